Background: an optimization exercise with open tools, aiming at small area. Do not read the settings as production practice. In this exercise RTL edits were held to simulation tests only and were not proved equivalent to the original. The runs stand in the order in which they began. Some may have run side by side, so a run need not build on the results above it, and the first need not be the original design. The series may have gaps, and a smaller design here may also do less where the tests do not look. In runs 5 to 18 the design's own scripts or RTL, not TritonCTS, make the clock network. The clock port is modelled as an ideal driver, which makes a skipped or thinned clock tree look cheaper than it is; a real chip needs a root buffer or a tree. Power figures rest on the tool's default switching activity, not on a simulated workload.

--- run.sh ---
#!/bin/bash
# synth_recipe.tcl (not shown) runs the flow's synth.tcl, then flattens the netlist and writes it again
# the make line also repeats each setting of config.mk as NAME=value (left out here)
make -C /OpenROAD-flow-scripts/flow DESIGN_CONFIG=/design/flow/config.mk WORK_HOME=/design/flow/orfs CLKGATE_MAP_FILE= SYNTH_SCRIPT=/design/flow/synth_recipe.tcl finish
--- config.mk ---
export PLATFORM = sky130hd
export DESIGN_NAME = TopModule
export DESIGN_NICKNAME = TopModule
export VERILOG_FILES = /design/flow/design.v
export SDC_FILE = /design/flow/constraint.sdc
export NUM_CORES = 4
export LEC_CHECK = 0
export CAP_MARGIN = 20
export CORE_MARGIN = 2
export CORE_UTILIZATION = 40
export SLEW_MARGIN = 20
--- constraint.sdc ---
create_clock -name core_clock -period 10.0 [get_ports {clk}]
set_input_delay 2.0000 -clock core_clock [delete_from_list [all_inputs] [get_ports {clk}]]
set_output_delay 2.0000 -clock core_clock [all_outputs]
set_load 0.01 [all_outputs]
--- design.v ---
module Readwrite_Logic(
  input clk,
  input rst,
  input read_in,
  input write_in,
  input chipSelect,
  input A0In,
  input reg[7:0] inDataBus,
  output writeICW1,
  output writeICW2to4,
  output writeOCW1,
  output writeOCW2,
  output writeOCW3,
  output read_flag,
  output reg[7:0] internalDataBus
  );
reg A0Out;
reg delay_write;
wire posedge_write;
always @(posedge clk or negedge rst) begin
  if (!rst)
    delay_write <= 1'b1;
  else if (chipSelect)
    delay_write <= 1'b1;
  else
    delay_write <= write_in;
end
assign posedge_write = (~delay_write) & write_in;
assign read_flag = ~read_in & ~chipSelect;
always @(posedge clk or negedge rst) begin
  if (!rst)
    A0Out <= 1'b0;
  else
    A0Out <= A0In;
end
always @(posedge clk or negedge rst) begin
  if (~rst) begin
    internalDataBus <= 8'b00000000;
  end
  else if ( (~write_in) & (~chipSelect) ) begin
    internalDataBus <= inDataBus;
  end
  else begin
    internalDataBus <= internalDataBus;
  end     
end
assign writeICW1 = posedge_write & ~A0Out & internalDataBus[4] ;
assign writeICW2to4 = posedge_write & A0Out;
assign writeOCW1 = posedge_write & A0Out;
assign writeOCW2 = posedge_write & ~A0Out & ~internalDataBus[4] & ~internalDataBus[3];
assign writeOCW3 = posedge_write & ~A0Out & ~internalDataBus[4] & internalDataBus[3];
endmodule
module Control_Logic(
  input clk,
  input rst,
  input reg [7:0] internalDataBus,
  input writeICW1,
  input writeICW2to4,
  input writeOCW1,
  input writeOCW2,
  input writeOCW3,
  input read,
  input INTA,
  input [7:0]IRR_after_priority_resolver,
  input SP,
  input   wire   [2:0]   cascade_in,
  output  reg    [2:0]   cascade_out,
  output  wire            cascade_io,
  input [7:0] highest_level_in_service,
  output reg [7:0] IMR,
  output reg [2:0] priority_rotate,
  output reg [7:0] clear_IRR,
  output reg [7:0] end_of_interrupt,
  output  reg  out_control_logic_data,
  output  reg  [7:0] control_logic_data,
  output reg level_edge_triggered,
  output reg [1:0]RR_RIS,
  output reg INT,
  output reg freeze
  );
  reg IC4_bit;
  reg single_or_cascade_bit;
  reg auto_rotate;
  reg [7:0] master_or_slave_config;
  reg AEOI;
  reg [7:0] outAddress;
  reg [7:0] acknowledge_interrupt;
  reg cascade_slave;
  reg cascade_slave_enable;
  wire interrupt_from_slave_device;
  reg cascade_output_ack_2; 
  reg [7:0] interrupt_when_ack1;
  wire writeICW2 , writeICW3 , writeICW4 , writeOCW1afterInit , writeOCW2afterInit , writeOCW3afterInit;
  parameter CMD_ENDED_STATE = 2'b00, ICW2_STATE = 2'b01 , ICW3_STATE = 2'b10 , ICW4_STATE = 2'b11; 
  reg [1:0] initialization_state,initialization_nextState;
  assign writeICW2 = (initialization_state == ICW2_STATE) & writeICW2to4;
  assign writeICW3 = (initialization_state == ICW3_STATE) & writeICW2to4;
  assign writeICW4 = (initialization_state == ICW4_STATE) & writeICW2to4;
  assign writeOCW1afterInit = (initialization_state == CMD_ENDED_STATE) & writeOCW1;
  assign writeOCW2afterInit = (initialization_state == CMD_ENDED_STATE) & writeOCW2;  
  assign writeOCW3afterInit = (initialization_state == CMD_ENDED_STATE) & writeOCW3;
  always @(posedge clk or negedge rst) begin
    if(~rst)begin
      initialization_state<=CMD_ENDED_STATE;
    end
    else begin
      initialization_state<=initialization_nextState;  
    end
  end
   always @(initialization_state or writeICW1 or writeICW2to4 or single_or_cascade_bit or IC4_bit) begin
        if (writeICW1 == 1'b1)
            initialization_nextState = ICW2_STATE; 
        else if (writeICW2to4 == 1'b1) begin
            case(initialization_state)
                ICW2_STATE: begin
                    if (single_or_cascade_bit == 1'b0) 
                        initialization_nextState = ICW3_STATE;
                    else if (IC4_bit == 1'b1)
                        initialization_nextState = ICW4_STATE; 
                    else
                        initialization_nextState = CMD_ENDED_STATE;
                end
                ICW3_STATE: begin
                    if (IC4_bit == 1'b1)
                        initialization_nextState = ICW4_STATE;
                    else
                        initialization_nextState = CMD_ENDED_STATE;
                end
                ICW4_STATE: begin
                    initialization_nextState = CMD_ENDED_STATE;
                end
                default: begin
                    initialization_nextState = CMD_ENDED_STATE;
                end
            endcase
        end
        else
            initialization_nextState = initialization_state;
    end
    parameter CTRL_ENDED_STATE = 2'b00, ACK1_STATE = 2'b01 , ACK2_STATE = 2'b10; 
    reg [1:0] control_state,next_controlState;
    reg  delay_INTA;
    wire posedge_INTA,negedge_INTA,end_of_INTA_sequence;
    always @(posedge clk or negedge rst) begin
        if (~rst)
            delay_INTA <= 1'b1;
        else
            delay_INTA <= INTA;
    end
    assign posedge_INTA = ~delay_INTA &  INTA;
    assign negedge_INTA =  delay_INTA & ~INTA;
    always @(posedge clk or negedge rst) begin
        if (~rst)
            control_state <= CTRL_ENDED_STATE;
        else if (writeICW1 == 1'b1)
            control_state <= CTRL_ENDED_STATE;
        else
            control_state <= next_controlState;
    end
    always @(control_state or writeOCW2afterInit or negedge_INTA or posedge_INTA) begin
        case (control_state)
            CTRL_ENDED_STATE: begin
                if (writeOCW2afterInit == 1'b1)
                    next_controlState = CTRL_ENDED_STATE;
                else if (negedge_INTA == 1'b1)
                    next_controlState = ACK1_STATE;
                else
                    next_controlState = CTRL_ENDED_STATE;
            end
            ACK1_STATE: begin
                if (negedge_INTA == 1'b1)
                    next_controlState = ACK2_STATE;
                else
                    next_controlState = ACK1_STATE;
            end
            ACK2_STATE: begin
                if (posedge_INTA == 1'b1)
                    next_controlState = CTRL_ENDED_STATE;
                else
                    next_controlState = ACK2_STATE;
            end
            default: begin
                next_controlState = CTRL_ENDED_STATE;
            end
        endcase
    end
    assign end_of_INTA_sequence =  (control_state != CTRL_ENDED_STATE) & (next_controlState == CTRL_ENDED_STATE);
    always @(posedge clk or negedge rst) begin
      if (~rst) begin
         level_edge_triggered <= 1'b0;
         single_or_cascade_bit <= 1'b0;
         IC4_bit <= 1'b0;
      end
      else if (writeICW1 == 1'b1) begin
          level_edge_triggered <= internalDataBus[3];
          single_or_cascade_bit <= internalDataBus[1];
          IC4_bit <= internalDataBus[0];
      end
      else begin
          level_edge_triggered <= level_edge_triggered;
          single_or_cascade_bit <= single_or_cascade_bit;
          IC4_bit <= IC4_bit;
      end
    end
    always @(posedge clk or negedge rst) begin
        if (~rst)
            outAddress <= 8'b00000000;
        else if (writeICW1 == 1'b1) 
            outAddress <= 8'b00000000; 
        else if (writeICW2 == 1'b1) 
            outAddress <= internalDataBus;
        else
            outAddress <= outAddress;
    end
    always @(posedge clk or negedge rst) begin
        if (~rst)
            master_or_slave_config <= 8'b00000000; 
        else if (writeICW1 == 1'b1)
            master_or_slave_config <= 8'b00000000;
        else if (writeICW3 == 1'b1)
            master_or_slave_config <= internalDataBus;
        else
            master_or_slave_config <= master_or_slave_config;
    end
    always @(posedge clk or negedge rst) begin
        if (~rst)
            AEOI <= 1'b0;
        else if (writeICW1 == 1'b1)
            AEOI <= 1'b0;
        else if (writeICW4 == 1'b1)
            AEOI <= internalDataBus[1];
        else
            AEOI <= AEOI;
    end
    always @(posedge clk or negedge rst) begin
        if (~rst)
            IMR <= 8'b11111111;
        else if (writeICW1 == 1'b1) 
            IMR <= 8'b11111111;
        else if (writeOCW1afterInit == 1'b1)
            IMR <= internalDataBus;
        else
            IMR <= IMR;
    end
    always @(writeICW1 or AEOI or end_of_INTA_sequence or writeOCW2afterInit 
            or internalDataBus or highest_level_in_service) begin
        if (writeICW1 == 1'b1)
            end_of_interrupt = 8'b11111111; 
        else if ((AEOI == 1'b1) && (end_of_INTA_sequence == 1'b1)) 
            end_of_interrupt = highest_level_in_service;
        else if (writeOCW2afterInit == 1'b1) begin
            case (internalDataBus[6:5])
                2'b01:   end_of_interrupt = highest_level_in_service;
                2'b11: begin   
                case (internalDataBus[2:0])
                    3'b000:  end_of_interrupt = 8'b00000001;
                    3'b001:  end_of_interrupt = 8'b00000010;
                    3'b010:  end_of_interrupt = 8'b00000100;
                    3'b011:  end_of_interrupt = 8'b00001000;
                    3'b100:  end_of_interrupt = 8'b00010000;
                    3'b101:  end_of_interrupt = 8'b00100000;
                    3'b110:  end_of_interrupt = 8'b01000000;
                    3'b111:  end_of_interrupt = 8'b10000000;
                    default: end_of_interrupt = 8'b00000000;
                endcase
                end
                default: end_of_interrupt = 8'b00000000;
            endcase
        end
        else
            end_of_interrupt = 8'b00000000;
    end
    always @(posedge clk or negedge rst) begin
        if (~rst)
            auto_rotate <= 1'b0;
        else if (writeICW1 == 1'b1)
            auto_rotate <= 1'b0;
        else if (writeOCW2afterInit == 1'b1) begin
            case (internalDataBus[7:5])
                3'b100:  auto_rotate <= 1'b1;
                3'b000:  auto_rotate <= 1'b0;
                default: auto_rotate <= auto_rotate;
            endcase
        end
        else
            auto_rotate <= auto_rotate;
    end
    always @(posedge clk or negedge rst) begin
        if (~rst)
            priority_rotate <= 3'b111;
        else if (writeICW1 == 1'b1)
            priority_rotate <= 3'b111;
        else if ((auto_rotate == 1'b1) && (end_of_INTA_sequence == 1'b1)) begin
            if (highest_level_in_service[0] == 1'b1) priority_rotate <= 3'b000;
            else if (highest_level_in_service[1] == 1'b1) priority_rotate <= 3'b001;
            else if (highest_level_in_service[2] == 1'b1) priority_rotate <= 3'b010;
            else if (highest_level_in_service[3] == 1'b1) priority_rotate <= 3'b011;
            else if (highest_level_in_service[4] == 1'b1) priority_rotate <= 3'b100;
            else if (highest_level_in_service[5] == 1'b1) priority_rotate <= 3'b101;
            else if (highest_level_in_service[6] == 1'b1) priority_rotate <= 3'b110;
            else if (highest_level_in_service[7] == 1'b1) priority_rotate <= 3'b111;
            else  priority_rotate <= 3'b111;
        end
        else if (writeOCW2afterInit == 1'b1) begin
            case (internalDataBus[7:5])
                3'b101:begin 
                        if (highest_level_in_service[0] == 1'b1) priority_rotate <= 3'b000;
                        else if (highest_level_in_service[1] == 1'b1) priority_rotate <= 3'b001;
                        else if (highest_level_in_service[2] == 1'b1) priority_rotate <= 3'b010;
                        else if (highest_level_in_service[3] == 1'b1) priority_rotate <= 3'b011;
                        else if (highest_level_in_service[4] == 1'b1) priority_rotate <= 3'b100;
                        else if (highest_level_in_service[5] == 1'b1) priority_rotate <= 3'b101;
                        else if (highest_level_in_service[6] == 1'b1) priority_rotate <= 3'b110;
                        else if (highest_level_in_service[7] == 1'b1) priority_rotate <= 3'b111;
                        else  priority_rotate <= 3'b111;
                end
                default: priority_rotate <= priority_rotate;
            endcase
        end
        else
            priority_rotate <= priority_rotate;
    end
    always @(posedge clk or negedge rst) begin
        if (~rst) begin
            RR_RIS[1:0] <= 2'b10;
        end
        else if (writeICW1 == 1'b1) begin
            RR_RIS[1:0] <= 2'b10;
        end
        else if (writeOCW3afterInit == 1'b1) begin
            RR_RIS[1:0] <= internalDataBus[1:0];
        end
        else begin
            RR_RIS <= RR_RIS;
        end
    end
    always @(single_or_cascade_bit or SP) begin
        if (single_or_cascade_bit == 1'b1)
            cascade_slave = 1'b0;
        else
            cascade_slave = ~SP;
    end
    assign cascade_io = cascade_slave;
    always @(cascade_slave or master_or_slave_config or cascade_in) begin
        if (cascade_slave == 1'b0)
            cascade_slave_enable = 1'b0;
        else if (master_or_slave_config[2:0] != cascade_in)
            cascade_slave_enable = 1'b0;
        else
            cascade_slave_enable = 1'b1;
    end
    assign interrupt_from_slave_device = (acknowledge_interrupt & master_or_slave_config) != 8'b00000000;
    always @(single_or_cascade_bit or cascade_slave or cascade_slave_enable or interrupt_from_slave_device) begin
        if (single_or_cascade_bit == 1'b1)
            cascade_output_ack_2 = 1'b1;
        else if (cascade_slave_enable == 1'b1)
            cascade_output_ack_2 = 1'b1;
        else if ((cascade_slave == 1'b0) && (interrupt_from_slave_device == 1'b0))
            cascade_output_ack_2 = 1'b1;
        else
            cascade_output_ack_2 = 1'b0;
    end
    always @(*) begin
        if (cascade_slave == 1'b1)
            cascade_out = 3'b000;
        else if ((control_state != ACK1_STATE) && (control_state != ACK2_STATE))
            cascade_out = 3'b000;
        else if (interrupt_from_slave_device == 1'b0)
            cascade_out = 3'b000;
        else begin
            if      (acknowledge_interrupt[0] == 1'b1) cascade_out = 3'b000;
            else if (acknowledge_interrupt[1] == 1'b1) cascade_out = 3'b001;
            else if (acknowledge_interrupt[2] == 1'b1) cascade_out = 3'b010;
            else if (acknowledge_interrupt[3] == 1'b1) cascade_out = 3'b011;
            else if (acknowledge_interrupt[4] == 1'b1) cascade_out = 3'b100;
            else if (acknowledge_interrupt[5] == 1'b1) cascade_out = 3'b101;
            else if (acknowledge_interrupt[6] == 1'b1) cascade_out = 3'b110;
            else if (acknowledge_interrupt[7] == 1'b1) cascade_out = 3'b111;
            else  cascade_out = 3'b111;
        end
    end
    always @(posedge clk or negedge rst) begin
        if (~rst)
            INT <= 1'b0;
        else if (writeICW1 == 1'b1)
            INT <= 1'b0;
        else if (IRR_after_priority_resolver != 8'b00000000)
            INT <= 1'b1;
        else if (end_of_INTA_sequence == 1'b1)
            INT <= 1'b0;
        else
            INT <= INT;
    end
    always @(posedge clk or negedge rst) begin
        if (~rst)
            freeze <= 1'b1;
        else if (next_controlState == CTRL_ENDED_STATE)
            freeze <= 1'b0;
        else
            freeze <= freeze;
    end  
    always @(writeICW1 or IRR_after_priority_resolver)begin
        if (writeICW1 == 1'b1)
            clear_IRR = 8'b11111111;
        else
            clear_IRR = IRR_after_priority_resolver;
    end
    always @(posedge clk or negedge rst) begin
        if (~rst)
            acknowledge_interrupt <= 8'b00000000;
        else if (writeICW1 == 1'b1)
            acknowledge_interrupt <= 8'b00000000;
        else if (end_of_INTA_sequence)
            acknowledge_interrupt <= 8'b00000000;
        else if(IRR_after_priority_resolver != 8'b00000000)
            acknowledge_interrupt <= IRR_after_priority_resolver;
        else
            acknowledge_interrupt <= acknowledge_interrupt;
    end
    always @(posedge clk or negedge rst) begin
        if (~rst)
            interrupt_when_ack1 <= 8'b00000000;
        else if (writeICW1 == 1'b1)
            interrupt_when_ack1 <= 8'b00000000;
        else if (control_state == ACK1_STATE)
            interrupt_when_ack1 <= IRR_after_priority_resolver;
        else
            interrupt_when_ack1 <= interrupt_when_ack1;
    end
        always @(INTA or control_state or cascade_output_ack_2 or cascade_slave or interrupt_when_ack1 
                or highest_level_in_service or outAddress) begin
        if (INTA == 1'b0) begin
            if(control_state == ACK2_STATE) begin
                    if (cascade_output_ack_2 == 1'b1) begin
                        out_control_logic_data = 1'b1;
                        if (cascade_slave == 1'b1) begin
                            if      (interrupt_when_ack1[0] == 1'b1) control_logic_data[2:0] = 3'b000;
                            else if (interrupt_when_ack1[1] == 1'b1) control_logic_data[2:0] = 3'b001;
                            else if (interrupt_when_ack1[2] == 1'b1) control_logic_data[2:0] = 3'b010;
                            else if (interrupt_when_ack1[3] == 1'b1) control_logic_data[2:0] = 3'b011;
                            else if (interrupt_when_ack1[4] == 1'b1) control_logic_data[2:0] = 3'b100;
                            else if (interrupt_when_ack1[5] == 1'b1) control_logic_data[2:0] = 3'b101;
                            else if (interrupt_when_ack1[6] == 1'b1) control_logic_data[2:0] = 3'b110;
                            else if (interrupt_when_ack1[7] == 1'b1) control_logic_data[2:0] = 3'b111;
                            else  control_logic_data[2:0] = 3'b111;
                        end
                        else begin
                            if      (highest_level_in_service[0] == 1'b1) control_logic_data[2:0] = 3'b000;
                            else if (highest_level_in_service[1] == 1'b1) control_logic_data[2:0] = 3'b001;
                            else if (highest_level_in_service[2] == 1'b1) control_logic_data[2:0] = 3'b010;
                            else if (highest_level_in_service[3] == 1'b1) control_logic_data[2:0] = 3'b011;
                            else if (highest_level_in_service[4] == 1'b1) control_logic_data[2:0] = 3'b100;
                            else if (highest_level_in_service[5] == 1'b1) control_logic_data[2:0] = 3'b101;
                            else if (highest_level_in_service[6] == 1'b1) control_logic_data[2:0] = 3'b110;
                            else if (highest_level_in_service[7] == 1'b1) control_logic_data[2:0] = 3'b111;
                            else  control_logic_data[2:0] = 3'b111;
                        end
                        control_logic_data = {outAddress[7:3], control_logic_data[2:0]};
                    end
                    else begin
                        out_control_logic_data = 1'b0;
                        control_logic_data     = 8'b00000000;
                    end
                end
            else begin
                out_control_logic_data = 1'b0;
                control_logic_data     = 8'b00000000;
            end
        end
        else begin
            out_control_logic_data = 1'b0;
            control_logic_data     = 8'b00000000;
        end
    end
endmodule
module Interrupt_Request_Reg (
    input   wire           clk,
    input   wire           rst,
    input   wire           level_or_edge_toriggered_config,  
    input   wire           freeze,  
    input   wire   [7:0]   clear_IRR,  
    input   wire   [7:0]   interrupt_request_pin,  
    output  reg   [7:0]   interrupt_request_register  
);
    reg     [7:0]   delay_request;  
    wire    [7:0]   posedge_edge_request;  
    genvar index;
    generate
    for (index = 0; index <= 7; index = index + 1) begin
        always @(posedge clk or negedge rst) begin
        if (~rst)
            delay_request[index] <= 1'b0;
        else if (clear_IRR[index])
            delay_request[index] <= 1'b0;
        else if (~interrupt_request_pin[index])
            delay_request[index] <= 1'b1;
        else
            delay_request[index] <= delay_request[index];
        end
        assign posedge_edge_request[index] = (delay_request[index] == 1'b1) & (interrupt_request_pin[index] == 1'b1);
        always @(posedge clk or negedge rst) begin
            if (~rst)
                interrupt_request_register[index] <= 1'b0;
            else if (clear_IRR[index])
                interrupt_request_register[index] <= 1'b0;
            else if (freeze)
                interrupt_request_register[index] <= interrupt_request_register[index];
            else if (level_or_edge_toriggered_config)
                interrupt_request_register[index] <= interrupt_request_pin[index];  
            else
                interrupt_request_register[index] <= posedge_edge_request[index];  
        end
    end
    endgenerate
endmodule
module Priority_Resolver (
    input   wire   [2:0]   priority_rotate,  
    input   wire   [7:0]   interrupt_mask,  
    input   reg   [7:0]   interrupt_request_register,  
    input   reg   [7:0]   in_service_register,  
    output  reg   [7:0]   interrupt  
);
    wire   [7:0]   masked_IRR;
    assign masked_IRR = interrupt_request_register & ~interrupt_mask;
    reg   [7:0]   rotate_right_IRR;
    reg   [7:0]   rotate_right_ISR;
    reg   [7:0]   priority_mask;
    reg  [7:0]    highest_priority_rotate;
    always @(masked_IRR or priority_rotate) begin
      case (priority_rotate)
            3'b000:  rotate_right_IRR = { masked_IRR[0],   masked_IRR[7:1] };
            3'b001:  rotate_right_IRR = { masked_IRR[1:0], masked_IRR[7:2] };
            3'b010:  rotate_right_IRR = { masked_IRR[2:0], masked_IRR[7:3] };
            3'b011:  rotate_right_IRR = { masked_IRR[3:0], masked_IRR[7:4] };
            3'b100:  rotate_right_IRR = { masked_IRR[4:0], masked_IRR[7:5] };
            3'b101:  rotate_right_IRR = { masked_IRR[5:0], masked_IRR[7:6] };
            3'b110:  rotate_right_IRR = { masked_IRR[6:0], masked_IRR[7]   };
            3'b111:  rotate_right_IRR = masked_IRR;
            default: rotate_right_IRR = masked_IRR;
      endcase
    end
    always @(in_service_register or priority_rotate) begin
        case (priority_rotate)
            3'b000:  rotate_right_ISR = { in_service_register[0],   in_service_register[7:1] };
            3'b001:  rotate_right_ISR = { in_service_register[1:0], in_service_register[7:2] };
            3'b010:  rotate_right_ISR = { in_service_register[2:0], in_service_register[7:3] };
            3'b011:  rotate_right_ISR = { in_service_register[3:0], in_service_register[7:4] };
            3'b100:  rotate_right_ISR = { in_service_register[4:0], in_service_register[7:5] };
            3'b101:  rotate_right_ISR = { in_service_register[5:0], in_service_register[7:6] };
            3'b110:  rotate_right_ISR = { in_service_register[6:0], in_service_register[7]   };
            3'b111:  rotate_right_ISR = in_service_register;
            default: rotate_right_ISR = in_service_register;
        endcase
    end
    always @(rotate_right_ISR) begin
        if      (rotate_right_ISR[0] == 1'b1) priority_mask = 8'b00000000;
        else if (rotate_right_ISR[1] == 1'b1) priority_mask = 8'b00000001;
        else if (rotate_right_ISR[2] == 1'b1) priority_mask = 8'b00000011;
        else if (rotate_right_ISR[3] == 1'b1) priority_mask = 8'b00000111;
        else if (rotate_right_ISR[4] == 1'b1) priority_mask = 8'b00001111;
        else if (rotate_right_ISR[5] == 1'b1) priority_mask = 8'b00011111;
        else if (rotate_right_ISR[6] == 1'b1) priority_mask = 8'b00111111;
        else if (rotate_right_ISR[7] == 1'b1) priority_mask = 8'b01111111;
        else                                  priority_mask = 8'b11111111;
    end
    always @(rotate_right_IRR or priority_mask) begin
      if      (rotate_right_IRR[0] == 1'b1)    highest_priority_rotate = 8'b00000001;
      else if (rotate_right_IRR[1] == 1'b1)    highest_priority_rotate = 8'b00000010;
      else if (rotate_right_IRR[2] == 1'b1)    highest_priority_rotate = 8'b00000100;
      else if (rotate_right_IRR[3] == 1'b1)    highest_priority_rotate = 8'b00001000;
      else if (rotate_right_IRR[4] == 1'b1)    highest_priority_rotate = 8'b00010000;
      else if (rotate_right_IRR[5] == 1'b1)    highest_priority_rotate = 8'b00100000;
      else if (rotate_right_IRR[6] == 1'b1)    highest_priority_rotate = 8'b01000000;
      else if (rotate_right_IRR[7] == 1'b1)    highest_priority_rotate = 8'b10000000;
      else                                     highest_priority_rotate = 8'b00000000;
      highest_priority_rotate = highest_priority_rotate & priority_mask;
    end
    always @(priority_rotate or highest_priority_rotate) begin
       case (priority_rotate)
            3'b000:  interrupt = { highest_priority_rotate[6:0], highest_priority_rotate[7]   };
            3'b001:  interrupt = { highest_priority_rotate[5:0], highest_priority_rotate[7:6] };
            3'b010:  interrupt = { highest_priority_rotate[4:0], highest_priority_rotate[7:5] };
            3'b011:  interrupt = { highest_priority_rotate[3:0], highest_priority_rotate[7:4] };
            3'b100:  interrupt = { highest_priority_rotate[2:0], highest_priority_rotate[7:3] };
            3'b101:  interrupt = { highest_priority_rotate[1:0], highest_priority_rotate[7:2] };
            3'b110:  interrupt = { highest_priority_rotate[0],   highest_priority_rotate[7:1] };
            3'b111:  interrupt = highest_priority_rotate;
            default: interrupt = highest_priority_rotate;
        endcase
    end
endmodule
module Interrupt_Service_Reg (
    input   wire           clk,
    input   wire           rst,
    input   wire   [2:0]   priority_rotate,
    input   wire   [7:0]   interrupt,
    input   wire   [7:0]   end_of_interrupt,
    output  reg   [7:0]   in_service_register,
    output  reg   [7:0]   highest_level_in_service
);
    wire   [7:0]   next_ISR;
    assign next_ISR = (in_service_register & ~end_of_interrupt)
                                     | (interrupt);
    always @(posedge clk or negedge rst) begin
        if (~rst)
            in_service_register <= 8'b00000000;
        else
            in_service_register <= next_ISR;
    end
    reg   [7:0]   next_chosen_level_ISR;
    always @(next_ISR or priority_rotate) begin
        next_chosen_level_ISR = next_ISR;
        case (priority_rotate)
            3'b000:  next_chosen_level_ISR = { next_chosen_level_ISR[0],   next_chosen_level_ISR[7:1] };
            3'b001:  next_chosen_level_ISR = { next_chosen_level_ISR[1:0], next_chosen_level_ISR[7:2] };
            3'b010:  next_chosen_level_ISR = { next_chosen_level_ISR[2:0], next_chosen_level_ISR[7:3] };
            3'b011:  next_chosen_level_ISR = { next_chosen_level_ISR[3:0], next_chosen_level_ISR[7:4] };
            3'b100:  next_chosen_level_ISR = { next_chosen_level_ISR[4:0], next_chosen_level_ISR[7:5] };
            3'b101:  next_chosen_level_ISR = { next_chosen_level_ISR[5:0], next_chosen_level_ISR[7:6] };
            3'b110:  next_chosen_level_ISR = { next_chosen_level_ISR[6:0], next_chosen_level_ISR[7]   };
            3'b111:  next_chosen_level_ISR = next_chosen_level_ISR;
            default: next_chosen_level_ISR = next_chosen_level_ISR;
        endcase
        if      (next_chosen_level_ISR[0] == 1'b1)    next_chosen_level_ISR = 8'b00000001;
        else if (next_chosen_level_ISR[1] == 1'b1)    next_chosen_level_ISR = 8'b00000010;
        else if (next_chosen_level_ISR[2] == 1'b1)    next_chosen_level_ISR = 8'b00000100;
        else if (next_chosen_level_ISR[3] == 1'b1)    next_chosen_level_ISR = 8'b00001000;
        else if (next_chosen_level_ISR[4] == 1'b1)    next_chosen_level_ISR = 8'b00010000;
        else if (next_chosen_level_ISR[5] == 1'b1)    next_chosen_level_ISR = 8'b00100000;
        else if (next_chosen_level_ISR[6] == 1'b1)    next_chosen_level_ISR = 8'b01000000;
        else if (next_chosen_level_ISR[7] == 1'b1)    next_chosen_level_ISR = 8'b10000000;
        else                                          next_chosen_level_ISR = 8'b00000000;
        case (priority_rotate)
            3'b000:  next_chosen_level_ISR = { next_chosen_level_ISR[6:0], next_chosen_level_ISR[7]   };
            3'b001:  next_chosen_level_ISR = { next_chosen_level_ISR[5:0], next_chosen_level_ISR[7:6] };
            3'b010:  next_chosen_level_ISR = { next_chosen_level_ISR[4:0], next_chosen_level_ISR[7:5] };
            3'b011:  next_chosen_level_ISR = { next_chosen_level_ISR[3:0], next_chosen_level_ISR[7:4] };
            3'b100:  next_chosen_level_ISR = { next_chosen_level_ISR[2:0], next_chosen_level_ISR[7:3] };
            3'b101:  next_chosen_level_ISR = { next_chosen_level_ISR[1:0], next_chosen_level_ISR[7:2] };
            3'b110:  next_chosen_level_ISR = { next_chosen_level_ISR[0],   next_chosen_level_ISR[7:1] };
            3'b111:  next_chosen_level_ISR = next_chosen_level_ISR;
            default: next_chosen_level_ISR = next_chosen_level_ISR;
        endcase
    end
    always @(posedge clk or negedge rst) begin
        if (~rst)
            highest_level_in_service <= 8'b00000000;
        else
            highest_level_in_service <= next_chosen_level_ISR;
    end
endmodule
module TopModule (
    input              clk,
    input              rst,
    input              chipSelect,
    input              read_in,
    input              write_in,
    input              A0In,
    input      [7:0]   inDataBus,
    output reg [7:0]   outDataBus,
    output reg         ioDataBus, 
    input      [2:0]   cascade_in,
    output     [2:0]   cascade_out,
    output             cascade_io,
    input              SP,
    input              interrupt_acknowledge_n,
    output             interrupt_to_cpu,
    input      [7:0]   interrupt_request
);
     wire [7:0]internal_data_bus;
     wire      writeICW1;
     wire      writeICW2to4;
     wire      writeOCW1;
     wire      writeOCW2;
     wire      write_operation_control_word_3;
     wire      writeOCW3;
     wire      read;
    Readwrite_Logic readwrite_Logic (
        .clk                              (clk),
        .rst                              (rst),
        .chipSelect                       (chipSelect),
        .read_in                          (read_in),
        .write_in                         (write_in),
        .A0In                             (A0In),
        .inDataBus                        (inDataBus),
        .internalDataBus                  (internal_data_bus),
        .writeICW1                        (writeICW1),
        .writeICW2to4                     (writeICW2to4),
        .writeOCW1                        (writeOCW1),
        .writeOCW2                        (writeOCW2),
        .writeOCW3                        (writeOCW3),
        .read_flag                        (read)
    );
    wire        out_control_data;
    wire        [7:0]control_data;
    wire        level_or_edge_toriggered_config;
    wire        enable_read_register;
    wire        read_register_isr_or_irr;
    wire[7:0]   interrupt;
    wire[7:0]   highest_level_in_service;
    wire[7:0]   interrupt_mask;
    wire[7:0]   end_of_interrupt;
    wire[2:0]   priority_rotate;
    wire        freeze;
    wire[7:0]   clear_IRR;
    wire [1:0]RR_RIS;
    Control_Logic control_Logic (
        .clk                              (clk),
        .rst                              (rst),
        .cascade_in                       (cascade_in),
        .cascade_out                      (cascade_out),
        .cascade_io                       (cascade_io),
        .SP                               (SP),
        .INTA                             (interrupt_acknowledge_n),
        .INT                              (interrupt_to_cpu),
        .internalDataBus                  (internal_data_bus),
        .writeICW1                        (writeICW1),
        .writeICW2to4                     (writeICW2to4),
        .writeOCW1                        (writeOCW1),
        .writeOCW2                        (writeOCW2),
        .writeOCW3                        (writeOCW3),
        .read                             (read),
        .out_control_logic_data           (out_control_data),
        .control_logic_data               (control_data),
        .level_edge_triggered             (level_or_edge_toriggered_config),
        .RR_RIS                           (RR_RIS),
        .IRR_after_priority_resolver      (interrupt),
        .highest_level_in_service         (highest_level_in_service),
        .IMR                              (interrupt_mask),
        .end_of_interrupt                 (end_of_interrupt),
        .priority_rotate                  (priority_rotate),
        .freeze                           (freeze),
        .clear_IRR                        (clear_IRR)
    );
    wire [7:0]   interrupt_request_register; 
    Interrupt_Request_Reg interrupt_request_reg (
        .clk                                (clk),
        .rst                                (rst),
        .level_or_edge_toriggered_config    (level_or_edge_toriggered_config),
        .freeze                             (freeze),
        .clear_IRR                          (clear_IRR),
        .interrupt_request_pin              (interrupt_request),
        .interrupt_request_register         (interrupt_request_register)
    );
    wire [7:0]   in_service_register; 
    Priority_Resolver priority_resolver (
        .priority_rotate                    (priority_rotate),
        .interrupt_mask                     (interrupt_mask),
        .interrupt_request_register         (interrupt_request_register),
        .in_service_register                (in_service_register),
        .interrupt                          (interrupt)
    );
    Interrupt_Service_Reg interrupt_service_reg (
        .clk                              (clk),
        .rst                              (rst),
        .priority_rotate                    (priority_rotate),
        .interrupt                          (interrupt),
        .end_of_interrupt                   (end_of_interrupt),
        .in_service_register                (in_service_register),
        .highest_level_in_service           (highest_level_in_service)
    );
    always @(out_control_data or control_data or  read or A0In or interrupt_mask or RR_RIS or
    interrupt_request_register or in_service_register ) begin
        if (out_control_data == 1'b1) begin  
            ioDataBus  = 1'b0; 
            outDataBus = control_data;
        end
        else if (read == 1'b0) begin
            ioDataBus  = 1'b1;
            outDataBus = 8'b00000000;
        end
        else if (A0In == 1'b1) begin  
            ioDataBus  = 1'b0;
            outDataBus = interrupt_mask;
        end
        else if (RR_RIS == 2'b10) begin  
            ioDataBus  = 1'b0;
            outDataBus = interrupt_request_register;
        end
        else if (RR_RIS == 2'b11) begin  
            ioDataBus  = 1'b0;
            outDataBus = in_service_register;
        end
        else begin
            ioDataBus  = 1'b1;
            outDataBus = 8'b00000000;
        end
    end
endmodule
==> results_dict.tcl, run 1 <==
set metrics [dict create \
    crit_path_start_kind "register" \
    synth_fp_nets 1062 \
    grt.total_usage_pct 30.14 \
    synth-edff-count 0 \
    clk_pin_slew_worst_paths_ns 0.07 \
    max_slew_margin_pct 17.72 \
    path_max_fanout 47 \
    vias_per_cell 6.742 \
    fin_nets 1061 \
    dp_hpwl_mm 23.26 \
    ys_warn_count 6 \
    cts_tree "built" \
    synthCells 1027 \
    leakagePower_nw 3.412 \
    port_buffers 40 \
    drv_slew 0 \
    ys_types 100 \
    routed_wl_mm 32.59 \
    critical_path.endpoint_type "register" \
    drt-initial-drc-count 1097 \
    r2r_cells 16 \
    drtAntennaViolNets 0 \
    cts_resized 0 \
    initial_core_util_pct 40.90 \
    numCtsBuffers 9 \
    arrival_ns 7.01 \
    synth-seq-cells 95 \
    clock_sinks 95 \
    clock_latency_ns 0.35 \
    areaGrowthSynthToFinish_pct 9.525 \
    yosysSeqAreaShare_pct 29.90 \
    first_pass_iters 6 \
    grt_pass1_vias 8062 \
    timing.rr.start "control_Logic.priority_rotate[2]" \
    power_density_nw_per_um2 372.8 \
    syn_area_um2 8013 \
    peakVddDrop_uv 114.0 \
    dieArea_um2 21180 \
    finClkSkew_ns 0.009212 \
    ctsHoldBuffers 0 \
    cts_root_buffer "clkbuf_16" \
    n_antenna_cell 0 \
    finalSetupViolCount 0 \
    gp_congestion 0.9946 \
    min_period_ns 6.777 \
    io_pins 41 \
    die_y_um 145.5 \
    fmax_ghz 0.1476 \
    utilization_pct 44.80 \
    antenna_found_initial 0 \
    outcome "timing/DRC/antenna clean" \
    reg2reg_to "interrupt_service_reg.highest_level_in_service[5]" \
    crit_required_ns 10.23 \
    post-cts-setup-buffers 0 \
    yosys_most_used_dff "dfrtp_1" \
    hold_viol_final 0 \
    core_area_um2 19590 \
    final_layout_size_suffix_gt1_share_pct 9.117 \
    whs_path_depth 2 \
    rsz0062_at_grt "no" \
    cap_viol_max_count 0 \
    h-tree-depth 3 \
    path_class "reg2reg" \
    grt_remaining_overflow 0 \
    grt_max_degree 79 \
    dr_total_vias 8737 \
    die_w_um 145.5 \
    routedWlPerCell_um 25.15 \
    reg2reg_slack_ns 3.22 \
    max_slew.worst_pin.slew_ns 1.203 \
    whs_endpoint "control_Logic.priority_rotate[1]" \
    async_flop_share_pct 100.0 \
    rows 51 \
    drcViolationCount 0 \
    hp-class "reg2reg" \
    finalSetupTns_ns 0 \
    synth_area_per_cell_um2 7.802 \
    fin_crit_sh_pct 67.77 \
    grt_pass1_wl_mm 49.87 \
    cts_max_path_buffers 2 \
    worstHoldStart "control_Logic.priority_rotate[1]" \
]
worst max-delay path, stage by stage, from the launching register on:
cell and delay, ns:
dfstp_2 0.51, buf_4 0.45, clkinv_1 0.51, buf_4 0.35, a32o_1 0.27, a211oi_1 0.57, o22ai_2 0.30, nor2_1 0.76
nand3_1 0.41, o211ai_1 0.75, inv_1 0.26, a221oi_2 0.48, a2111oi_2 0.13, nand2_2 0.16, nor2_1 0.11, a2111o_1 0.43
a2bb2oi_1 0.14
final cells by class:
class	instances	area (um2)
fill	2036	10810
inverter	32	120.1
clock inverter	7	63.81
multi-input combinational	832	5121
tap	265	331.6
timing repair buffer	56	518.0
sequential	95	2396
clock buffer	9	225.2
registers in the layout, summed over array words and instances (netlist names), 3 cells and up:
signal                                            count
control_Logic.interrupt_when_ack1                     7
readwrite_Logic.internalDataBus                       8
interrupt_service_reg.in_service_register             8
interrupt_service_reg.highest_level_in_service        8
interrupt_request_reg.delay_request                   8
control_Logic.master_or_slave_config                  8
control_Logic.acknowledge_interrupt                   8
control_Logic.priority_rotate                         3
control_Logic.IMR                                     8
control_Logic.outAddress                              5
interrupt_request_reg.interrupt_request_register      8
worst max-delay path by stage:
stage / startpoint / to / depth (start not counted) / slack, ns
6_report: control_Logic.priority_rotate[2] / interrupt_service_reg.highest_level_in_service[5] / 16 / 3.22
5_1_grt: write_in / interrupt_service_reg.highest_level_in_service[7] / 14 / 3.10
4_1_cts: interrupt_acknowledge_n / interrupt_service_reg.highest_level_in_service[6] / 15 / 3.37
3_5_place_dp: interrupt_acknowledge_n / interrupt_service_reg.highest_level_in_service[6] / 15 / 3.04
3_3_place_gp: interrupt_acknowledge_n / interrupt_service_reg.highest_level_in_service[6] / 15 / 3.17
2_1_floorplan: write_in / interrupt_service_reg.highest_level_in_service[3] / 14 / 4.65
where the power goes:
part	leakage, nW	total, W	internal [W]	switching, W
Combinational	2.12	0.00221	0.000716	0.00149
Clock	0.136	0.000341	0.000175	0.000166
Sequential	1.16	0.000725	0.000524	0.000200
Total	3.41	0.00327	0.00141	0.00186
cells in the mapped netlist, types with 10 or more instances:
library cell	n	area [um2]
and2_1	11	68.82
a22oi_1	16	120.1
a31oi_1	14	87.58
nor2b_1	25	156.4
nor3_1	28	140.1
nor2_1	120	450.4
dfstp_2	15	394.1
dfrtp_1	80	2002
o21ai_0	61	305.3
mux2i_1	23	230.2
nand3_1	40	200.2
o211ai_1	14	105.1
a221oi_1	11	96.34
o22ai_1	10	62.56
a211oi_1	13	97.59
nand2_1	128	480.5
nand2b_1	17	106.4
inv_1	31	116.4
a21oi_1	86	430.4
buf_2	13	65.06
clkbuf_1	37	138.9
routing by layer:
layer | part of all wire [%] | vias up | GRT usage [%]
met5 | 0 | - | 0
met3 | 8.9 | 114 | 5.392
met1 | 42 | 4227 | 41.16
met4 | 4.6 | 0 | 13.73
li1 | - | 3823 | -
met2 | 44 | 573 | 46.61
placed cells by master, fill, tap and decap left out, types with 13 or more instances in the layout:
cell type        netlist  routed
clkdlybuf4s50_1        0      39
dfstp_2               15      15
o211ai_1              14      14
a31oi_1               14      14
inv_1                 31      31
a21oi_1               86      86
nor3_1                28      28
nand2b_1              17      17
a211oi_1              13      13
nand3_1               40      40
a22oi_1               16      16
o21ai_0               61      61
dfrtp_1               80      80
buf_4                  6      17
nor2b_1               25      25
nand2_1              128     128
mux2i_1               23      23
nor2_1               120     120
cell families (layout without fill, tap and decap cells):
group	count (synthesis)	in the layout	synth area share, %
flip-flops	95	95	29.90
multiplexers	31	31	4.138
AO/OA/AOI/OAI	345	345	30.43
adder cells (fa/ha/maj)	8	8	1.249
buffers and inverters	100	104	6.246
XOR/XNOR	3	3	0.3280
AND/OR/NAND/NOR	445	445	27.70
through the flow:
stage               cell area (um2)  worst slack, ns  power, W  hold slack (ns)  std cells
CTS                            8775            3.366  0.003182           0.5075       1296
floorplan                      8013            4.647  0.002204           0.4691       1027
finish                         8776            3.223  0.003272           0.5060       1296
detailed placement             8486            3.042  0.002825           0.4961       1280
global placement               8482            3.167  0.002865           0.4866       1280
global route                   8776            3.096  0.003433           0.5374       1296
==> inputs of run 2 (changes only) <==
==> design.v (replaced) <==
module TopModule (
    input              clk,
    input              rst,
    input              chipSelect,
    input              read_in,
    input              write_in,
    input              A0In,
    input      [7:0]   inDataBus,
    output reg [7:0]   outDataBus,
    output reg         ioDataBus,
    input      [2:0]   cascade_in,
    output reg [2:0]   cascade_out,
    output             cascade_io,
    input              SP,
    input              interrupt_acknowledge_n,
    output reg         interrupt_to_cpu,
    input      [7:0]   interrupt_request
);
    integer i;
    reg       delay_write;
    reg       a0_q;
    reg [7:0] data_q;
    always @(posedge clk or negedge rst) begin
        if (!rst) delay_write <= 1'b1;
        else      delay_write <= chipSelect | write_in;
    end
    always @(posedge clk) begin
        a0_q   <= A0In;
        data_q <= inDataBus;
    end
    wire write_pulse = ~delay_write & write_in;
    wire write_a1    = write_pulse & a0_q;
    wire write_a0    = write_pulse & ~a0_q;
    wire write_icw1  = write_a0 & data_q[4];
    wire write_ocw2  = write_a0 & ~data_q[4] & ~data_q[3];
    wire write_ocw3  = write_a0 & ~data_q[4] & data_q[3];
    reg [1:0] init_state;    
    reg       ic4;
    reg       single;
    reg       ltim;
    wire init_done  = (init_state == 2'd0);
    wire write_icw2 = write_a1 & (init_state == 2'd1);
    wire write_icw3 = write_a1 & (init_state == 2'd2);
    wire write_icw4 = write_a1 & (init_state == 2'd3);
    wire write_ocw1 = write_a1 & init_done;
    wire ocw2       = write_ocw2 & init_done;
    wire ocw3       = write_ocw3 & init_done;
    always @(posedge clk or negedge rst) begin
        if (!rst)
            init_state <= 2'd0;
        else if (write_icw1)
            init_state <= 2'd1;
        else if (write_a1) begin
            case (init_state)
                2'd1:    init_state <= ~single ? 2'd2 : (ic4 ? 2'd3 : 2'd0);
                2'd2:    init_state <= ic4 ? 2'd3 : 2'd0;
                default: init_state <= 2'd0;
            endcase
        end
    end
    always @(posedge clk) begin
        if (write_icw1) ic4 <= data_q[0];
    end
    always @(posedge clk or negedge rst) begin
        if (!rst) begin
            ltim   <= 1'b0;
            single <= 1'b0;
        end else if (write_icw1) begin
            ltim   <= data_q[3];
            single <= data_q[1];
        end
    end
    reg [7:3] vector_base;
    reg [7:0] icw3;
    reg       aeoi;
    reg [7:0] imr;
    reg       auto_rotate;
    reg [1:0] rr_ris;
    always @(posedge clk or negedge rst) begin
        if (!rst) begin
            vector_base <= 5'd0;
            icw3        <= 8'd0;
            aeoi        <= 1'b0;
            imr         <= 8'hff;
            auto_rotate <= 1'b0;
            rr_ris      <= 2'b10;
        end else if (write_icw1) begin
            vector_base <= 5'd0;
            icw3        <= 8'd0;
            aeoi        <= 1'b0;
            imr         <= 8'hff;
            auto_rotate <= 1'b0;
            rr_ris      <= 2'b10;
        end else begin
            if (write_icw2) vector_base <= data_q[7:3];
            if (write_icw3) icw3 <= data_q;
            if (write_icw4) aeoi <= data_q[1];
            if (write_ocw1) imr <= data_q;
            if (ocw2 & ~data_q[6] & ~data_q[5])
                auto_rotate <= data_q[7];
            if (ocw3) rr_ris <= data_q[1:0];
        end
    end
    reg       delay_inta;
    reg       ack1, ack2;    
    reg       freeze;
    always @(posedge clk or negedge rst) begin
        if (!rst) delay_inta <= 1'b1;
        else      delay_inta <= interrupt_acknowledge_n;
    end
    wire neg_inta = delay_inta & ~interrupt_acknowledge_n;
    wire pos_inta = ~delay_inta & interrupt_acknowledge_n;
    wire idle     = ~ack1 & ~ack2;
    wire go_ack1  = idle & neg_inta & ~ocw2;
    wire go_ack2  = ack1 & neg_inta;
    wire end_seq  = ack2 & pos_inta;
    wire next_idle = (idle & ~go_ack1) | end_seq;
    always @(posedge clk or negedge rst) begin
        if (!rst) begin
            ack1 <= 1'b0;
            ack2 <= 1'b0;
        end else if (write_icw1) begin
            ack1 <= 1'b0;
            ack2 <= 1'b0;
        end else begin
            ack1 <= go_ack1 | (ack1 & ~neg_inta);
            ack2 <= go_ack2 | (ack2 & ~pos_inta);
        end
    end
    always @(posedge clk or negedge rst) begin
        if (!rst) freeze <= 1'b1;
        else if (next_idle) freeze <= 1'b0;
    end
    reg  [7:0] irr;
    reg  [7:0] low_seen;
    reg  [7:0] isr;
    reg  [2:0] rotate;
    reg  [2:0] rotate_q;     
    reg  [7:0] interrupt;
    reg  [7:0] hlis;         
    wire [7:0] masked = irr & ~imr;
    wire [7:0] cand   = masked | isr;
    reg  [7:0] hi_part, grant, grant_hi, grant_all;
    reg        seen_hi, seen_all;
    always @(*) begin
        for (i = 0; i < 8; i = i + 1)
            hi_part[i] = cand[i] & (i > rotate);
        seen_hi = 1'b0; seen_all = 1'b0;
        for (i = 0; i < 8; i = i + 1) begin
            grant_hi[i]  = hi_part[i] & ~seen_hi;
            grant_all[i] = cand[i] & ~seen_all;
            seen_hi  = seen_hi | hi_part[i];
            seen_all = seen_all | cand[i];
        end
        grant     = seen_hi ? grant_hi : grant_all;
        interrupt = grant & ~isr;
    end
    reg  [7:0] h_hi, h_all;
    reg        hs_hi, hs_all;
    always @(*) begin
        hs_hi = 1'b0; hs_all = 1'b0;
        for (i = 0; i < 8; i = i + 1) begin
            h_hi[i]  = isr[i] & (i > rotate_q) & ~hs_hi;
            h_all[i] = isr[i] & ~hs_all;
            hs_hi  = hs_hi | (isr[i] & (i > rotate_q));
            hs_all = hs_all | isr[i];
        end
        hlis = hs_hi ? h_hi : h_all;
    end
    wire [2:0] hlis_level = ~{ |(hlis & 8'h0f), |(hlis & 8'h33), |(hlis & 8'h55) };
    wire [2:0] int_level  = ~{ |(interrupt & 8'h0f), |(interrupt & 8'h33), |(interrupt & 8'h55) };
    wire       int_any    = |interrupt;
    reg [7:0] eoi;
    always @(*) begin
        if (write_icw1)
            eoi = 8'hff;
        else if (aeoi & end_seq)
            eoi = hlis;
        else if (ocw2 & ~data_q[6] & data_q[5])
            eoi = hlis;
        else if (ocw2 & data_q[6] & data_q[5])
            eoi = 8'd1 << data_q[2:0];
        else
            eoi = 8'd0;
    end
    always @(posedge clk or negedge rst) begin
        if (!rst) isr <= 8'd0;
        else      isr <= (isr & ~eoi) | interrupt;
    end
    always @(posedge clk) rotate_q <= rotate;
    always @(posedge clk or negedge rst) begin
        if (!rst)
            rotate <= 3'b111;
        else if (write_icw1)
            rotate <= 3'b111;
        else if (auto_rotate & end_seq)
            rotate <= hlis_level;
        else if (ocw2 & (data_q[7:5] == 3'b101))
            rotate <= hlis_level;
    end
    wire [7:0] clear_irr = interrupt | {8{write_icw1}};
    always @(posedge clk or negedge rst) begin
        if (!rst) begin
            low_seen <= 8'd0;
            irr      <= 8'd0;
        end else begin
            low_seen <= ~clear_irr & (low_seen | ~interrupt_request);
            for (i = 0; i < 8; i = i + 1)
                if (clear_irr[i])
                    irr[i] <= 1'b0;
                else if (!freeze)
                    irr[i] <= interrupt_request[i] & (ltim | low_seen[i]);
        end
    end
    always @(posedge clk or negedge rst) begin
        if (!rst)
            interrupt_to_cpu <= 1'b0;
        else if (write_icw1)
            interrupt_to_cpu <= 1'b0;
        else if (int_any)
            interrupt_to_cpu <= 1'b1;
        else if (end_seq)
            interrupt_to_cpu <= 1'b0;
    end
    reg       ack_valid;
    reg [2:0] ack_level;
    reg [2:0] ack1_level;    
    always @(posedge clk or negedge rst) begin
        if (!rst)
            ack_valid <= 1'b0;
        else if (write_icw1 | end_seq)
            ack_valid <= 1'b0;
        else if (int_any)
            ack_valid <= 1'b1;
    end
    always @(posedge clk) begin
        if (int_any) ack_level <= int_level;
        if (ack1)    ack1_level <= int_level;
    end
    wire cascade_slave = ~single & ~SP;
    assign cascade_io  = cascade_slave;
    wire slave_match = cascade_slave & (icw3[2:0] == cascade_in);
    wire from_slave  = ack_valid & icw3[ack_level];
    wire drive_vector = single | slave_match | (~cascade_slave & ~from_slave);
    always @(*) begin
        if (~cascade_slave & ~idle & from_slave)
            cascade_out = ack_level;
        else
            cascade_out = 3'b000;
    end
    wire out_vector = ~interrupt_acknowledge_n & ack2 & drive_vector;
    wire read       = ~read_in & ~chipSelect;
    always @(*) begin
        if (out_vector) begin
            ioDataBus  = 1'b0;
            outDataBus = {vector_base, cascade_slave ? ack1_level : hlis_level};
        end else if (!read) begin
            ioDataBus  = 1'b1;
            outDataBus = 8'd0;
        end else if (A0In) begin
            ioDataBus  = 1'b0;
            outDataBus = imr;
        end else if (rr_ris == 2'b10) begin
            ioDataBus  = 1'b0;
            outDataBus = irr;
        end else if (rr_ris == 2'b11) begin
            ioDataBus  = 1'b0;
            outDataBus = isr;
        end else begin
            ioDataBus  = 1'b1;
            outDataBus = 8'd0;
        end
    end
endmodule
==> run 2 against run 1 <==
  * Wire length fell by 59%
  * Synthesized cell count is 48% lower
  * Sequential power fell by 15%
  * Die area decreased by 41%
  * Design area is 39% lower
  * Non-clock buffer count decreased by 14
  * Global-route usage decreased by 7.8 points
  * Via count is 54% lower
  * Critical path depth shrank 8
  * Clock power grew 2%
  * First-iteration DRC count fell by 70%
  * Combinational power shrank 76%
  * Critical endpoint is now outDataBus[3]
  * Largest power group is now registers
==> results_dict.tcl, run 2 <==
set metrics [dict create \
    crit_chain "clkdlybuf4s50_1, xnor2_1, a31oi_1, a31oi_1, o21ai_2, nand3_1, o21ai_1, clkdlybuf4s50_1" \
    crit_required_ns 8.00 \
    synth-edff-count 7 \
    ys_types 76 \
    place_inst 691 \
    areaGrowthSynthToFinish_pct 16.59 \
    cts_resized 0 \
    yosysMostFrequentCell "nand2_1" \
    port_buffers 40 \
    grt_pass1_wl_mm 21.51 \
    drt-initial-drc-count 326 \
    io_pins 41 \
    post-cts-setup-buffers 0 \
    cts_root_buffer "clkbuf_16" \
    synth_top_area_share_pct 25.99 \
    min_period_ns 6.234 \
    layout_commonest_cell "nand2_1" \
    dr_total_vias 4011 \
    leakagePower_nw 2.206 \
    utilization_pct 47.40 \
    async_flop_share_pct 76.83 \
    drcViolationCount 0 \
    power_density_nw_per_um2 276.9 \
    dp_hpwl_mm 9.728 \
    drv_slew 0 \
    grt_max_degree 64 \
    core_area_um2 11370 \
    max_slew_margin_pct 44.96 \
    gp_congestion 0.8945 \
    fin_cells 707 \
    first_pass_iters 7 \
    cts_max_path_buffers 2 \
    rsz0062_at_grt "no" \
    vias_per_cell 5.673 \
    outcome "timing/DRC/antenna clean" \
    fin_nets 590 \
    finalSetupTns_ns 0 \
    routedWlPerCell_um 18.69 \
    drtAntennaViolNets 0 \
    syn_area_um2 4622 \
    critical_path.endpoint_type "output pin" \
    synth_area_per_cell_um2 8.688 \
    hp-class "reg2reg" \
    cap_viol_max_count 0 \
    final_layout_size_suffix_gt1_share_pct 11.17 \
    yosys-top-cells-count "85 x nand2_1, 48 x dfrtp_1, 44 x nor2_1" \
    max_slew.worst_pin.slew_ns 0.8256 \
    fmax_ghz 0.1604 \
    peakVddDrop_uv 140.6 \
    ys_warn_count 1 \
    h-tree-depth 3 \
    routed_wl_mm 13.22 \
    yosysSeqAreaShare_pct 44.26 \
    grt_remaining_overflow 0 \
    n_antenna_cell 0 \
    ctsHoldBuffers 0 \
    die_w_um 111.5 \
    hold_viol_final 0 \
    clock_sinks 82 \
    synth_fp_nets 563 \
    cp_slowest_cell "o21ai_2" \
    fin_crit_sh_pct 62.34 \
    path_class "in2out" \
    grt.total_usage_pct 22.30 \
    synthCells 532 \
    die_y_um 111.5 \
    finClkSkew_ns 0.01053 \
    rows 39 \
    yosysTopAreaCell "dfrtp_1" \
    max_stage_delay_ns 0.56 \
    antenna_found_initial 0 \
    mostFrequentLayoutCells "85 x nand2_1, 48 x dfrtp_1, 44 x nor2_1, 39 x clkdlybuf4s50_1, 38 x o21ai_0" \
    arrival_ns 4.23 \
    cts_tree "built" \
    finalSetupViolCount 0 \
    initial_core_util_pct 40.65 \
    dieArea_um2 12430 \
    path_max_fanout 17 \
    grt_pass1_vias 3909 \
    yosys_most_used_dff "dfrtp_1" \
    synth-seq-cells 82 \
    numCtsBuffers 9 \
    clk_pin_slew_worst_paths_ns 0.06 \
    yosys-top-cells-area "dfrtp_1 26%, dfstp_2 8.5%, nand2_1 6.9%, dfxtp_1 5.2%, edfxtp_1 4.5%" \
    clock_latency_ns 0.35 \
    crit_path_start_kind "primary input" \
]
-- run 2: changes by cell type after synthesis, moves of 12 or more --
cell / before / now
a21oi_1: 86 / 37
clkbuf_1: 37 / 17
dfrtp_1: 80 / 48
nand2_1: 128 / 85
o21ai_0: 61 / 38
nor3_1: 28 / 8
nor2b_1: 25 / 8
a22oi_1: 16 / 1
dfxtp_1: 0 / 12
mux2i_1: 23 / 11
nor2_1: 120 / 44
-- run 2: layer usage --
metal,track usage [%],vias to the layer above,part of all wire [%]
li1,-,1946,-
met1,31.10,1953,47
met2,34.47,89,47
met3,4.137,23,4.0
met4,8.971,0,2.6
met5,0,-,0
-- run 2: report_power, final --
group / switching [W] / internal (W) / leakage [nW]
Clock: 0.000141 / 0.000208 / 0.150
Combinational: 0.000300 / 0.000229 / 1.17
Sequential: 0.000160 / 0.000455 / 0.884
-- run 2: critical path, delay by kind of cell --
family                 cells  cell delay (ns)
AO/OA/AOI/OAI              4             0.96
XOR/XNOR                   1             0.13
buffers and inverters      2             0.97
AND/OR/NAND/NOR            1             0.15
-- run 2: cell type report --
type,count,area [um2]
fillers,1147,5981
multi-input cells,401,2354
flip-flops and latches,82,2046
repair buffers,42,410.4
clock buffers,10,250.2
well taps,143,178.9
inverters,23,86.33
clock inverters,6,63.81
-- run 2: cell families (layout without fill, tap and decap cells) --
logic type	count (synthesis)	after routing	synth area share (%)
compound gates	139	139	19.49
xor+xnor	3	3	0.5686
fa+ha+maj	4	4	1.083
buf+inv	49	81	4.819
flops	82	82	44.26
mux	15	15	3.844
simple gates	240	240	25.93
-- run 2: path summary, 6_finish.rpt --
path,start,end,slack (ns),cells past startpoint
setup / recovery,cascade_in[2],outDataBus[3],3.77,8
hold / removal,icw3[6],icw3[6],0.47,2
setup reg to reg,imr[0],ack_level[2],7.51,7
hold reg to reg,icw3[6],icw3[6],0.47,2
max in group asynchronous,rst,icw3[1],7.63,2
min in group asynchronous,rst,vector_base[5],1.82,2
-- run 2: metrics by stage --
| step | area (um2) | setup slack [ns] | hold slack (ns) | total power, W |
|---|---|---|---|---|
| floorplan | 4622 | 5.016 | 0.4024 | 0.0009673 |
| global placement | 5075 | 3.871 | 0.4495 | 0.001136 |
| detailed placement | 5075 | 3.752 | 0.4570 | 0.001145 |
| CTS | 5389 | 3.739 | 0.4703 | 0.001496 |
| global route | 5389 | 3.543 | 0.4872 | 0.001592 |
| finish | 5389 | 3.766 | 0.4654 | 0.001492 |
==> inputs of run 3 (changes only) <==
--- a/design.v
+++ b/design.v
@@ -19,3 +19,3 @@
     integer i;
-    reg       delay_write;
+    reg       write_low;     
     reg       a0_q;
@@ -23,4 +23,4 @@
     always @(posedge clk or negedge rst) begin
-        if (!rst) delay_write <= 1'b1;
-        else      delay_write <= chipSelect | write_in;
+        if (!rst) write_low <= 1'b0;
+        else      write_low <= ~chipSelect & ~write_in;
     end
@@ -30,3 +30,3 @@
     end
-    wire write_pulse = ~delay_write & write_in;
+    wire write_pulse = write_low & write_in;
     wire write_a1    = write_pulse & a0_q;
@@ -75,5 +75,5 @@
     reg       aeoi;
-    reg [7:0] imr;
+    reg [7:0] imr_n;        
     reg       auto_rotate;
-    reg [1:0] rr_ris;
+    reg [1:0] rr_ris;        
     always @(posedge clk or negedge rst) begin
@@ -83,5 +83,5 @@
             aeoi        <= 1'b0;
-            imr         <= 8'hff;
+            imr_n       <= 8'h00;
             auto_rotate <= 1'b0;
-            rr_ris      <= 2'b10;
+            rr_ris      <= 2'b00;
         end else if (write_icw1) begin
@@ -90,5 +90,5 @@
             aeoi        <= 1'b0;
-            imr         <= 8'hff;
+            imr_n       <= 8'h00;
             auto_rotate <= 1'b0;
-            rr_ris      <= 2'b10;
+            rr_ris      <= 2'b00;
         end else begin
@@ -97,17 +97,17 @@
             if (write_icw4) aeoi <= data_q[1];
-            if (write_ocw1) imr <= data_q;
+            if (write_ocw1) imr_n <= ~data_q;
             if (ocw2 & ~data_q[6] & ~data_q[5])
                 auto_rotate <= data_q[7];
-            if (ocw3) rr_ris <= data_q[1:0];
-        end
-    end
-    reg       delay_inta;
+            if (ocw3) rr_ris <= {~data_q[1], data_q[0]};
+        end
+    end
+    reg       inta_low;      
     reg       ack1, ack2;    
-    reg       freeze;
-    always @(posedge clk or negedge rst) begin
-        if (!rst) delay_inta <= 1'b1;
-        else      delay_inta <= interrupt_acknowledge_n;
-    end
-    wire neg_inta = delay_inta & ~interrupt_acknowledge_n;
-    wire pos_inta = ~delay_inta & interrupt_acknowledge_n;
+    reg       thawed;        
+    always @(posedge clk or negedge rst) begin
+        if (!rst) inta_low <= 1'b0;
+        else      inta_low <= ~interrupt_acknowledge_n;
+    end
+    wire neg_inta = ~inta_low & ~interrupt_acknowledge_n;
+    wire pos_inta = inta_low & interrupt_acknowledge_n;
     wire idle     = ~ack1 & ~ack2;
@@ -130,4 +130,4 @@
     always @(posedge clk or negedge rst) begin
-        if (!rst) freeze <= 1'b1;
-        else if (next_idle) freeze <= 1'b0;
+        if (!rst) thawed <= 1'b0;
+        else if (next_idle) thawed <= 1'b1;
     end
@@ -136,3 +136,4 @@
     reg  [7:0] isr;
-    reg  [2:0] rotate;
+    reg  [2:0] rotate_n;     
+    wire [2:0] rotate = ~rotate_n;
     reg  [2:0] rotate_q;     
@@ -140,3 +141,3 @@
     reg  [7:0] hlis;         
-    wire [7:0] masked = irr & ~imr;
+    wire [7:0] masked = irr & imr_n;
     wire [7:0] cand   = masked | isr;
@@ -192,9 +193,9 @@
         if (!rst)
-            rotate <= 3'b111;
+            rotate_n <= 3'b000;
         else if (write_icw1)
-            rotate <= 3'b111;
+            rotate_n <= 3'b000;
         else if (auto_rotate & end_seq)
-            rotate <= hlis_level;
+            rotate_n <= ~hlis_level;
         else if (ocw2 & (data_q[7:5] == 3'b101))
-            rotate <= hlis_level;
+            rotate_n <= ~hlis_level;
     end
@@ -210,3 +211,3 @@
                     irr[i] <= 1'b0;
-                else if (!freeze)
+                else if (thawed)
                     irr[i] <= interrupt_request[i] & (ltim | low_seen[i]);
@@ -224,3 +225,3 @@
     end
-    reg       ack_valid;
+    reg       from_slave;
     reg [2:0] ack_level;
@@ -229,7 +230,7 @@
         if (!rst)
-            ack_valid <= 1'b0;
+            from_slave <= 1'b0;
         else if (write_icw1 | end_seq)
-            ack_valid <= 1'b0;
+            from_slave <= 1'b0;
         else if (int_any)
-            ack_valid <= 1'b1;
+            from_slave <= |(interrupt & icw3);
     end
@@ -242,3 +243,2 @@
     wire slave_match = cascade_slave & (icw3[2:0] == cascade_in);
-    wire from_slave  = ack_valid & icw3[ack_level];
     wire drive_vector = single | slave_match | (~cascade_slave & ~from_slave);
@@ -261,7 +261,7 @@
             ioDataBus  = 1'b0;
-            outDataBus = imr;
-        end else if (rr_ris == 2'b10) begin
+            outDataBus = ~imr_n;
+        end else if (rr_ris == 2'b00) begin
             ioDataBus  = 1'b0;
             outDataBus = irr;
-        end else if (rr_ris == 2'b11) begin
+        end else if (rr_ris == 2'b01) begin
             ioDataBus  = 1'b0;
==> flow/run.sh (new file) <==
#!/bin/bash
# Own layout flow: the standard ORFS flow with these changes:
#  - synthesis is the standard one, but ABC maps the logic with an area-oriented
#    script (flow/area.abc) instead of ORFS's speed script; registers are untouched;
#  - port buffers use the smallest buffer cell;
#  - clock tree built from clkbuf_4 without dummy loads, then the clock buffers
#    whose sinks see a slow edge are upsized to clkbuf_8 (flow/fix_cts.tcl).
set -euo pipefail
W=$(pwd)
F=$W/flow
export MY_ABC_SCRIPT=$F/area.abc
export RES=$W/orfs/results/sky130hd/TopModule/base

# synthesis script: the standard flow's, with the abc command overridden
{ head -n 1 synth_recipe.tcl; cat "$F/abc_override.tcl"; tail -n +2 synth_recipe.tcl; } > my_synth.tcl
# config: the standard flow's, plus the extra settings
{ cat config.mk; echo; cat "$F/extra.mk"; } > my_config.mk
sed -e "s#$W/synth_recipe.tcl#$W/my_synth.tcl#g" -e "s#$W/config.mk#$W/my_config.mk#g" standard.sh > my_standard.sh

bash my_standard.sh synth > synth.log 2>&1
bash my_standard.sh cts > place_cts.log 2>&1
openroad -no_init -exit "$F/fix_cts.tcl" > fix_cts.log 2>&1
bash my_standard.sh finish > route_finish.log 2>&1
test -f out/final.def
==> flow/abc_override.tcl (new file) <==
proc abc {args} {
  set i [lsearch -exact $args -script]
  if {$i >= 0} { set args [lreplace $args $i [expr {$i + 1}] -script $::env(MY_ABC_SCRIPT)] }
  yosys abc {*}$args
}
==> flow/area.abc (new file) <==
strash
&get -n
&deepsyn -T 10
&dch -f
&nf -a -R 1000
&put
topo
==> flow/extra.mk (new file) <==
export BUFFER_PORTS_ARGS = -buffer_cell sky130_fd_sc_hd__buf_1
export CTS_ARGS = -sink_clustering_enable -repair_clock_nets -buf_list sky130_fd_sc_hd__clkbuf_4 -dont_use_dummy_load
==> flow/fix_cts.tcl (new file) <==
# After CTS: upsize the clock buffers (clkbuf_4) whose sinks see a slow clock
# edge to clkbuf_8, then legalise the placement again.
read_liberty $::env(FLOW_HOME)/platforms/sky130hd/lib/sky130_fd_sc_hd__tt_025C_1v80.lib
read_db $::env(RES)/4_cts.odb
read_sdc $::env(RES)/4_cts.sdc
source $::env(FLOW_HOME)/platforms/sky130hd/setRC.tcl
set_propagated_clock [all_clocks]
estimate_parasitics -placement
set big [[ord::get_db] findMaster sky130_fd_sc_hd__clkbuf_8]
foreach inst [[ord::get_db_block] getInsts] {
  if {[[$inst getMaster] getName] ne "sky130_fd_sc_hd__clkbuf_4"} { continue }
  set net [[$inst findITerm X] getNet]
  if {$net eq "NULL"} { continue }
  set worst 0
  foreach it [$net getITerms] {
    if {[$it getIoType] eq "INPUT"} {
      set pin [get_pins [$it getName]]
      foreach e {rise fall} {
        set s [expr {[sta::time_ui_sta [get_property $pin slew_max_$e]] * 1e12}]
        if {$s > $worst} { set worst $s }
      }
    }
  }
  if {$worst > 105} {
    puts "upsize [$inst getName]: worst sink slew $worst ps"
    $inst swapMaster $big
  }
}
detailed_placement
check_placement
estimate_parasitics -placement
set worst 0
foreach pin [all_registers -clock_pins] {
  foreach e {rise fall} {
    set s [expr {[sta::time_ui_sta [get_property $pin slew_max_$e]] * 1e12}]
    if {$s > $worst} { set worst $s }
  }
}
puts "worst flip-flop clock pin slew after upsizing: $worst ps"
write_db $::env(RES)/4_cts.odb
==> standard.sh (new file) <==
#!/bin/bash
# synth_recipe.tcl (not shown) runs the flow's synth.tcl, then flattens the netlist and writes it again
# the make line also repeats each setting of config.mk as NAME=value (left out here)
make -C /OpenROAD-flow-scripts/flow DESIGN_CONFIG=/design/flow/config.mk WORK_HOME=/design/flow/orfs CLKGATE_MAP_FILE= SYNTH_SCRIPT=/design/flow/synth_recipe.tcl "${@:-finish}"
removed: run.sh
==> run 3 against run 2 <==
  * Still clean on timing, DRC and antenna
  * Non-clock buffer count fell by 1
  * Clock-buffer cell count shrank 1
  * First-iteration DRC count down 29%
  * Design area is 20% lower
  * Clock skew is 0.019 ns higher
  * Final cell count is 16% lower
==> results_dict.tcl, run 3 <==
set metrics [dict create \
    outcome "timing/DRC/antenna clean" \
    post-cts-setup-buffers 0 \
    hp-class "reg2reg" \
    ctsHoldBuffers 0 \
    cts_tree "built" \
    rsz0062_at_grt "no" \
    fin_cells 597 \
    yosys-top-cells-count "63 x dfrtp_1, 55 x nor2_1, 43 x nand2_1" \
    path_max_fanout 8 \
    min_period_ns 6.152 \
    initial_core_util_pct 41.57 \
    max_slew.worst_pin.slew_ns 1.057 \
    cts_resized 0 \
    clock_sinks 82 \
    dp_hpwl_mm 7.977 \
    max_stage_delay_ns 0.82 \
    drtAntennaViolNets 0 \
    areaGrowthSynthToFinish_pct 11.10 \
    dr_total_vias 3514 \
    synth_area_per_cell_um2 9.276 \
    finalSetupViolCount 0 \
    die_y_um 102.5 \
    syn_area_um2 3877 \
    crit_required_ns 8.00 \
    grt_remaining_overflow 0 \
    fin_crit_sh_pct 61.52 \
    n_antenna_cell 0 \
    grt_pass1_wl_mm 17.84 \
    io_pins 41 \
    synth_top_area_share_pct 40.66 \
    vias_per_cell 5.886 \
    final_layout_size_suffix_gt1_share_pct 2.564 \
    fin_area_um2 4308 \
    design_power_total_w 0.001096 \
    async_flop_share_pct 76.83 \
    dieArea_um2 10500 \
    ys_warn_count 1 \
    antenna_found_initial 0 \
    max_slew_margin_pct 29.00 \
    ys_types 44 \
    h-tree-depth 3 \
    yosysSeqAreaShare_pct 52.27 \
    yosys-top-cells-area "dfrtp_1 41%, dfxtp_1 6.2%, edfxtp_1 5.4%, nor2_1 5.3%, a21oi_1 4.8%" \
    gp_congestion 0.9234 \
    critical_path.endpoint_type "output pin" \
    first_pass_iters 5 \
    grt.total_usage_pct 22.54 \
    yosys_most_used_dff "dfrtp_1" \
    yosysMostFrequentCell "dfrtp_1" \
    drt-initial-drc-count 232 \
    fmax_ghz 0.1626 \
    mostFrequentLayoutCells "63 x dfrtp_1, 55 x nor2_1, 43 x nand2_1, 39 x buf_1, 37 x a21oi_1" \
    routed_wl_mm 10.83 \
    finalSetupTns_ns 0 \
    cts_root_buffer "clkbuf_4" \
    peakVddDrop_uv 83.12 \
    cts_max_path_buffers 2 \
    place_inst 588 \
    synth-edff-count 7 \
    clk_pin_slew_worst_paths_ns 0.07 \
    synth-seq-cells 82 \
    clock_latency_ns 0.37 \
    die_w_um 102.5 \
    setup_slack_ns 3.848 \
    yosysTopAreaCell "dfrtp_1" \
    arrival_ns 4.15 \
    layout_commonest_cell "dfrtp_1" \
    drcViolationCount 0 \
    critPathMostFrequentCell "buf_1" \
    synthCells 418 \
    rows 35 \
    crit_chain "buf_1, or3_1, nor3_1, a22oi_1, o211ai_1, o21ai_0, a21oi_1, buf_1" \
    numCtsBuffers 9 \
    hold_viol_final 0 \
    fin_nets 501 \
    routedWlPerCell_um 18.14 \
    cap_viol_max_count 0 \
    power_density_nw_per_um2 254.4 \
    cp_slowest_cell "nor3_1" \
    path_class "in2out" \
    drv_slew 0 \
    finClkSkew_ns 0.02958 \
    grt_pass1_vias 3416 \
    synth_fp_nets 449 \
    leakagePower_nw 1.723 \
    port_buffers 40 \
    place_area_um2 4198 \
    grt_max_degree 64 \
    crit_path_start_kind "primary input" \
    dp_slack_ns 3.892 \
    core_area_um2 9328 \
]
## run 3: critical path, delay by kind of cell
| family | cells | cell delay (ns) |
|---|---|---|
| simple gates | 2 | 1.22 |
| compound gates | 4 | 0.64 |
| buf+inv | 2 | 0.28 |
## run 3: layer usage
metal,global-route usage [%],share of wire (%)
met1,31.09,44
met2,34.94,46
met3,3.899,6.4
met4,9.949,3.4
met5,0,0
## run 3: path summary, 6_finish.rpt
path | depth (start not counted) | end | start | slack [ns]
setup / recovery | 8 | outDataBus[2] | chipSelect | 3.85
hold / removal | 2 | low_seen[3] | low_seen[3] | 0.51
setup reg to reg | 14 | ack_level[0] | rotate_n[2] | 6.45
hold reg to reg | 2 | low_seen[3] | low_seen[3] | 0.51
max in group asynchronous | 2 | rotate_n[1] | rst | 7.63
min in group asynchronous | 2 | irr[5] | rst | 1.80
## run 3: power by group
group	internal (W)	switching (W)	leakage, nW	total (W)
combinational	0.000143	0.000224	0.740	0.000367
clock	0.0000680	0.000103	0.0569	0.000171
sequential	0.000435	0.000122	0.926	0.000558
## run 3: cell type report
type,instances,area [um2]
clock buffer,9,105.1
fill,910,5020
timing repair buffer,41,158.9
multi-input combinational,314,1773
tap,129,161.4
inverter,22,82.58
sequential,82,2027
## run 3: cell families (layout without fill, tap and decap cells)
group                      after synthesis  in the layout  share of synthesized area [%]
AOI/OAI and AO/OA                      128            128                          22.04
xor gates and xnor gates                 3              3                         0.6778
adders and majority gates                4              4                          1.291
buffers and inverters                   22             72                          2.130
DFF                                     82             82                          52.27
and+or+nand+nor                        179            179                          21.59
## run 3: through the flow
stage / util, % / hold WS (ns)
final: 46.18 / 0.5128
after global routing: 46.18 / 0.5271
after CTS: 45.73 / 0.5160
after detailed placement: 45.00 / 0.4877
after global placement: 45.00 / 0.4871
after floorplan: - / 0.4650
==> inputs of run 4 (changes only) <==
--- a/flow/fix_cts.tcl
+++ b/flow/fix_cts.tcl
@@ -23,3 +23,3 @@
   }
-  if {$worst > 105} {
+  if {$worst > 120} {
     puts "upsize [$inst getName]: worst sink slew $worst ps"
==> run 4 against run 3 <==
  * Maximum frequency down 0.29%
  * Sequential share of layout area up 0.19 points
  * Die area unchanged
  * Largest cell class unchanged
  * Wire length up 0.54%
  * Register-to-register slack worse by 0.04 ns
==> results_dict.tcl, run 4 <==
set metrics [dict create \
    yosys.area_share.simple_pct 21.59 \
    yosys_most_used_dff "dfrtp_1" \
    max_slew.worst_pin.slew_ns 1.108 \
    synth-seq-cells 82 \
    grt_pass1_wl_mm 17.83 \
    peakVddDrop_uv 83.52 \
    synth_fa_ha_area_share_pct 1.291 \
    grt.total_usage_pct 22.68 \
    synth_fp_nets 449 \
    leakagePower_nw 1.717 \
    dr_total_vias 3521 \
    path_max_fanout 8 \
    synth_area_per_cell_um2 9.276 \
    setup_slack_ns 3.830 \
    hold_viol_final 0 \
    n_antenna_cell 0 \
    routedWlPerCell_um 18.24 \
    max_slew_margin_pct 25.95 \
    yosysTopAreaCell "dfrtp_1" \
    syn_area_um2 3877 \
    dp_slack_ns 3.892 \
    hp-class "reg2reg" \
    cts_root_buffer "clkbuf_4" \
    min_period_ns 6.170 \
    final_layout_size_suffix_gt1_share_pct 2.350 \
    die_w_um 102.5 \
    cts_resized 0 \
    synth_top_area_share_pct 40.66 \
    synth_top_family_by_area "compound AO/OA/AOI/OAI gates" \
    yosysSeqAreaShare_pct 52.27 \
    arrival_ns 4.17 \
    async_flop_share_pct 76.83 \
    synth_compound_area_share_pct 22.04 \
    ctsHoldBuffers 0 \
    path_class "in2out" \
    yosys-top-cells-count "63 x dfrtp_1, 55 x nor2_1, 43 x nand2_1" \
    yosysMostFrequentCell "dfrtp_1" \
    mostFrequentLayoutCells "63 x dfrtp_1, 55 x nor2_1, 43 x nand2_1, 39 x buf_1, 37 x a21oi_1" \
    cts_max_path_buffers 2 \
    ys_warn_count 1 \
    fmax_ghz 0.1621 \
    gp_congestion 0.9234 \
    die_y_um 102.5 \
    layout_commonest_cell "dfrtp_1" \
    fin_area_um2 4290 \
    place_area_um2 4198 \
    fin_nets 501 \
    numCtsBuffers 9 \
    clock_latency_ns 0.37 \
    synthCells 418 \
    h-tree-depth 3 \
    clk_pin_slew_worst_paths_ns 0.11 \
    crit_required_ns 8.00 \
    vias_per_cell 5.898 \
    finClkSkew_ns 0.03700 \
    drcViolationCount 0 \
    ys_types 44 \
    drv_slew 0 \
    hold_ws_ns 0.5184 \
    finalSetupTns_ns 0 \
    dp_hpwl_mm 7.977 \
    muxShareOfSynthArea_pct 0 \
    first_pass_iters 6 \
    cap_viol_max_count 0 \
    routed_wl_mm 10.89 \
    yosys-top-cells-area "dfrtp_1 41%, dfxtp_1 6.2%, edfxtp_1 5.4%, nor2_1 5.3%, a21oi_1 4.8%" \
    grt_remaining_overflow 0 \
    cts_tree "built" \
    power_density_nw_per_um2 253.5 \
    synth-edff-count 7 \
    clock_sinks 82 \
    crit_path_start_kind "primary input" \
    rsz0062_at_grt "no" \
    post-cts-setup-buffers 0 \
    grt_max_degree 64 \
    fin_crit_sh_pct 61.70 \
    finalSetupViolCount 0 \
    areaGrowthSynthToFinish_pct 10.65 \
    drt-initial-drc-count 172 \
    core_area_um2 9328 \
    synth-xor-area-share_pct 0.6776 \
    critical_path.endpoint_type "output pin" \
    io_pins 41 \
    antenna_found_initial 0 \
    dieArea_um2 10500 \
    outcome "timing/DRC/antenna clean" \
    port_buffers 40 \
    rows 35 \
    grt_pass1_vias 3406 \
    drtAntennaViolNets 0 \
    initial_core_util_pct 41.57 \
]
-- run 4: power by group --
group / internal, W / leakage (nW) / total, W / switching [W]
clock: 0.0000595 / 0.0518 / 0.000162 / 0.000103
sequential: 0.000435 / 0.926 / 0.000558 / 0.000123
combinational: 0.000143 / 0.740 / 0.000368 / 0.000225
total: 0.000638 / 1.72 / 0.00109 / 0.000450
-- run 4: per-stage QoR --
stage          instances  util (%)  total power [W]
2_1_floorplan        418         -        0.0007879
3_3_place_gp         588     45.00        0.0009180
3_5_place_dp         588     45.00        0.0009230
4_1_cts              597     45.73         0.001064
5_1_grt              597     46.00         0.001168
6_report             597     46.00         0.001088
-- run 4: final cells by class --
| class | count | area (um2) |
|---|---|---|
| timing repair buffer | 41 | 158.9 |
| sequential | 82 | 2027 |
| fill | 913 | 5037 |
| clock buffer | 9 | 92.59 |
| multi-input combinational | 314 | 1768 |
| inverter | 22 | 82.58 |
| tap | 129 | 161.4 |
-- run 4: worst max-delay path, cell delays in order --
cell and delay [ns]:
buf_1 0.11, or3_1 0.39, nor3b_1 0.90, a22oi_1 0.15
o211ai_1 0.19, o21ai_0 0.13, a21oi_1 0.12, buf_1 0.17
-- run 4: layer usage --
layer  global-route usage (%)  vias to the layer above  part of all wire [%]
li1                         -                     1655                     -
met1                    31.09                     1692                    44
met2                    35.19                      138                    46
met3                    4.378                       36                   6.5
met4                    9.744                        0                   3.2
met5                        0                        -                     0
-- run 4: cells by family (layout without fill, tap and decap cells) --
kind of cell / count (synthesis) / after routing
xor gates and xnor gates: 3 / 3
AOI/OAI and AO/OA: 128 / 128
buffers and inverters: 22 / 72
and+or+nand+nor: 179 / 179
adders and majority gates: 4 / 4
DFF: 82 / 82
-- run 4: path summary, 6_finish.rpt --
kind	start	end	slack, ns	depth (start not counted)
max	chipSelect	outDataBus[2]	3.83	8
min	low_seen[3]	low_seen[3]	0.52	2
max reg2reg	irr[1]	ack_level[0]	6.41	14
min reg2reg	low_seen[3]	low_seen[3]	0.52	2
max in group asynchronous	rst	isr[6]	7.63	2
min in group asynchronous	rst	irr[1]	1.78	2
==> inputs of run 5 (changes only) <==
--- a/flow/run.sh
+++ b/flow/run.sh
@@ -3,6 +3,6 @@
 #  - synthesis is the standard one, but ABC maps the logic with an area-oriented
-#    script (flow/area.abc) instead of ORFS's speed script; registers are untouched;
+#    script, tried with several seeds (flow/abc_override.tcl), instead of ORFS's
+#    speed script; registers are untouched;
 #  - port buffers use the smallest buffer cell;
-#  - clock tree built from clkbuf_4 without dummy loads, then the clock buffers
-#    whose sinks see a slow edge are upsized to clkbuf_8 (flow/fix_cts.tcl).
+#  - the clock tree is built by flow/clock_tree.tcl in place of ORFS's CTS step.
 set -euo pipefail
@@ -10,3 +10,4 @@
 F=$W/flow
-export MY_ABC_SCRIPT=$F/area.abc
+export MY_ABC_SEEDS="1 2 3 4 5 6"
+export MY_ABC_TIME=10
 export RES=$W/orfs/results/sky130hd/TopModule/base
@@ -20,4 +21,4 @@
 bash my_standard.sh synth > synth.log 2>&1
-bash my_standard.sh cts > place_cts.log 2>&1
-openroad -no_init -exit "$F/fix_cts.tcl" > fix_cts.log 2>&1
+bash my_standard.sh place > place.log 2>&1
+openroad -no_init -exit "$F/clock_tree.tcl" > clock_tree.log 2>&1
 bash my_standard.sh finish > route_finish.log 2>&1
==> flow/abc_override.tcl (replaced) <==
# ABC maps the logic with an area-oriented script in place of ORFS's: deep
# AIG restructuring then area-oriented mapping, tried with several random
# seeds; the mapping with the smallest cell area is kept.
proc abc {args} {
  set i [lsearch -exact $args -script]
  if {$i >= 0} { set args [lreplace $args $i [expr {$i + 1}]] }
  set libargs {}
  foreach lib $::env(LIB_FILES) { lappend libargs -liberty $lib }
  design -save abc_input
  set best_area -1
  foreach seed $::env(MY_ABC_SEEDS) {
    design -load abc_input
    set script [file join $::env(OBJECTS_DIR) abc_seed_$seed.script]
    set f [open $script w]
    puts $f "strash\n&get -n\n&deepsyn -T $::env(MY_ABC_TIME) -S $seed\n&dch -f\n&nf -a -R 1000\n&put\ntopo"
    close $f
    yosys abc -script $script {*}$args
    set stat [tee -q -s result.string stat {*}$libargs]
    if {![regexp {Chip area for module[^:]*:\s*([0-9.]+)} $stat -> area]} { error "no area from stat" }
    puts "ABC seed $seed: cell area $area"
    if {$best_area < 0 || $area < $best_area} {
      set best_area $area
      design -save abc_best
    }
  }
  design -load abc_best
  puts "ABC: kept the mapping with cell area $best_area"
}
==> flow/clock_tree.tcl (new file) <==
# Clock tree built by hand in place of ORFS's CTS step: the flip-flops are
# split into groups_n groups of equal size by recursive bisection; each group
# gets a clkbuf_8 at its centre, and one clkbuf_4 root, driven by the clock
# port, drives the group buffers. Group buffers whose flip-flops still see a
# slow clock edge are then upsized to clkbuf_16.
set groups_n 5
set slew_limit_ps 112

proc split_groups {items k} {
  # Split items into k groups of near-equal size, cutting across the longer
  # side of their bounding box each time.
  if {$k == 1} { return [list $items] }
  set xs [lmap s $items {lindex $s 1}]
  set ys [lmap s $items {lindex $s 2}]
  set dx [expr {[tcl::mathfunc::max {*}$xs] - [tcl::mathfunc::min {*}$xs]}]
  set dy [expr {[tcl::mathfunc::max {*}$ys] - [tcl::mathfunc::min {*}$ys]}]
  set idx [expr {$dx >= $dy ? 1 : 2}]
  set sorted [lsort -real -index $idx $items]
  set k1 [expr {$k / 2}]
  set n1 [expr {int(round([llength $sorted] * double($k1) / $k))}]
  return [concat [split_groups [lrange $sorted 0 [expr {$n1 - 1}]] $k1] \
                 [split_groups [lrange $sorted $n1 end] [expr {$k - $k1}]]]
}

proc worst_sink_slew {net} {
  set worst 0
  foreach it [$net getITerms] {
    if {[$it getIoType] ne "INPUT"} { continue }
    set pin [get_pins [$it getName]]
    foreach e {rise fall} {
      set s [expr {[sta::time_ui_sta [get_property $pin slew_max_$e]] * 1e12}]
      if {$s > $worst} { set worst $s }
    }
  }
  return $worst
}

read_liberty $::env(FLOW_HOME)/platforms/sky130hd/lib/sky130_fd_sc_hd__tt_025C_1v80.lib
read_db $::env(RES)/3_place.odb
read_sdc $::env(RES)/3_place.sdc
source $::env(FLOW_HOME)/platforms/sky130hd/setRC.tcl

set db [ord::get_db]
set block [ord::get_db_block]
set clknet [$block findNet clk]
set bufm [$db findMaster sky130_fd_sc_hd__clkbuf_8]
set rootm [$db findMaster sky130_fd_sc_hd__clkbuf_4]
set bigm [$db findMaster sky130_fd_sc_hd__clkbuf_16]

set sinks {}
foreach it [$clknet getITerms] {
  set bb [[$it getInst] getBBox]
  lappend sinks [list $it [expr {([$bb xMin] + [$bb xMax]) / 2.0}] [expr {([$bb yMin] + [$bb yMax]) / 2.0}]]
}
set groups [split_groups $sinks $groups_n]

set rootnet [odb::dbNet_create $block clknet_root]
$rootnet setSigType CLOCK
set leaves {}
set n 0
set lx 0.0
set ly 0.0
foreach g $groups {
  set sx 0.0
  set sy 0.0
  foreach s $g { set sx [expr {$sx + [lindex $s 1]}]; set sy [expr {$sy + [lindex $s 2]}] }
  set cx [expr {$sx / [llength $g]}]
  set cy [expr {$sy / [llength $g]}]
  set buf [odb::dbInst_create $block $bufm clkbuf_leaf_$n]
  set net [odb::dbNet_create $block clknet_leaf_$n]
  $net setSigType CLOCK
  foreach s $g {
    set it [lindex $s 0]
    $it disconnect
    $it connect $net
  }
  [$buf findITerm X] connect $net
  [$buf findITerm A] connect $rootnet
  $buf setLocation [expr {int($cx)}] [expr {int($cy)}]
  $buf setPlacementStatus PLACED
  lappend leaves $buf
  set lx [expr {$lx + $cx}]
  set ly [expr {$ly + $cy}]
  incr n
}
set root [odb::dbInst_create $block $rootm clkbuf_root]
[$root findITerm A] connect $clknet
[$root findITerm X] connect $rootnet
$root setLocation [expr {int($lx / $n)}] [expr {int($ly / $n)}]
$root setPlacementStatus PLACED
puts "clock tree: [llength $sinks] flip-flops in $n groups of [join [lmap g $groups {llength $g}] {, }]"

detailed_placement
set_propagated_clock [all_clocks]
estimate_parasitics -placement
foreach buf $leaves {
  set w [worst_sink_slew [[$buf findITerm X] getNet]]
  if {$w > $slew_limit_ps} {
    puts "upsize [$buf getName]: worst flip-flop clock slew $w ps"
    $buf swapMaster $bigm
  }
}
detailed_placement
check_placement
estimate_parasitics -placement
set worst 0
foreach pin [all_registers -clock_pins] {
  foreach e {rise fall} {
    set s [expr {[sta::time_ui_sta [get_property $pin slew_max_$e]] * 1e12}]
    if {$s > $worst} { set worst $s }
  }
}
puts "worst flip-flop clock pin slew: $worst ps"
report_clock_skew
report_worst_slack -min
report_worst_slack -max
write_db $::env(RES)/4_1_cts.odb
write_db $::env(RES)/4_cts.odb
write_sdc $::env(RES)/4_cts.sdc
==> flow/extra.mk (replaced) <==
export BUFFER_PORTS_ARGS = -buffer_cell sky130_fd_sc_hd__buf_1
removed: flow/area.abc
removed: flow/fix_cts.tcl
==> run 5 against run 4 <==
  * Area after synthesis down 1.1%
  * Sequential power down 3.9%
  * Maximum frequency about the same
  * Design area down 0.17%
  * Flip-flop and latch count unchanged
  * Clock power about the same
  * Register-to-register slack better by 0.06 ns
  * Utilization up 0.14 points
  * Critical path type unchanged
  * Critical endpoint is now outDataBus[1]
  * Largest power group unchanged
  * Highest routed layer unchanged
==> results_dict.tcl, run 5 <==
set metrics [dict create \
    rsz0062_at_grt "no" \
    dp_hpwl_mm 8.048 \
    seq_power_share_pct 50.3 \
    finalSetupViolCount 0 \
    fin_cells 581 \
    clock_latency_ns 0.42 \
    vias_per_cell 5.776 \
    yosysMostFrequentCell "dfrtp_1" \
    internal_power_w 0.0006326 \
    power_density_nw_per_um2 248.8 \
    clk_pin_slew_worst_paths_ns 0.10 \
    critical_path.endpoint_type "output pin" \
    cap_viol_max_count 0 \
    path_class "in2out" \
    antenna_found_initial 0 \
    ys_types 46 \
    yosys_most_used_dff "dfrtp_1" \
    leakagePower_nw 1.720 \
    cpLargestDelayFamily "simple AND/OR/NAND/NOR gates" \
    grt_remaining_overflow 0 \
    initial_core_util_pct 41.29 \
    n_antenna_cell 0 \
    max_slew.worst_pin.slew_ns 1.041 \
    gp_congestion 0.9236 \
    fmax_ghz 0.1622 \
    rows 35 \
    routed_wl_mm 10.80 \
    first_pass_iters 6 \
    yosys-top-cells-area "dfrtp_1 41%, dfxtp_1 6.3%, edfxtp_1 5.5%, nand2_1 5.0%, o21ai_0 4.7%" \
    comb_power_share_pct 34.8 \
    nFillCells 917 \
    dieArea_um2 10380 \
    outcome "timing/DRC/antenna clean" \
    final_layout_size_suffix_gt1_share_pct 3.097 \
    areaGrowthSynthToFinish_pct 11.72 \
    crit_chain "buf_1, xor2_1, nor4_1, o31ai_1, nor2_1, nor4_2, a22oi_1, o21ai_0, a21oi_1, o21ai_0, buf_1" \
    yosysTopAreaCell "dfrtp_1" \
    port_buffers 40 \
    switching_power_w 0.0004331 \
    grt.total_usage_pct 21.60 \
    yosys-top-cells-count "63 x dfrtp_1, 51 x nand2_1, 36 x o21ai_0" \
    synth_area_per_cell_um2 9.584 \
    critPathBufInv 2 \
    r2r_cells 14 \
    synth-edff-count 7 \
    fin_crit_sh_pct 61.65 \
    finClkSkew_ns 0.02202 \
    mostFrequentLayoutCells "63 x dfrtp_1, 51 x nand2_1, 39 x buf_1, 35 x o21ai_0, 33 x nor2_1" \
    cp.depth 11 \
    reg2reg_to "from_slave" \
    hp-class "reg2reg" \
    synth-seq-cells 82 \
    async_flop_share_pct 76.83 \
    crit_path_start_kind "primary input" \
    ys_warn_count 1 \
    cp_slowest_cell "nor2_1" \
    peakVddDrop_uv 101.8 \
    layout_commonest_cell "dfrtp_1" \
    drcViolationCount 0 \
    place_inst 575 \
    crit_required_ns 8.00 \
    path_max_fanout 9 \
    grt_max_degree 64 \
    p_sw_share_pct 40.64 \
    synth_top_area_share_pct 41.12 \
    grt_pass1_vias 3282 \
    fin_nets 485 \
    arrival_ns 4.17 \
    drtAntennaViolNets 0 \
    drv_slew 0 \
    yosysSeqAreaShare_pct 52.87 \
    dr_total_vias 3356 \
    hold_viol_final 0 \
    min_period_ns 6.165 \
    finalSetupTns_ns 0 \
    max_stage_delay_ns 0.56 \
    synth_fp_nets 431 \
    routedWlPerCell_um 18.59 \
    synthCells 400 \
    cp-endpoint "outDataBus[1]" \
    timing.rr.start "isr[2]" \
    die_y_um 101.9 \
    reg2reg_slack_ns 6.47 \
    core_area_um2 9284 \
    syn_area_um2 3834 \
    max_slew_margin_pct 30.09 \
    drt-initial-drc-count 295 \
    grt_pass1_wl_mm 17.64 \
    startpoint "cascade_in[1]" \
    die_w_um 101.9 \
    utilization_pct 46.13 \
    p_clk_share_pct 14.9 \
    io_pins 41 \
]
-- run 5: cell count changes after synthesis, sizes merged, moves of 4 or more --
cell     previous run  this run
nand2              43        51
o21ai              29        36
nor2               55        33
nand3              19        13
nor2b               3         9
a211oi              7         3
a2111oi             3         7
a21oi              37        25
o31ai               0         4
-- run 5: power by group through the flow --
stage / combinational (W) / clock, W / sequential (W)
2_1_floorplan: 0.000274 / 0 / 0.000499
3_3_place_gp: 0.000362 / 0 / 0.000536
3_5_place_dp: 0.000365 / 0 / 0.000537
5_1_grt: 0.000419 / 0.000176 / 0.000550
6_report: 0.000371 / 0.000159 / 0.000536
-- run 5: per-stage QoR --
stage | area [um2] | power, W | setup WS (ns) | hold WS [ns]
final | 4283 | 0.001066 | 3.835 | 0.4979
after global routing | 4283 | 0.001145 | 3.693 | 0.5404
after detailed placement | 4195 | 0.0009022 | 3.769 | 0.4833
after global placement | 4184 | 0.0008973 | 3.240 | 0.4825
after floorplan | 3834 | 0.0007733 | 4.124 | 0.4563
-- run 5: kinds of logic after synthesis --
kind of cell / share of synthesized area (%)
and+or+nand+nor: 20.72
buffers and inverters: 1.958
xor gates and xnor gates: 0.6855
DFF: 52.87
adders and majority gates: 1.306
AOI/OAI and AO/OA: 22.45
-- run 5: metal layers --
layer | track usage [%] | wire [um] | vias to the layer above
met5 | 0 | 0 | -
met4 | 4.000 | 223 | 0
met3 | 2.326 | 687 | 20
met2 | 34.72 | 4990 | 121
met1 | 32.16 | 4896 | 1612
li1 | - | - | 1603
-- run 5: worst min-delay path by stage --
stage                     startpoint  endpoint  slack [ns]  cells past startpoint
final                       imr_n[7]  imr_n[7]        0.50                      2
after global placement      imr_n[7]  imr_n[7]        0.48                      2
after detailed placement    imr_n[7]  imr_n[7]        0.48                      2
after global routing         icw3[7]   icw3[7]        0.54                      1
after floorplan            data_q[3]      ltim        0.46                      2
-- run 5: area by class of cell --
type	instances	area [um2]	share of cell area, %
Sequential cell	82	2027	47.33
Timing Repair Buffer	46	193.9	4.528
Multi-Input combinational cell	298	1738	40.58
Tap cell	129	161.4	3.769
Inverter	20	75.07	1.753
Buffer	6	87.58	2.045
-- run 5: worst reg2reg max path, stage by stage, from the launching register on --
cell and delay (ns):
dfrtp_1 0.47, a21oi_1 0.27, nand2_1 0.09, o21a_1 0.20
a21oi_1 0.15, o21ai_0 0.16, nor2_1 0.18, nand2_1 0.14
clkinv_1 0.11, a21oi_1 0.08, nor3_1 0.71, nor4_1 0.20
and4_1 0.31, a221oi_1 0.25, nor3_1 0.07
==> inputs of run 6 (changes only) <==
--- a/design.v
+++ b/design.v
@@ -103,3 +103,3 @@
     end
-    reg       inta_low;      
+    reg       delay_inta;    
     reg       ack1, ack2;    
@@ -107,7 +107,7 @@
     always @(posedge clk or negedge rst) begin
-        if (!rst) inta_low <= 1'b0;
-        else      inta_low <= ~interrupt_acknowledge_n;
-    end
-    wire neg_inta = ~inta_low & ~interrupt_acknowledge_n;
-    wire pos_inta = inta_low & interrupt_acknowledge_n;
+        if (!rst) delay_inta <= 1'b1;
+        else      delay_inta <= interrupt_acknowledge_n;
+    end
+    wire neg_inta = delay_inta & ~interrupt_acknowledge_n;
+    wire pos_inta = ~delay_inta & interrupt_acknowledge_n;
     wire idle     = ~ack1 & ~ack2;
@@ -136,4 +136,3 @@
     reg  [7:0] isr;
-    reg  [2:0] rotate_n;     
-    wire [2:0] rotate = ~rotate_n;
+    reg  [2:0] rotate;       
     reg  [2:0] rotate_q;     
@@ -193,9 +192,9 @@
         if (!rst)
-            rotate_n <= 3'b000;
+            rotate <= 3'b111;
         else if (write_icw1)
-            rotate_n <= 3'b000;
+            rotate <= 3'b111;
         else if (auto_rotate & end_seq)
-            rotate_n <= ~hlis_level;
+            rotate <= hlis_level;
         else if (ocw2 & (data_q[7:5] == 3'b101))
-            rotate_n <= ~hlis_level;
+            rotate <= hlis_level;
     end
--- a/flow/run.sh
+++ b/flow/run.sh
@@ -10,4 +10,4 @@
 F=$W/flow
-export MY_ABC_SEEDS="1 2 3 4 5 6"
-export MY_ABC_TIME=10
+export MY_ABC_SEEDS="1 2 3 4 5 6 7 8"
+export MY_ABC_TIME=15
 export RES=$W/orfs/results/sky130hd/TopModule/base
--- a/flow/abc_override.tcl
+++ b/flow/abc_override.tcl
@@ -28 +28,5 @@
 }
+
+# Leave half and full adders to ABC as well: the design has no arithmetic,
+# and the adder cells ORFS extracts are larger than ABC's gates.
+proc extract_fa {args} {}
==> run 6 against run 5 <==
  * Design area decreased by 1.6%
  * Total power decreased by 6.4%
  * Register-to-register slack about the same
  * Via count increased by 1.8%
  * Critical path depth decreased by 3
  * Flip-flop and latch count unchanged
  * First-iteration DRC count decreased by 26%
  * Die area decreased by 0.98%
  * Combinational power decreased by 15%
  * Maximum frequency decreased by 1.2%
  * Critical path type unchanged
==> results_dict.tcl, run 6 <==
set metrics [dict create \
    outcome "timing/DRC/antenna clean" \
    synth-edff-count 7 \
    yosysSeqAreaShare_pct 53.54 \
    async_flop_share_pct 76.83 \
    routedWlPerCell_um 18.37 \
    clk_pin_slew_worst_paths_ns 0.10 \
    arrival_ns 4.24 \
    yosysMostFrequentCell "nor2_1" \
    hp-class "reg2reg" \
    leakagePower_nw 1.719 \
    ys_types 45 \
    drv_slew 0 \
    grt_pass1_vias 3304 \
    grt_remaining_overflow 0 \
    drcViolationCount 0 \
    initial_core_util_pct 41.07 \
    grt.met3_usage_pct 2.139 \
    die_y_um 101.4 \
    grt_max_degree 64 \
    rows 35 \
    internal_power_w 0.0006031 \
    finClkSkew_ns 0.01577 \
    busiest_layer "met2" \
    grt.total_usage_pct 21.31 \
    yosys_most_used_dff "dfrtp_1" \
    hold_viol_final 0 \
    routed_wl_mm 10.75 \
    power_density_nw_per_um2 236.7 \
    finalSetupTns_ns 0 \
    comb_power_share_pct 31.7 \
    areaGrowthSynthToFinish_pct 11.08 \
    mostFrequentLayoutCells "67 x nor2_1, 59 x dfrtp_1, 54 x nand2_1, 39 x buf_1, 29 x a21oi_1" \
    fin_nets 485 \
    synth_fp_nets 435 \
    synth_top_area_share_pct 38.91 \
    io_pins 41 \
    cap_viol_max_count 0 \
    max_slew_margin_pct 22.01 \
    synth_area_per_cell_um2 9.301 \
    p_clk_share_pct 16.0 \
    antenna_found_initial 0 \
    final_layout_size_suffix_gt1_share_pct 3.070 \
    finalSetupViolCount 0 \
    synth-seq-cells 82 \
    peakVddDrop_uv 98.66 \
    max_slew.worst_pin.slew_ns 1.167 \
    hold_ws_ns 0.5049 \
    dp_hpwl_mm 7.934 \
    seq_power_share_pct 52.4 \
    grt_pass1_wl_mm 17.32 \
    drt-initial-drc-count 218 \
    yosysTopAreaCell "dfrtp_1" \
    crit_path_start_kind "primary input" \
    die_w_um 101.4 \
    synthCells 408 \
    dr_total_vias 3416 \
    ys_warn_count 1 \
    path_class "in2out" \
    port_buffers 40 \
    met2_usage_pct 36.58 \
    fin_area_um2 4215 \
    dieArea_um2 10280 \
    min_period_ns 6.243 \
    clock_latency_ns 0.41 \
    fin_crit_sh_pct 62.43 \
    critical_path.endpoint_type "output pin" \
    rsz0062_at_grt "no" \
    layout_commonest_cell "nor2_1" \
    grt_use_met1_pct 29.17 \
    crit_required_ns 8.00 \
    drtAntennaViolNets 0 \
    yosys-top-cells-count "67 x nor2_1, 59 x dfrtp_1, 54 x nand2_1" \
    core_area_um2 9240 \
    switching_power_w 0.0003945 \
    first_pass_iters 5 \
    p_sw_share_pct 39.55 \
    fmax_ghz 0.1602 \
    vias_per_cell 5.839 \
    syn_area_um2 3795 \
    yosys-top-cells-area "dfrtp_1 39%, nor2_1 6.6%, dfxtp_1 6.3%, edfxtp_1 5.5%, nand2_1 5.3%" \
    path_max_fanout 8 \
    gp_congestion 0.8760 \
    n_antenna_cell 0 \
    place_area_um2 4123 \
]
## run 6: cell types whose count changed after synthesis, sizes merged, moves of 4 or more
cell	before	now
o21ai	36	26
dfstp	0	4
or2	1	5
nor2	33	67
clkinv	20	9
dfrtp	63	59
a31oi	1	7
nor4	6	1
ha	4	0
a21oi	25	29
## run 6: metal layers
metal	up-vias	part of all wire, %
met5	-	0
met4	0	2.4
met3	24	6.1
met2	140	48
met1	1639	43
li1	1613	-
## run 6: cell type report
cell class / instances / area (um2)
buffer: 6 / 87.58
fill: 918 / 5025
inverter: 9 / 33.78
multi-input combinational: 317 / 1734
sequential: 82 / 2032
tap: 129 / 161.4
timing repair buffer: 42 / 166.4
## run 6: cell families after synthesis
| family | Yosys count | synth area share [%] |
|---|---|---|
| AO/OA/AOI/OAI | 121 | 21.79 |
| buffers and inverters | 9 | 0.8901 |
| multiplexers | 1 | 0.2638 |
| flip-flops | 82 | 53.54 |
| XOR/XNOR | 3 | 0.6925 |
| AND/OR/NAND/NOR | 192 | 22.82 |
## run 6: critical path, cell delays in order
cell	delay, ns
buf_1	0.09
or3_1	0.39
nor3b_1	0.95
a22oi_1	0.22
o211ai_1	0.17
o21ai_0	0.12
a21oi_1	0.14
buf_1	0.16
## run 6: power groups by stage
| stage | Sequential (W) | Clock (W) | Combinational, W |
|---|---|---|---|
| after global placement | 0.000523 | 0 | 0.000310 |
| after floorplan | 0.000485 | 0 | 0.000238 |
| after detailed placement | 0.000525 | 0 | 0.000314 |
| final | 0.000522 | 0.000159 | 0.000316 |
| after global routing | 0.000533 | 0.000177 | 0.000356 |
## run 6: per-stage QoR
| stage | instances | setup slack (ns) | power (W) | utilization (%) |
|---|---|---|---|---|
| 2_1_floorplan | 408 | 4.499 | 0.0007237 | - |
| 3_3_place_gp | 578 | 3.857 | 0.0008336 | 44.54 |
| 3_5_place_dp | 579 | 3.805 | 0.0008398 | 44.62 |
| 5_1_grt | 585 | 3.653 | 0.001066 | 45.62 |
| 6_report | 585 | 3.757 | 0.0009976 | 45.62 |
## run 6: final timing paths
kind                       cells past startpoint              to       start  slack [ns]
setup / recovery                               8   outDataBus[0]  chipSelect        3.76
hold / removal                                 0     rotate_q[0]   rotate[0]        0.50
setup reg to reg                              14    ack_level[1]      isr[3]        6.46
hold reg to reg                                0     rotate_q[0]   rotate[0]        0.50
max in group asynchronous                      2          isr[1]         rst        7.69
min in group asynchronous                      2  vector_base[6]         rst        1.77
==> inputs of run 7 (changes only) <==
--- a/config.mk
+++ b/config.mk
@@ -10,2 +10,3 @@
 export CORE_UTILIZATION = 40
+export GPL_TIMING_DRIVEN = 0
 export SLEW_MARGIN = 20
==> run 7 against run 6 <==
  * Sequential power down 1%
  * Clock power decreased by 6%
  * Combinational power increased by 1%
  * Area after synthesis is the same
  * Setup slack got worse by 0.062 ns
  * Still clean on timing, DRC and antenna
==> results_dict.tcl, run 7 <==
set metrics [dict create \
    outcome "timing/DRC/antenna clean" \
    synth-seq-cells 82 \
    grt_pass1_vias 3131 \
    peakVddDrop_uv 112.7 \
    design_power_total_w 0.0009851 \
    critPathMostFrequentCell "buf_1" \
    grt_pass1_wl_mm 16.48 \
    comb_power_share_pct 32.5 \
    cap_viol_max_count 0 \
    timing.rr.start "isr[2]" \
    rows 35 \
    yosysTopAreaCell "dfrtp_1" \
    ys_types 45 \
    max_slew.worst_pin.slew_ns 1.161 \
    switching_power_w 0.0003883 \
    dp_slack_ns 3.751 \
    synth_area_per_cell_um2 9.301 \
    routedWlPerCell_um 17.73 \
    yosys-top-cells-count "67 x nor2_1, 59 x dfrtp_1, 54 x nand2_1" \
    whs_endpoint "rotate_q[0]" \
    yosysMostFrequentCell "nor2_1" \
    hp-class "reg2reg" \
    dieArea_um2 10280 \
    min_period_ns 6.305 \
    crit_chain "buf_1, or3_1, nor3b_1, a22oi_1, o211ai_1, o21ai_0, a21oi_1, buf_1" \
    routed_wl_mm 10.41 \
    worstHoldStart "rotate[0]" \
    layout_commonest_cell "nor2_1" \
    synth_top_area_share_pct 38.91 \
    reg2reg_to "ack_level[0]" \
    areaGrowthSynthToFinish_pct 11.84 \
    clock_latency_ns 0.42 \
    critical_path.endpoint_type "output pin" \
    reg2reg_slack_ns 6.53 \
    fmax_ghz 0.1586 \
    grt.total_usage_pct 20.27 \
    clk_pin_slew_worst_paths_ns 0.11 \
    utilization_pct 45.93 \
    internal_power_w 0.0005968 \
    dp_hpwl_mm 7.723 \
    n_antenna_cell 0 \
    max_stage_delay_ns 0.94 \
    final_layout_size_suffix_gt1_share_pct 3.493 \
    synthCells 408 \
    first_pass_iters 4 \
    core_area_um2 9240 \
    io_pins 41 \
    r2r_cells 14 \
    arrival_ns 4.30 \
    crit_path_start_kind "primary input" \
    fin_cells 587 \
    path_max_fanout 8 \
    crit_required_ns 8.00 \
    antenna_found_initial 0 \
    drt-initial-drc-count 190 \
    async_flop_share_pct 76.83 \
    max_slew_margin_pct 22.43 \
    fin_nets 487 \
    vias_per_cell 5.833 \
    yosysSeqAreaShare_pct 53.54 \
    power_density_nw_per_um2 232.1 \
    die_w_um 101.4 \
    hold_viol_final 0 \
    leakagePower_nw 1.732 \
    grt_remaining_overflow 0 \
    cp_slowest_cell "nor3b_1" \
    syn_area_um2 3795 \
    path_class "in2out" \
    seq_power_share_pct 52.3 \
    drv_slew 0 \
    p_clk_share_pct 15.2 \
    yosys-top-cells-area "dfrtp_1 39%, nor2_1 6.6%, dfxtp_1 6.3%, edfxtp_1 5.5%, nand2_1 5.3%" \
    setup_slack_ns 3.695 \
    synth-edff-count 7 \
    drtAntennaViolNets 0 \
    fin_crit_sh_pct 63.05 \
    initial_core_util_pct 41.07 \
    finClkSkew_ns 0.01048 \
    place_inst 581 \
    die_y_um 101.4 \
    port_buffers 40 \
    rsz0062_at_grt "no" \
    ys_warn_count 1 \
    finalSetupTns_ns 0 \
    mostFrequentLayoutCells "67 x nor2_1, 59 x dfrtp_1, 54 x nand2_1, 39 x buf_1, 29 x a21oi_1" \
    drcViolationCount 0 \
    yosys_most_used_dff "dfrtp_1" \
    finalSetupViolCount 0 \
    grt_max_degree 28 \
    gp_congestion 0.8878 \
    p_sw_share_pct 39.41 \
    whs_path_depth 0 \
    dr_total_vias 3424 \
    synth_fp_nets 435 \
]
## run 7: per-layer routing
layer | wire, um | vias to the layer above | track usage [%]
met3 | 543 | 19 | 1.863
met5 | 0 | - | 0
met1 | 4679 | 1673 | 28.91
met4 | 246 | 0 | 4.366
li1 | - | 1615 | -
met2 | 4936 | 117 | 33.88
## run 7: how the worst max path moves through the flow
stage / from / end / slack [ns] / cells past startpoint
3_5_place_dp: chipSelect / outDataBus[0] / 3.75 / 8
5_1_grt: chipSelect / outDataBus[0] / 3.57 / 8
2_1_floorplan: chipSelect / outDataBus[0] / 4.50 / 6
3_3_place_gp: SP / outDataBus[1] / 3.46 / 8
6_report: chipSelect / outDataBus[0] / 3.70 / 8
## run 7: through the flow
step | area (um2) | hold slack (ns)
finish | 4244 | 0.4849
global route | 4244 | 0.4940
detailed placement | 4163 | 0.4733
global placement | 4106 | 0.4720
floorplan | 3795 | 0.4354
## run 7: logic make-up (layout without fill, tap and decap cells)
kind of cell	Yosys count	after routing	synth area share, %
AND/OR/NAND/NOR	192	192	22.82
AO/OA/AOI/OAI	121	121	21.79
flip-flops	82	82	53.54
buffers and inverters	9	59	0.8901
XOR/XNOR	3	3	0.6925
multiplexers	1	1	0.2638
## run 7: cell type report
cell class                      count  area, um2
Buffer                              6      76.32
Fill cell                         899       4996
Inverter                            9      33.78
Multi-Input combinational cell    317       1734
Sequential cell                    82       2032
Tap cell                          129      161.4
Timing Repair Buffer               44      206.4
## run 7: power groups by stage
stage	sequential, W	combinational [W]	clock [W]
after floorplan	0.000485	0.000238	0
after global placement	0.000516	0.000309	0
after detailed placement	0.000518	0.000316	0
after global routing	0.000525	0.000362	0.000165
final	0.000515	0.000320	0.000150
## run 7: critical path, delay by kind of cell
kind            cells  cell delay (ns)
simple gates        2             1.33
compound gates      4             0.71
buf+inv             2             0.25
==> inputs of run 8 (changes only) <==
--- a/flow/clock_tree.tcl
+++ b/flow/clock_tree.tcl
@@ -6,3 +6,3 @@
 set groups_n 5
-set slew_limit_ps 112
+set slew_limit_ps 122
 
--- a/config.mk
+++ b/config.mk
@@ -9,4 +9,3 @@
 export CORE_MARGIN = 2
-export CORE_UTILIZATION = 40
-export GPL_TIMING_DRIVEN = 0
+export CORE_UTILIZATION = 60
 export SLEW_MARGIN = 20
==> run 8 against run 7 <==
  * Area after synthesis is the same
  * Clock skew up 0.0037 ns
  * Via count rose by 0.64%
  * Critical endpoint unchanged
  * Final cell count decreased by 9.5%
  * Combinational power about the same
==> results_dict.tcl, run 8 <==
set metrics [dict create \
    nFillCells 480 \
    grt_max_degree 64 \
    internal_power_w 0.0005945 \
    dp_slack_ns 3.806 \
    switching_power_w 0.0003947 \
    vias_per_cell 6.490 \
    hold_viol_final 0 \
    power_density_nw_per_um2 238.8 \
    dp_hpwl_mm 7.318 \
    yosysMostFrequentCell "nor2_1" \
    io_pins 41 \
    yosys.area_share.simple_pct 22.82 \
    synth_top_area_share_pct 38.91 \
    routedWlPerCell_um 18.79 \
    dieArea_um2 6977 \
    die_y_um 83.53 \
    synth-edff-count 7 \
    yosys_most_used_dff "dfrtp_1" \
    fin_crit_sh_pct 61.07 \
    seq_power_share_pct 52.8 \
    p_sw_share_pct 39.90 \
    max_stage_delay_ns 0.85 \
    ys_types 45 \
    initial_core_util_pct 62.98 \
    fin_nets 485 \
    muxShareOfSynthArea_pct 0.2638 \
    layout_commonest_cell "nor2_1" \
    rsz0062_at_grt "no" \
    critical_path.endpoint_type "output pin" \
    areaGrowthSynthToFinish_pct 9.133 \
    grt_pass1_wl_mm 16.70 \
    yosysSeqAreaShare_pct 53.54 \
    synth-seq-cells 82 \
    synthCells 408 \
    cap_viol_max_count 0 \
    grt.total_usage_pct 29.44 \
    setup_slack_ns 3.894 \
    path_class "in2out" \
    max_slew.worst_pin.slew_ns 1.095 \
    first_pass_iters 5 \
    peakVddDrop_uv 182.0 \
    yosys-top-cells-count "67 x nor2_1, 59 x dfrtp_1, 54 x nand2_1" \
    comb_power_share_pct 32.5 \
    critPathMostFrequentCell "buf_1" \
    yosys-top-cells-area "dfrtp_1 39%, nor2_1 6.6%, dfxtp_1 6.3%, edfxtp_1 5.5%, nand2_1 5.3%" \
    async_flop_share_pct 76.83 \
    grt_pass1_vias 3204 \
    finalSetupTns_ns 0 \
    p_clk_share_pct 14.7 \
    fmax_ghz 0.1638 \
    drv_slew 0 \
    leakagePower_nw 1.714 \
    rows 28 \
    outcome "timing/DRC/antenna clean" \
    clock_latency_ns 0.41 \
    drtAntennaViolNets 0 \
    grt_remaining_overflow 0 \
    ys_warn_count 1 \
    core_area_um2 6026 \
    max_slew_margin_pct 26.45 \
    synth-xor-area-share_pct 0.6924 \
    die_w_um 83.53 \
    finClkSkew_ns 0.01418 \
    arrival_ns 4.11 \
    synth_top_family_by_area "simple AND/OR/NAND/NOR gates" \
    routed_wl_mm 9.980 \
    crit_required_ns 8.00 \
    clk_pin_slew_worst_paths_ns 0.10 \
    path_max_fanout 8 \
    synth_area_per_cell_um2 9.301 \
    gp_congestion 0.9344 \
    dr_total_vias 3446 \
    crit_chain "buf_1, or3_1, nor3_1, a22oi_1, o211ai_1, o21ai_0, a21oi_1, buf_1" \
    n_antenna_cell 0 \
    synth_fp_nets 435 \
    min_period_ns 6.107 \
    synth_fa_ha_area_share_pct 0 \
    final_layout_size_suffix_gt1_share_pct 3.289 \
    mostFrequentLayoutCells "67 x nor2_1, 59 x dfrtp_1, 54 x nand2_1, 39 x buf_1, 29 x a21oi_1" \
    yosysTopAreaCell "dfrtp_1" \
    crit_path_start_kind "primary input" \
    drt-initial-drc-count 282 \
    syn_area_um2 3795 \
    antenna_found_initial 0 \
    cp_slowest_cell "nor3_1" \
    drcViolationCount 0 \
    synth_compound_area_share_pct 21.79 \
    finalSetupViolCount 0 \
    hp-class "reg2reg" \
    port_buffers 40 \
]
[run 8: cell counts after synthesis]
No cell type changed its count.
[run 8: critical path, delay by kind of cell]
kind,cells,cell delay (ns)
buffers and inverters,2,0.25
and+or+nand+nor,2,1.26
AOI/OAI and AO/OA,4,0.59
[run 8: through the flow]
step                cells  utilization, %  total power (W)  instance area (um2)  hold slack [ns]
floorplan             408               -        0.0007237                 3795           0.4354
global placement      524           67.17        0.0008280                 4048           0.4766
detailed placement    525           67.30        0.0008385                 4055           0.4779
global route          531           68.73         0.001055                 4141           0.4968
finish                531           68.73        0.0009891                 4141           0.4983
[run 8: worst paths after layout]
path / start / to / slack [ns] / cells after the start
min in group asynchronous: rst / low_seen[6] / 1.74 / 2
max in group asynchronous: rst / imr_n[4] / 7.71 / 2
min reg2reg: rotate[0] / rotate_q[0] / 0.50 / 0
max: chipSelect / outDataBus[0] / 3.89 / 8
max reg2reg: isr[2] / ack_level[1] / 6.51 / 13
min: rotate[0] / rotate_q[0] / 0.50 / 0
[run 8: power by group through the flow]
stage	Sequential [W]	Combinational, W	Clock (W)
finish	0.000522	0.000321	0.000146
global route	0.000532	0.000361	0.000162
detailed placement	0.000524	0.000315	0
global placement	0.000522	0.000306	0
floorplan	0.000485	0.000238	0
[run 8: cells by family after synthesis]
logic type | after synthesis
AO/OA/AOI/OAI | 121
XOR/XNOR | 3
flip-flops | 82
AND/OR/NAND/NOR | 192
buffers and inverters | 9
multiplexers | 1
[run 8: cell type report]
class / instances / area [um2] / area share [%]
Sequential cell: 82 / 2032 / 49.06
Multi-Input combinational cell: 317 / 1739 / 41.99
Timing Repair Buffer: 42 / 166.4 / 4.018
Tap cell: 75 / 93.84 / 2.266
Buffer: 6 / 76.32 / 1.843
Inverter: 9 / 33.78 / 0.8157
[run 8: per-layer routing]
metal  global-route usage [%]  part of all wire [%]  up-vias
met5                        0                     0        -
met4                    7.331                   2.6        0
met3                    3.759                   8.7       29
met2                    47.58                    46      189
met1                    42.81                    42     1609
li1                         -                     -     1619
==> inputs of run 9 (changes only) <==
--- a/config.mk
+++ b/config.mk
@@ -9,3 +9,3 @@
 export CORE_MARGIN = 2
-export CORE_UTILIZATION = 60
+export CORE_UTILIZATION = 40
 export SLEW_MARGIN = 20
==> run 9 against run 8 <==
  * Die area grew 47%
  * Worst hold slack gained 0.0067 ns
  * Sequential share of layout area shrank 0.73 points
  * Wire length grew 7.6%
  * Utilization shrank 23 points
  * Setup slack lost 0.11 ns
  * Clock skew grew 0.0012 ns
  * Register-to-register slack lost 0.16 ns
  * Synthesized cell count is the same
  * Critical path depth is the same
  * Combinational power shrank 1%
  * Design area grew 1.5%
  * Critical path type unchanged
==> results_dict.tcl, run 9 <==
set metrics [dict create \
    place_area_um2 4123 \
    layout_commonest_cell "nor2_1" \
    max_slew_margin_pct 23.82 \
    gp_congestion 0.8760 \
    clock_latency_ns 0.40 \
    grt_max_degree 64 \
    synth_fp_nets 435 \
    ys_warn_count 1 \
    finalSetupViolCount 0 \
    synth-seq-cells 82 \
    grt_remaining_overflow 0 \
    core_area_um2 9240 \
    worstHoldStart "rotate[0]" \
    p_clk_share_pct 15.0 \
    fmax_ghz 0.1608 \
    first_pass_iters 5 \
    dr_total_vias 3441 \
    met2_length_mm 5.148 \
    mostFrequentLayoutCells "67 x nor2_1, 59 x dfrtp_1, 54 x nand2_1, 39 x buf_1, 29 x a21oi_1" \
    drcViolationCount 0 \
    path_max_fanout 8 \
    grt_pass1_wl_mm 17.31 \
    power_density_nw_per_um2 234.9 \
    crit_path_start_kind "primary input" \
    routedWlPerCell_um 18.35 \
    comb_power_share_pct 32.1 \
    fin_nets 485 \
    critical_path.endpoint_type "output pin" \
    hp-class "reg2reg" \
    routed_wl_mm 10.74 \
    cp_slowest_cell "nor3b_1" \
    drv_slew 0 \
    crit_required_ns 8.00 \
    n_antenna_cell 0 \
    initial_core_util_pct 41.07 \
    rows 35 \
    cap_viol_max_count 0 \
    drtAntennaViolNets 0 \
    wl_met3_um 676 \
    arrival_ns 4.22 \
    die_w_um 101.4 \
    synthCells 408 \
    hold_ws_ns 0.5050 \
    critPathMostFrequentCell "buf_1" \
    startpoint "chipSelect" \
    timing.rr.start "isr[2]" \
    yosys-top-cells-count "67 x nor2_1, 59 x dfrtp_1, 54 x nand2_1" \
    hold_viol_final 0 \
    synth_top_area_share_pct 38.91 \
    max_stage_delay_ns 0.92 \
    areaGrowthSynthToFinish_pct 10.78 \
    finClkSkew_ns 0.01540 \
    rsz0062_at_grt "no" \
    finalSetupTns_ns 0 \
    peakVddDrop_uv 98.68 \
    ys_types 45 \
    outcome "timing/DRC/antenna clean" \
    yosysMostFrequentCell "nor2_1" \
    switching_power_w 0.0003931 \
    syn_area_um2 3795 \
    highest_layer "met4" \
    yosysSeqAreaShare_pct 53.54 \
    synth-edff-count 7 \
    leakagePower_nw 1.714 \
    grt.total_usage_pct 21.32 \
    vias_per_cell 5.882 \
    synth_area_per_cell_um2 9.301 \
    p_sw_share_pct 39.81 \
    yosysTopAreaCell "dfrtp_1" \
    die_y_um 101.4 \
    internal_power_w 0.0005945 \
    seq_power_share_pct 53.0 \
    yosys_most_used_dff "dfrtp_1" \
    wl_met1_mm 4.577 \
    dp_hpwl_mm 7.934 \
    drt-initial-drc-count 175 \
    clk_pin_slew_worst_paths_ns 0.10 \
    fin_cells 585 \
    io_pins 41 \
    fin_area_um2 4204 \
    max_slew.worst_pin.slew_ns 1.140 \
    nFillCells 920 \
    port_buffers 40 \
    async_flop_share_pct 76.83 \
    crit_chain "buf_1, or3_1, nor3b_1, a22oi_1, o211ai_1, o21ai_0, a21oi_1, buf_1" \
    min_period_ns 6.219 \
    path_class "in2out" \
    fin_crit_sh_pct 62.19 \
    grt_pass1_vias 3311 \
    antenna_found_initial 0 \
    place_inst 579 \
    yosys-top-cells-area "dfrtp_1 39%, nor2_1 6.6%, dfxtp_1 6.3%, edfxtp_1 5.5%, nand2_1 5.3%" \
    dieArea_um2 10280 \
    final_layout_size_suffix_gt1_share_pct 3.070 \
]
==> run 9: cell types whose count changed in the layout (fill, tap and decap cells not counted) <==
cell | previous run | this run
nor3b_2 | 2 | 1
nor3b_1 | 3 | 4
==> run 9: per-layer routing <==
layer  up-vias  global-route usage, %
li1       1619                      -
met1      1651                  29.12
met2       143                  36.53
met3        28                  1.863
met4         0                  5.925
met5         -                      0
==> run 9: path summary, 6_finish.rpt <==
check	end	slack (ns)	cells after the start
min	rotate_q[0]	0.51	0
max in group asynchronous	auto_rotate	7.69	2
max	outDataBus[0]	3.78	8
max reg2reg	ack_level[1]	6.35	14
min in group asynchronous	isr[7]	1.77	2
min reg2reg	rotate_q[0]	0.51	0
==> run 9: kinds of logic after synthesis <==
logic type | synth area share [%]
mux | 0.2638
buf+inv | 0.8901
simple gates | 22.82
compound gates | 21.79
flops | 53.54
xor+xnor | 0.6925
==> run 9: power groups by stage <==
| stage | Clock [W] | Combinational, W | Sequential [W] |
|---|---|---|---|
| floorplan | 0 | 0.000238 | 0.000485 |
| global placement | 0 | 0.000310 | 0.000523 |
| detailed placement | 0 | 0.000314 | 0.000525 |
| global route | 0.000167 | 0.000356 | 0.000532 |
| finish | 0.000148 | 0.000317 | 0.000523 |
==> run 9: layout make-up <==
class | instances | area, um2 | share of cell area (%)
Buffer | 6 | 76.32 | 1.815
Inverter | 9 | 33.78 | 0.8036
Multi-Input combinational cell | 317 | 1734 | 41.25
Sequential cell | 82 | 2032 | 48.33
Tap cell | 129 | 161.4 | 3.839
Timing Repair Buffer | 42 | 166.4 | 3.958
==> run 9: critical path, delay by kind of cell <==
family | cells | cell delay (ns)
AO/OA/AOI/OAI | 4 | 0.65
buffers and inverters | 2 | 0.25
AND/OR/NAND/NOR | 2 | 1.31
==> run 9: stage by stage <==
| stage | total power (W) | utilization (%) | worst slack [ns] |
|---|---|---|---|
| 5_1_grt | 0.001055 | 45.50 | 3.653 |
| 3_5_place_dp | 0.0008398 | 44.62 | 3.805 |
| 3_3_place_gp | 0.0008336 | 44.54 | 3.857 |
| 2_1_floorplan | 0.0007237 | - | 4.499 |
| 6_report | 0.0009876 | 45.50 | 3.781 |
==> inputs of run 10 (changes only) <==
--- a/flow/abc_override.tcl
+++ b/flow/abc_override.tcl
@@ -1,4 +1,4 @@
 # ABC maps the logic with an area-oriented script in place of ORFS's: deep
-# AIG restructuring then area-oriented mapping, tried with several random
-# seeds; the mapping with the smallest cell area is kept.
+# AIG restructuring then two rounds of area-oriented mapping, tried with
+# several random seeds; the mapping with the smallest cell area is kept.
 proc abc {args} {
@@ -14,3 +14,4 @@
     set f [open $script w]
-    puts $f "strash\n&get -n\n&deepsyn -T $::env(MY_ABC_TIME) -S $seed\n&dch -f\n&nf -a -R 1000\n&put\ntopo"
+    set map "&dch -f\n&nf -a -p -C 32 -F 8 -A 8 -R 1000\n&put"
+    puts $f "strash\n&get -n\n&deepsyn -T $::env(MY_ABC_TIME) -S $seed\n$map\n&get -n\n$map\ntopo"
     close $f
==> run 10 against run 9 <==
  * Flip-flop and latch count unchanged
  * Combinational power increased by 2%
  * Critical path depth decreased by 2
  * Synthesized cell count decreased by 1.5%
  * Design area decreased by 0.98%
  * Maximum frequency increased by 1.9%
  * Global-route usage increased by 0.11 points
  * Die area decreased by 0.47%
  * Worst hold slack got worse by 0.0019 ns
  * Sequential share of layout area increased by 0.48 points
==> results_dict.tcl, run 10 <==
set metrics [dict create \
    first_pass_iters 5 \
    finClkSkew_ns 0.01377 \
    antenna_found_initial 0 \
    place_inst 555 \
    grt_max_degree 64 \
    power_density_nw_per_um2 241.5 \
    die_y_um 101.2 \
    dp_hpwl_mm 7.973 \
    drtAntennaViolNets 0 \
    yosysMostFrequentCell "nor2_1" \
    syn_area_um2 3776 \
    hp-class "reg2reg" \
    synth_fp_nets 429 \
    clk_pin_slew_worst_paths_ns 0.10 \
    rsz0062_at_grt "no" \
    reg2reg_to "from_slave" \
    drcViolationCount 0 \
    rows 35 \
    critPathBufInv 2 \
    r2r_cells 15 \
    fin_cells 561 \
    reg2reg_slack_ns 6.52 \
    gp_congestion 0.9429 \
    fmax_ghz 0.1639 \
    hold_viol_final 0 \
    cpLargestDelayFamily "simple AND/OR/NAND/NOR gates" \
    crit_path_start_kind "primary input" \
    critical_path.endpoint_type "output pin" \
    vias_per_cell 6.178 \
    cp-endpoint "outDataBus[0]" \
    grt_pass1_wl_mm 17.35 \
    layout_commonest_cell "nor2_1" \
    crit_required_ns 8.00 \
    grt_pass1_vias 3221 \
    cap_viol_max_count 0 \
    port_buffers 40 \
    grt.total_usage_pct 21.43 \
    synth-edff-count 7 \
    outcome "timing/DRC/antenna clean" \
    path_max_fanout 8 \
    synth_area_per_cell_um2 9.393 \
    routedWlPerCell_um 19.15 \
    synthCells 402 \
    cp.depth 6 \
    startpoint "chipSelect" \
    yosys-top-cells-area "dfrtp_1 39%, nor2_1 6.7%, dfxtp_1 6.4%, edfxtp_1 5.6%, o21ai_0 4.4%" \
    yosysTopAreaCell "dfrtp_1" \
    fin_crit_sh_pct 61.01 \
    clock_latency_ns 0.41 \
    peakVddDrop_uv 111.0 \
    dr_total_vias 3466 \
    synth-seq-cells 82 \
    io_pins 41 \
    nFillCells 950 \
    mostFrequentLayoutCells "67 x nor2_1, 59 x dfrtp_1, 40 x nand2_1, 39 x buf_1, 33 x o21ai_0" \
    initial_core_util_pct 41.06 \
    finalSetupTns_ns 0 \
    drt-initial-drc-count 212 \
    n_antenna_cell 0 \
    drv_slew 0 \
    routed_wl_mm 10.74 \
    path_class "in2out" \
    yosys_most_used_dff "dfrtp_1" \
    dieArea_um2 10230 \
    leakagePower_nw 1.652 \
    async_flop_share_pct 76.83 \
    max_slew_margin_pct 20.66 \
    cp_slowest_cell "nor3_1" \
    yosysSeqAreaShare_pct 53.81 \
    min_period_ns 6.101 \
    yosys-top-cells-count "67 x nor2_1, 59 x dfrtp_1, 40 x nand2_1" \
    final_layout_size_suffix_gt1_share_pct 3.111 \
    timing.rr.start "isr[3]" \
    crit_chain "buf_1, or3_1, nor3_1, a221oi_1, nor3_1, buf_1" \
    max_stage_delay_ns 0.92 \
    die_w_um 101.2 \
    areaGrowthSynthToFinish_pct 10.24 \
    ys_warn_count 1 \
    grt_remaining_overflow 0 \
    finalSetupViolCount 0 \
    core_area_um2 9196 \
    fin_nets 479 \
    ys_types 45 \
    arrival_ns 4.10 \
    synth_top_area_share_pct 39.10 \
    max_slew.worst_pin.slew_ns 1.181 \
]
==> run 10: cell type report <==
class | count | area [um2] | share of cell area [%]
plain buffers | 6 | 76.32 | 1.833
inverters | 7 | 26.28 | 0.6312
multi-input cells | 313 | 1723 | 41.39
flip-flops and latches | 82 | 2032 | 48.81
well taps | 111 | 138.9 | 3.336
repair buffers | 42 | 166.4 | 3.998
==> run 10: stage by stage <==
step / hold slack [ns] / total power (W) / utilization [%] / worst slack, ns / cell area [um2]
2_1_floorplan: 0.4414 / 0.0007372 / - / 4.643 / 3776
3_3_place_gp: 0.4869 / 0.0008507 / 44.38 / 3.955 / 4081
3_5_place_dp: 0.4893 / 0.0008582 / 44.38 / 3.921 / 4081
5_1_grt: 0.5100 / 0.001077 / 45.27 / 3.830 / 4163
6_report: 0.5032 / 0.001005 / 45.27 / 3.899 / 4163
==> run 10: worst min-delay path by stage <==
stage / startpoint / endpoint / slack (ns) / cells after the start
after floorplan: rotate[0] / rotate_q[0] / 0.44 / 0
after global placement: icw3[6] / icw3[6] / 0.49 / 1
after detailed placement: interrupt_to_cpu / interrupt_to_cpu / 0.49 / 1
after global routing: rotate[0] / rotate_q[0] / 0.51 / 0
final: rotate[0] / rotate_q[0] / 0.50 / 0
==> run 10: kinds of logic (layout without fill, tap and decap cells) <==
family          after synthesis  in the layout  share of synthesized area (%)
simple gates                179            179                          21.64
compound gates              131            131                          23.16
flops                        82             82                          53.81
buf+inv                       7             55                         0.6960
xor+xnor                      3              3                         0.6960
==> run 10: worst reg2reg max path, stage by stage, from the launching register on <==
cell and delay, ns:
dfrtp_1 0.48, nor2_1 0.23, and3_1 0.24, o22ai_1 0.10, nor3_1 0.16, o32ai_1 0.14
nor2_1 0.15, nand2_1 0.13, nor2_1 0.16, a21oi_1 0.12, nor3_1 0.75, or2_0 0.22
nor3_1 0.06, nand2_1 0.21, o21ai_0 0.09, and2_0 0.16
==> run 10: metal layers <==
metal | global-route usage, % | vias to the layer above | wire [um]
met5 | 0 | - | 0
li1 | - | 1605 | -
met1 | 30.54 | 1699 | 4769
met4 | 6.237 | 0 | 415
met3 | 1.656 | 28 | 559
met2 | 35.30 | 134 | 4998
==> run 10: power by group <==
part	total, W	switching, W	internal [W]
sequential	0.000535	0.000112	0.000423
clock	0.000147	0.0000976	0.0000499
combinational	0.000323	0.000191	0.000132
total	0.00101	0.000400	0.000605
==> inputs of run 11 (changes only) <==
--- a/design.v
+++ b/design.v
@@ -207,7 +207,4 @@
             low_seen <= ~clear_irr & (low_seen | ~interrupt_request);
-            for (i = 0; i < 8; i = i + 1)
-                if (clear_irr[i])
-                    irr[i] <= 1'b0;
-                else if (thawed)
-                    irr[i] <= interrupt_request[i] & (ltim | low_seen[i]);
+            irr      <= {8{thawed}} & ~clear_irr & interrupt_request &
+                        ({8{ltim}} | low_seen);
         end
==> run 11 against run 10 <==
  * Still clean on timing, DRC and antenna
  * Register-to-register slack got worse by 0.50 ns
  * Worst hold slack lost 0.0073 ns
  * Global-route usage increased by 0.48 points
  * Setup slack worse by 0.48 ns
  * Sequential power increased by 3%
  * Critical path type unchanged
  * Largest power group unchanged
  * Highest routed layer unchanged
==> results_dict.tcl, run 11 <==
set metrics [dict create \
    yosys.area_share.simple_pct 21.50 \
    finClkSkew_ns 0.01267 \
    yosys-top-cells-count "59 x dfrtp_1, 42 x nand2_1, 36 x nor2_1" \
    synth-seq-cells 82 \
    yosys_most_used_dff "dfrtp_1" \
    hp-class "reg2reg" \
    dieArea_um2 10070 \
    yosysMostFrequentCell "dfrtp_1" \
    dr_total_vias 3302 \
    path_max_fanout 8 \
    synth_fa_ha_area_share_pct 0 \
    crit_path_start_kind "primary input" \
    synth_compound_area_share_pct 21.66 \
    seq_power_share_pct 52.1 \
    hold_viol_final 0 \
    fmax_ghz 0.1518 \
    synth_top_family_by_area "compound AO/OA/AOI/OAI gates" \
    finalSetupTns_ns 0 \
    rsz0062_at_grt "no" \
    mostFrequentLayoutCells "59 x dfrtp_1, 42 x nand2_1, 39 x buf_1, 36 x nor2_1, 33 x o21ai_0" \
    cp_slowest_cell "nor4_2" \
    whs_path_depth 0 \
    drt-initial-drc-count 253 \
    synth_top_area_share_pct 39.76 \
    path_class "in2out" \
    synthCells 379 \
    fin_area_um2 4139 \
    min_period_ns 6.586 \
    max_stage_delay_ns 0.69 \
    internal_power_w 0.0006284 \
    outcome "timing/DRC/antenna clean" \
    synth-edff-count 7 \
    r2r_cells 14 \
    comb_power_share_pct 33.8 \
    peakVddDrop_uv 171.8 \
    final_layout_size_suffix_gt1_share_pct 4.398 \
    synth_fp_nets 406 \
    arrival_ns 4.59 \
    leakagePower_nw 1.628 \
    yosys-top-cells-area "dfrtp_1 40%, dfxtp_1 6.5%, edfxtp_1 5.7%, o21ai_0 4.4%, nand2_1 4.2%" \
    max_slew.worst_pin.slew_ns 0.8869 \
    yosysSeqAreaShare_pct 54.72 \
    gp_congestion 0.8990 \
    utilization_pct 45.44 \
    switching_power_w 0.0004335 \
    n_antenna_cell 0 \
    drtAntennaViolNets 0 \
    muxShareOfSynthArea_pct 0 \
    synth_area_per_cell_um2 9.798 \
    areaGrowthSynthToFinish_pct 11.46 \
    die_w_um 100.4 \
    layout_commonest_cell "dfrtp_1" \
    critPathMostFrequentCell "buf_1" \
    p_clk_share_pct 14.1 \
    core_area_um2 9109 \
    syn_area_um2 3714 \
    grt_pass1_wl_mm 17.27 \
    port_buffers 40 \
    crit_chain "buf_1, nor2_1, a2111oi_0, buf_4, or2_0, or3_1, nor4_2, a22oi_1, o21ai_0, a221o_1, buf_1" \
    routed_wl_mm 10.92 \
    ys_warn_count 1 \
    grt.total_usage_pct 21.91 \
    crit_required_ns 8.00 \
    io_pins 41 \
    ys_types 49 \
    first_pass_iters 5 \
    clk_pin_slew_worst_paths_ns 0.11 \
    critical_path.endpoint_type "output pin" \
    grt_pass1_vias 3018 \
    finalSetupViolCount 0 \
    die_y_um 100.4 \
    grt_max_degree 64 \
    max_slew_margin_pct 40.38 \
    clock_latency_ns 0.42 \
    fin_crit_sh_pct 65.86 \
    cap_viol_max_count 0 \
    rows 35 \
    initial_core_util_pct 40.77 \
    synth-xor-area-share_pct 0.7075 \
    grt_remaining_overflow 0 \
    async_flop_share_pct 76.83 \
    fin_nets 461 \
    hold_ws_ns 0.4959 \
    dp_hpwl_mm 7.968 \
    p_sw_share_pct 40.82 \
    place_area_um2 4063 \
    drv_slew 0 \
    routedWlPerCell_um 20.11 \
    vias_per_cell 6.081 \
    antenna_found_initial 0 \
    power_density_nw_per_um2 256.6 \
    drcViolationCount 0 \
    yosysTopAreaCell "dfrtp_1" \
]
run 11: final timing paths:
kind	slack, ns	from	to
setup / recovery	3.41	SP	outDataBus[1]
hold / removal	0.50	rotate[0]	rotate_q[0]
setup reg to reg	6.02	isr[1]	ack_level[0]
hold reg to reg	0.50	rotate[0]	rotate_q[0]
max in group asynchronous	7.69	rst	irr[1]
min in group asynchronous	1.75	rst	vector_base[6]
run 11: stage by stage:
stage	std cells	power [W]	setup WS, ns
after floorplan	379	0.0007675	3.721
after global placement	537	0.0009072	3.152
after detailed placement	537	0.0009080	3.445
after global routing	543	0.001127	3.208
final	543	0.001062	3.414
run 11: final cells by class:
cell class / instances / area, um2
fillers: 912 / 4970
well taps: 111 / 138.9
inverters: 14 / 52.55
plain buffers: 6 / 76.32
multi-input cells: 283 / 1635
flip-flops and latches: 82 / 2032
repair buffers: 47 / 203.9
run 11: kinds of logic after synthesis:
| logic type | Yosys count |
|---|---|
| buffers and inverters | 14 |
| AO/OA/AOI/OAI | 116 |
| XOR/XNOR | 3 |
| flip-flops | 82 |
| AND/OR/NAND/NOR | 164 |
run 11: power by group through the flow:
| stage | logic [W] | registers (W) | clock network [W] |
|---|---|---|---|
| after floorplan | 0.000260 | 0.000507 | 0 |
| after global placement | 0.000353 | 0.000555 | 0 |
| after detailed placement | 0.000353 | 0.000555 | 0 |
| after global routing | 0.000401 | 0.000564 | 0.000163 |
| final | 0.000359 | 0.000553 | 0.000150 |
run 11: routing by layer:
metal / global-route usage [%] / share of wire (%)
met1: 32.29 / 45
met2: 35.98 / 45
met3: 2.437 / 7.4
met4: 2.950 / 2.2
met5: 0 / 0
run 11: worst max-delay path, delay by kind of cell:
| kind | cells | cell delay (ns) |
|---|---|---|
| AND/OR/NAND/NOR | 4 | 1.63 |
| AO/OA/AOI/OAI | 4 | 0.56 |
| buffers and inverters | 3 | 0.39 |
==> inputs of run 12 (changes only) <==
--- a/config.mk
+++ b/config.mk
@@ -7,5 +7,6 @@
 export LEC_CHECK = 0
-export CAP_MARGIN = 20
+export CAP_MARGIN = 5
 export CORE_MARGIN = 2
 export CORE_UTILIZATION = 40
-export SLEW_MARGIN = 20
+export GPL_TIMING_DRIVEN = 0
+export SLEW_MARGIN = 5
==> run 12 against run 11 <==
  * Clock power is essentially flat
  * Final cell count shrank 0.55%
  * Critical path type unchanged
  * Register-to-register slack lost 0.22 ns
  * Worst hold slack lost 0.0057 ns
  * Sequential share of layout area is essentially flat
==> results_dict.tcl, run 12 <==
set metrics [dict create \
    outcome "timing/DRC/antenna clean" \
    yosys-top-cells-area "dfrtp_1 40%, dfxtp_1 6.5%, edfxtp_1 5.7%, o21ai_0 4.4%, nand2_1 4.2%" \
    dr_total_vias 3225 \
    finalSetupViolCount 0 \
    fmax_ghz 0.1462 \
    rows 35 \
    setup_slack_ns 3.161 \
    clock_latency_ns 0.42 \
    hp-class "reg2reg" \
    finClkSkew_ns 0.01013 \
    peakVddDrop_uv 184.0 \
    drv_slew 0 \
    gp_congestion 0.8851 \
    synth_area_per_cell_um2 9.798 \
    yosys-top-cells-count "59 x dfrtp_1, 42 x nand2_1, 36 x nor2_1" \
    whs_path_depth 0 \
    drtAntennaViolNets 0 \
    path_class "in2out" \
    max_slew_margin_pct 20.29 \
    yosys_most_used_dff "dfrtp_1" \
    grt_pass1_wl_mm 17.23 \
    synth_top_area_share_pct 39.76 \
    synth-edff-count 7 \
    yosysMostFrequentCell "dfrtp_1" \
    initial_core_util_pct 40.77 \
    dp_hpwl_mm 7.932 \
    async_flop_share_pct 76.83 \
    antenna_found_initial 0 \
    arrival_ns 4.84 \
    mostFrequentLayoutCells "59 x dfrtp_1, 42 x nand2_1, 40 x buf_1, 36 x nor2_1, 33 x o21ai_0" \
    dp_slack_ns 3.204 \
    leakagePower_nw 1.612 \
    synth_fp_nets 406 \
    syn_area_um2 3714 \
    comb_power_share_pct 34.3 \
    areaGrowthSynthToFinish_pct 11.35 \
    p_sw_share_pct 40.77 \
    power_density_nw_per_um2 255.8 \
    vias_per_cell 5.972 \
    max_slew.worst_pin.slew_ns 1.187 \
    dieArea_um2 10070 \
    drcViolationCount 0 \
    crit_path_start_kind "primary input" \
    min_period_ns 6.839 \
    routed_wl_mm 10.72 \
    crit_required_ns 8.00 \
    synthCells 379 \
    final_layout_size_suffix_gt1_share_pct 3.963 \
    grt_remaining_overflow 0 \
    path_max_fanout 8 \
    cap_viol_max_count 0 \
    internal_power_w 0.0006266 \
    r2r_cells 14 \
    switching_power_w 0.0004313 \
    fin_nets 458 \
    fin_crit_sh_pct 68.39 \
    grt_pass1_vias 3211 \
    rsz0062_at_grt "no" \
    grt_max_degree 35 \
    n_antenna_cell 0 \
    yosysSeqAreaShare_pct 54.72 \
    die_w_um 100.4 \
    layout_commonest_cell "dfrtp_1" \
    grt.total_usage_pct 21.68 \
    nFillCells 930 \
    io_pins 41 \
    synth-seq-cells 82 \
    drt-initial-drc-count 216 \
    routedWlPerCell_um 19.85 \
    ys_warn_count 1 \
    core_area_um2 9109 \
    first_pass_iters 4 \
    p_clk_share_pct 14.2 \
    die_y_um 100.4 \
    yosysTopAreaCell "dfrtp_1" \
    critical_path.endpoint_type "output pin" \
    hold_viol_final 0 \
    ys_types 49 \
    clk_pin_slew_worst_paths_ns 0.11 \
    seq_power_share_pct 51.5 \
    port_buffers 40 \
    finalSetupTns_ns 0 \
]
[run 12: cell counts after synthesis]
Identical to the previous run, type by type.
[run 12: area by class of cell]
cell class / instances / area [um2] / area share [%]
flip-flops and latches: 82 / 2032 / 49.14
multi-input cells: 283 / 1648 / 39.85
repair buffers: 44 / 187.7 / 4.539
well taps: 111 / 138.9 / 3.359
plain buffers: 6 / 76.32 / 1.846
inverters: 14 / 52.55 / 1.271
[run 12: power by group through the flow]
| stage | clock [W] | sequential [W] | combinational [W] |
|---|---|---|---|
| after floorplan | 0 | 0.000507 | 0.000260 |
| final | 0.000150 | 0.000545 | 0.000363 |
| after global placement | 0 | 0.000545 | 0.000348 |
| after global routing | 0.000168 | 0.000557 | 0.000404 |
| after detailed placement | 0 | 0.000549 | 0.000358 |
[run 12: final timing paths]
check / startpoint / to / slack [ns]
worst max-delay path: SP / outDataBus[0] / 3.16
max in group asynchronous: rst / delay_inta / 7.67
worst max register to register: isr[1] / from_slave / 5.80
worst min-delay path: rotate[0] / rotate_q[0] / 0.49
worst min register to register: rotate[0] / rotate_q[0] / 0.49
min in group asynchronous: rst / imr_n[6] / 1.62
[run 12: metal layers]
metal  track usage (%)  part of all wire (%)
met1             30.68                    46
met2             35.05                    46
met3             2.716                   5.2
met4             6.428                   2.4
met5                 0                     0
[run 12: worst max-delay path: stages]
cell	delay, ns
buf_1	0.07
nor2_1	0.23
nand4b_1	0.13
nor3_1	0.57
or2_0	0.47
or3_1	0.24
nand2b_1	0.35
nor2_1	0.07
a221o_1	0.27
a221o_1	0.29
buf_1	0.14
[run 12: kinds of logic after synthesis]
family	after synthesis	synth area share (%)
flip-flops	82	54.72
XOR/XNOR	3	0.7077
AO/OA/AOI/OAI	116	21.67
buffers and inverters	14	1.415
AND/OR/NAND/NOR	164	21.50
[run 12: per-stage QoR]
| step | total power, W | util [%] | cell area [um2] | hold WS (ns) | instances |
|---|---|---|---|---|---|
| floorplan | 0.0007675 | - | 3714 | 0.4344 | 379 |
| global route | 0.001129 | 45.40 | 4135 | 0.5002 | 540 |
| global placement | 0.0008929 | 43.94 | 4003 | 0.4596 | 530 |
| detailed placement | 0.0009065 | 44.51 | 4054 | 0.4697 | 533 |
| finish | 0.001058 | 45.40 | 4135 | 0.4902 | 540 |
==> inputs of run 13 (changes only) <==
--- a/config.mk
+++ b/config.mk
@@ -7,3 +7,3 @@
 export LEC_CHECK = 0
-export CAP_MARGIN = 5
+export CAP_MARGIN = 0
 export CORE_MARGIN = 2
@@ -11,2 +11,2 @@
 export GPL_TIMING_DRIVEN = 0
-export SLEW_MARGIN = 5
+export SLEW_MARGIN = 0
==> run 13 against run 12 <==
  * Utilization is 0.19 points lower
  * Setup slack worse by 0.32 ns
  * Critical path depth is 1 lower
  * Total power is 0.47% lower
  * Synthesized cell count stayed put
  * Via count is 0.40% higher
  * Area after synthesis stayed put
  * Global-route usage is 0.21 points lower
  * Sequential power hardly changed
  * Clock skew is 0.0040 ns higher
  * Largest cell class unchanged
  * Design area is 0.42% lower
==> results_dict.tcl, run 13 <==
set metrics [dict create \
    yosysTopAreaCell "dfrtp_1" \
    yosysMostFrequentCell "dfrtp_1" \
    synth-seq-cells 82 \
    drtAntennaViolNets 0 \
    yosys-top-cells-area "dfrtp_1 40%, dfxtp_1 6.5%, edfxtp_1 5.7%, o21ai_0 4.4%, nand2_1 4.2%" \
    finalSetupViolCount 0 \
    grt.total_usage_pct 21.47 \
    clock_latency_ns 0.43 \
    syn_area_um2 3714 \
    ys_warn_count 1 \
    routed_wl_mm 10.58 \
    final_layout_size_suffix_gt1_share_pct 3.513 \
    dieArea_um2 10070 \
    fmax_ghz 0.1397 \
    cap_viol_max_count 0 \
    crit_chain "buf_1, nor2_1, a2111oi_0, or2_0, or3_1, nand2b_1, nor2_1, a221o_1, a221o_1, buf_1" \
    hold_viol_final 0 \
    vias_per_cell 6.019 \
    cpLargestDelayFamily "compound AO/OA/AOI/OAI gates" \
    arrival_ns 5.16 \
    synth_top_area_share_pct 39.76 \
    synth_area_per_cell_um2 9.798 \
    reg2reg_slack_ns 5.71 \
    gp_congestion 0.8851 \
    dp_slack_ns 2.852 \
    areaGrowthSynthToFinish_pct 10.88 \
    grt_remaining_overflow 0 \
    min_period_ns 7.157 \
    max_stage_delay_ns 1.16 \
    layout_commonest_cell "dfrtp_1" \
    synth-edff-count 7 \
    yosys_most_used_dff "dfrtp_1" \
    finalSetupTns_ns 0 \
    synthCells 379 \
    grt_max_degree 35 \
    drv_slew 0 \
    grt_pass1_vias 3131 \
    fin_nets 456 \
    yosys-top-cells-count "59 x dfrtp_1, 42 x nand2_1, 36 x nor2_1" \
    initial_core_util_pct 40.77 \
    grt_pass1_wl_mm 17.09 \
    core_area_um2 9109 \
    die_y_um 100.4 \
    cp_slowest_cell "a2111oi_0" \
    rows 35 \
    drt-initial-drc-count 265 \
    mostFrequentLayoutCells "59 x dfrtp_1, 42 x nand2_1, 39 x buf_1, 36 x nor2_1, 33 x o21ai_0" \
    crit_required_ns 8.00 \
    max_slew.worst_pin.slew_ns 1.364 \
    hp-class "reg2reg" \
    routedWlPerCell_um 19.67 \
    die_w_um 100.4 \
    rsz0062_at_grt "no" \
    port_buffers 40 \
    dr_total_vias 3238 \
    yosysSeqAreaShare_pct 54.72 \
    synth_fp_nets 406 \
    ys_types 49 \
    nFillCells 925 \
    critical_path.endpoint_type "output pin" \
    drcViolationCount 0 \
    finClkSkew_ns 0.01415 \
    io_pins 41 \
    first_pass_iters 5 \
    setup_slack_ns 2.843 \
    async_flop_share_pct 76.83 \
    peakVddDrop_uv 145.5 \
    crit_path_start_kind "primary input" \
    power_density_nw_per_um2 255.7 \
    fin_crit_sh_pct 71.57 \
    antenna_found_initial 0 \
    critPathBufInv 2 \
    n_antenna_cell 0 \
    max_slew_margin_pct 6.687 \
    path_max_fanout 8 \
    clk_pin_slew_worst_paths_ns 0.11 \
    outcome "timing/DRC/antenna clean" \
    path_class "in2out" \
    leakagePower_nw 1.606 \
    dp_hpwl_mm 7.879 \
]
[run 13: cell counts after synthesis]
No cell type changed its count.
[run 13: cells by family after synthesis]
family,after synthesis,share of synthesized area (%)
AOI/OAI and AO/OA,116,21.67
xor gates and xnor gates,3,0.7077
buffers and inverters,14,1.415
DFF,82,54.72
and+or+nand+nor,164,21.50
[run 13: worst register-to-register path, cell delays in order (launching register included)]
cell and delay [ns]:
dfrtp_1 0.50, a21oi_1 0.29, nor2_1 0.09, o21ai_0 0.28
a21oi_1 0.15, nor3b_1 0.20, nor2_1 0.10, nor4_1 0.47
nand2_1 0.19, nor2_1 0.15, a21oi_1 0.06, nor3_1 0.92
nand2b_1 0.25, nor4_1 0.11, a221oi_1 0.32, nor3_1 0.07
[run 13: through the flow]
stage,utilization (%),instance area [um2],cells,power (W),hold WS [ns]
floorplan,-,3714,379,0.0007675,0.4344
global placement,43.94,4003,530,0.0008929,0.4596
detailed placement,44.37,4041,532,0.0009037,0.4691
global route,45.21,4118,538,0.001126,0.4856
finish,45.21,4118,538,0.001053,0.4662
[run 13: metal layers]
layer	vias to the layer above	global-route usage, %	wire length [um]
li1	1527	-	-
met1	1575	31.27	4809
met2	113	34.95	4945
met3	23	1.462	525
met4	0	5.690	301
met5	-	0	0
[run 13: where the power goes]
part	internal [W]	leakage, nW	total, W	switching (W)
clock network	0.0000498	0.0406	0.000150	0.0000998
registers	0.000432	0.922	0.000543	0.000111
logic	0.000144	0.643	0.000360	0.000216
total	0.000626	1.61	0.00105	0.000427
[run 13: final cells by class]
cell class / instances / area, um2 / share of cell area (%)
inverters: 14 / 52.55 / 1.276
multi-input cells: 283 / 1642 / 39.87
well taps: 111 / 138.9 / 3.373
plain buffers: 6 / 76.32 / 1.854
flip-flops and latches: 82 / 2032 / 49.35
repair buffers: 42 / 176.4 / 4.284
[run 13: path summary, 6_finish.rpt]
path | startpoint | to | cells after the start
max | SP | outDataBus[0] | 10
min | rotate[0] | rotate_q[0] | 0
max reg2reg | isr[1] | from_slave | 15
min reg2reg | rotate[0] | rotate_q[0] | 0
max in group asynchronous | rst | delay_inta | 2
min in group asynchronous | rst | vector_base[5] | 1
==> inputs of run 14 (changes only) <==
--- a/flow/clock_tree.tcl
+++ b/flow/clock_tree.tcl
@@ -41,2 +41,5 @@
 source $::env(FLOW_HOME)/platforms/sky130hd/setRC.tcl
+
+# first shrink oversized repair buffers (flow/downsize.tcl)
+source [file join [file dirname [info script]] downsize.tcl]
 
==> flow/downsize.tcl (new file) <==
# Buffers that the placement repair inserted or upsized are often larger than
# needed: try each with smaller buffer cells, smallest first, and keep the
# first that leaves no slew or capacitance violation at its output or its
# loads, with the slew limit tightened to 1.2 ns.
proc buffer_ok {inst} {
  # no capacitance violation at the buffer's output or its loads, and no
  # load whose slew is over 1.2 ns (the library's limit is 1.5 ns)
  sta::redirect_string_begin
  report_check_types -max_capacitance -violators
  set s [sta::redirect_string_end]
  set out [$inst findITerm X]
  set pins [list "[$inst getName]/X"]
  foreach it [[$out getNet] getITerms] {
    if {[$it getIoType] ne "INPUT"} { continue }
    set name "[[$it getInst] getName]/[[$it getMTerm] getName]"
    lappend pins $name
    foreach e {rise fall} {
      if {[sta::time_ui_sta [get_property [get_pins $name] slew_max_$e]] > 1.2e-9} { return 0 }
    }
  }
  foreach line [split $s "\n"] {
    if {![string match *VIOLATED* $line]} { continue }
    if {[lsearch -exact $pins [lindex $line 0]] >= 0} { return 0 }
  }
  return 1
}
estimate_parasitics -placement
set sizes {buf_1 buf_2 buf_4 buf_6 buf_8 buf_12 buf_16}
foreach pass {1 2} {
foreach inst [[ord::get_db_block] getInsts] {
  set m [$inst getMaster]
  set mname [$m getName]
  if {![regexp {^sky130_fd_sc_hd__(clk)?buf_([0-9]+)$} $mname]} { continue }
  if {[string match clkbuf_* [$inst getName]]} { continue }
  set area [expr {[$m getWidth] * [$m getHeight]}]
  foreach s $sizes {
    set cand [[ord::get_db] findMaster sky130_fd_sc_hd__$s]
    if {[$cand getWidth] * [$cand getHeight] >= $area} { break }
    $inst swapMaster $cand
    estimate_parasitics -placement
    if {[buffer_ok $inst]} {
      puts "downsize [$inst getName]: $mname -> sky130_fd_sc_hd__$s"
      break
    }
    $inst swapMaster $m
    estimate_parasitics -placement
  }
}
}
==> run 14 against run 13 <==
  * Still clean on timing, DRC and antenna
  * Wire length is essentially flat
  * Sequential share of layout area grew 0.20 points
  * Final cell count is the same
  * Synthesized cell count is the same
  * Critical endpoint unchanged
==> results_dict.tcl, run 14 <==
set metrics [dict create \
    outcome "timing/DRC/antenna clean" \
    max_slew_margin_pct 4.377 \
    synth_top_area_share_pct 39.76 \
    antenna_found_initial 0 \
    synthCells 379 \
    fin_area_um2 4101 \
    areaGrowthSynthToFinish_pct 10.44 \
    min_period_ns 7.187 \
    dr_total_vias 3223 \
    finClkSkew_ns 0.01539 \
    port_buffers 40 \
    path_class "in2out" \
    die_w_um 100.4 \
    rsz0062_at_grt "no" \
    drtAntennaViolNets 0 \
    worstHoldStart "rotate[0]" \
    routedWlPerCell_um 19.68 \
    grt_pass1_vias 3131 \
    clk_pin_slew_worst_paths_ns 0.11 \
    die_y_um 100.4 \
    drv_slew 0 \
    layout_commonest_cell "dfrtp_1" \
    drt-initial-drc-count 276 \
    yosysMostFrequentCell "dfrtp_1" \
    dieArea_um2 10070 \
    max_slew.worst_pin.slew_ns 1.398 \
    yosys-top-cells-area "dfrtp_1 40%, dfxtp_1 6.5%, edfxtp_1 5.7%, o21ai_0 4.4%, nand2_1 4.2%" \
    grt.total_usage_pct 21.46 \
    hp-class "reg2reg" \
    routed_wl_mm 10.59 \
    io_pins 41 \
    reg2reg_to "from_slave" \
    finalSetupTns_ns 0 \
    place_area_um2 4041 \
    cp_slowest_cell "a2111oi_0" \
    rows 35 \
    crit_chain "buf_1, nor2_1, a2111oi_0, or2_0, or3_1, nand2b_1, nor2_1, a221o_1, a221o_1, buf_1" \
    finalSetupViolCount 0 \
    n_antenna_cell 0 \
    ys_warn_count 1 \
    ys_types 49 \
    core_area_um2 9109 \
    fin_nets 456 \
    mostFrequentLayoutCells "59 x dfrtp_1, 42 x nand2_1, 40 x buf_1, 36 x nor2_1, 33 x o21ai_0" \
    synth_area_per_cell_um2 9.798 \
    fmax_ghz 0.1391 \
    max_stage_delay_ns 1.18 \
    clock_latency_ns 0.43 \
    fin_crit_sh_pct 71.87 \
    power_density_nw_per_um2 256.4 \
    cap_viol_max_count 0 \
    async_flop_share_pct 76.83 \
    yosys-top-cells-count "59 x dfrtp_1, 42 x nand2_1, 36 x nor2_1" \
    yosysTopAreaCell "dfrtp_1" \
    whs_endpoint "rotate_q[0]" \
    arrival_ns 5.19 \
    synth-seq-cells 82 \
    vias_per_cell 5.991 \
    yosysSeqAreaShare_pct 54.72 \
    grt_pass1_wl_mm 17.08 \
    dp_hpwl_mm 7.879 \
    synth-edff-count 7 \
    r2r_cells 15 \
    final_layout_size_suffix_gt1_share_pct 3.279 \
    reg2reg_slack_ns 5.82 \
    leakagePower_nw 1.596 \
    timing.rr.start "isr[1]" \
    whs_path_depth 0 \
    synth_fp_nets 406 \
    grt_max_degree 35 \
    path_max_fanout 8 \
    crit_required_ns 8.00 \
    yosys_most_used_dff "dfrtp_1" \
    gp_congestion 0.8851 \
    peakVddDrop_uv 145.3 \
    first_pass_iters 6 \
    crit_path_start_kind "primary input" \
    critical_path.endpoint_type "output pin" \
    hold_viol_final 0 \
    drcViolationCount 0 \
    initial_core_util_pct 40.77 \
    grt_remaining_overflow 0 \
    syn_area_um2 3714 \
]
==> run 14: cell counts after synthesis <==
Identical to the previous run, type by type.
==> run 14: where the power goes <==
group / switching [W] / total (W) / internal (W)
clock network: 0.000100 / 0.000150 / 0.0000498
registers: 0.000112 / 0.000544 / 0.000432
logic: 0.000215 / 0.000358 / 0.000143
==> run 14: final cells by class <==
| cell class | instances | area (um2) |
|---|---|---|
| fillers | 927 | 5007 |
| flip-flops and latches | 82 | 2032 |
| multi-input cells | 283 | 1642 |
| repair buffers | 42 | 160.2 |
| well taps | 111 | 138.9 |
| plain buffers | 6 | 76.32 |
| inverters | 14 | 52.55 |
==> run 14: worst max path at each step <==
stage | end | slack (ns) | cells past startpoint | start
6_report | outDataBus[0] | 2.81 | 10 | SP
2_1_floorplan | outDataBus[0] | 3.72 | 7 | SP
3_3_place_gp | outDataBus[0] | 2.58 | 9 | SP
5_1_grt | outDataBus[0] | 2.68 | 10 | SP
3_5_place_dp | outDataBus[0] | 2.85 | 10 | SP
==> run 14: worst max-delay path: cells and delay by family <==
kind / cells / cell delay [ns]
and+or+nand+nor: 5 / 1.24
AOI/OAI and AO/OA: 3 / 1.73
buffers and inverters: 2 / 0.21
==> run 14: kinds of logic after synthesis <==
| kind of cell | count (synthesis) | synth area share [%] |
|---|---|---|
| xor gates and xnor gates | 3 | 0.7077 |
| and+or+nand+nor | 164 | 21.50 |
| buffers and inverters | 14 | 1.415 |
| AOI/OAI and AO/OA | 116 | 21.67 |
| DFF | 82 | 54.72 |
==> run 14: routing by layer <==
layer / GRT usage (%) / routed length, um / vias up
li1: - / - / 1522
met1: 31.22 / 4827 / 1571
met2: 34.95 / 4946 / 109
met3: 1.462 / 513 / 21
met4: 5.690 / 299 / 0
met5: 0 / 0 / -
==> run 14: metrics by stage <==
step	total power, W	std cells	hold slack (ns)	worst slack, ns	utilization (%)
floorplan	0.0007675	379	0.4344	3.721	-
global placement	0.0008929	530	0.4596	2.577	43.94
detailed placement	0.0009037	532	0.4691	2.852	44.37
global route	0.001125	538	0.4856	2.682	45.03
finish	0.001052	538	0.4629	2.813	45.03
==> inputs of run 15 (changes only) <==
--- a/design.v
+++ b/design.v
@@ -111,3 +111,2 @@
     wire neg_inta = delay_inta & ~interrupt_acknowledge_n;
-    wire pos_inta = ~delay_inta & interrupt_acknowledge_n;
     wire idle     = ~ack1 & ~ack2;
@@ -115,3 +114,3 @@
     wire go_ack2  = ack1 & neg_inta;
-    wire end_seq  = ack2 & pos_inta;
+    wire end_seq  = ack2 & interrupt_acknowledge_n;
     wire next_idle = (idle & ~go_ack1) | end_seq;
@@ -126,3 +125,3 @@
             ack1 <= go_ack1 | (ack1 & ~neg_inta);
-            ack2 <= go_ack2 | (ack2 & ~pos_inta);
+            ack2 <= go_ack2 | (ack2 & ~interrupt_acknowledge_n);
         end
@@ -239,5 +238,5 @@
     wire slave_match = cascade_slave & (icw3[2:0] == cascade_in);
-    wire drive_vector = single | slave_match | (~cascade_slave & ~from_slave);
-    always @(*) begin
-        if (~cascade_slave & ~idle & from_slave)
+    wire drive_vector = slave_match | (~cascade_slave & ~from_slave);
+    always @(*) begin
+        if (SP & ~idle & from_slave)
             cascade_out = ack_level;
==> run 15 against run 14 <==
  * Design area decreased by 0.15%
  * Sequential share of layout area increased by 0.076 points
  * Wire length increased by 1.6%
  * Largest power group unchanged
  * Critical endpoint unchanged
  * Register-to-register slack improved by 0.37 ns
  * Largest cell class unchanged
  * Utilization decreased by 0.069 points
  * Clock power about the same
==> results_dict.tcl, run 15 <==
set metrics [dict create \
    outcome "timing/DRC/antenna clean" \
    min_period_ns 6.701 \
    critPathMostFrequentCell "buf_1" \
    critical_path.endpoint_type "output pin" \
    clk_pin_slew_worst_paths_ns 0.10 \
    synth-seq-cells 82 \
    reg2reg_slack_ns 6.19 \
    drtAntennaViolNets 0 \
    seqCellArea_um2 2032 \
    fin_nets 459 \
    grt_remaining_overflow 0 \
    yosys_most_used_dff "dfrtp_1" \
    power_density_nw_per_um2 262.9 \
    final_layout_size_suffix_gt1_share_pct 3.256 \
    die_w_um 100.2 \
    core_area_um2 9109 \
    first_pass_iters 4 \
    mostFrequentLayoutCells "59 x dfrtp_1, 48 x nand2_1, 40 x buf_1, 38 x o21ai_0, 30 x nor2_1" \
    io_pins 41 \
    yosysMostFrequentCell "dfrtp_1" \
    worstHoldStart "thawed" \
    synth_top_area_share_pct 39.85 \
    yosysSeqAreaShare_pct 54.85 \
    r2r_cells 11 \
    max_slew.worst_pin.slew_ns 1.296 \
    gp_congestion 0.9051 \
    yosys.area_share.simple_pct 21.07 \
    vias_per_cell 6.048 \
    place_area_um2 4045 \
    synth_compound_area_share_pct 22.19 \
    port_buffers 40 \
    grt_pass1_wl_mm 17.27 \
    reg2reg_to "ack_level[0]" \
    path_class "in2out" \
    whs_endpoint "thawed" \
    fmax_ghz 0.1492 \
    yosys-top-cells-count "59 x dfrtp_1, 48 x nand2_1, 38 x o21ai_0" \
    max_slew_margin_pct 12.80 \
    drv_slew 0 \
    cap_viol_max_count 0 \
    multiInputGateArea_um2 1639 \
    dp_hpwl_mm 8.012 \
    fin_area_um2 4095 \
    rsz0062_at_grt "no" \
    synth-xor-area-share_pct 0.7092 \
    dieArea_um2 10050 \
    layout_commonest_cell "dfrtp_1" \
    finClkSkew_ns 0.01640 \
    areaGrowthSynthToFinish_pct 10.54 \
    grt_max_degree 40 \
    routed_wl_mm 10.76 \
    path_max_fanout 7 \
    rows 35 \
    grt_pass1_vias 3055 \
    synth-edff-count 7 \
    leakagePower_nw 1.588 \
    async_flop_share_pct 76.83 \
    synth_top_family_by_area "compound AO/OA/AOI/OAI gates" \
    nFillCells 901 \
    clock_latency_ns 0.42 \
    peakVddDrop_uv 164.1 \
    grt.total_usage_pct 21.83 \
    crit_path_start_kind "primary input" \
    synth_fp_nets 407 \
    synth_fa_ha_area_share_pct 0 \
    die_y_um 100.2 \
    finalSetupTns_ns 0 \
    cp_slowest_cell "nor4b_1" \
    dr_total_vias 3272 \
    max_stage_delay_ns 0.54 \
    fin_crit_sh_pct 67.01 \
    n_antenna_cell 0 \
    finalSetupViolCount 0 \
    initial_core_util_pct 40.67 \
    drt-initial-drc-count 252 \
    hp-class "reg2reg" \
    yosysTopAreaCell "dfrtp_1" \
    whs_path_depth 1 \
    hold_viol_final 0 \
    synth_area_per_cell_um2 9.749 \
    timing.rr.start "isr[3]" \
    yosys-top-cells-area "dfrtp_1 40%, dfxtp_1 6.5%, edfxtp_1 5.7%, o21ai_0 5.1%, nand2_1 4.9%" \
    routedWlPerCell_um 19.88 \
    antenna_found_initial 0 \
    syn_area_um2 3705 \
    ys_types 46 \
    ys_warn_count 1 \
    arrival_ns 4.70 \
    drcViolationCount 0 \
    crit_chain "buf_1, nand2b_1, nor2_1, nand4_1, nand2_1, or3_1, nor4b_1, clkdlybuf4s18_2, a221oi_1, o21ai_0, buf_1" \
    muxShareOfSynthArea_pct 0.2702 \
    synthCells 380 \
    crit_required_ns 8.00 \
]
==> run 15: layout make-up <==
type	count	area share, %
Buffer	6	1.864
Tap cell	111	3.391
Inverter	9	0.8249
Timing Repair Buffer	44	4.277
Multi-Input combinational cell	289	40.02
Sequential cell	82	49.62
==> run 15: how the worst max path moves through the flow <==
stage          cells past startpoint            end               startpoint
6_report                          11  outDataBus[0]  interrupt_acknowledge_n
3_5_place_dp                      10  outDataBus[0]  interrupt_acknowledge_n
5_1_grt                           11  outDataBus[0]  interrupt_acknowledge_n
3_3_place_gp                      10  outDataBus[0]  interrupt_acknowledge_n
2_1_floorplan                      7  outDataBus[0]                       SP
==> run 15: critical path, delay by kind of cell <==
kind	cells	cell delay (ns)
compound gates	2	0.28
buf+inv	3	0.79
simple gates	6	1.61
==> run 15: per-stage QoR <==
step                hold slack, ns  total power, W  utilization [%]  worst slack, ns  instances
finish                      0.4679        0.001076            44.96            3.299        541
global placement            0.4486       0.0009181            43.85            2.831        531
floorplan                   0.4276       0.0007892                -            3.974        380
detailed placement          0.4455       0.0009271            44.41            2.972        534
global route                0.4935        0.001157            44.96            3.145        541
==> run 15: power breakdown <==
| part | switching (W) | internal [W] | total, W |
|---|---|---|---|
| clock | 0.000101 | 0.0000499 | 0.000151 |
| combinational | 0.000218 | 0.000141 | 0.000359 |
| sequential | 0.000121 | 0.000446 | 0.000567 |
| total | 0.000440 | 0.000637 | 0.00108 |
==> run 15: metal layers <==
| metal | vias up | part of all wire (%) | GRT usage, % |
|---|---|---|---|
| li1 | 1528 | - | - |
| met1 | 1599 | 46 | 33.18 |
| met2 | 125 | 46 | 34.49 |
| met3 | 20 | 5.9 | 1.532 |
| met4 | 0 | 2.3 | 4.636 |
| met5 | - | 0 | 0 |
==> run 15: cells by family after synthesis <==
family | after synthesis
flops | 82
buf+inv | 9
compound gates | 123
xor+xnor | 3
simple gates | 162
mux | 1
==> inputs of run 16 (changes only) <==
--- a/flow/run.sh
+++ b/flow/run.sh
@@ -10,3 +10,3 @@
 F=$W/flow
-export MY_ABC_SEEDS="1 2 3 4 5 6 7 8"
+export MY_ABC_SEEDS="1 2 3 4 5 6 7 8 9 10 11 12 13 14 15 16"
 export MY_ABC_TIME=15
--- a/flow/downsize.tcl
+++ b/flow/downsize.tcl
@@ -32,3 +32,3 @@
   set mname [$m getName]
-  if {![regexp {^sky130_fd_sc_hd__(clk)?buf_([0-9]+)$} $mname]} { continue }
+  if {![regexp {^sky130_fd_sc_hd__((clk)?buf_[0-9]+|clkdlybuf4s[0-9]+_[0-9]+|dlygate4sd[0-9]_1|dlymetal6s[0-9]s_1)$} $mname]} { continue }
   if {[string match clkbuf_* [$inst getName]]} { continue }
--- a/config.mk
+++ b/config.mk
@@ -7,3 +7,3 @@
 export LEC_CHECK = 0
-export CAP_MARGIN = 0
+export CAP_MARGIN = 10
 export CORE_MARGIN = 2
@@ -11,2 +11,2 @@
 export GPL_TIMING_DRIVEN = 0
-export SLEW_MARGIN = 0
+export SLEW_MARGIN = 10
==> run 16 against run 15 <==
  * Clock power about the same
  * Wire length decreased by 2.9%
  * Worst hold slack gained 0.0058 ns
  * Synthesized cell count stayed put
  * Largest cell class unchanged
  * Highest routed layer unchanged
==> results_dict.tcl, run 16 <==
set metrics [dict create \
    min_period_ns 6.696 \
    leakagePower_nw 1.611 \
    yosysTopAreaCell "dfrtp_1" \
    dp_hpwl_mm 7.684 \
    finClkSkew_ns 0.01675 \
    synth-seq-cells 82 \
    hp-class "reg2reg" \
    die_w_um 100.0 \
    rows 35 \
    max_slew_margin_pct 22.92 \
    rsz0062_at_grt "no" \
    synth-edff-count 7 \
    utilization_pct 44.88 \
    dieArea_um2 10010 \
    vias_per_cell 6.004 \
    seqCellArea_um2 2032 \
    synthCells 380 \
    routed_wl_mm 10.45 \
    fmax_ghz 0.1494 \
    power_density_nw_per_um2 242.3 \
    synth_top_area_share_pct 40.01 \
    nFillCells 935 \
    grt_max_degree 24 \
    clk_pin_slew_worst_paths_ns 0.10 \
    fin_crit_sh_pct 66.96 \
    p_clk_share_pct 15.0 \
    core_area_um2 9109 \
    path_class "in2out" \
    yosys-top-cells-count "59 x dfrtp_1, 53 x nand2_1, 37 x o21ai_0" \
    hold_viol_final 0 \
    areaGrowthSynthToFinish_pct 10.78 \
    seq_power_share_pct 53.1 \
    antenna_found_initial 0 \
    comb_power_share_pct 31.9 \
    die_y_um 100.0 \
    design_power_total_w 0.0009905 \
    drt-initial-drc-count 265 \
    grt_remaining_overflow 0 \
    critical_path.endpoint_type "output pin" \
    final_layout_size_suffix_gt1_share_pct 3.497 \
    fin_nets 458 \
    mostFrequentLayoutCells "59 x dfrtp_1, 53 x nand2_1, 41 x buf_1, 37 x o21ai_0, 29 x nor2_1" \
    io_pins 41 \
    synth_fp_nets 407 \
    first_pass_iters 5 \
    arrival_ns 4.70 \
    grt.total_usage_pct 21.38 \
    ys_types 40 \
    peakVddDrop_uv 122.0 \
    grt_pass1_wl_mm 16.96 \
    drv_slew 0 \
    yosys-top-cells-area "dfrtp_1 40%, dfxtp_1 6.5%, edfxtp_1 5.7%, nand2_1 5.4%, o21ai_0 5.0%" \
    internal_power_w 0.0006034 \
    drtAntennaViolNets 0 \
    yosys_most_used_dff "dfrtp_1" \
    synth_area_per_cell_um2 9.710 \
    multiInputGateArea_um2 1643 \
    finalSetupViolCount 0 \
    outcome "timing/DRC/antenna clean" \
    crit_required_ns 8.00 \
    n_antenna_cell 0 \
    crit_path_start_kind "primary input" \
    drcViolationCount 0 \
    port_buffers 40 \
    routedWlPerCell_um 19.35 \
    yosysMostFrequentCell "dfrtp_1" \
    syn_area_um2 3690 \
    path_max_fanout 8 \
    initial_core_util_pct 40.51 \
    async_flop_share_pct 76.83 \
    grt_pass1_vias 3124 \
    ys_warn_count 1 \
    gp_congestion 0.9500 \
    dr_total_vias 3242 \
    max_slew.worst_pin.slew_ns 1.147 \
    yosysSeqAreaShare_pct 55.07 \
    cap_viol_max_count 0 \
    layout_commonest_cell "dfrtp_1" \
    p_sw_share_pct 39.08 \
    finalSetupTns_ns 0 \
    clock_latency_ns 0.42 \
    switching_power_w 0.0003871 \
]
[run 16: cell types whose count changed after synthesis, moves of 3 or more]
cell,delta
a22oi_1,-3
nand2b_1,-3
nand2_1,+5
a41o_1,+3
and2_0,-3
[run 16: per-stage QoR]
stage          instance area (um2)  std cells  hold WS [ns]  setup slack, ns
6_report                      4088        540        0.4737            3.304
5_1_grt                       4088        540        0.4992            3.126
3_5_place_dp                  4059        534        0.4555            3.361
3_3_place_gp                  3979        531        0.4479            2.855
2_1_floorplan                 3690        380        0.4276            3.984
[run 16: logic make-up after synthesis]
kind of cell	after synthesis	synth area share [%]
buffers and inverters	9	0.9155
flip-flops	82	55.07
XOR/XNOR	3	0.7122
AO/OA/AOI/OAI	119	21.60
AND/OR/NAND/NOR	167	21.70
[run 16: worst paths after layout]
path,startpoint,to,slack [ns],cells past startpoint
setup / recovery,interrupt_acknowledge_n,outDataBus[0],3.30,9
hold / removal,thawed,thawed,0.47,1
setup reg to reg,isr[2],from_slave,5.94,14
hold reg to reg,thawed,thawed,0.47,1
max in group asynchronous,rst,from_slave,7.10,2
min in group asynchronous,rst,rr_ris[1],1.75,1
[run 16: power groups by stage]
stage	sequential, W	combinational [W]	clock, W
floorplan	0.000493	0.000233	0
global placement	0.000527	0.000302	0
detailed placement	0.000528	0.000314	0
global route	0.000537	0.000355	0.000167
finish	0.000526	0.000316	0.000149
[run 16: layout make-up]
| cell class | count | share of cell area (%) |
|---|---|---|
| well taps | 111 | 3.398 |
| plain buffers | 6 | 1.867 |
| repair buffers | 43 | 4.010 |
| inverters | 9 | 0.8264 |
| flip-flops and latches | 82 | 49.71 |
| multi-input cells | 289 | 40.19 |
[run 16: routing by layer]
layer	vias up	routed length [um]	track usage (%)
met5	-	0	0
met4	0	244	4.110
met3	20	726	1.532
met2	126	4785	35.34
met1	1575	4693	31.45
li1	1521	-	-
[run 16: worst max-delay path, cell delays in order]
cell and delay [ns]:
buf_1 0.20, nand2b_1 0.19, or3_1 0.24, nand2_1 0.22
or3_1 0.42, nor4b_2 0.77, a221oi_1 0.29, o21ai_0 0.17
buf_1 0.18
==> inputs of run 17 (changes only) <==
--- a/config.mk
+++ b/config.mk
@@ -7,3 +7,3 @@
 export LEC_CHECK = 0
-export CAP_MARGIN = 10
+export CAP_MARGIN = 5
 export CORE_MARGIN = 2
@@ -11,2 +11,2 @@
 export GPL_TIMING_DRIVEN = 0
-export SLEW_MARGIN = 10
+export SLEW_MARGIN = 5
==> run 17 against run 16 <==
  * Clock power barely moved
  * Maximum frequency barely moved
  * Critical path type unchanged
  * First-iteration DRC count fell by 25%
  * Final cell count fell by 0.19%
  * Still clean on timing, DRC and antenna
  * Register-to-register slack improved by 0.29 ns
  * Critical endpoint unchanged
  * Sequential share of layout area barely moved
==> results_dict.tcl, run 17 <==
set metrics [dict create \
    yosys-top-cells-area "dfrtp_1 40%, dfxtp_1 6.5%, edfxtp_1 5.7%, o21ai_0 5.1%, nand2_1 4.9%" \
    routed_wl_mm 10.75 \
    yosys-top-cells-count "59 x dfrtp_1, 48 x nand2_1, 38 x o21ai_0" \
    clock_latency_ns 0.42 \
    dr_total_vias 3245 \
    drtAntennaViolNets 0 \
    dieArea_um2 10050 \
    design_power_total_w 0.001079 \
    synth-edff-count 7 \
    arrival_ns 4.69 \
    routedWlPerCell_um 19.95 \
    syn_area_um2 3705 \
    whs_endpoint "thawed" \
    clk_pin_slew_worst_paths_ns 0.10 \
    min_period_ns 6.692 \
    crit_path_start_kind "primary input" \
    cp_slowest_cell "nor4b_2" \
    dp_hpwl_mm 8.032 \
    io_pins 41 \
    power_density_nw_per_um2 263.7 \
    hp-class "reg2reg" \
    antenna_found_initial 0 \
    critPathMostFrequentCell "buf_1" \
    async_flop_share_pct 76.83 \
    fmax_ghz 0.1494 \
    synthCells 380 \
    cap_viol_max_count 0 \
    finalSetupViolCount 0 \
    nFillCells 921 \
    crit_required_ns 8.00 \
    mostFrequentLayoutCells "59 x dfrtp_1, 48 x nand2_1, 41 x buf_1, 38 x o21ai_0, 30 x nor2_1" \
    grt_pass1_vias 3049 \
    port_buffers 40 \
    drcViolationCount 0 \
    max_slew_margin_pct 14.05 \
    critical_path.endpoint_type "output pin" \
    fin_crit_sh_pct 66.92 \
    die_y_um 100.2 \
    r2r_cells 11 \
    grt_max_degree 25 \
    synth_top_area_share_pct 39.85 \
    drt-initial-drc-count 200 \
    n_antenna_cell 0 \
    peakVddDrop_uv 168.1 \
    finalSetupTns_ns 0 \
    gp_congestion 0.9051 \
    areaGrowthSynthToFinish_pct 10.44 \
    ys_warn_count 1 \
    crit_chain "buf_1, nand2b_1, nor2_1, nand4_1, nand2_1, or3_1, nor4b_2, a221oi_1, o21ai_0, buf_1" \
    path_class "in2out" \
    synth_area_per_cell_um2 9.749 \
    yosysSeqAreaShare_pct 54.85 \
    synth_fp_nets 407 \
    grt_pass1_wl_mm 17.02 \
    utilization_pct 44.92 \
    ys_types 46 \
    reg2reg_slack_ns 6.23 \
    die_w_um 100.2 \
    path_max_fanout 8 \
    outcome "timing/DRC/antenna clean" \
    grt_remaining_overflow 0 \
    hold_viol_final 0 \
    layout_commonest_cell "dfrtp_1" \
    rows 35 \
    whs_path_depth 1 \
    final_layout_size_suffix_gt1_share_pct 3.037 \
    max_slew.worst_pin.slew_ns 1.278 \
    core_area_um2 9109 \
    vias_per_cell 6.020 \
    yosysTopAreaCell "dfrtp_1" \
    worstHoldStart "thawed" \
    synth-seq-cells 82 \
    finClkSkew_ns 0.02155 \
    max_stage_delay_ns 0.73 \
    fin_nets 457 \
    cpLargestDelayFamily "simple AND/OR/NAND/NOR gates" \
    reg2reg_to "ack_level[0]" \
    rsz0062_at_grt "no" \
    leakagePower_nw 1.578 \
    initial_core_util_pct 40.67 \
    yosys_most_used_dff "dfrtp_1" \
    drv_slew 0 \
    first_pass_iters 5 \
    grt.total_usage_pct 21.56 \
    timing.rr.start "isr[2]" \
    cp.depth 10 \
    critPathBufInv 2 \
    yosysMostFrequentCell "dfrtp_1" \
]
-- run 17: cell count changes after synthesis, sizes merged, moves of 3 or more --
cell,delta
a22oi,+3
a41o,-3
and2,+3
nand2,-5
nand2b,+3
-- run 17: metrics by stage --
stage / instances / worst slack (ns) / area [um2] / hold WS (ns)
after detailed placement: 533 / 2.934 / 4049 / 0.4455
after global placement: 531 / 2.831 / 3994 / 0.4486
after global routing: 539 / 3.129 / 4091 / 0.4885
final: 539 / 3.308 / 4091 / 0.4645
after floorplan: 380 / 3.974 / 3705 / 0.4276
-- run 17: area by class of cell --
cell class              count  area [um2]  area share [%]
plain buffers               6       76.32           1.865
multi-input cells         289        1652           40.37
well taps                 111       138.9           3.394
repair buffers             42       158.9           3.884
inverters                   9       33.78          0.8257
flip-flops and latches     82        2032           49.66
-- run 17: layer usage --
| metal | GRT usage, % | up-vias | routed length, um |
|---|---|---|---|
| li1 | - | 1524 | - |
| met1 | 32.63 | 1601 | 5109 |
| met2 | 33.82 | 94 | 4826 |
| met3 | 1.114 | 26 | 471 |
| met4 | 6.006 | 0 | 346 |
| met5 | 0 | - | 0 |
-- run 17: worst max-delay path by stage --
| stage | startpoint | to | slack (ns) |
|---|---|---|---|
| after floorplan | SP | outDataBus[0] | 3.97 |
| after global placement | interrupt_acknowledge_n | outDataBus[0] | 2.83 |
| after detailed placement | interrupt_acknowledge_n | outDataBus[0] | 2.93 |
| after global routing | interrupt_acknowledge_n | outDataBus[0] | 3.13 |
| final | interrupt_acknowledge_n | outDataBus[0] | 3.31 |
-- run 17: kinds of logic (layout without fill, tap and decap cells) --
kind of cell | Yosys count | count (layout) | share of synthesized area (%)
compound gates | 123 | 123 | 22.19
xor+xnor | 3 | 3 | 0.7093
flops | 82 | 82 | 54.85
mux | 1 | 1 | 0.2702
buf+inv | 9 | 57 | 0.9118
simple gates | 162 | 162 | 21.07
-- run 17: power by group --
group / switching [W] / internal (W) / leakage [nW] / total [W]
logic: 0.000219 / 0.000140 / 0.615 / 0.000360
registers: 0.000122 / 0.000446 / 0.922 / 0.000568
clock network: 0.000101 / 0.0000500 / 0.0406 / 0.000151
total: 0.000442 / 0.000636 / 1.58 / 0.00108
==> inputs of run 18 (changes only) <==
--- a/flow/clock_tree.tcl
+++ b/flow/clock_tree.tcl
@@ -1,7 +1,2 @@
-# Clock tree built by hand in place of ORFS's CTS step: the flip-flops are
-# split into groups_n groups of equal size by recursive bisection; each group
-# gets a clkbuf_8 at its centre, and one clkbuf_4 root, driven by the clock
-# port, drives the group buffers. Group buffers whose flip-flops still see a
-# slow clock edge are then upsized to clkbuf_16.
-set groups_n 5
+set groups_n 4
 set slew_limit_ps 122
@@ -59,4 +54,8 @@
 
-set rootnet [odb::dbNet_create $block clknet_root]
-$rootnet setSigType CLOCK
+if {$groups_n > 4} {
+  set rootnet [odb::dbNet_create $block clknet_root]
+  $rootnet setSigType CLOCK
+} else {
+  set rootnet $clknet
+}
 set leaves {}
@@ -88,7 +87,9 @@
 }
-set root [odb::dbInst_create $block $rootm clkbuf_root]
-[$root findITerm A] connect $clknet
-[$root findITerm X] connect $rootnet
-$root setLocation [expr {int($lx / $n)}] [expr {int($ly / $n)}]
-$root setPlacementStatus PLACED
+if {$groups_n > 4} {
+  set root [odb::dbInst_create $block $rootm clkbuf_root]
+  [$root findITerm A] connect $clknet
+  [$root findITerm X] connect $rootnet
+  $root setLocation [expr {int($lx / $n)}] [expr {int($ly / $n)}]
+  $root setPlacementStatus PLACED
+}
 puts "clock tree: [llength $sinks] flip-flops in $n groups of [join [lmap g $groups {llength $g}] {, }]"
--- a/config.mk
+++ b/config.mk
@@ -7,6 +7,6 @@
 export LEC_CHECK = 0
-export CAP_MARGIN = 5
+export CAP_MARGIN = 10
 export CORE_MARGIN = 2
-export CORE_UTILIZATION = 40
+export CORE_UTILIZATION = 70
 export GPL_TIMING_DRIVEN = 0
-export SLEW_MARGIN = 5
+export SLEW_MARGIN = 10
==> run 18 against run 17 <==
  * Critical path depth unchanged
  * Sequential share of layout area increased by 0.71 points
  * Final cell count decreased by 8.2%
  * Register-to-register slack improved by 0.20 ns
  * Still clean on timing, DRC and antenna
  * Highest routed layer unchanged
  * Largest cell class unchanged
  * Clock power decreased by 15%
  * First-iteration DRC count increased to 2.6 times the previous value
  * Utilization increased by 34 points
  * Global-route usage increased by 14 points
  * Flip-flop and latch count unchanged
==> results_dict.tcl, run 18 <==
set metrics [dict create \
    drv_slew 0 \
    dp_hpwl_mm 7.707 \
    routed_wl_mm 10.31 \
    port_buffers 40 \
    drt-initial-drc-count 517 \
    yosysTopAreaCell "dfrtp_1" \
    n_antenna_cell 0 \
    path_class "in2out" \
    cp_slowest_cell "nor4b_2" \
    finalSetupViolCount 0 \
    rsz0062_at_grt "no" \
    ys_types 46 \
    min_period_ns 6.710 \
    finalSetupTns_ns 0 \
    cap_viol_max_count 0 \
    arrival_ns 4.71 \
    areaGrowthSynthToFinish_pct 8.882 \
    max_stage_delay_ns 0.79 \
    power_density_nw_per_um2 263.3 \
    io_pins 41 \
    drcViolationCount 0 \
    yosys-top-cells-area "dfrtp_1 40%, dfxtp_1 6.5%, edfxtp_1 5.7%, o21ai_0 5.1%, nand2_1 4.9%" \
    synth_top_area_share_pct 39.85 \
    hp-class "reg2reg" \
    mostFrequentLayoutCells "59 x dfrtp_1, 48 x nand2_1, 39 x buf_1, 38 x o21ai_0, 30 x nor2_1" \
    final_layout_size_suffix_gt1_share_pct 3.059 \
    outcome "timing/DRC/antenna clean" \
    path_max_fanout 8 \
    synth_fp_nets 407 \
    vias_per_cell 6.966 \
    yosys_most_used_dff "dfrtp_1" \
    synthCells 380 \
    grt.total_usage_pct 35.87 \
    crit_path_start_kind "primary input" \
    grt_remaining_overflow 0 \
    clock_latency_ns 0.17 \
    leakagePower_nw 1.573 \
    layout_commonest_cell "dfrtp_1" \
    max_slew_margin_pct 27.50 \
    dr_total_vias 3448 \
    initial_core_util_pct 72.54 \
    rows 26 \
    antenna_found_initial 0 \
    ys_warn_count 1 \
    fin_crit_sh_pct 67.10 \
    syn_area_um2 3705 \
    peakVddDrop_uv 193.3 \
    async_flop_share_pct 76.83 \
    yosysMostFrequentCell "dfrtp_1" \
    yosysSeqAreaShare_pct 54.85 \
    reg2reg_slack_ns 6.43 \
    fin_nets 454 \
    die_w_um 76.75 \
    critPathMostFrequentCell "buf_1" \
    gp_congestion 0.9608 \
    routedWlPerCell_um 20.82 \
    grt_max_degree 36 \
    max_slew.worst_pin.slew_ns 1.079 \
    crit_required_ns 8.00 \
    grt_pass1_wl_mm 16.73 \
    die_y_um 76.75 \
    hold_viol_final 0 \
    crit_chain "buf_1, nand2b_1, nor2_1, nand4_1, nand2_1, or3_1, nor4b_2, a221oi_1, o21ai_0, buf_1" \
    critical_path.endpoint_type "output pin" \
    synth-seq-cells 82 \
    fmax_ghz 0.1490 \
    first_pass_iters 6 \
    core_area_um2 5107 \
    utilization_pct 78.98 \
    synth_area_per_cell_um2 9.749 \
    yosys-top-cells-count "59 x dfrtp_1, 48 x nand2_1, 38 x o21ai_0" \
    drtAntennaViolNets 0 \
    clk_pin_slew_worst_paths_ns 0.09 \
    synth-edff-count 7 \
    finClkSkew_ns 0.02723 \
    grt_pass1_vias 3253 \
    dieArea_um2 5891 \
]
==> run 18: cell counts after synthesis <==
Identical to the previous run, type by type.
==> run 18: final timing paths <==
path,startpoint,end,depth (start not counted)
worst max-delay path,interrupt_acknowledge_n,outDataBus[2],10
worst min register to register,rotate[0],rotate_q[0],0
max in group asynchronous,rst,isr[1],2
worst min-delay path,rotate[0],rotate_q[0],0
worst max register to register,isr[2],ack_level[2],13
min in group asynchronous,rst,write_low,1
==> run 18: final cells by class <==
class                           count  area, um2
Sequential cell                    82       2032
Multi-Input combinational cell    289       1658
Fill cell                         353       1074
Timing Repair Buffer               41      156.4
Tap cell                           70      87.58
Buffer                              4      66.31
Inverter                            9      33.78
==> run 18: power breakdown <==
part | leakage (nW) | switching, W | internal, W
sequential | 0.922 | 0.000120 | 0.000446
clock | 0.0339 | 0.0000822 | 0.0000465
combinational | 0.617 | 0.000227 | 0.000141
total | 1.57 | 0.000429 | 0.000633
==> run 18: cells by family after synthesis <==
group | Yosys count | synth area share, %
AND/OR/NAND/NOR | 162 | 21.07
AO/OA/AOI/OAI | 123 | 22.19
flip-flops | 82 | 54.85
buffers and inverters | 9 | 0.9118
XOR/XNOR | 3 | 0.7093
multiplexers | 1 | 0.2702
==> run 18: stage by stage <==
stage	instances	cell area [um2]	hold slack [ns]	setup WS [ns]	total power, W
floorplan	380	3705	0.4276	3.974	0.0007892
global placement	490	3943	0.4540	3.058	0.0009001
detailed placement	491	3976	0.4576	3.159	0.0009219
global route	495	4034	0.4863	3.158	0.001125
finish	495	4034	0.4743	3.290	0.001062
==> run 18: worst max-delay path: cells and delay by family <==
kind                   cells  cell delay (ns)
AOI/OAI and AO/OA          2             0.41
buffers and inverters      2             0.40
and+or+nand+nor            6             1.90
==> run 18: per-layer routing <==
layer  track usage (%)  wire [um]  vias to the layer above
li1                  -          -                     1523
met1             50.49       3936                     1639
met2             58.16       5031                      253
met3             5.412       1046                       33
met4             11.09        293                        0
met5                 0          0                        -

-- re-timing with driven ports --
In the flow no input, the clock included, has a driving cell. The finished layouts below were timed again as built, in two steps. Step 1 sets driving cells, clkbuf_16 on the clock port and buf_2 on the other inputs (assumed; they add their load-dependent delay and slew). Step 2 moves the port delays by t, midway between the first and last clock arrival at a register: inputs arrive t later, outputs are due t later. That takes back most of the time a late clock gives input paths. Slacks: ideal / step 1 / step 2; pairs: ideal / step 1.
run | shift t [ns] | setup slack, ns | worst hold slack (ns) | cell pins on the clock port's net
run 1 | 0.390 | 3.223 / 3.223 / 2.943 | 0.506 / 0.506 / 0.506 | 1
run 2 | 0.381 | 3.766 / 3.739 / 3.739 | 0.465 / 0.465 / 0.465 | 1
run 3 | 0.384 | 3.848 / 3.828 / 3.828 | 0.513 / 0.513 / 0.513 | 1
run 4 | 0.386 | 3.830 / 3.810 / 3.810 | 0.518 / 0.518 / 0.518 | 1
run 5 | 0.439 | 3.835 / 3.806 / 3.806 | 0.498 / 0.498 / 0.498 | 1
run 6 | 0.432 | 3.757 / 3.735 / 3.735 | 0.505 / 0.505 / 0.505 | 1
run 7 | 0.436 | 3.695 / 3.675 / 3.675 | 0.485 / 0.485 / 0.485 | 1
run 8 | 0.432 | 3.893 / 3.873 / 3.873 | 0.498 / 0.498 / 0.498 | 1
run 9 | 0.426 | 3.781 / 3.759 / 3.759 | 0.505 / 0.505 / 0.505 | 1
run 10 | 0.432 | 3.899 / 3.878 / 3.878 | 0.503 / 0.503 / 0.503 | 1
run 11 | 0.439 | 3.414 / 3.390 / 3.390 | 0.496 / 0.496 / 0.496 | 1
run 12 | 0.440 | 3.161 / 3.141 / 3.141 | 0.490 / 0.490 / 0.490 | 1
run 13 | 0.456 | 2.843 / 2.822 / 2.822 | 0.466 / 0.466 / 0.466 | 1
run 14 | 0.455 | 2.813 / 2.792 / 2.792 | 0.463 / 0.463 / 0.463 | 1
run 15 | 0.440 | 3.299 / 3.278 / 3.278 | 0.468 / 0.468 / 0.468 | 1
run 16 | 0.438 | 3.304 / 3.284 / 3.284 | 0.474 / 0.474 / 0.474 | 1
run 17 | 0.436 | 3.308 / 3.286 / 3.286 | 0.465 / 0.465 / 0.465 | 1
run 18 | 0.226 | 3.290 / 3.269 / 3.269 | 0.474 / 0.474 / 0.474 | 4
After both steps setup and hold are still met in every run listed. The setup slack of run 1, which loses most, moves by 0.000 ns with the drivers and by -0.280 ns with both steps.
